This design comes from an exercise in tuning for small area on the open sky130 flow, not from production work.
At most, simulation tests tie the RTL to the original design; equivalence was not proved.
Runs are listed by start time; runs that overlapped did not see each other's results, and the first one shown may already differ from the original design.
Not every run is shown, and edits may drop behaviour that the tests do not exercise.
The RTL of runs 1 and 2 was laid out without a check of its function.

### flow/run.sh
#!/bin/bash
# synth_recipe.tcl (not shown) runs the flow's synth.tcl, then flattens the netlist and writes it again
# the make line also repeats each setting of config.mk as NAME=value (left out here)
make -C /OpenROAD-flow-scripts/flow DESIGN_CONFIG=/design/flow/config.mk WORK_HOME=/design/flow/orfs CLKGATE_MAP_FILE= SYNTH_SCRIPT=/design/flow/synth_recipe.tcl finish
### flow/config.mk
export PLATFORM = sky130hd
export DESIGN_NAME = Display_Top
export DESIGN_NICKNAME = Display_Top
export VERILOG_FILES = /design/flow/design.v
export SDC_FILE = /design/flow/constraint.sdc
export NUM_CORES = 4
export LEC_CHECK = 0
export CAP_MARGIN = 20
export CORE_MARGIN = 2
export CORE_UTILIZATION = 40
export PLACE_DENSITY = 0.6
export SLEW_MARGIN = 20
### flow/constraint.sdc
create_clock -name core_clock -period 15.0 [get_ports {iClk}]
set_input_delay 3.0000 -clock core_clock [delete_from_list [all_inputs] [get_ports {iClk}]]
set_output_delay 3.0000 -clock core_clock [all_outputs]
set_load 0.01 [all_outputs]
### flow/design.v
`timescale 1ns / 1ps
module Font_Rom (
    input  logic [6:0] char_code,  
    input  logic [3:0] row_addr,   
    output logic [7:0] row_data    
);
    always_comb begin
        case (char_code)
            7'h30: case(row_addr)  
                0: row_data = 8'h3C; 1: row_data = 8'h42; 2: row_data = 8'h42; 3: row_data = 8'h42;
                4: row_data = 8'h42; 5: row_data = 8'h42; 6: row_data = 8'h42; 7: row_data = 8'h3C;
                default: row_data = 0; endcase
            7'h31: case(row_addr)  
                0: row_data = 8'h08; 1: row_data = 8'h18; 2: row_data = 8'h28; 3: row_data = 8'h08;
                4: row_data = 8'h08; 5: row_data = 8'h08; 6: row_data = 8'h08; 7: row_data = 8'h3E;
                default: row_data = 0; endcase
            7'h32: case(row_addr)  
                0: row_data = 8'h3C; 1: row_data = 8'h42; 2: row_data = 8'h02; 3: row_data = 8'h0C;
                4: row_data = 8'h30; 5: row_data = 8'h40; 6: row_data = 8'h42; 7: row_data = 8'h7E;
                default: row_data = 0; endcase
            7'h33: case(row_addr)  
                0: row_data = 8'h3C; 1: row_data = 8'h42; 2: row_data = 8'h02; 3: row_data = 8'h1C;
                4: row_data = 8'h02; 5: row_data = 8'h02; 6: row_data = 8'h42; 7: row_data = 8'h3C;
                default: row_data = 0; endcase
            7'h34: case(row_addr)  
                0: row_data = 8'h04; 1: row_data = 8'h0C; 2: row_data = 8'h14; 3: row_data = 8'h24;
                4: row_data = 8'h44; 5: row_data = 8'h7E; 6: row_data = 8'h04; 7: row_data = 8'h04;
                default: row_data = 0; endcase
            7'h35: case(row_addr)  
                0: row_data = 8'h7E; 1: row_data = 8'h40; 2: row_data = 8'h40; 3: row_data = 8'h7C;
                4: row_data = 8'h02; 5: row_data = 8'h02; 6: row_data = 8'h42; 7: row_data = 8'h3C;
                default: row_data = 0; endcase
            7'h36: case(row_addr)  
                0: row_data = 8'h3C; 1: row_data = 8'h40; 2: row_data = 8'h40; 3: row_data = 8'h7C;
                4: row_data = 8'h42; 5: row_data = 8'h42; 6: row_data = 8'h42; 7: row_data = 8'h3C;
                default: row_data = 0; endcase
            7'h37: case(row_addr)  
                0: row_data = 8'h7E; 1: row_data = 8'h02; 2: row_data = 8'h04; 3: row_data = 8'h08;
                4: row_data = 8'h10; 5: row_data = 8'h10; 6: row_data = 8'h10; 7: row_data = 8'h10;
                default: row_data = 0; endcase
            7'h38: case(row_addr)  
                0: row_data = 8'h3C; 1: row_data = 8'h42; 2: row_data = 8'h42; 3: row_data = 8'h3C;
                4: row_data = 8'h42; 5: row_data = 8'h42; 6: row_data = 8'h42; 7: row_data = 8'h3C;
                default: row_data = 0; endcase
            7'h39: case(row_addr)  
                0: row_data = 8'h3C; 1: row_data = 8'h42; 2: row_data = 8'h42; 3: row_data = 8'h3E;
                4: row_data = 8'h02; 5: row_data = 8'h02; 6: row_data = 8'h42; 7: row_data = 8'h3C;
                default: row_data = 0; endcase
            7'h41: case(row_addr)  
                0: row_data = 8'h18; 1: row_data = 8'h24; 2: row_data = 8'h42; 3: row_data = 8'h42;
                4: row_data = 8'h7E; 5: row_data = 8'h42; 6: row_data = 8'h42; 7: row_data = 8'h42;
                default: row_data = 0; endcase
            7'h42: case(row_addr)  
                0: row_data = 8'h7C; 1: row_data = 8'h42; 2: row_data = 8'h42; 3: row_data = 8'h7C; 
                4: row_data = 8'h42; 5: row_data = 8'h42; 6: row_data = 8'h42; 7: row_data = 8'h7C; 
                default: row_data = 0; endcase
            7'h43: case(row_addr)  
                0: row_data = 8'h3C; 1: row_data = 8'h42; 2: row_data = 8'h40; 3: row_data = 8'h40;
                4: row_data = 8'h40; 5: row_data = 8'h40; 6: row_data = 8'h42; 7: row_data = 8'h3C;
                default: row_data = 0; endcase
            7'h44: case(row_addr)  
                0: row_data = 8'h78; 1: row_data = 8'h44; 2: row_data = 8'h42; 3: row_data = 8'h42;
                4: row_data = 8'h42; 5: row_data = 8'h42; 6: row_data = 8'h44; 7: row_data = 8'h78;
                default: row_data = 0; endcase
            7'h45: case(row_addr)  
                0: row_data = 8'h7E; 1: row_data = 8'h40; 2: row_data = 8'h40; 3: row_data = 8'h7C;
                4: row_data = 8'h40; 5: row_data = 8'h40; 6: row_data = 8'h40; 7: row_data = 8'h7E;
                default: row_data = 0; endcase
            7'h46: case(row_addr)  
                0: row_data = 8'h7E; 1: row_data = 8'h40; 2: row_data = 8'h40; 3: row_data = 8'h7C;
                4: row_data = 8'h40; 5: row_data = 8'h40; 6: row_data = 8'h40; 7: row_data = 8'h40;
                default: row_data = 0; endcase
            7'h47: case(row_addr)  
                0: row_data = 8'h3C; 1: row_data = 8'h42; 2: row_data = 8'h40; 3: row_data = 8'h40;
                4: row_data = 8'h4E; 5: row_data = 8'h42; 6: row_data = 8'h42; 7: row_data = 8'h3C;
                default: row_data = 0; endcase
            7'h48: case(row_addr)  
                0: row_data = 8'h42; 1: row_data = 8'h42; 2: row_data = 8'h42; 3: row_data = 8'h7E;
                4: row_data = 8'h42; 5: row_data = 8'h42; 6: row_data = 8'h42; 7: row_data = 8'h42;
                default: row_data = 0; endcase
            7'h49: case(row_addr)  
                0: row_data = 8'h3C; 1: row_data = 8'h18; 2: row_data = 8'h18; 3: row_data = 8'h18;
                4: row_data = 8'h18; 5: row_data = 8'h18; 6: row_data = 8'h18; 7: row_data = 8'h3C;
                default: row_data = 0; endcase
            7'h4C: case(row_addr)  
                0: row_data = 8'h40; 1: row_data = 8'h40; 2: row_data = 8'h40; 3: row_data = 8'h40;
                4: row_data = 8'h40; 5: row_data = 8'h40; 6: row_data = 8'h40; 7: row_data = 8'h7E;
                default: row_data = 0; endcase
            7'h4D: case(row_addr)  
                0: row_data = 8'h42; 1: row_data = 8'h66; 2: row_data = 8'h5A; 3: row_data = 8'h42;
                4: row_data = 8'h42; 5: row_data = 8'h42; 6: row_data = 8'h42; 7: row_data = 8'h42;
                default: row_data = 0; endcase
            7'h4E: case(row_addr)  
                0: row_data = 8'h42; 1: row_data = 8'h62; 2: row_data = 8'h52; 3: row_data = 8'h4A;
                4: row_data = 8'h46; 5: row_data = 8'h42; 6: row_data = 8'h42; 7: row_data = 8'h42;
                default: row_data = 0; endcase
            7'h4F: case(row_addr)  
                0: row_data = 8'h3C; 1: row_data = 8'h42; 2: row_data = 8'h42; 3: row_data = 8'h42;
                4: row_data = 8'h42; 5: row_data = 8'h42; 6: row_data = 8'h42; 7: row_data = 8'h3C;
                default: row_data = 0; endcase
            7'h50: case(row_addr)  
                0: row_data = 8'h7C; 1: row_data = 8'h42; 2: row_data = 8'h42; 3: row_data = 8'h7C;
                4: row_data = 8'h40; 5: row_data = 8'h40; 6: row_data = 8'h40; 7: row_data = 8'h40;
                default: row_data = 0; endcase
            7'h52: case(row_addr)  
                0: row_data = 8'h7C; 1: row_data = 8'h42; 2: row_data = 8'h42; 3: row_data = 8'h7C;
                4: row_data = 8'h44; 5: row_data = 8'h42; 6: row_data = 8'h42; 7: row_data = 8'h42;
                default: row_data = 0; endcase
            7'h53: case(row_addr)  
                0: row_data = 8'h3C; 1: row_data = 8'h42; 2: row_data = 8'h40; 3: row_data = 8'h3C;
                4: row_data = 8'h02; 5: row_data = 8'h42; 6: row_data = 8'h42; 7: row_data = 8'h3C;
                default: row_data = 0; endcase
            7'h54: case(row_addr)  
                0: row_data = 8'h7E; 1: row_data = 8'h18; 2: row_data = 8'h18; 3: row_data = 8'h18;
                4: row_data = 8'h18; 5: row_data = 8'h18; 6: row_data = 8'h18; 7: row_data = 8'h18;
                default: row_data = 0; endcase
            7'h55: case(row_addr)  
                0: row_data = 8'h42; 1: row_data = 8'h42; 2: row_data = 8'h42; 3: row_data = 8'h42;
                4: row_data = 8'h42; 5: row_data = 8'h42; 6: row_data = 8'h42; 7: row_data = 8'h3C;
                default: row_data = 0; endcase
            7'h56: case(row_addr)  
                0: row_data = 8'h42; 1: row_data = 8'h42; 2: row_data = 8'h42; 3: row_data = 8'h42;
                4: row_data = 8'h42; 5: row_data = 8'h24; 6: row_data = 8'h24; 7: row_data = 8'h18;
                default: row_data = 0; endcase
            7'h57: case(row_addr)  
                0: row_data = 8'h42; 1: row_data = 8'h42; 2: row_data = 8'h42; 3: row_data = 8'h42;
                4: row_data = 8'h5A; 5: row_data = 8'h5A; 6: row_data = 8'h66; 7: row_data = 8'h42;
                default: row_data = 0; endcase
            7'h59: case(row_addr)  
                0: row_data = 8'h82; 1: row_data = 8'h44; 2: row_data = 8'h28; 3: row_data = 8'h10;
                4: row_data = 8'h10; 5: row_data = 8'h10; 6: row_data = 8'h10; 7: row_data = 8'h10;
                default: row_data = 0; endcase
            7'h3A: case(row_addr)  
                2: row_data = 8'h18; 3: row_data = 8'h18; 
                5: row_data = 8'h18; 6: row_data = 8'h18; default: row_data = 0; endcase
            7'h3F: case(row_addr)  
                0: row_data = 8'h3C; 1: row_data = 8'h42; 2: row_data = 8'h02; 3: row_data = 8'h04;
                4: row_data = 8'h08; 5: row_data = 8'h00; 6: row_data = 8'h00; 7: row_data = 8'h08;
                default: row_data = 0; endcase
            default: row_data = 8'h00; 
        endcase
    end
endmodule
`timescale 1ns / 1ps
module Text_Display (
    input logic       clk,
    input logic [9:0] x,
    input logic [9:0] y,         
    input logic [3:0] min10, min1,   
    input logic [3:0] sec10, sec1,   
    input logic [2:0] state,     
    input logic       wait_p1,   
    input logic       wait_p2,   
    input logic [1:0] score_p1,   
    input logic [1:0] score_p2,   
    output logic        is_text,   
    output logic [11:0] txt_rgb    
);
    localparam int CELL_W = 16;
    localparam int CELL_H = 32;
    localparam int SCORE_X = 200;
    localparam int SCORE_Y = 32; 
    localparam int SCORE_CHARS = 5;
    localparam int TIMER_X = 320;
    localparam int TIMER_Y = 32;
    localparam int TIMER_CHARS = 5;
    localparam int TIMER_W = CELL_W * TIMER_CHARS;
    localparam int GAP = CELL_W;
    localparam int PLAYER_X = TIMER_X + TIMER_W + GAP;
    localparam int PLAYER_Y = 32;
    localparam int STATE_X = 320;
    localparam int STATE_Y = 64;
    localparam int STATE_MAX_CHARS = 11;
    wire in_score  = (y >= SCORE_Y && y < SCORE_Y + CELL_H) && (x >= SCORE_X && x < SCORE_X + (CELL_W * SCORE_CHARS));
    wire in_timer  = (y >= TIMER_Y && y < TIMER_Y + CELL_H) && (x >= TIMER_X && x < TIMER_X + (CELL_W * TIMER_CHARS));
    wire in_player = (y >= PLAYER_Y && y < PLAYER_Y + CELL_H) && (x >= PLAYER_X && x < PLAYER_X + (CELL_W * 13));
    wire in_state  = (y >= STATE_Y && y < STATE_Y + CELL_H) && (x >= STATE_X && x < STATE_X + (CELL_W * STATE_MAX_CHARS));
    wire is_box = (in_score || in_timer || in_player || in_state);
    wire [9:0] x_rel = in_score  ? (x - SCORE_X)  :
                       in_timer  ? (x - TIMER_X)  :
                       in_player ? (x - PLAYER_X) :
                       in_state  ? (x - STATE_X)  : 10'd0;
    wire [9:0] y_rel = in_score  ? (y - SCORE_Y)  :
                       in_timer  ? (y - TIMER_Y)  :
                       in_player ? (y - PLAYER_Y) :
                       in_state  ? (y - STATE_Y)  : 10'd0;
    wire [3:0] font_row = y_rel[4:1] - 4'd4; 
    wire [2:0] font_col = 3'd7 - x_rel[3:1];
    logic [6:0] char_code;
    always_comb begin
        char_code = 7'h20;  
        if (in_score) begin
            case ((x - SCORE_X) / CELL_W)
                0: char_code = {3'b011, 2'b00, score_p1};  
                1: char_code = 7'h20;
                2: char_code = 7'h3A;  
                3: char_code = 7'h20;
                4: char_code = {3'b011, 2'b00, score_p2};  
                default: char_code = 7'h20;
            endcase
        end else if (in_timer) begin
            case ((x - TIMER_X) / CELL_W)
                0: char_code = {3'b011, min10};
                1: char_code = {3'b011, min1};
                2: char_code = 7'h3A;
                3: char_code = {3'b011, sec10};
                4: char_code = {3'b011, sec1};
                default: char_code = 7'h20;
            endcase
        end else if (in_player) begin
            case ((x - PLAYER_X) / CELL_W)
                0: char_code = 7'h50; 1: char_code = 7'h4C; 2: char_code = 7'h41;
                3: char_code = 7'h59; 4: char_code = 7'h45; 5: char_code = 7'h52;
                6: char_code = 7'h20;
                7: begin
                    if (wait_p1) char_code = 7'h31;
                    else if (wait_p2) char_code = 7'h32;
                    else char_code = 7'h2D;
                end
                8: char_code = 7'h20; 9: char_code = 7'h54; 10: char_code = 7'h55;
                11: char_code = 7'h52; 12: char_code = 7'h4E;
                default: char_code = 7'h20;
            endcase
        end else if (in_state) begin
            case (state)
                0: begin  
                    case ((x - STATE_X) / CELL_W)
                        0: char_code = 7'h53; 1: char_code = 7'h54; 2: char_code = 7'h41;
                        3: char_code = 7'h52; 4: char_code = 7'h54; 5: char_code = 7'h20;
                        6: char_code = 7'h47; 7: char_code = 7'h41; 8: char_code = 7'h4D;
                        9: char_code = 7'h45; 10: char_code = 7'h3F;
                        default: char_code = 7'h20;
                    endcase
                end
                1: begin
                    case ((x - STATE_X) / CELL_W)
                        0: char_code = 7'h52; 1: char_code = 7'h45; 2: char_code = 7'h41;
                        3: char_code = 7'h44; 4: char_code = 7'h59; 5: char_code = 7'h3F;
                        default: char_code = 7'h20;
                    endcase
                end
                2: begin  
                    case ((x - STATE_X) / CELL_W)
                        0: char_code = 7'h52; 1: char_code = 7'h55; 2: char_code = 7'h4E;
                        3: char_code = 7'h4E; 4: char_code = 7'h49; 5: char_code = 7'h4E; 6: char_code = 7'h47;
                        default: char_code = 7'h20;
                    endcase
                end
                3: begin  
                    case ((x - STATE_X) / CELL_W)
                        0: char_code = 7'h50; 1: char_code = 7'h41; 2: char_code = 7'h55;
                        3: char_code = 7'h53; 4: char_code = 7'h45;
                        default: char_code = 7'h20;
                    endcase
                end
                4: begin  
                    case ((x - STATE_X) / CELL_W)
                        0: char_code = 7'h54; 1: char_code = 7'h49; 2: char_code = 7'h4D; 3: char_code = 7'h45;
                        4: char_code = 7'h20; 5: char_code = 7'h4F; 6: char_code = 7'h56; 7: char_code = 7'h45; 8: char_code = 7'h52;
                        default: char_code = 7'h20;
                    endcase
                end
                5: begin  
                    case ((x - STATE_X) / CELL_W)
                        0: char_code = 7'h47; 1: char_code = 7'h41; 2: char_code = 7'h4D; 3: char_code = 7'h45;
                        4: char_code = 7'h20; 5: char_code = 7'h45; 6: char_code = 7'h4E; 7: char_code = 7'h44;
                        default: char_code = 7'h20;
                    endcase
                end
                6: begin  
                    case ((x - STATE_X) / CELL_W)
                        0: char_code = 7'h52; 1: char_code = 7'h45; 2: char_code = 7'h53; 3: char_code = 7'h54;
                        4: char_code = 7'h41; 5: char_code = 7'h52; 6: char_code = 7'h54;
                        default: char_code = 7'h20;
                    endcase
                end
                default: char_code = 7'h20;
            endcase
        end
    end
    wire [3:0] row_up   = font_row - 4'd1; 
    wire [3:0] row_down = font_row + 4'd1;
    logic [7:0] data_c;  
    logic [7:0] data_u;  
    logic [7:0] data_d;  
    Font_Rom U_Font_C ( .char_code(char_code), .row_addr(font_row), .row_data(data_c) );
    Font_Rom U_Font_U ( .char_code(char_code), .row_addr(row_up),   .row_data(data_u) );
    Font_Rom U_Font_D ( .char_code(char_code), .row_addr(row_down), .row_data(data_d) );
    wire px_c = data_c[font_col];        
    wire px_u = data_u[font_col];        
    wire px_d = data_d[font_col];        
    wire px_l = (font_col < 3'd7) ? data_c[font_col + 1] : 1'b0;  
    wire px_r = (font_col > 3'd0) ? data_c[font_col - 1] : 1'b0;  
    wire is_main   = px_c;
    wire is_border = (!px_c) && (px_u || px_d || px_l || px_r);
    assign is_text = is_box && (is_main || is_border);
    assign txt_rgb = is_main ? 12'hFFF : 12'h000;  
endmodule
`timescale 1ns / 1ps
`timescale 1ns / 1ps
module Game_Piece_Display (
    input  logic       iClk,
    input  logic       iRst,
    input  logic [9:0] iX,
    input  logic [9:0] iY,
    input  logic [5:0] iP1_Pos,
    input  logic [5:0] iP2_Pos,
    output logic       oIs_P1,
    output logic       oIs_P2
);
    logic [9:0] p1_draw_x, p1_draw_y;
    logic [9:0] p2_draw_x, p2_draw_y;
    logic [5:0] p1_anim_pos, p2_anim_pos;
    Piece_Motion_Ctrl U_P1_MOTION (
        .iClk        (iClk),
        .iRst        (iRst),
        .iTarget_Pos (iP1_Pos),
        .oDraw_X     (p1_draw_x),
        .oDraw_Y     (p1_draw_y),
        .oCurrent_Pos(p1_anim_pos)
    );
    Piece_Motion_Ctrl U_P2_MOTION (
        .iClk        (iClk),
        .iRst        (iRst),
        .iTarget_Pos (iP2_Pos),
        .oDraw_X     (p2_draw_x),
        .oDraw_Y     (p2_draw_y),
        .oCurrent_Pos(p2_anim_pos)
    );
    logic [9:0] cX1, cY1;
    logic [9:0] cX2, cY2;
    localparam OFFSET = 8;
    localparam SIZE = 10;
    always_comb begin
        int diff_x, diff_y;
        diff_x = (p1_draw_x > p2_draw_x) ? (p1_draw_x - p2_draw_x) : (p2_draw_x - p1_draw_x);
        diff_y = (p1_draw_y > p2_draw_y) ? (p1_draw_y - p2_draw_y) : (p2_draw_y - p1_draw_y);
        if (diff_x < 5 && diff_y < 5) begin
            cX1 = p1_draw_x - OFFSET;
            cY1 = p1_draw_y - OFFSET;
            cX2 = p2_draw_x + OFFSET;
            cY2 = p2_draw_y + OFFSET;
        end else begin
            cX1 = p1_draw_x;
            cY1 = p1_draw_y;
            cX2 = p2_draw_x;
            cY2 = p2_draw_y;
        end
    end
    always_comb begin
        if (iX >= cX1 - SIZE && iX <= cX1 + SIZE &&
            iY >= cY1 - SIZE && iY <= cY1 + SIZE)
            oIs_P1 = 1;
        else oIs_P1 = 0;
        if (iX >= cX2 - SIZE && iX <= cX2 + SIZE &&
            iY >= cY2 - SIZE && iY <= cY2 + SIZE)
            oIs_P2 = 1;
        else oIs_P2 = 0;
    end
endmodule
module Piece_Motion_Ctrl (
    input logic iClk,
    input logic iRst,
    input logic [5:0] iTarget_Pos,
    output logic [9:0] oDraw_X,
    output logic [9:0] oDraw_Y,
    output logic [5:0] oCurrent_Pos
);
    function automatic logic [19:0] get_coord(input logic [5:0] pos);
        logic [9:0] x, y;
        case (pos)
            6'd0:    {x, y} = {10'd88, 10'd220};
            6'd1:    {x, y} = {10'd88, 10'd264};
            6'd2:    {x, y} = {10'd88, 10'd308};
            6'd3:    {x, y} = {10'd88, 10'd352};
            6'd4:    {x, y} = {10'd88, 10'd396};
            6'd5:    {x, y} = {10'd88, 10'd440};
            6'd6:    {x, y} = {10'd132, 10'd440};
            6'd7:    {x, y} = {10'd177, 10'd440};
            6'd8:    {x, y} = {10'd177, 10'd396};
            6'd9:    {x, y} = {10'd177, 10'd352};
            6'd10:   {x, y} = {10'd177, 10'd308};
            6'd11:   {x, y} = {10'd177, 10'd264};
            6'd12:   {x, y} = {10'd177, 10'd220};
            6'd13:   {x, y} = {10'd222, 10'd220};
            6'd14:   {x, y} = {10'd267, 10'd220};
            6'd15:   {x, y} = {10'd267, 10'd264};
            6'd16:   {x, y} = {10'd267, 10'd308};
            6'd17:   {x, y} = {10'd267, 10'd352};
            6'd18:   {x, y} = {10'd267, 10'd396};
            6'd19:   {x, y} = {10'd267, 10'd440};
            6'd20:   {x, y} = {10'd312, 10'd440};
            6'd21:   {x, y} = {10'd358, 10'd440};
            6'd22:   {x, y} = {10'd358, 10'd396};
            6'd23:   {x, y} = {10'd358, 10'd352};
            6'd24:   {x, y} = {10'd358, 10'd308};
            6'd25:   {x, y} = {10'd358, 10'd264};
            6'd26:   {x, y} = {10'd358, 10'd220};
            6'd27:   {x, y} = {10'd403, 10'd220};
            6'd28:   {x, y} = {10'd449, 10'd220};
            6'd29:   {x, y} = {10'd449, 10'd264};
            6'd30:   {x, y} = {10'd449, 10'd308};
            6'd31:   {x, y} = {10'd449, 10'd352};
            6'd32:   {x, y} = {10'd449, 10'd396};
            6'd33:   {x, y} = {10'd449, 10'd440};
            6'd34:   {x, y} = {10'd493, 10'd440};
            6'd35:   {x, y} = {10'd539, 10'd440};
            6'd36:   {x, y} = {10'd539, 10'd396};
            6'd37:   {x, y} = {10'd539, 10'd352};
            6'd38:   {x, y} = {10'd539, 10'd308};
            6'd39:   {x, y} = {10'd539, 10'd264};
            6'd40:   {x, y} = {10'd539, 10'd220};
            default: {x, y} = {10'd0, 10'd0};
        endcase
        get_coord = {x, y};
    endfunction
    logic [5:0] curr_pos_reg;
    logic [9:0] curr_x_reg, curr_y_reg;
    logic [9:0] dest_x_reg, dest_y_reg;
    logic [5:0] curr_pos_next;
    logic [9:0] curr_x_next, curr_y_next;
    logic [9:0] dest_x_next, dest_y_next;
    assign oCurrent_Pos = curr_pos_reg;
    assign oDraw_X      = curr_x_reg;
    assign oDraw_Y      = curr_y_reg;
    logic [17:0] speed_cnt;
    logic        move_tick;
    localparam SPEED_VAL = 18'd50;   
    always_ff @(posedge iClk) begin
        if (iRst) begin
            speed_cnt <= 0;
            move_tick <= 0;
        end else begin
            if (speed_cnt >= SPEED_VAL) begin
                speed_cnt <= 0;
                move_tick <= 1;
            end else begin
                speed_cnt <= speed_cnt + 1;
                move_tick <= 0;
            end
        end
    end
    typedef enum logic [1:0] {
        IDLE,
        CALC_NEXT,
        SLIDING
    } anim_state_t;
    anim_state_t state, state_next;
    function automatic logic is_special_move(input logic [5:0] from,
                                             input logic [5:0] to);
        is_special_move = (from == 3 && to == 10) || (from == 8 && to == 17) ||
                          (from == 23 && to == 30) ||   
                          (from == 11 && to == 0) || (from == 35 && to == 32) ||
                          (from == 26 && to == 14);     
    endfunction
    always_ff @(posedge iClk) begin
        if (iRst) begin
            state                    <= IDLE;
            curr_pos_reg             <= 0;
            {curr_x_reg, curr_y_reg} <= {10'd88, 10'd220};   
            {dest_x_reg, dest_y_reg} <= {10'd88, 10'd220};
        end else begin
            state                    <= state_next;
            curr_pos_reg             <= curr_pos_next;
            {curr_x_reg, curr_y_reg} <= {curr_x_next, curr_y_next};
            {dest_x_reg, dest_y_reg} <= {dest_x_next, dest_y_next};
        end
    end
    always_comb begin
        state_next                 = state;
        curr_pos_next              = curr_pos_reg;
        {curr_x_next, curr_y_next} = {curr_x_reg, curr_y_reg};
        {dest_x_next, dest_y_next} = {dest_x_reg, dest_y_reg};
        case (state)
            IDLE: begin
                if (curr_pos_reg != iTarget_Pos) begin
                    state_next = CALC_NEXT;
                end
            end
            CALC_NEXT: begin
                if (is_special_move(curr_pos_reg, iTarget_Pos)) begin
                    curr_pos_next = iTarget_Pos;
                    {dest_x_next, dest_y_next} = get_coord(iTarget_Pos);
                end   
                else if (curr_pos_reg < iTarget_Pos) begin
                    curr_pos_next = curr_pos_reg + 1;
                    {dest_x_next, dest_y_next} = get_coord(curr_pos_reg + 1);
                end else if (curr_pos_reg > iTarget_Pos) begin
                    curr_pos_next = curr_pos_reg - 1;
                    {dest_x_next, dest_y_next} = get_coord(curr_pos_reg - 1);
                end
                state_next = SLIDING;
            end
            SLIDING: begin
                if (move_tick) begin
                    if (curr_x_reg < dest_x_reg) begin
                        curr_x_next = curr_x_reg + 1;
                    end else if (curr_x_reg > dest_x_reg) begin
                        curr_x_next = curr_x_reg - 1;
                    end
                    if (curr_y_reg < dest_y_reg) begin
                        curr_y_next = curr_y_reg + 1;
                    end else if (curr_y_reg > dest_y_reg) begin
                        curr_y_next = curr_y_reg - 1;
                    end
                    if ((curr_x_reg == dest_x_reg || (curr_x_reg > dest_x_reg ? curr_x_reg - dest_x_reg < 2 : dest_x_reg - curr_x_reg < 2)) && 
                            (curr_y_reg == dest_y_reg || (curr_y_reg > dest_y_reg ? curr_y_reg - dest_y_reg < 2 : dest_y_reg - curr_y_reg < 2))) begin
                        curr_x_next = dest_x_reg;
                        curr_y_next = dest_y_reg;
                        if (curr_pos_reg == iTarget_Pos)
                            state_next = IDLE;   
                        else state_next = CALC_NEXT;   
                    end
                end
            end
        endcase
    end
endmodule
`timescale 1ns / 1ps
module Display_Top (
    input  logic       iClk,
    input  logic       iRst,
    input  logic [9:0] iX_Pixel,
    input  logic [9:0] iY_Pixel,
    input  logic       iDE,
    input  logic [3:0] iCam_R,
    input  logic [3:0] iCam_G,
    input  logic [3:0] iCam_B,
    input  logic       iIs_Cam_Region,
    input  logic [11:0] iBg_RGB,
    input  logic [5:0] iP1_Pos,
    input  logic [5:0] iP2_Pos,
    input  logic [3:0] iMin10,
    input  logic [3:0] iMin1,
    input  logic [3:0] iSec10,
    input  logic [3:0] iSec1,
    input  logic [2:0] iGame_State,
    input  logic       iWait_P1,
    input  logic       iWait_P2,
    input  logic [1:0] score_p1,         
    input  logic [1:0] score_p2,         
    output logic [3:0] oFinal_R,
    output logic [3:0] oFinal_G,
    output logic [3:0] oFinal_B
);
    logic [11:0] bg_rgb;
    assign bg_rgb = iBg_RGB;
    logic        is_text;
    logic [11:0] txt_rgb;
    Text_Display U_TEXT (
        .clk     (iClk),
        .x       (iX_Pixel),
        .y       (iY_Pixel),
        .min10   (iMin10),
        .min1    (iMin1),
        .sec10   (iSec10),
        .sec1    (iSec1),
        .state   (iGame_State),
        .wait_p1 (iWait_P1),
        .wait_p2 (iWait_P2),
        .score_p1(score_p1),
        .score_p2(score_p2),
        .is_text (is_text),
        .txt_rgb (txt_rgb)
    );
    logic is_p1, is_p2;
    Game_Piece_Display U_PIECE (
        .iClk   (iClk),
        .iRst   (iRst),
        .iX     (iX_Pixel),
        .iY     (iY_Pixel),
        .iP1_Pos(iP1_Pos),
        .iP2_Pos(iP2_Pos),
        .oIs_P1 (is_p1),
        .oIs_P2 (is_p2)
    );
    always_comb begin
        if (!iDE) begin
            {oFinal_R, oFinal_G, oFinal_B} = 12'h000;
        end else if (is_text) begin
            {oFinal_R, oFinal_G, oFinal_B} = txt_rgb;
        end else if (is_p1) begin
            {oFinal_R, oFinal_G, oFinal_B} = 12'hf00;   
        end else if (is_p2) begin
            {oFinal_R, oFinal_G, oFinal_B} = 12'h00f;   
        end else if (iIs_Cam_Region) begin
            {oFinal_R, oFinal_G, oFinal_B} = {
                iCam_R, iCam_G, iCam_B
            };   
        end else begin
            {oFinal_R, oFinal_G, oFinal_B} = bg_rgb;
        end
    end
endmodule
==> results of run 1 <==
## layout by cell type, fill, tap and decap left out, drive strengths merged, types with 20 or more instances in the layout
cell type,Yosys,routed
a311oi,20,20
nor3,147,147
ha,336,336
xnor2,144,144
nand3,126,126
o21ai,328,328
o21bai,26,26
xor2,55,55
dfxtp,128,128
a22oi,20,20
a211oi,119,119
nor4,61,61
inv,201,202
o31ai,28,28
a21oi,399,399
mux2i,48,48
conb,1,24
o32ai,26,26
o211ai,71,71
o22ai,69,69
buf,70,111
a21boi,23,23
nand4,68,68
a31oi,60,60
or4,21,21
a21o,79,79
clkinv,12,20
clkdlybuf4s50,0,95
o2111ai,21,21
nand2,379,379
a211o,46,46
o21a,31,31
o221ai,20,20
a2111oi,30,30
and3,29,29
nor2,426,426
nor2b,53,53
a221oi,25,25
nand2b,58,58
## critical path: cells and delay by family
| family | cells | cell delay (ns) |
|---|---|---|
| buf+inv | 8 | 2.60 |
| compound gates | 10 | 2.45 |
| simple gates | 7 | 2.29 |
| fa+ha+maj | 3 | 1.00 |
| mux | 1 | 0.07 |
## metrics by stage
step	area [sq um]	utilization [%]	hold slack [ns]
finish	31800	43.7	0.461
global route	31800	43.7	0.477
CTS	31800	43.7	0.459
detailed placement	31100	42.8	0.445
global placement	31100	42.8	0.442
floorplan	29300	-	0.426
## cells by family after synthesis
| group | synth area share, % |
|---|---|
| and+or+nand+nor | 24.2 |
| buffers and inverters | 7.06 |
| other | 0.0128 |
| AOI/OAI and AO/OA | 35.9 |
| adders and majority gates | 15.4 |
| xor gates and xnor gates | 6.07 |
| DFF | 8.76 |
| muxes | 2.53 |
## final timing paths
kind,end,slack (ns),startpoint
max,oFinal_R[3],0.56,iX_Pixel[6]
min,U_PIECE.U_P2_MOTION.speed_cnt[0],0.46,U_PIECE.U_P2_MOTION.speed_cnt[0]
max reg2reg,U_PIECE.U_P1_MOTION.curr_x_reg[9],8.87,U_PIECE.U_P1_MOTION.curr_x_reg[1]
min reg2reg,U_PIECE.U_P2_MOTION.speed_cnt[0],0.46,U_PIECE.U_P2_MOTION.speed_cnt[0]
## layout make-up
type / instances / area, sq um
Clock inverter: 13 / 188
Inverter: 213 / 800
Timing Repair Buffer: 206 / 1780
Multi-Input combinational cell: 3688 / 24800
Sequential cell: 128 / 2560
Tap cell: 959 / 1200
Antenna cell: 1 / 2.50
Clock buffer: 18 / 429
Fill cell: 7646 / 40900
## per-layer routing
layer / share of wire (%) / up-vias / wire length, um / track usage, %
met1: 41 / 15900 / 51100 / 41.0
met4: 5.0 / 4 / 6120 / 13.4
met5: 0.019 / - / 23 / 0
li1: - / 16000 / - / -
met3: 8.1 / 413 / 9970 / 4.65
met2: 45 / 1816 / 56000 / 51.8
==> out/metrics.yaml, run 1 <==
seq_area_frac_synth_pct: 8.76
syn_area_sq_um: 29300
clk_pin_slew_ns: 0.06
synth_flop_cell: "dfxtp_1"
antenna_found_initial: 2
instances_no_fill: 5226
coreArea_sq_um: 72700
crit_slowest_cell: "clkdlybuf4s50_1"
syn_to_final_growth_pct: 8.57
ys_top_cells_by_count: "425 x nor2_1, 395 x a21oi_1, 377 x nand2_1, 336 x ha_1, 318 x o21ai_0"
largestRegisters: "U_PIECE.U_P1_MOTION.speed_cnt (18), U_PIECE.U_P2_MOTION.speed_cnt (18)"
cap_violations: 0
critical-path-max-stage-delay_ns: 0.66
wirelength_um: 123000
setup_slack_ns: 0.558
synth_area_leader_cell: "ha_1"
htree_num_levels: 4
track_usage_pct: 31.6
critPathRequiredTime_ns: 12.00
vias: 34100
ios: 97
start_kind: "input port"
placementRows: 99
nets: 4689
fin_crit_sh_pct: 96.3
first_iter_violations: 4591
synth.area.top_cells: "ha_1 14%, dfxtp_1 8.8%, a21oi_1 6.8%, nor2_1 5.5%, o21ai_0 5.4%"
ant_nets: 0
drive_above_1_share_pct: 5.88
final_hold_viol_count: 0
insertion_delay_ns: 0.43
skew_ns: 0.0111
worst_ep_arrival_time_ns: 11.44
outcome: "finished clean"
finalSetupViolCount: 0
grt_overflow: 0
crit_top_cell: "inv_1"
dp_cells: 5194
grt_max_degree: 92
cts_hold_buf: 0
hpwl_um: 92000
post_cts_resized: 0
clock_sinks: 128
die_area_sq_um: 75300
drtPass1Iterations: 7
netlist_instances: 4317
cts_tree: "done"
min_path_type: "reg -> reg"
dp_worst_setup_slack_ns: 0.798
grt_pass1_wl_um: 189000
ys_seq_elements: 128
portBuffers: 96
cts_setup_buffers: 0
place.gp.congestion: 1.04
die_y_um: 274
die_width_um: 274
rsz0062_at_grt: "no"
numCtsBuffers: 17
drc: 0
maxSlewHeadroom_pct: 24.2
ys_async_sr_fraction_pct: 0
syn_avg_cell_area_sq_um: 6.78
via_per_inst: 6.52
start_util_pct: 40.2
worst_r2r_path_depth: 27
grt_pass1_vias: 31100
synth_edf_count: 0
path_class: "in -> out"
cp_max_fo: 12
worst_pin_slew_ns: 1.13
yosysUniqueCellTypes: 118
wl_per_cell_um: 23.6
fin_crit_ns: 14.44
clockRootBuffer: "clkbuf_16"
report.final.slew_viol_count: 0
hold_depth: 1
setup_tns_ns: 0
end_kind: "output pin"
yosysTopAreaCellShare_pct: 14.4
ctsLongestPathBuffers: 2
synth_most_common_cell: "nor2_1"
max_freq_ghz: 0.0692
synth_warnings: 5
Power of run 1 is not shown: the default activity estimate is doubtful for this run.
==> run 2: changes to the inputs <==
==> flow/design.v (replaced) <==
module Font_Rom (
    input  logic [4:0] g,
    input  logic [3:0] r,
    output logic [7:0] main_row,
    output logic [7:0] text_row
);
    always_comb begin
        case ({g, r})
            9'd3: {text_row, main_row} = 16'h3C00;
            9'd4: {text_row, main_row} = 16'h7E3C;
            9'd5: {text_row, main_row} = 16'hFF42;
            9'd6: {text_row, main_row} = 16'hE742;
            9'd7: {text_row, main_row} = 16'hE742;
            9'd8: {text_row, main_row} = 16'hE742;
            9'd9: {text_row, main_row} = 16'hE742;
            9'd10: {text_row, main_row} = 16'hFF42;
            9'd11: {text_row, main_row} = 16'h7E3C;
            9'd12: {text_row, main_row} = 16'h3C00;
            9'd19: {text_row, main_row} = 16'h0800;
            9'd20: {text_row, main_row} = 16'h1C08;
            9'd21: {text_row, main_row} = 16'h3C18;
            9'd22: {text_row, main_row} = 16'h7C28;
            9'd23: {text_row, main_row} = 16'h3C08;
            9'd24: {text_row, main_row} = 16'h1C08;
            9'd25: {text_row, main_row} = 16'h1C08;
            9'd26: {text_row, main_row} = 16'h3E08;
            9'd27: {text_row, main_row} = 16'h7F3E;
            9'd28: {text_row, main_row} = 16'h3E00;
            9'd35: {text_row, main_row} = 16'h3C00;
            9'd36: {text_row, main_row} = 16'h7E3C;
            9'd37: {text_row, main_row} = 16'hFF42;
            9'd38: {text_row, main_row} = 16'h4F02;
            9'd39: {text_row, main_row} = 16'h3E0C;
            9'd40: {text_row, main_row} = 16'h7C30;
            9'd41: {text_row, main_row} = 16'hF240;
            9'd42: {text_row, main_row} = 16'hFF42;
            9'd43: {text_row, main_row} = 16'hFF7E;
            9'd44: {text_row, main_row} = 16'h7E00;
            9'd51: {text_row, main_row} = 16'h3C00;
            9'd52: {text_row, main_row} = 16'h7E3C;
            9'd53: {text_row, main_row} = 16'hFF42;
            9'd54: {text_row, main_row} = 16'h5F02;
            9'd55: {text_row, main_row} = 16'h3E1C;
            9'd56: {text_row, main_row} = 16'h1F02;
            9'd57: {text_row, main_row} = 16'h4702;
            9'd58: {text_row, main_row} = 16'hFF42;
            9'd59: {text_row, main_row} = 16'h7E3C;
            9'd60: {text_row, main_row} = 16'h3C00;
            9'd67: {text_row, main_row} = 16'h0400;
            9'd68: {text_row, main_row} = 16'h0E04;
            9'd69: {text_row, main_row} = 16'h1E0C;
            9'd70: {text_row, main_row} = 16'h3E14;
            9'd71: {text_row, main_row} = 16'h7E24;
            9'd72: {text_row, main_row} = 16'hFE44;
            9'd73: {text_row, main_row} = 16'hFF7E;
            9'd74: {text_row, main_row} = 16'h7E04;
            9'd75: {text_row, main_row} = 16'h0E04;
            9'd76: {text_row, main_row} = 16'h0400;
            9'd83: {text_row, main_row} = 16'h7E00;
            9'd84: {text_row, main_row} = 16'hFF7E;
            9'd85: {text_row, main_row} = 16'hFE40;
            9'd86: {text_row, main_row} = 16'hFC40;
            9'd87: {text_row, main_row} = 16'hFE7C;
            9'd88: {text_row, main_row} = 16'h7F02;
            9'd89: {text_row, main_row} = 16'h4702;
            9'd90: {text_row, main_row} = 16'hFF42;
            9'd91: {text_row, main_row} = 16'h7E3C;
            9'd92: {text_row, main_row} = 16'h3C00;
            9'd99: {text_row, main_row} = 16'h3C00;
            9'd100: {text_row, main_row} = 16'h7E3C;
            9'd101: {text_row, main_row} = 16'hFC40;
            9'd102: {text_row, main_row} = 16'hFC40;
            9'd103: {text_row, main_row} = 16'hFE7C;
            9'd104: {text_row, main_row} = 16'hFF42;
            9'd105: {text_row, main_row} = 16'hE742;
            9'd106: {text_row, main_row} = 16'hFF42;
            9'd107: {text_row, main_row} = 16'h7E3C;
            9'd108: {text_row, main_row} = 16'h3C00;
            9'd115: {text_row, main_row} = 16'h7E00;
            9'd116: {text_row, main_row} = 16'hFF7E;
            9'd117: {text_row, main_row} = 16'h7F02;
            9'd118: {text_row, main_row} = 16'h0E04;
            9'd119: {text_row, main_row} = 16'h1C08;
            9'd120: {text_row, main_row} = 16'h3810;
            9'd121: {text_row, main_row} = 16'h3810;
            9'd122: {text_row, main_row} = 16'h3810;
            9'd123: {text_row, main_row} = 16'h3810;
            9'd124: {text_row, main_row} = 16'h1000;
            9'd131: {text_row, main_row} = 16'h3C00;
            9'd132: {text_row, main_row} = 16'h7E3C;
            9'd133: {text_row, main_row} = 16'hFF42;
            9'd134: {text_row, main_row} = 16'hFF42;
            9'd135: {text_row, main_row} = 16'h7E3C;
            9'd136: {text_row, main_row} = 16'hFF42;
            9'd137: {text_row, main_row} = 16'hE742;
            9'd138: {text_row, main_row} = 16'hFF42;
            9'd139: {text_row, main_row} = 16'h7E3C;
            9'd140: {text_row, main_row} = 16'h3C00;
            9'd147: {text_row, main_row} = 16'h3C00;
            9'd148: {text_row, main_row} = 16'h7E3C;
            9'd149: {text_row, main_row} = 16'hFF42;
            9'd150: {text_row, main_row} = 16'hFF42;
            9'd151: {text_row, main_row} = 16'h7F3E;
            9'd152: {text_row, main_row} = 16'h3F02;
            9'd153: {text_row, main_row} = 16'h4702;
            9'd154: {text_row, main_row} = 16'hFF42;
            9'd155: {text_row, main_row} = 16'h7E3C;
            9'd156: {text_row, main_row} = 16'h3C00;
            9'd165: {text_row, main_row} = 16'h1800;
            9'd166: {text_row, main_row} = 16'h3C18;
            9'd167: {text_row, main_row} = 16'h3C18;
            9'd168: {text_row, main_row} = 16'h1800;
            9'd169: {text_row, main_row} = 16'h3C18;
            9'd170: {text_row, main_row} = 16'h3C18;
            9'd171: {text_row, main_row} = 16'h1800;
            9'd243: {text_row, main_row} = 16'h3C00;
            9'd244: {text_row, main_row} = 16'h7E3C;
            9'd245: {text_row, main_row} = 16'hFF42;
            9'd246: {text_row, main_row} = 16'h4702;
            9'd247: {text_row, main_row} = 16'h0E04;
            9'd248: {text_row, main_row} = 16'h1C08;
            9'd249: {text_row, main_row} = 16'h0800;
            9'd250: {text_row, main_row} = 16'h0800;
            9'd251: {text_row, main_row} = 16'h1C08;
            9'd252: {text_row, main_row} = 16'h0800;
            9'd259: {text_row, main_row} = 16'h7C00;
            9'd260: {text_row, main_row} = 16'hFE7C;
            9'd261: {text_row, main_row} = 16'hFF42;
            9'd262: {text_row, main_row} = 16'hFF42;
            9'd263: {text_row, main_row} = 16'hFE7C;
            9'd264: {text_row, main_row} = 16'hFC40;
            9'd265: {text_row, main_row} = 16'hE040;
            9'd266: {text_row, main_row} = 16'hE040;
            9'd267: {text_row, main_row} = 16'hE040;
            9'd268: {text_row, main_row} = 16'h4000;
            9'd275: {text_row, main_row} = 16'h4000;
            9'd276: {text_row, main_row} = 16'hE040;
            9'd277: {text_row, main_row} = 16'hE040;
            9'd278: {text_row, main_row} = 16'hE040;
            9'd279: {text_row, main_row} = 16'hE040;
            9'd280: {text_row, main_row} = 16'hE040;
            9'd281: {text_row, main_row} = 16'hE040;
            9'd282: {text_row, main_row} = 16'hFE40;
            9'd283: {text_row, main_row} = 16'hFF7E;
            9'd284: {text_row, main_row} = 16'h7E00;
            9'd291: {text_row, main_row} = 16'h1800;
            9'd292: {text_row, main_row} = 16'h3C18;
            9'd293: {text_row, main_row} = 16'h7E24;
            9'd294: {text_row, main_row} = 16'hE742;
            9'd295: {text_row, main_row} = 16'hFF42;
            9'd296: {text_row, main_row} = 16'hFF7E;
            9'd297: {text_row, main_row} = 16'hFF42;
            9'd298: {text_row, main_row} = 16'hE742;
            9'd299: {text_row, main_row} = 16'hE742;
            9'd300: {text_row, main_row} = 16'h4200;
            9'd307: {text_row, main_row} = 16'h8200;
            9'd308: {text_row, main_row} = 16'hC782;
            9'd309: {text_row, main_row} = 16'hEE44;
            9'd310: {text_row, main_row} = 16'h7C28;
            9'd311: {text_row, main_row} = 16'h3810;
            9'd312: {text_row, main_row} = 16'h3810;
            9'd313: {text_row, main_row} = 16'h3810;
            9'd314: {text_row, main_row} = 16'h3810;
            9'd315: {text_row, main_row} = 16'h3810;
            9'd316: {text_row, main_row} = 16'h1000;
            9'd323: {text_row, main_row} = 16'h7E00;
            9'd324: {text_row, main_row} = 16'hFF7E;
            9'd325: {text_row, main_row} = 16'hFE40;
            9'd326: {text_row, main_row} = 16'hFC40;
            9'd327: {text_row, main_row} = 16'hFE7C;
            9'd328: {text_row, main_row} = 16'hFC40;
            9'd329: {text_row, main_row} = 16'hE040;
            9'd330: {text_row, main_row} = 16'hFE40;
            9'd331: {text_row, main_row} = 16'hFF7E;
            9'd332: {text_row, main_row} = 16'h7E00;
            9'd339: {text_row, main_row} = 16'h7C00;
            9'd340: {text_row, main_row} = 16'hFE7C;
            9'd341: {text_row, main_row} = 16'hFF42;
            9'd342: {text_row, main_row} = 16'hFF42;
            9'd343: {text_row, main_row} = 16'hFE7C;
            9'd344: {text_row, main_row} = 16'hFE44;
            9'd345: {text_row, main_row} = 16'hE742;
            9'd346: {text_row, main_row} = 16'hE742;
            9'd347: {text_row, main_row} = 16'hE742;
            9'd348: {text_row, main_row} = 16'h4200;
            9'd355: {text_row, main_row} = 16'h7E00;
            9'd356: {text_row, main_row} = 16'hFF7E;
            9'd357: {text_row, main_row} = 16'h7E18;
            9'd358: {text_row, main_row} = 16'h3C18;
            9'd359: {text_row, main_row} = 16'h3C18;
            9'd360: {text_row, main_row} = 16'h3C18;
            9'd361: {text_row, main_row} = 16'h3C18;
            9'd362: {text_row, main_row} = 16'h3C18;
            9'd363: {text_row, main_row} = 16'h3C18;
            9'd364: {text_row, main_row} = 16'h1800;
            9'd371: {text_row, main_row} = 16'h4200;
            9'd372: {text_row, main_row} = 16'hE742;
            9'd373: {text_row, main_row} = 16'hE742;
            9'd374: {text_row, main_row} = 16'hE742;
            9'd375: {text_row, main_row} = 16'hE742;
            9'd376: {text_row, main_row} = 16'hE742;
            9'd377: {text_row, main_row} = 16'hE742;
            9'd378: {text_row, main_row} = 16'hFF42;
            9'd379: {text_row, main_row} = 16'h7E3C;
            9'd380: {text_row, main_row} = 16'h3C00;
            9'd387: {text_row, main_row} = 16'h4200;
            9'd388: {text_row, main_row} = 16'hE742;
            9'd389: {text_row, main_row} = 16'hF762;
            9'd390: {text_row, main_row} = 16'hFF52;
            9'd391: {text_row, main_row} = 16'hFF4A;
            9'd392: {text_row, main_row} = 16'hEF46;
            9'd393: {text_row, main_row} = 16'hE742;
            9'd394: {text_row, main_row} = 16'hE742;
            9'd395: {text_row, main_row} = 16'hE742;
            9'd396: {text_row, main_row} = 16'h4200;
            9'd403: {text_row, main_row} = 16'h3C00;
            9'd404: {text_row, main_row} = 16'h7E3C;
            9'd405: {text_row, main_row} = 16'hFF42;
            9'd406: {text_row, main_row} = 16'hFE40;
            9'd407: {text_row, main_row} = 16'h7E3C;
            9'd408: {text_row, main_row} = 16'h7F02;
            9'd409: {text_row, main_row} = 16'hE742;
            9'd410: {text_row, main_row} = 16'hFF42;
            9'd411: {text_row, main_row} = 16'h7E3C;
            9'd412: {text_row, main_row} = 16'h3C00;
            9'd419: {text_row, main_row} = 16'h3C00;
            9'd420: {text_row, main_row} = 16'h7E3C;
            9'd421: {text_row, main_row} = 16'hFF42;
            9'd422: {text_row, main_row} = 16'hE240;
            9'd423: {text_row, main_row} = 16'hEE40;
            9'd424: {text_row, main_row} = 16'hFF4E;
            9'd425: {text_row, main_row} = 16'hEF42;
            9'd426: {text_row, main_row} = 16'hFF42;
            9'd427: {text_row, main_row} = 16'h7E3C;
            9'd428: {text_row, main_row} = 16'h3C00;
            9'd435: {text_row, main_row} = 16'h4200;
            9'd436: {text_row, main_row} = 16'hE742;
            9'd437: {text_row, main_row} = 16'hFF66;
            9'd438: {text_row, main_row} = 16'hFF5A;
            9'd439: {text_row, main_row} = 16'hFF42;
            9'd440: {text_row, main_row} = 16'hE742;
            9'd441: {text_row, main_row} = 16'hE742;
            9'd442: {text_row, main_row} = 16'hE742;
            9'd443: {text_row, main_row} = 16'hE742;
            9'd444: {text_row, main_row} = 16'h4200;
            9'd451: {text_row, main_row} = 16'h7800;
            9'd452: {text_row, main_row} = 16'hFC78;
            9'd453: {text_row, main_row} = 16'hFE44;
            9'd454: {text_row, main_row} = 16'hE742;
            9'd455: {text_row, main_row} = 16'hE742;
            9'd456: {text_row, main_row} = 16'hE742;
            9'd457: {text_row, main_row} = 16'hE742;
            9'd458: {text_row, main_row} = 16'hFE44;
            9'd459: {text_row, main_row} = 16'hFC78;
            9'd460: {text_row, main_row} = 16'h7800;
            9'd467: {text_row, main_row} = 16'h3C00;
            9'd468: {text_row, main_row} = 16'h7E3C;
            9'd469: {text_row, main_row} = 16'h3C18;
            9'd470: {text_row, main_row} = 16'h3C18;
            9'd471: {text_row, main_row} = 16'h3C18;
            9'd472: {text_row, main_row} = 16'h3C18;
            9'd473: {text_row, main_row} = 16'h3C18;
            9'd474: {text_row, main_row} = 16'h3C18;
            9'd475: {text_row, main_row} = 16'h7E3C;
            9'd476: {text_row, main_row} = 16'h3C00;
            9'd483: {text_row, main_row} = 16'h3C00;
            9'd484: {text_row, main_row} = 16'h7E3C;
            9'd485: {text_row, main_row} = 16'hFF42;
            9'd486: {text_row, main_row} = 16'hE742;
            9'd487: {text_row, main_row} = 16'hE742;
            9'd488: {text_row, main_row} = 16'hE742;
            9'd489: {text_row, main_row} = 16'hE742;
            9'd490: {text_row, main_row} = 16'hFF42;
            9'd491: {text_row, main_row} = 16'h7E3C;
            9'd492: {text_row, main_row} = 16'h3C00;
            9'd499: {text_row, main_row} = 16'h4200;
            9'd500: {text_row, main_row} = 16'hE742;
            9'd501: {text_row, main_row} = 16'hE742;
            9'd502: {text_row, main_row} = 16'hE742;
            9'd503: {text_row, main_row} = 16'hE742;
            9'd504: {text_row, main_row} = 16'hE742;
            9'd505: {text_row, main_row} = 16'h7E24;
            9'd506: {text_row, main_row} = 16'h7E24;
            9'd507: {text_row, main_row} = 16'h3C18;
            9'd508: {text_row, main_row} = 16'h1800;
            default: {text_row, main_row} = 16'h0000;
        endcase
    end
endmodule
`timescale 1ns / 1ps
module Text_Display (
    input  logic [9:0] x,
    input  logic [9:0] y,
    input  logic [3:0] min10, min1,
    input  logic [3:0] sec10, sec1,
    input  logic [2:0] state,
    input  logic       wait_p1,
    input  logic       wait_p2,
    input  logic [1:0] score_p1,
    input  logic [1:0] score_p2,
    output logic       is_text,    
    output logic       is_main     
);
    localparam logic [4:0] G_COL = 5'd10, G_SP = 5'd11, G_Q = 5'd15;
    localparam logic [4:0] G_P = 5'd16, G_L = 5'd17, G_A = 5'd18, G_Y = 5'd19,
                           G_E = 5'd20, G_R = 5'd21, G_T = 5'd22, G_U = 5'd23,
                           G_N = 5'd24, G_S = 5'd25, G_G = 5'd26, G_M = 5'd27,
                           G_D = 5'd28, G_I = 5'd29, G_O = 5'd30, G_V = 5'd31;
    wire row1 = (y[9:5] == 5'd1);
    wire row2 = (y[9:5] == 5'd2);
    wire [6:0] xs = x[9:3];   
    wire in_score  = row1 && (x >= 10'd200) && (x < 10'd280);
    wire in_timer  = row1 && (x[9:4] >= 6'd20) && (x[9:4] < 6'd25);
    wire in_player = row1 && (x[9:4] >= 6'd26) && (x[9:4] < 6'd39);
    wire in_state  = row2 && (x[9:4] >= 6'd20) && (x[9:4] < 6'd31);
    wire [6:0] sx = x[9:3] - 7'd25;           
    wire [2:0] score_cell = sx[3:1];
    wire [3:0] ccell = x[7:4] - 4'd4;          
    wire [3:0] pcell = x[7:4] - 4'd10;        
    logic [4:0] g;
    always_comb begin
        g = G_SP;
        if (in_score) begin
            case (score_cell)
                3'd0: g = {3'b000, score_p1};
                3'd2: g = G_COL;
                3'd4: g = {3'b000, score_p2};
                default: g = G_SP;
            endcase
        end else if (in_timer) begin
            case (ccell[2:0])
                3'd0: g = {1'b0, min10};
                3'd1: g = {1'b0, min1};
                3'd2: g = G_COL;
                3'd3: g = {1'b0, sec10};
                default: g = {1'b0, sec1};
            endcase
        end else if (in_player) begin
            case (pcell)
                4'd0: g = G_P;  4'd1: g = G_L;  4'd2: g = G_A;  4'd3: g = G_Y;
                4'd4: g = G_E;  4'd5: g = G_R;
                4'd7: g = wait_p1 ? 5'd1 : wait_p2 ? 5'd2 : G_SP;
                4'd9: g = G_T;  4'd10: g = G_U; 4'd11: g = G_R; 4'd12: g = G_N;
                default: g = G_SP;
            endcase
        end else if (in_state) begin
            case (state)
                3'd0: case (ccell)   
                    4'd0: g = G_S; 4'd1: g = G_T; 4'd2: g = G_A; 4'd3: g = G_R; 4'd4: g = G_T;
                    4'd6: g = G_G; 4'd7: g = G_A; 4'd8: g = G_M; 4'd9: g = G_E; 4'd10: g = G_Q;
                    default: g = G_SP;
                endcase
                3'd1: case (ccell)   
                    4'd0: g = G_R; 4'd1: g = G_E; 4'd2: g = G_A; 4'd3: g = G_D; 4'd4: g = G_Y;
                    4'd5: g = G_Q;
                    default: g = G_SP;
                endcase
                3'd2: case (ccell)   
                    4'd0: g = G_R; 4'd1: g = G_U; 4'd2: g = G_N; 4'd3: g = G_N; 4'd4: g = G_I;
                    4'd5: g = G_N; 4'd6: g = G_G;
                    default: g = G_SP;
                endcase
                3'd3: case (ccell)   
                    4'd0: g = G_P; 4'd1: g = G_A; 4'd2: g = G_U; 4'd3: g = G_S; 4'd4: g = G_E;
                    default: g = G_SP;
                endcase
                3'd4: case (ccell)   
                    4'd0: g = G_T; 4'd1: g = G_I; 4'd2: g = G_M; 4'd3: g = G_E;
                    4'd5: g = G_O; 4'd6: g = G_V; 4'd7: g = G_E; 4'd8: g = G_R;
                    default: g = G_SP;
                endcase
                3'd5: case (ccell)   
                    4'd0: g = G_G; 4'd1: g = G_A; 4'd2: g = G_M; 4'd3: g = G_E;
                    4'd5: g = G_E; 4'd6: g = G_N; 4'd7: g = G_D;
                    default: g = G_SP;
                endcase
                3'd6: case (ccell)   
                    4'd0: g = G_R; 4'd1: g = G_E; 4'd2: g = G_S; 4'd3: g = G_T;
                    4'd4: g = G_A; 4'd5: g = G_R; 4'd6: g = G_T;
                    default: g = G_SP;
                endcase
                default: g = G_SP;
            endcase
        end
    end
    wire [2:0] col = x[3:1] ^ {in_score, 2'b00};
    logic [7:0] main_row, text_row;
    Font_Rom U_FONT (.g(g), .r(y[4:1]), .main_row(main_row), .text_row(text_row));
    assign is_main = main_row[3'd7 - col];
    assign is_text = text_row[3'd7 - col];
endmodule
`timescale 1ns / 1ps
module Game_Piece_Display (
    input  logic       iClk,
    input  logic       iRst,
    input  logic [9:0] iX,
    input  logic [9:0] iY,
    input  logic [5:0] iP1_Pos,
    input  logic [5:0] iP2_Pos,
    output logic       oIs_P1,
    output logic       oIs_P2
);
    logic [5:0] speed_cnt;
    wire move_tick = (speed_cnt == 6'd51);
    always_ff @(posedge iClk) begin
        if (iRst) speed_cnt <= 6'd0;
        else      speed_cnt <= move_tick ? 6'd1 : speed_cnt + 6'd1;
    end
    logic [9:0] p1_x, p1_y, p2_x, p2_y;
    Piece_Motion_Ctrl U_P1_MOTION (
        .iClk(iClk), .iRst(iRst), .iTick(move_tick), .iTarget_Pos(iP1_Pos),
        .oDraw_X(p1_x), .oDraw_Y(p1_y)
    );
    Piece_Motion_Ctrl U_P2_MOTION (
        .iClk(iClk), .iRst(iRst), .iTick(move_tick), .iTarget_Pos(iP2_Pos),
        .oDraw_X(p2_x), .oDraw_Y(p2_y)
    );
    wire [10:0] dx = {1'b0, p1_x} - {1'b0, p2_x};
    wire [10:0] dy = {1'b0, p1_y} - {1'b0, p2_y};
    wire near_x = ($signed(dx) < 11'sd5) && ($signed(dx) > -11'sd5);
    wire near_y = ($signed(dy) < 11'sd5) && ($signed(dy) > -11'sd5);
    wire close = near_x && near_y;
    wire [9:0] cX1 = close ? p1_x - 10'd8 : p1_x;
    wire [9:0] cY1 = close ? p1_y - 10'd8 : p1_y;
    wire [9:0] cX2 = close ? p2_x + 10'd8 : p2_x;
    wire [9:0] cY2 = close ? p2_y + 10'd8 : p2_y;
    function automatic logic hit(input logic [9:0] v, input logic [9:0] c);
        logic [10:0] d;
        d = {1'b0, v} - {1'b0, c} + 11'd10;
        hit = (c >= 10'd10) && (d <= 11'd20);
    endfunction
    assign oIs_P1 = hit(iX, cX1) && hit(iY, cY1);
    assign oIs_P2 = hit(iX, cX2) && hit(iY, cY2);
endmodule
module Piece_Motion_Ctrl (
    input  logic       iClk,
    input  logic       iRst,
    input  logic       iTick,
    input  logic [5:0] iTarget_Pos,
    output logic [9:0] oDraw_X,
    output logic [9:0] oDraw_Y
);
    function automatic logic [19:0] get_coord(input logic [5:0] pos);
        logic [9:0] x, y;
        case (pos)
            6'd0:    {x, y} = {10'd88, 10'd220};
            6'd1:    {x, y} = {10'd88, 10'd264};
            6'd2:    {x, y} = {10'd88, 10'd308};
            6'd3:    {x, y} = {10'd88, 10'd352};
            6'd4:    {x, y} = {10'd88, 10'd396};
            6'd5:    {x, y} = {10'd88, 10'd440};
            6'd6:    {x, y} = {10'd132, 10'd440};
            6'd7:    {x, y} = {10'd177, 10'd440};
            6'd8:    {x, y} = {10'd177, 10'd396};
            6'd9:    {x, y} = {10'd177, 10'd352};
            6'd10:   {x, y} = {10'd177, 10'd308};
            6'd11:   {x, y} = {10'd177, 10'd264};
            6'd12:   {x, y} = {10'd177, 10'd220};
            6'd13:   {x, y} = {10'd222, 10'd220};
            6'd14:   {x, y} = {10'd267, 10'd220};
            6'd15:   {x, y} = {10'd267, 10'd264};
            6'd16:   {x, y} = {10'd267, 10'd308};
            6'd17:   {x, y} = {10'd267, 10'd352};
            6'd18:   {x, y} = {10'd267, 10'd396};
            6'd19:   {x, y} = {10'd267, 10'd440};
            6'd20:   {x, y} = {10'd312, 10'd440};
            6'd21:   {x, y} = {10'd358, 10'd440};
            6'd22:   {x, y} = {10'd358, 10'd396};
            6'd23:   {x, y} = {10'd358, 10'd352};
            6'd24:   {x, y} = {10'd358, 10'd308};
            6'd25:   {x, y} = {10'd358, 10'd264};
            6'd26:   {x, y} = {10'd358, 10'd220};
            6'd27:   {x, y} = {10'd403, 10'd220};
            6'd28:   {x, y} = {10'd449, 10'd220};
            6'd29:   {x, y} = {10'd449, 10'd264};
            6'd30:   {x, y} = {10'd449, 10'd308};
            6'd31:   {x, y} = {10'd449, 10'd352};
            6'd32:   {x, y} = {10'd449, 10'd396};
            6'd33:   {x, y} = {10'd449, 10'd440};
            6'd34:   {x, y} = {10'd493, 10'd440};
            6'd35:   {x, y} = {10'd539, 10'd440};
            6'd36:   {x, y} = {10'd539, 10'd396};
            6'd37:   {x, y} = {10'd539, 10'd352};
            6'd38:   {x, y} = {10'd539, 10'd308};
            6'd39:   {x, y} = {10'd539, 10'd264};
            6'd40:   {x, y} = {10'd539, 10'd220};
            default: {x, y} = {10'd0, 10'd0};
        endcase
        get_coord = {x, y};
    endfunction
    function automatic logic is_special_move(input logic [5:0] from, input logic [5:0] to);
        is_special_move = (from == 6'd3 && to == 6'd10) || (from == 6'd8 && to == 6'd17) ||
                          (from == 6'd23 && to == 6'd30) || (from == 6'd11 && to == 6'd0) ||
                          (from == 6'd35 && to == 6'd32) || (from == 6'd26 && to == 6'd14);
    endfunction
    localparam logic [1:0] IDLE = 2'd0, CALC_NEXT = 2'd1, SLIDING = 2'd2;
    logic [1:0] state;
    logic [5:0] curr_pos;
    logic [9:0] curr_x, curr_y;
    assign oDraw_X = curr_x;
    assign oDraw_Y = curr_y;
    logic [9:0] dest_x, dest_y;
    assign {dest_x, dest_y} = get_coord(curr_pos);
    wire [10:0] ddx = {1'b0, curr_x} - {1'b0, dest_x};
    wire [10:0] ddy = {1'b0, curr_y} - {1'b0, dest_y};
    wire x_lt = ddx[10];
    wire x_gt = !ddx[10] && (ddx != 11'd0);
    wire y_lt = ddy[10];
    wire y_gt = !ddy[10] && (ddy != 11'd0);
    wire x_near = (ddx == 11'd0) || (ddx == 11'd1) || (ddx == 11'h7FF);
    wire y_near = (ddy == 11'd0) || (ddy == 11'd1) || (ddy == 11'h7FF);
    wire at_target = (curr_pos == iTarget_Pos);
    always_ff @(posedge iClk) begin
        if (iRst) begin
            state    <= IDLE;
            curr_pos <= 6'd0;
            curr_x   <= 10'd88;
            curr_y   <= 10'd220;
        end else begin
            case (state)
                IDLE: if (!at_target) state <= CALC_NEXT;
                CALC_NEXT: begin
                    if (is_special_move(curr_pos, iTarget_Pos)) curr_pos <= iTarget_Pos;
                    else if (curr_pos < iTarget_Pos)             curr_pos <= curr_pos + 6'd1;
                    else if (curr_pos > iTarget_Pos)             curr_pos <= curr_pos - 6'd1;
                    state <= SLIDING;
                end
                SLIDING: if (iTick) begin
                    if (x_near && y_near) begin
                        curr_x <= dest_x;
                        curr_y <= dest_y;
                        state  <= at_target ? IDLE : CALC_NEXT;
                    end else begin
                        if (x_lt) curr_x <= curr_x + 10'd1;
                        else if (x_gt) curr_x <= curr_x - 10'd1;
                        if (y_lt) curr_y <= curr_y + 10'd1;
                        else if (y_gt) curr_y <= curr_y - 10'd1;
                    end
                end
                default: ;
            endcase
        end
    end
endmodule
`timescale 1ns / 1ps
module Display_Top (
    input  logic       iClk,
    input  logic       iRst,
    input  logic [9:0] iX_Pixel,
    input  logic [9:0] iY_Pixel,
    input  logic       iDE,
    input  logic [3:0] iCam_R,
    input  logic [3:0] iCam_G,
    input  logic [3:0] iCam_B,
    input  logic       iIs_Cam_Region,
    input  logic [11:0] iBg_RGB,
    input  logic [5:0] iP1_Pos,
    input  logic [5:0] iP2_Pos,
    input  logic [3:0] iMin10,
    input  logic [3:0] iMin1,
    input  logic [3:0] iSec10,
    input  logic [3:0] iSec1,
    input  logic [2:0] iGame_State,
    input  logic       iWait_P1,
    input  logic       iWait_P2,
    input  logic [1:0] score_p1,
    input  logic [1:0] score_p2,
    output logic [3:0] oFinal_R,
    output logic [3:0] oFinal_G,
    output logic [3:0] oFinal_B
);
    logic is_text, is_main;
    Text_Display U_TEXT (
        .x       (iX_Pixel),
        .y       (iY_Pixel),
        .min10   (iMin10),
        .min1    (iMin1),
        .sec10   (iSec10),
        .sec1    (iSec1),
        .state   (iGame_State),
        .wait_p1 (iWait_P1),
        .wait_p2 (iWait_P2),
        .score_p1(score_p1),
        .score_p2(score_p2),
        .is_text (is_text),
        .is_main (is_main)
    );
    logic is_p1, is_p2;
    Game_Piece_Display U_PIECE (
        .iClk   (iClk),
        .iRst   (iRst),
        .iX     (iX_Pixel),
        .iY     (iY_Pixel),
        .iP1_Pos(iP1_Pos),
        .iP2_Pos(iP2_Pos),
        .oIs_P1 (is_p1),
        .oIs_P2 (is_p2)
    );
    always_comb begin
        if (!iDE)                 {oFinal_R, oFinal_G, oFinal_B} = 12'h000;
        else if (is_text)         {oFinal_R, oFinal_G, oFinal_B} = is_main ? 12'hfff : 12'h000;
        else if (is_p1)           {oFinal_R, oFinal_G, oFinal_B} = 12'hf00;
        else if (is_p2)           {oFinal_R, oFinal_G, oFinal_B} = 12'h00f;
        else if (iIs_Cam_Region)  {oFinal_R, oFinal_G, oFinal_B} = {iCam_R, iCam_G, iCam_B};
        else                      {oFinal_R, oFinal_G, oFinal_B} = iBg_RGB;
    end
endmodule
--- a/flow/config.mk
+++ b/flow/config.mk
@@ -12 +12,2 @@
 export SLEW_MARGIN = 20
+export SYNTH_MEMORY_MAX_BITS = 16384
==> out/metrics.yaml, run 2 <==
outcome: "finished clean"
grt_pass1_vias: 18800
worst_pin_slew_ns: 1.08
num_antenna_cells: 0
final_cell_mix: "243 x a21oi_1, 231 x inv_1, 231 x ha_1"
post_cts_resized: 0
ys_async_sr_fraction_pct: 0
netlist_instances: 2597
synth_fa_ha_area_share_pct: 17.6
syn_to_final_growth_pct: 8.63
cp_max_fo: 32
nets: 2923
seq_area_frac_synth_pct: 10.5
synthSimpleGateAreaFrac_pct: 21.9
syn_avg_cell_area_sq_um: 7.06
numCtsBuffers: 9
wl_per_cell_um: 19.1
die_width_um: 218
drive_above_1_share_pct: 4.01
yosys.area_share.xor_xnor_pct: 6.01
portBuffers: 96
first_iter_violations: 2026
synth_top_family_by_area: "compound AO/OA/AOI/OAI gates"
die_area_sq_um: 47600
fin_crit_ns: 12.99
vias: 19800
coreArea_sq_um: 45300
insertion_delay_ns: 0.37
path_class: "in -> out"
final_hold_viol_count: 0
synth_most_common_cell: "a21oi_1"
synth_mux_area_share_pct: 4.63
rrSetupSlack_ns: 9.74
start_util_pct: 40.5
wirelength_um: 61000
ios: 97
maxSlewHeadroom_pct: 27.8
ys_top_cells_by_count: "243 x a21oi_1, 232 x ha_1, 231 x inv_1, 219 x nor2_1, 210 x nand2_1"
skew_ns: 0.00970
clk_pin_slew_ns: 0.06
rsz0062_at_grt: "no"
cp_cell_sequence: "clkdlybuf4s50_1 > inv_1 > ha_1 > nand2_1 > a311o_1 > o211ai_1 > mux2i_1 > a21o_1 > buf_4 > nand2_1 > o221ai_1 > o21ai_0 > or4_1 > a32oi_1 > o22a_1 > o21a_2 > a21boi_0 > clkdlybuf4s50_1"
place.gp.congestion: 0.976
via_per_inst: 6.20
start_kind: "input port"
worst_ep_arrival_time_ns: 9.99
max_freq_ghz: 0.0770
synth_compound_area_share_pct: 30.9
syn_area_sq_um: 18300
cts_tree: "done"
end_kind: "output pin"
setup_tns_ns: 0
grt_max_degree: 50
ctsLongestPathBuffers: 2
min_path_type: "reg -> reg"
hpwl_um: 46500
drc: 0
synth_area_leader_cell: "ha_1"
ant_nets: 0
fin_crit_sh_pct: 86.6
cts_hold_buf: 0
cts_setup_buffers: 0
critPathRequiredTime_ns: 12.00
die_y_um: 218
synth.area.top_cells: "ha_1 16%, dfxtp_1 10%, a21oi_1 6.6%, inv_1 4.7%, nor2_1 4.5%"
layout_commonest_cell: "a21oi_1"
yosysTopAreaCellShare_pct: 15.8
antenna_found_initial: 0
synth_edf_count: 0
crit_slowest_cell: "ha_1"
clock_sinks: 96
critical-path-max-stage-delay_ns: 0.92
ys_seq_elements: 96
grt_overflow: 0
cp_num_buf_inv: 4
placementRows: 78
htree_num_levels: 3
synth_flop_cell: "dfxtp_1"
yosysUniqueCellTypes: 104
track_usage_pct: 25.1
grt_pass1_wl_um: 98700
finalSetupViolCount: 0
synth_warnings: 5
clockRootBuffer: "clkbuf_16"
drtPass1Iterations: 8
report.final.slew_viol_count: 0
cap_violations: 0
crit_family: "compound AO/OA/AOI/OAI gates"
[run 2: final timing paths]
check                               to                             from  cells after the start
hold / removal    U_PIECE.speed_cnt[0]             U_PIECE.speed_cnt[0]                      1
hold reg to reg   U_PIECE.speed_cnt[0]             U_PIECE.speed_cnt[0]                      1
setup reg to reg              register  U_PIECE.U_P2_MOTION.curr_pos[1]                     19
setup / recovery           oFinal_B[3]                      iX_Pixel[5]                     18
[run 2: layout make-up]
cell class | instances | area [sq um]
Fill cell | 4690 | 25400
Multi-Input combinational cell | 2125 | 14900
Sequential cell | 96 | 1920
Timing Repair Buffer | 122 | 1150
Inverter | 236 | 886
Tap cell | 600 | 751
Clock buffer | 10 | 229
Clock inverter | 4 | 95.1
[run 2: metrics by stage]
step,worst slack (ns),util [%],cell area [sq um],hold slack [ns],std cells
floorplan,5.30,-,18300,0.437,2597
global placement,2.28,43.3,19600,0.451,3179
detailed placement,1.94,43.3,19600,0.475,3179
CTS,1.94,44.0,19900,0.484,3193
global route,1.56,44.0,19900,0.507,3193
finish,2.01,44.0,19900,0.473,3193
[run 2: kinds of logic (layout without fill, tap and decap cells)]
kind of cell | Yosys count | in the layout
AO/OA/AOI/OAI | 852 | 852
AND/OR/NAND/NOR | 820 | 820
buffers and inverters | 376 | 372
adder cells (fa/ha/maj) | 248 | 248
XOR/XNOR | 125 | 125
flip-flops | 96 | 96
multiplexers | 80 | 80
[run 2: layer usage]
layer | part of all wire, % | GRT usage, % | vias to the layer above
met3 | 7.2 | 2.87 | 173
li1 | - | - | 9477
met1 | 43 | 32.8 | 9217
met5 | 0 | 0 | -
met4 | 3.7 | 9.14 | 0
met2 | 46 | 42.5 | 936
Power of run 2 is not shown: the default activity estimate is doubtful for this run.
==> run 3: changes to the inputs <==
--- a/flow/design.v
+++ b/flow/design.v
@@ -402,2 +402,24 @@
 );
+    function automatic logic [10:0] sub10(input logic [9:0] a, input logic [9:0] b);
+        logic c;
+        c = 1'b1;
+        for (int i = 0; i < 10; i++) begin
+            sub10[i] = a[i] ^ ~b[i] ^ c;
+            c = (a[i] & ~b[i]) | (c & (a[i] | ~b[i]));
+        end
+        sub10[10] = ~c;
+    endfunction
+    function automatic logic in_win(input logic [10:0] d, input logic [10:0] lo,
+                                    input logic [10:0] hi);
+        in_win = ((d ^ 11'h400) >= (lo ^ 11'h400)) && ((d ^ 11'h400) <= (hi ^ 11'h400));
+    endfunction
+    function automatic logic hit1(input logic [10:0] d, input logic [9:0] p, input logic close);
+        if (!close)          hit1 = (p >= 10'd10) && in_win(d, 11'h7F6, 11'd10);
+        else if (p >= 10'd8) hit1 = (p >= 10'd18) && in_win(d, 11'h7EE, 11'd2);
+        else                 hit1 = in_win(d, 11'd1006, 11'd1023);
+    endfunction
+    function automatic logic hit2(input logic [10:0] d, input logic [9:0] p, input logic close);
+        if (!close) hit2 = (p >= 10'd10) && in_win(d, 11'h7F6, 11'd10);
+        else        hit2 = (p >= 10'd2) && in_win(d, -11'd2, 11'd18);
+    endfunction
     logic [5:0] speed_cnt;
@@ -417,18 +439,7 @@
     );
-    wire [10:0] dx = {1'b0, p1_x} - {1'b0, p2_x};
-    wire [10:0] dy = {1'b0, p1_y} - {1'b0, p2_y};
-    wire near_x = ($signed(dx) < 11'sd5) && ($signed(dx) > -11'sd5);
-    wire near_y = ($signed(dy) < 11'sd5) && ($signed(dy) > -11'sd5);
-    wire close = near_x && near_y;
-    wire [9:0] cX1 = close ? p1_x - 10'd8 : p1_x;
-    wire [9:0] cY1 = close ? p1_y - 10'd8 : p1_y;
-    wire [9:0] cX2 = close ? p2_x + 10'd8 : p2_x;
-    wire [9:0] cY2 = close ? p2_y + 10'd8 : p2_y;
-    function automatic logic hit(input logic [9:0] v, input logic [9:0] c);
-        logic [10:0] d;
-        d = {1'b0, v} - {1'b0, c} + 11'd10;
-        hit = (c >= 10'd10) && (d <= 11'd20);
-    endfunction
-    assign oIs_P1 = hit(iX, cX1) && hit(iY, cY1);
-    assign oIs_P2 = hit(iX, cX2) && hit(iY, cY2);
+    wire [10:0] dx = sub10(p1_x, p2_x);
+    wire [10:0] dy = sub10(p1_y, p2_y);
+    wire close = in_win(dx, 11'h7FC, 11'd4) && in_win(dy, 11'h7FC, 11'd4);
+    assign oIs_P1 = hit1(sub10(iX, p1_x), p1_x, close) && hit1(sub10(iY, p1_y), p1_y, close);
+    assign oIs_P2 = hit2(sub10(iX, p2_x), p2_x, close) && hit2(sub10(iY, p2_y), p2_y, close);
 endmodule
@@ -442,48 +453,49 @@
 );
+    function automatic logic [10:0] sub10(input logic [9:0] a, input logic [9:0] b);
+        logic c;
+        c = 1'b1;
+        for (int i = 0; i < 10; i++) begin
+            sub10[i] = a[i] ^ ~b[i] ^ c;
+            c = (a[i] & ~b[i]) | (c & (a[i] | ~b[i]));
+        end
+        sub10[10] = ~c;
+    endfunction
+    function automatic logic [9:0] step10(input logic [9:0] a, input logic up);
+        logic t;
+        t = 1'b1;
+        for (int i = 0; i < 10; i++) begin
+            step10[i] = a[i] ^ t;
+            t = t & (a[i] ~^ up);
+        end
+    endfunction
+    function automatic logic [5:0] step6(input logic [5:0] a, input logic up);
+        logic t;
+        t = 1'b1;
+        for (int i = 0; i < 6; i++) begin
+            step6[i] = a[i] ^ t;
+            t = t & (a[i] ~^ up);
+        end
+    endfunction
     function automatic logic [19:0] get_coord(input logic [5:0] pos);
         logic [9:0] x, y;
-        case (pos)
-            6'd0:    {x, y} = {10'd88, 10'd220};
-            6'd1:    {x, y} = {10'd88, 10'd264};
-            6'd2:    {x, y} = {10'd88, 10'd308};
-            6'd3:    {x, y} = {10'd88, 10'd352};
-            6'd4:    {x, y} = {10'd88, 10'd396};
-            6'd5:    {x, y} = {10'd88, 10'd440};
-            6'd6:    {x, y} = {10'd132, 10'd440};
-            6'd7:    {x, y} = {10'd177, 10'd440};
-            6'd8:    {x, y} = {10'd177, 10'd396};
-            6'd9:    {x, y} = {10'd177, 10'd352};
-            6'd10:   {x, y} = {10'd177, 10'd308};
-            6'd11:   {x, y} = {10'd177, 10'd264};
-            6'd12:   {x, y} = {10'd177, 10'd220};
-            6'd13:   {x, y} = {10'd222, 10'd220};
-            6'd14:   {x, y} = {10'd267, 10'd220};
-            6'd15:   {x, y} = {10'd267, 10'd264};
-            6'd16:   {x, y} = {10'd267, 10'd308};
-            6'd17:   {x, y} = {10'd267, 10'd352};
-            6'd18:   {x, y} = {10'd267, 10'd396};
-            6'd19:   {x, y} = {10'd267, 10'd440};
-            6'd20:   {x, y} = {10'd312, 10'd440};
-            6'd21:   {x, y} = {10'd358, 10'd440};
-            6'd22:   {x, y} = {10'd358, 10'd396};
-            6'd23:   {x, y} = {10'd358, 10'd352};
-            6'd24:   {x, y} = {10'd358, 10'd308};
-            6'd25:   {x, y} = {10'd358, 10'd264};
-            6'd26:   {x, y} = {10'd358, 10'd220};
-            6'd27:   {x, y} = {10'd403, 10'd220};
-            6'd28:   {x, y} = {10'd449, 10'd220};
-            6'd29:   {x, y} = {10'd449, 10'd264};
-            6'd30:   {x, y} = {10'd449, 10'd308};
-            6'd31:   {x, y} = {10'd449, 10'd352};
-            6'd32:   {x, y} = {10'd449, 10'd396};
-            6'd33:   {x, y} = {10'd449, 10'd440};
-            6'd34:   {x, y} = {10'd493, 10'd440};
-            6'd35:   {x, y} = {10'd539, 10'd440};
-            6'd36:   {x, y} = {10'd539, 10'd396};
-            6'd37:   {x, y} = {10'd539, 10'd352};
-            6'd38:   {x, y} = {10'd539, 10'd308};
-            6'd39:   {x, y} = {10'd539, 10'd264};
-            6'd40:   {x, y} = {10'd539, 10'd220};
-            default: {x, y} = {10'd0, 10'd0};
-        endcase
+        x[0] = (pos[5] & ~pos[4] & ~pos[3]) | (~pos[5] & ~pos[4] & pos[3] & pos[1]) | (~pos[5] & pos[4] & ~pos[3] & ~pos[2]) | (~pos[5] & pos[4] & pos[3] & pos[2]) | (~pos[5] & ~pos[4] & pos[3] & ~pos[2]) | (~pos[5] & pos[3] & pos[1] & pos[0]) | (~pos[5] & ~pos[4] & pos[3] & ~pos[0]) | (pos[5] & ~pos[4] & ~pos[2] & ~pos[1] & ~pos[0]) | (~pos[4] & ~pos[3] & pos[2] & pos[1] & pos[0]);
+        x[1] = (~pos[5] & pos[4] & ~pos[2]) | (pos[5] & ~pos[4] & ~pos[3] & pos[2]) | (~pos[5] & pos[4] & ~pos[3] & pos[0]) | (~pos[5] & ~pos[4] & pos[3] & pos[2] & pos[0]) | (~pos[5] & pos[4] & ~pos[3] & pos[1]) | (pos[5] & ~pos[4] & ~pos[3] & pos[1] & pos[0]) | (~pos[5] & ~pos[4] & pos[3] & pos[2] & pos[1]) | (pos[5] & ~pos[4] & pos[3] & ~pos[2] & ~pos[1] & ~pos[0]);
+        x[2] = (~pos[5] & pos[4] & ~pos[3] & pos[2] & pos[0]) | (~pos[5] & pos[4] & pos[3] & ~pos[2] & ~pos[1]) | (~pos[5] & ~pos[3] & pos[2] & pos[1] & ~pos[0]) | (~pos[5] & pos[4] & pos[3] & ~pos[2] & ~pos[0]) | (pos[5] & ~pos[4] & ~pos[3] & ~pos[2] & pos[1] & ~pos[0]) | (~pos[5] & ~pos[4] & pos[3] & pos[2] & ~pos[1] & pos[0]);
+        x[3] = (~pos[5] & ~pos[3] & ~pos[2]) | (pos[5] & ~pos[4] & ~pos[3] & pos[2]) | (~pos[5] & ~pos[3] & ~pos[1] & ~pos[0]) | (~pos[4] & ~pos[3] & ~pos[2] & pos[1]) | (~pos[5] & ~pos[4] & pos[2] & ~pos[1] & pos[0]) | (~pos[5] & ~pos[4] & pos[3] & pos[2] & pos[1]) | (pos[5] & ~pos[4] & pos[3] & ~pos[2] & ~pos[1] & ~pos[0]);
+        x[4] = (~pos[5] & ~pos[4] & ~pos[1]) | (~pos[5] & ~pos[4] & ~pos[2]) | (pos[5] & ~pos[4] & ~pos[3] & pos[2]) | (~pos[4] & ~pos[3] & pos[1] & pos[0]) | (~pos[5] & ~pos[3] & pos[2] & ~pos[1] & ~pos[0]) | (~pos[5] & pos[3] & ~pos[2] & pos[1] & pos[0]) | (~pos[4] & pos[3] & ~pos[2] & ~pos[1] & ~pos[0]);
+        x[5] = (~pos[5] & ~pos[4] & pos[3] & ~pos[2]) | (~pos[5] & pos[4] & ~pos[3] & pos[2]) | (~pos[5] & pos[3] & ~pos[2] & ~pos[1]) | (~pos[5] & pos[3] & ~pos[2] & ~pos[0]) | (~pos[5] & ~pos[4] & pos[3] & ~pos[1] & ~pos[0]) | (~pos[5] & ~pos[3] & pos[2] & pos[1] & pos[0]) | (pos[5] & ~pos[4] & ~pos[3] & ~pos[2] & pos[1] & ~pos[0]);
+        x[6] = (~pos[5] & pos[4] & pos[2] & pos[0]) | (~pos[5] & ~pos[4] & ~pos[3] & ~pos[2]) | (~pos[5] & pos[4] & pos[3] & ~pos[0]) | (~pos[5] & pos[2] & ~pos[1] & pos[0]) | (~pos[4] & ~pos[3] & ~pos[2] & ~pos[0]) | (~pos[5] & ~pos[4] & ~pos[3] & ~pos[1]) | (~pos[5] & pos[4] & pos[2] & pos[1]) | (~pos[5] & pos[4] & pos[3] & ~pos[1]) | (~pos[4] & ~pos[3] & ~pos[2] & ~pos[1]);
+        x[7] = (~pos[5] & pos[3] & pos[2] & ~pos[1]) | (~pos[5] & ~pos[4] & pos[3] & ~pos[2]) | (~pos[5] & pos[4] & pos[3] & pos[2]) | (pos[5] & ~pos[4] & ~pos[3] & ~pos[2] & ~pos[1]) | (~pos[5] & ~pos[4] & ~pos[3] & pos[2] & pos[1]) | (~pos[5] & pos[3] & ~pos[2] & pos[1] & pos[0]) | (pos[5] & ~pos[4] & ~pos[3] & ~pos[2] & ~pos[0]);
+        x[8] = (~pos[5] & pos[4]) | (~pos[5] & pos[3] & pos[2] & pos[1]) | (pos[5] & ~pos[4] & ~pos[3] & ~pos[2] & ~pos[1]) | (pos[5] & ~pos[4] & ~pos[3] & ~pos[2] & ~pos[0]);
+        x[9] = (pos[5] & ~pos[4] & ~pos[3] & pos[2]) | (pos[5] & ~pos[4] & ~pos[3] & pos[1] & pos[0]) | (pos[5] & ~pos[4] & pos[3] & ~pos[2] & ~pos[1] & ~pos[0]);
+        y[0] = 1'b0;
+        y[1] = 1'b0;
+        y[2] = (~pos[5] & ~pos[2] & ~pos[0]) | (~pos[5] & pos[3] & ~pos[0]) | (~pos[4] & ~pos[3] & ~pos[1] & ~pos[0]) | (~pos[5] & pos[4] & pos[1] & ~pos[0]) | (~pos[4] & ~pos[2] & ~pos[1] & ~pos[0]) | (~pos[5] & ~pos[4] & pos[3] & pos[2] & ~pos[1]) | (~pos[5] & pos[4] & pos[3] & ~pos[2] & pos[1]) | (pos[5] & ~pos[4] & ~pos[3] & pos[2] & ~pos[0]);
+        y[3] = (~pos[5] & pos[2] & ~pos[1]) | (~pos[5] & ~pos[4] & pos[2]) | (pos[5] & ~pos[4] & ~pos[3] & ~pos[2]) | (~pos[5] & pos[4] & ~pos[2] & pos[1]) | (~pos[4] & ~pos[2] & ~pos[1] & ~pos[0]) | (~pos[4] & ~pos[3] & ~pos[1] & ~pos[0]) | (~pos[4] & ~pos[3] & ~pos[2] & ~pos[1]) | (~pos[5] & ~pos[3] & pos[2] & ~pos[0]) | (pos[5] & ~pos[4] & ~pos[3] & pos[1] & pos[0]) | (~pos[5] & pos[3] & ~pos[2] & pos[1] & pos[0]) | (~pos[5] & pos[4] & pos[3] & ~pos[2] & pos[0]);
+        y[4] = (~pos[4] & ~pos[3] & pos[1] & ~pos[0]) | (~pos[5] & pos[4] & ~pos[1] & ~pos[0]) | (~pos[5] & pos[3] & pos[1] & ~pos[0]) | (~pos[5] & pos[4] & ~pos[2] & pos[1] & pos[0]) | (~pos[5] & ~pos[4] & pos[3] & pos[2] & ~pos[1]) | (pos[5] & ~pos[4] & ~pos[3] & ~pos[2] & pos[0]) | (~pos[5] & ~pos[3] & pos[2] & ~pos[1] & pos[0]) | (~pos[5] & ~pos[3] & ~pos[2] & ~pos[1] & ~pos[0]) | (~pos[5] & ~pos[4] & ~pos[3] & pos[2] & pos[1]) | (pos[5] & ~pos[4] & pos[3] & ~pos[2] & ~pos[1] & ~pos[0]);
+        y[5] = (~pos[4] & ~pos[3] & ~pos[2] & pos[1]) | (~pos[5] & ~pos[3] & pos[2] & pos[0]) | (~pos[5] & pos[4] & ~pos[3] & ~pos[1]) | (~pos[4] & ~pos[3] & pos[1] & ~pos[0]) | (~pos[5] & pos[4] & pos[3] & pos[2] & pos[1]) | (pos[5] & ~pos[4] & ~pos[3] & ~pos[1] & pos[0]) | (~pos[5] & ~pos[3] & pos[1] & pos[0]) | (~pos[5] & pos[4] & ~pos[2] & ~pos[1] & ~pos[0]) | (~pos[5] & ~pos[4] & ~pos[2] & pos[1] & ~pos[0]) | (~pos[5] & ~pos[4] & pos[3] & ~pos[2] & ~pos[1] & pos[0]);
+        y[6] = (~pos[5] & ~pos[4] & pos[3] & pos[2] & ~pos[1]) | (~pos[5] & pos[4] & pos[3] & ~pos[2] & pos[1]) | (~pos[5] & pos[4] & pos[2] & pos[1] & pos[0]) | (~pos[5] & pos[3] & pos[2] & ~pos[1] & ~pos[0]) | (~pos[5] & ~pos[4] & pos[3] & pos[2] & ~pos[0]) | (~pos[5] & ~pos[4] & pos[3] & ~pos[1] & pos[0]) | (pos[5] & ~pos[4] & ~pos[3] & pos[2] & ~pos[1] & pos[0]) | (~pos[5] & ~pos[4] & ~pos[3] & ~pos[2] & ~pos[1] & ~pos[0]) | (~pos[5] & pos[4] & ~pos[3] & ~pos[2] & ~pos[1] & pos[0]) | (pos[5] & ~pos[4] & pos[3] & ~pos[2] & ~pos[1] & ~pos[0]) | (~pos[5] & ~pos[4] & ~pos[3] & ~pos[2] & pos[1] & pos[0]);
+        y[7] = (~pos[5] & ~pos[4] & pos[2] & ~pos[0]) | (~pos[5] & pos[4] & ~pos[2] & pos[1]) | (~pos[4] & ~pos[2] & ~pos[1] & ~pos[0]) | (pos[5] & ~pos[4] & ~pos[3] & ~pos[2]) | (~pos[5] & ~pos[3] & pos[2] & ~pos[1]) | (~pos[4] & ~pos[3] & ~pos[1] & ~pos[0]) | (~pos[5] & ~pos[4] & ~pos[3] & pos[2]) | (~pos[5] & ~pos[4] & pos[2] & ~pos[1]) | (~pos[5] & ~pos[3] & pos[2] & ~pos[0]) | (~pos[5] & pos[2] & ~pos[1] & ~pos[0]);
+        y[8] = (~pos[4] & ~pos[3] & pos[2]) | (~pos[5] & pos[4] & ~pos[3]) | (~pos[4] & ~pos[3] & pos[1]) | (~pos[5] & pos[3] & ~pos[2] & ~pos[1]) | (~pos[4] & ~pos[3] & pos[0]) | (~pos[5] & pos[4] & pos[2] & pos[0]) | (~pos[5] & ~pos[4] & pos[3] & ~pos[2]) | (pos[5] & ~pos[4] & ~pos[3]) | (~pos[5] & pos[4] & pos[2] & pos[1]) | (~pos[5] & pos[2] & pos[1] & pos[0]);
+        y[9] = 1'b0;
         get_coord = {x, y};
@@ -503,10 +515,16 @@
     assign {dest_x, dest_y} = get_coord(curr_pos);
-    wire [10:0] ddx = {1'b0, curr_x} - {1'b0, dest_x};
-    wire [10:0] ddy = {1'b0, curr_y} - {1'b0, dest_y};
+    wire [10:0] ddx = sub10(curr_x, dest_x);
+    wire [10:0] ddy = sub10(curr_y, dest_y);
     wire x_lt = ddx[10];
-    wire x_gt = !ddx[10] && (ddx != 11'd0);
     wire y_lt = ddy[10];
-    wire y_gt = !ddy[10] && (ddy != 11'd0);
-    wire x_near = (ddx == 11'd0) || (ddx == 11'd1) || (ddx == 11'h7FF);
-    wire y_near = (ddy == 11'd0) || (ddy == 11'd1) || (ddy == 11'h7FF);
+    wire x_eq = (ddx == 11'd0);
+    wire y_eq = (ddy == 11'd0);
+    wire x_near = (ddx[10:1] == 10'd0) || (ddx == 11'h7FF);
+    wire y_near = (ddy[10:1] == 10'd0) || (ddy == 11'h7FF);
+    logic pos_lt;
+    always_comb begin
+        pos_lt = 1'b0;
+        for (int i = 0; i < 6; i++)
+            pos_lt = (~curr_pos[i] & iTarget_Pos[i]) | (pos_lt & ~(curr_pos[i] ^ iTarget_Pos[i]));
+    end
     wire at_target = (curr_pos == iTarget_Pos);
@@ -523,4 +541,3 @@
                     if (is_special_move(curr_pos, iTarget_Pos)) curr_pos <= iTarget_Pos;
-                    else if (curr_pos < iTarget_Pos)             curr_pos <= curr_pos + 6'd1;
-                    else if (curr_pos > iTarget_Pos)             curr_pos <= curr_pos - 6'd1;
+                    else if (!at_target)                        curr_pos <= step6(curr_pos, pos_lt);
                     state <= SLIDING;
@@ -533,6 +550,4 @@
                     end else begin
-                        if (x_lt) curr_x <= curr_x + 10'd1;
-                        else if (x_gt) curr_x <= curr_x - 10'd1;
-                        if (y_lt) curr_y <= curr_y + 10'd1;
-                        else if (y_gt) curr_y <= curr_y - 10'd1;
+                        if (!x_eq) curr_x <= step10(curr_x, x_lt);
+                        if (!y_eq) curr_y <= step10(curr_y, y_lt);
                     end
==> out/metrics.yaml, run 3 <==
ios: 97
num_antenna_cells: 0
syn_to_final_growth_pct: 9.57
rsz0062_at_grt: "no"
vias: 16600
crit_slowest_cell: "o41ai_1"
reg2reg_to: "U_PIECE.U_P2_MOTION.curr_x[8]"
critPathRequiredTime_ns: 12.00
yosysUniqueCellTypes: 108
final_hold_viol_count: 0
hpwl_um: 39900
cp_max_fo: 7
wl_per_cell_um: 21.4
start_kind: "input port"
die_y_um: 193
maxSlewHeadroom_pct: 26.5
yosysTopAreaCellShare_pct: 11.7
track_usage_pct: 27.4
place.gp.congestion: 1.04
synth_edf_count: 0
critPathLaunch: "iY_Pixel[1]"
n_fill_cell: 3692
cts_hold_buf: 0
crit_top_cell: "fa_1"
cp_cell_sequence: "clkdlybuf4s50_1 > fa_1 > fa_1 > fa_1 > fa_1 > fa_1 > fa_1 > fa_1 > fa_1 > fa_1 > nor4_1 > nand3b_1 > nor2b_1 > nor2_1 > o41ai_1 > a211oi_1 > o21ai_1 > clkdlybuf4s50_1"
insertion_delay_ns: 0.34
ctsLongestPathBuffers: 2
instances_no_fill: 2521
nets: 2281
synth_warnings: 5
cp_num_buf_inv: 2
setup_tns_ns: 0
htree_num_levels: 3
crit_family: "adder cells"
fin_crit_sh_pct: 86.3
outcome: "finished clean"
seq_area_frac_synth_pct: 8.67
drc: 0
ys_top_cells_by_count: "220 x nor2_1, 205 x a21oi_1, 170 x nand2_1, 164 x o21ai_0, 110 x inv_1"
wirelength_um: 53900
synth.area.top_cells: "fa_1 12%, dfxtp_1 8.7%, a21oi_1 7.2%, nor2_1 5.8%, o21ai_0 5.7%"
clockRootBuffer: "clkbuf_16"
synth_most_common_cell: "nor2_1"
numCtsBuffers: 9
cts_setup_buffers: 0
worst_ep_arrival_time_ns: 9.95
whs_ns: 0.470
grt_pass1_wl_um: 85000
die_width_um: 193
coreArea_sq_um: 35400
finalSetupViolCount: 0
portBuffers: 96
setup.worst_path.end: "oFinal_B[2]"
report.final.slew_viol_count: 0
drive_above_1_share_pct: 5.58
via_per_inst: 6.60
r2r-start: "U_PIECE.U_P2_MOTION.curr_pos[5]"
first_iter_violations: 2194
post_cts_resized: 0
placementRows: 69
cts_tree: "done"
cap_violations: 0
netlist_instances: 2077
start_util_pct: 40.5
critical-path-max-stage-delay_ns: 0.96
worst_r2r_path_depth: 23
cp.depth: 18
antenna_found_initial: 0
ys_seq_elements: 62
die_area_sq_um: 37300
clk_pin_slew_ns: 0.05
min_path_type: "reg -> reg"
syn_avg_cell_area_sq_um: 6.90
syn_area_sq_um: 14300
end_kind: "output pin"
rrSetupSlack_ns: 6.91
path_class: "in -> out"
synth_flop_cell: "dfxtp_1"
final_cell_mix: "219 x nor2_1, 205 x a21oi_1, 170 x nand2_1"
dp_cells: 2506
worst_pin_slew_ns: 1.09
max_freq_ghz: 0.0772
layout_commonest_cell: "nor2_1"
grt_max_degree: 50
clock_sinks: 62
ys_async_sr_fraction_pct: 0
drtPass1Iterations: 8
ant_nets: 0
grt_overflow: 0
skew_ns: 0.00750
fin_crit_ns: 12.95
final_util_pct: 44.3
synth_area_leader_cell: "fa_1"
grt_pass1_vias: 15200
==> run 3: cell type report <==
type / count / area, sq um / area share (%)
Sequential cell: 62 / 1240 / 7.91
Multi-Input combinational cell: 1748 / 12000 / 76.6
Clock buffer: 14 / 264 / 1.68
Inverter: 112 / 420 / 2.68
Timing Repair Buffer: 123 / 1160 / 7.38
Tap cell: 461 / 577 / 3.68
Clock inverter: 1 / 5.00 / 0.0319
==> run 3: layer usage <==
metal	track usage [%]	wire (um)
met1	37.9	22900
met2	43.3	24200
met3	4.60	4920
met4	9.30	1880
met5	0	0
==> run 3: how the worst min path moves through the flow <==
stage	from	to	depth (start not counted)
after global placement	U_PIECE.speed_cnt[0]	U_PIECE.speed_cnt[0]	1
after floorplan	U_PIECE.speed_cnt[0]	U_PIECE.speed_cnt[0]	1
after global routing	U_PIECE.speed_cnt[0]	U_PIECE.speed_cnt[0]	1
after detailed placement	U_PIECE.speed_cnt[0]	U_PIECE.speed_cnt[0]	1
final	U_PIECE.speed_cnt[0]	U_PIECE.speed_cnt[0]	1
after CTS	U_PIECE.speed_cnt[0]	U_PIECE.speed_cnt[0]	1
==> run 3: kinds of logic after synthesis <==
kind of cell	share of synthesized area [%]
AND/OR/NAND/NOR	27.0
flip-flops	8.67
adder cells (fa/ha/maj)	16.7
XOR/XNOR	2.45
AO/OA/AOI/OAI	35.5
buffers and inverters	7.52
multiplexers	2.24
==> run 3: metrics by stage <==
| step | setup slack (ns) | instance area (sq um) |
|---|---|---|
| CTS | 2.12 | 15700 |
| floorplan | 3.69 | 14300 |
| global route | 1.72 | 15700 |
| global placement | 2.27 | 15400 |
| finish | 2.05 | 15700 |
| detailed placement | 2.08 | 15400 |
Power of run 3 is not shown: the default activity estimate is doubtful for this run.
==> run 4: changes to the inputs <==
--- a/flow/design.v
+++ b/flow/design.v
@@ -545,10 +545,5 @@
                 SLIDING: if (iTick) begin
-                    if (x_near && y_near) begin
-                        curr_x <= dest_x;
-                        curr_y <= dest_y;
-                        state  <= at_target ? IDLE : CALC_NEXT;
-                    end else begin
-                        if (!x_eq) curr_x <= step10(curr_x, x_lt);
-                        if (!y_eq) curr_y <= step10(curr_y, y_lt);
-                    end
+                    if (!x_eq) curr_x <= step10(curr_x, x_lt);
+                    if (!y_eq) curr_y <= step10(curr_y, y_lt);
+                    if (x_near && y_near) state <= at_target ? IDLE : CALC_NEXT;
                 end
--- a/flow/config.mk
+++ b/flow/config.mk
@@ -9,4 +9,4 @@
 export CORE_MARGIN = 2
-export CORE_UTILIZATION = 40
-export PLACE_DENSITY = 0.6
+export CORE_UTILIZATION = 60
+export PLACE_DENSITY = 0.75
 export SLEW_MARGIN = 20
==> out/metrics.yaml, run 4 <==
outcome: "finished clean"
htree_num_levels: 3
nets: 2138
drive_above_1_share_pct: 5.99
reg2reg_to: "U_PIECE.U_P1_MOTION.state[0]"
n_fill_cell: 1970
cts_setup_buffers: 0
drtPass1Iterations: 9
crit_slowest_cell: "o41ai_2"
place.gp.congestion: 1.08
yosysTopAreaCellShare_pct: 12.4
final_area_sq_um: 14900
synth_area_leader_cell: "fa_1"
ys_seq_elements: 62
multi_input_area_sq_um: 11400
hold_end: "U_PIECE.speed_cnt[0]"
cp_max_fo: 9
placementRows: 55
numCtsBuffers: 9
worst_pin_slew_ns: 1.14
finalSetupViolCount: 0
maxSlewHeadroom_pct: 23.8
vias: 15600
seq_area_frac_synth_pct: 9.13
crit_family: "adder cells"
fin_crit_sh_pct: 87.9
antenna_found_initial: 1
cp_cell_sequence: "clkdlybuf4s50_1 > fa_1 > fa_1 > fa_1 > fa_1 > fa_1 > fa_1 > fa_1 > fa_1 > fa_1 > and3_1 > nand3_1 > nor4_1 > a21oi_1 > o41ai_2 > a21oi_1 > a211oi_2 > clkdlybuf4s50_1"
end_kind: "output pin"
start_util_pct: 60.6
wl_per_cell_um: 21.8
grt_pass1_wl_um: 76100
ys_top_cells_by_count: "210 x nor2_1, 172 x nand2_1, 152 x a21oi_1, 141 x o21ai_0, 107 x inv_1"
post_cts_resized: 0
grt_overflow: 0
syn_area_sq_um: 13600
rsz0062_at_grt: "no"
hold_depth: 1
r2r-start: "U_PIECE.U_P1_MOTION.curr_pos[5]"
final_hold_viol_count: 0
grt_pass1_vias: 14400
synth_warnings: 5
dpl_cell_area_sq_um: 14500
layout_commonest_cell: "nor2_1"
synth_flop_cell: "dfxtp_1"
synth_most_common_cell: "nor2_1"
cap_violations: 0
worst_r2r_path_depth: 23
drc: 0
cts_tree: "done"
regArea_sq_um: 1240
skew_ns: 0.0115
min_path_type: "reg -> reg"
ys_async_sr_fraction_pct: 0
first_iter_violations: 2110
portBuffers: 96
wirelength_um: 48000
syn_to_final_growth_pct: 9.27
start_kind: "input port"
via_per_inst: 7.07
worstHoldStart: "U_PIECE.speed_cnt[0]"
clk_pin_slew_ns: 0.05
cts_hold_buf: 0
grt_max_degree: 59
die_width_um: 155
synth_edf_count: 0
rrSetupSlack_ns: 7.53
max_freq_ghz: 0.0758
synth.area.top_cells: "fa_1 12%, dfxtp_1 9.1%, nor2_1 5.8%, a21oi_1 5.6%, o21ai_0 5.2%"
coreArea_sq_um: 22400
clockRootBuffer: "clkbuf_16"
worst_ep_arrival_time_ns: 10.19
cp_num_buf_inv: 2
syn_avg_cell_area_sq_um: 7.10
path_class: "in -> out"
critical-path-max-stage-delay_ns: 0.93
ios: 97
critPathRequiredTime_ns: 12.00
fin_crit_ns: 13.19
netlist_instances: 1914
clock_sinks: 62
die_area_sq_um: 23900
hpwl_um: 35800
setup_tns_ns: 0
ant_nets: 0
ctsLongestPathBuffers: 2
track_usage_pct: 38.9
yosysUniqueCellTypes: 106
die_y_um: 155
final_cell_mix: "210 x nor2_1, 172 x nand2_1, 152 x a21oi_1"
crit_top_cell: "fa_1"
report.final.slew_viol_count: 0
insertion_delay_ns: 0.35
## run 4: cell types whose count changed after synthesis, sizes merged, moves of 18 or more
cell	previous run	this run
a21oi	205	154
and2	21	3
clkbuf	102	75
nor3	90	61
o21ai	177	149
o22ai	35	15
xnor2	25	44
## run 4: how the worst max path moves through the flow
stage | endpoint | cells past startpoint | slack, ns | from
floorplan | oFinal_R[3] | 19 | 3.23 | iY_Pixel[0]
global placement | oFinal_R[0] | 18 | 2.16 | iX_Pixel[1]
detailed placement | oFinal_R[1] | 18 | 1.82 | iX_Pixel[1]
CTS | oFinal_R[1] | 18 | 1.86 | iX_Pixel[1]
global route | oFinal_G[1] | 22 | 1.49 | iY_Pixel[0]
finish | oFinal_R[1] | 18 | 1.81 | iX_Pixel[1]
## run 4: kinds of logic after synthesis
family,count (synthesis),synth area share [%]
DFF,62,9.13
and+or+nand+nor,729,26.6
AOI/OAI and AO/OA,645,32.5
buffers and inverters,242,7.58
muxes,39,3.04
adders and majority gates,140,17.5
xor gates and xnor gates,57,3.67
## run 4: area by class of cell
cell class	instances	area share, %
clock inverters	7	0.657
flip-flops and latches	62	8.36
repair buffers	122	7.75
multi-input cells	1610	76.5
inverters	109	2.75
clock buffers	9	1.52
diodes	1	0.0168
well taps	285	2.40
## run 4: through the flow
step	std cells	hold WS, ns	worst slack, ns	utilization (%)
after floorplan	1914	0.431	3.23	-
after global placement	2188	0.446	2.16	64.7
after detailed placement	2188	0.466	1.82	64.7
after CTS	2204	0.474	1.86	66.1
after global routing	2204	0.482	1.49	66.2
final	2205	0.463	1.81	66.2
## run 4: worst register-to-register path: stages, from the launching register on
cell	delay, ns
dfxtp_1	0.80
clkinv_1	0.66
nor2_1	0.77
o31ai_1	0.18
o21ai_0	0.14
ha_1	0.21
fa_1	0.20
fa_1	0.20
fa_1	0.22
fa_1	0.22
fa_1	0.17
inv_1	0.05
fa_1	0.41
fa_1	0.42
fa_1	0.42
fa_1	0.65
or4_1	0.58
nor3_1	0.26
o21ai_0	0.19
nor2_1	0.21
nor2_1	0.06
nor2_1	0.09
nor2_1	0.05
nor3_1	0.19
## run 4: per-layer routing
metal  GRT usage, %  vias to the layer above  wire length, um  share of wire [%]
met5              0                        -               16              0.033
met4           18.4                        2             2320                4.8
met3           6.19                      232             4830                 10
met2           62.6                     1026            21700                 45
met1           51.3                     7234            19100                 40
li1               -                     7091                -                  -
Power of run 4 is not shown: the default activity estimate is doubtful for this run.
==> run 5: changes to the inputs <==
==> flow/flow/run.sh (new file) <==
#!/bin/bash
# Own layout flow: the standard layout (standard.sh) with an area-oriented ABC script
# in synthesis. Each step's full output goes to a log file in this folder.
set -euo pipefail
W=$(pwd)
sed "s#@ABC_SCRIPT@#$W/flow/abc_area.script#" flow/abc_proc.tcl > own_synth.tcl
cat synth_recipe.tcl >> own_synth.tcl
bash standard.sh SYNTH_SCRIPT="$W/own_synth.tcl" finish > layout.log 2>&1
==> flow/flow/abc_area.script (new file) <==
strash
&get -n
&deepsyn -J 20
&put
dch -f
map -a
topo
==> flow/flow/abc_proc.tcl (new file) <==
# Own flow: the standard synthesis (synth_recipe.tcl, appended below) with ORFS's
# delay-oriented ABC mapping replaced by an area-oriented one. Only the combinational
# logic between the registers is re-mapped; the registers are those of the standard synthesis.
proc abc {args} {
  set kept {}
  set skip 0
  foreach a $args {
    if {$skip} { set skip 0; continue }
    if {$a in {-script -constr -D}} { set skip 1; continue }
    lappend kept $a
  }
  yosys abc -script @ABC_SCRIPT@ {*}$kept
}
==> flow/standard.sh (new file) <==
#!/bin/bash
# synth_recipe.tcl (not shown) runs the flow's synth.tcl, then flattens the netlist and writes it again
# the make line also repeats each setting of config.mk as NAME=value (left out here)
make -C /OpenROAD-flow-scripts/flow DESIGN_CONFIG=/design/flow/config.mk WORK_HOME=/design/flow/orfs CLKGATE_MAP_FILE= SYNTH_SCRIPT=/design/flow/synth_recipe.tcl "${@:-finish}"
removed: flow/run.sh
==> out/metrics.yaml, run 5 <==
hold_end: "U_PIECE.U_P1_MOTION.state[1]"
synth.area.top_cells: "fa_1 15%, nor2_1 11%, dfxtp_1 11%, clkinv_1 10%, nand2_1 7.6%"
critical-path-max-stage-delay_ns: 0.62
cts_hold_buf: 0
path_class: "in -> out"
crit_top_cell: "clkinv_1"
rsz0062_at_grt: "no"
hpwl_um: 34200
drive_above_1_share_pct: 2.86
rrSetupSlack_ns: 6.84
ys_async_sr_fraction_pct: 0
first_iter_violations: 2151
syn_area_sq_um: 11400
nets: 2177
synth_warnings: 5
netlist_instances: 1829
crit_family: "buffers and inverters"
ant_nets: 0
report.final.slew_viol_count: 0
grt_overflow: 0
start_util_pct: 61.1
num_antenna_cells: 0
skew_ns: 0.00665
final_hold_viol_count: 0
htree_num_levels: 3
synth_most_common_cell: "nor2_1"
end_kind: "output pin"
cts_setup_buffers: 0
wl_per_cell_um: 19.8
ios: 97
grt_pass1_vias: 13900
outcome: "finished clean"
fin_crit_ns: 13.72
post_cts_resized: 0
clockRootBuffer: "clkbuf_16"
hold_depth: 2
maxSlewHeadroom_pct: 33.6
synth_area_leader_cell: "fa_1"
placementRows: 50
via_per_inst: 6.68
worst_pin_slew_ns: 0.971
fin_crit_sh_pct: 91.5
cp_num_buf_inv: 10
min_path_type: "reg -> reg"
grt_max_degree: 34
cts_tree: "done"
grt_pass1_wl_um: 69800
gr-usage-met2_pct: 69.4
reg2reg_to: "U_PIECE.U_P2_MOTION.curr_x[9]"
critPathRequiredTime_ns: 12.00
grt_use_met3_pct: 9.69
finalSetupViolCount: 0
die_area_sq_um: 20200
syn_to_final_growth_pct: 15.0
max_freq_ghz: 0.0729
syn_avg_cell_area_sq_um: 6.25
synth_flop_cell: "dfxtp_1"
drtPass1Iterations: 7
clock_sinks: 62
place.gp.congestion: 1.12
portBuffers: 96
start_kind: "input port"
drc: 0
seq_area_frac_synth_pct: 10.9
synth_edf_count: 0
ys_top_cells_by_count: "338 x nor2_1, 317 x clkinv_1, 230 x nand2_1, 154 x o21ai_0, 143 x a21oi_1"
vias: 14600
setup_tns_ns: 0
layout_commonest_cell: "nor2_1"
use_met1_pct: 54.7
clk_pin_slew_ns: 0.06
worst_ep_arrival_time_ns: 10.72
dp_worst_setup_slack_ns: 1.60
cp_max_fo: 24
coreArea_sq_um: 18700
insertion_delay_ns: 0.34
yosysUniqueCellTypes: 52
crit_slowest_cell: "clkdlybuf4s50_1"
antenna_found_initial: 0
r2r-start: "U_PIECE.U_P2_MOTION.curr_pos[1]"
whs_ns: 0.479
ys_seq_elements: 62
worst_r2r_path_depth: 31
numCtsBuffers: 9
cap_violations: 0
worstHoldStart: "U_PIECE.U_P1_MOTION.state[0]"
yosysTopAreaCellShare_pct: 14.7
setup_slack_ns: 1.28
die_width_um: 142
top_usage_layer: "met2"
track_usage_pct: 43.0
ctsLongestPathBuffers: 2
die_y_um: 142
final_cell_mix: "337 x nor2_1, 317 x clkinv_1, 230 x nand2_1"
wirelength_um: 43500
[run 5: cell count changes after synthesis, moves of 18 or more]
| cell | previous run | this run |
|---|---|---|
| a211oi_1 | 39 | 13 |
| nand2_1 | 172 | 230 |
| xnor2_1 | 44 | 2 |
| inv_1 | 107 | 0 |
| clkinv_1 | 1 | 317 |
| nand2b_1 | 34 | 0 |
| buf_2 | 22 | 0 |
| a21o_1 | 18 | 0 |
| clkbuf_1 | 75 | 0 |
| and3_1 | 19 | 0 |
| nor2_1 | 210 | 338 |
| mux2i_1 | 27 | 2 |
[run 5: layout make-up]
class | count | area [sq um]
clock buffer | 11 | 253
clock inverter | 5 | 81.3
fill | 1562 | 5560
inverter | 317 | 1190
multi-input combinational | 1450 | 9000
sequential | 62 | 1240
tap | 234 | 293
timing repair buffer | 113 | 1090
[run 5: logic make-up after synthesis]
| family | Yosys count | share of synthesized area (%) |
|---|---|---|
| buf+inv | 317 | 10.4 |
| mux | 3 | 0.274 |
| xor+xnor | 10 | 0.767 |
| compound gates | 508 | 27.6 |
| fa+ha+maj | 139 | 20.7 |
| simple gates | 790 | 29.4 |
| flops | 62 | 10.9 |
[run 5: worst max path at each step]
stage / start / endpoint / slack, ns / depth (start not counted)
5_1_grt: iX_Pixel[5] / oFinal_R[1] / 0.68 / 34
3_3_place_gp: iX_Pixel[4] / oFinal_R[1] / 1.73 / 35
6_report: iX_Pixel[5] / oFinal_R[0] / 1.28 / 36
2_1_floorplan: iX_Pixel[4] / oFinal_G[0] / 3.77 / 24
4_1_cts: iX_Pixel[5] / oFinal_R[0] / 1.60 / 34
3_5_place_dp: iX_Pixel[5] / oFinal_R[0] / 1.60 / 34
[run 5: metrics by stage]
step           instances  instance area, sq um  util, %
2_1_floorplan       1829                 11400        -
3_3_place_gp        2176                 12800     68.5
3_5_place_dp        2176                 12800     68.5
4_1_cts             2192                 13100     70.3
5_1_grt             2192                 13100     70.3
6_report            2192                 13100     70.3
[run 5: routing by layer]
metal	vias up	share of wire, %
li1	6657	-
met4	0	5.8
met1	6552	37
met5	-	0
met3	285	12
met2	1155	45
[run 5: worst min-delay path: cells and delay by family, from the launching register on]
family | cells | cell delay, ns
DFF | 1 | 0.32
buffers and inverters | 1 | 0.06
AOI/OAI and AO/OA | 1 | 0.05
Power of run 5 is not shown: the default activity estimate is doubtful for this run.
==> run 6: changes to the inputs <==
--- a/flow/design.v
+++ b/flow/design.v
@@ -1,289 +1,294 @@
 module Font_Rom (
-    input  logic [4:0] g,
-    input  logic [3:0] r,
-    output logic [7:0] main_row,
-    output logic [7:0] text_row
+    input  logic [4:0] g,         
+    input  logic [3:0] r,         
+    input  logic [2:0] col,       
+    output logic       is_main,   
+    output logic       is_text    
 );
+    logic [7:0] m, v;   
     always_comb begin
         case ({g, r})
-            9'd3: {text_row, main_row} = 16'h3C00;
-            9'd4: {text_row, main_row} = 16'h7E3C;
-            9'd5: {text_row, main_row} = 16'hFF42;
-            9'd6: {text_row, main_row} = 16'hE742;
-            9'd7: {text_row, main_row} = 16'hE742;
-            9'd8: {text_row, main_row} = 16'hE742;
-            9'd9: {text_row, main_row} = 16'hE742;
-            9'd10: {text_row, main_row} = 16'hFF42;
-            9'd11: {text_row, main_row} = 16'h7E3C;
-            9'd12: {text_row, main_row} = 16'h3C00;
-            9'd19: {text_row, main_row} = 16'h0800;
-            9'd20: {text_row, main_row} = 16'h1C08;
-            9'd21: {text_row, main_row} = 16'h3C18;
-            9'd22: {text_row, main_row} = 16'h7C28;
-            9'd23: {text_row, main_row} = 16'h3C08;
-            9'd24: {text_row, main_row} = 16'h1C08;
-            9'd25: {text_row, main_row} = 16'h1C08;
-            9'd26: {text_row, main_row} = 16'h3E08;
-            9'd27: {text_row, main_row} = 16'h7F3E;
-            9'd28: {text_row, main_row} = 16'h3E00;
-            9'd35: {text_row, main_row} = 16'h3C00;
-            9'd36: {text_row, main_row} = 16'h7E3C;
-            9'd37: {text_row, main_row} = 16'hFF42;
-            9'd38: {text_row, main_row} = 16'h4F02;
-            9'd39: {text_row, main_row} = 16'h3E0C;
-            9'd40: {text_row, main_row} = 16'h7C30;
-            9'd41: {text_row, main_row} = 16'hF240;
-            9'd42: {text_row, main_row} = 16'hFF42;
-            9'd43: {text_row, main_row} = 16'hFF7E;
-            9'd44: {text_row, main_row} = 16'h7E00;
-            9'd51: {text_row, main_row} = 16'h3C00;
-            9'd52: {text_row, main_row} = 16'h7E3C;
-            9'd53: {text_row, main_row} = 16'hFF42;
-            9'd54: {text_row, main_row} = 16'h5F02;
-            9'd55: {text_row, main_row} = 16'h3E1C;
-            9'd56: {text_row, main_row} = 16'h1F02;
-            9'd57: {text_row, main_row} = 16'h4702;
-            9'd58: {text_row, main_row} = 16'hFF42;
-            9'd59: {text_row, main_row} = 16'h7E3C;
-            9'd60: {text_row, main_row} = 16'h3C00;
-            9'd67: {text_row, main_row} = 16'h0400;
-            9'd68: {text_row, main_row} = 16'h0E04;
-            9'd69: {text_row, main_row} = 16'h1E0C;
-            9'd70: {text_row, main_row} = 16'h3E14;
-            9'd71: {text_row, main_row} = 16'h7E24;
-            9'd72: {text_row, main_row} = 16'hFE44;
-            9'd73: {text_row, main_row} = 16'hFF7E;
-            9'd74: {text_row, main_row} = 16'h7E04;
-            9'd75: {text_row, main_row} = 16'h0E04;
-            9'd76: {text_row, main_row} = 16'h0400;
-            9'd83: {text_row, main_row} = 16'h7E00;
-            9'd84: {text_row, main_row} = 16'hFF7E;
-            9'd85: {text_row, main_row} = 16'hFE40;
-            9'd86: {text_row, main_row} = 16'hFC40;
-            9'd87: {text_row, main_row} = 16'hFE7C;
-            9'd88: {text_row, main_row} = 16'h7F02;
-            9'd89: {text_row, main_row} = 16'h4702;
-            9'd90: {text_row, main_row} = 16'hFF42;
-            9'd91: {text_row, main_row} = 16'h7E3C;
-            9'd92: {text_row, main_row} = 16'h3C00;
-            9'd99: {text_row, main_row} = 16'h3C00;
-            9'd100: {text_row, main_row} = 16'h7E3C;
-            9'd101: {text_row, main_row} = 16'hFC40;
-            9'd102: {text_row, main_row} = 16'hFC40;
-            9'd103: {text_row, main_row} = 16'hFE7C;
-            9'd104: {text_row, main_row} = 16'hFF42;
-            9'd105: {text_row, main_row} = 16'hE742;
-            9'd106: {text_row, main_row} = 16'hFF42;
-            9'd107: {text_row, main_row} = 16'h7E3C;
-            9'd108: {text_row, main_row} = 16'h3C00;
-            9'd115: {text_row, main_row} = 16'h7E00;
-            9'd116: {text_row, main_row} = 16'hFF7E;
-            9'd117: {text_row, main_row} = 16'h7F02;
-            9'd118: {text_row, main_row} = 16'h0E04;
-            9'd119: {text_row, main_row} = 16'h1C08;
-            9'd120: {text_row, main_row} = 16'h3810;
-            9'd121: {text_row, main_row} = 16'h3810;
-            9'd122: {text_row, main_row} = 16'h3810;
-            9'd123: {text_row, main_row} = 16'h3810;
-            9'd124: {text_row, main_row} = 16'h1000;
-            9'd131: {text_row, main_row} = 16'h3C00;
-            9'd132: {text_row, main_row} = 16'h7E3C;
-            9'd133: {text_row, main_row} = 16'hFF42;
-            9'd134: {text_row, main_row} = 16'hFF42;
-            9'd135: {text_row, main_row} = 16'h7E3C;
-            9'd136: {text_row, main_row} = 16'hFF42;
-            9'd137: {text_row, main_row} = 16'hE742;
-            9'd138: {text_row, main_row} = 16'hFF42;
-            9'd139: {text_row, main_row} = 16'h7E3C;
-            9'd140: {text_row, main_row} = 16'h3C00;
-            9'd147: {text_row, main_row} = 16'h3C00;
-            9'd148: {text_row, main_row} = 16'h7E3C;
-            9'd149: {text_row, main_row} = 16'hFF42;
-            9'd150: {text_row, main_row} = 16'hFF42;
-            9'd151: {text_row, main_row} = 16'h7F3E;
-            9'd152: {text_row, main_row} = 16'h3F02;
-            9'd153: {text_row, main_row} = 16'h4702;
-            9'd154: {text_row, main_row} = 16'hFF42;
-            9'd155: {text_row, main_row} = 16'h7E3C;
-            9'd156: {text_row, main_row} = 16'h3C00;
-            9'd165: {text_row, main_row} = 16'h1800;
-            9'd166: {text_row, main_row} = 16'h3C18;
-            9'd167: {text_row, main_row} = 16'h3C18;
-            9'd168: {text_row, main_row} = 16'h1800;
-            9'd169: {text_row, main_row} = 16'h3C18;
-            9'd170: {text_row, main_row} = 16'h3C18;
-            9'd171: {text_row, main_row} = 16'h1800;
-            9'd243: {text_row, main_row} = 16'h3C00;
-            9'd244: {text_row, main_row} = 16'h7E3C;
-            9'd245: {text_row, main_row} = 16'hFF42;
-            9'd246: {text_row, main_row} = 16'h4702;
-            9'd247: {text_row, main_row} = 16'h0E04;
-            9'd248: {text_row, main_row} = 16'h1C08;
-            9'd249: {text_row, main_row} = 16'h0800;
-            9'd250: {text_row, main_row} = 16'h0800;
-            9'd251: {text_row, main_row} = 16'h1C08;
-            9'd252: {text_row, main_row} = 16'h0800;
-            9'd259: {text_row, main_row} = 16'h7C00;
-            9'd260: {text_row, main_row} = 16'hFE7C;
-            9'd261: {text_row, main_row} = 16'hFF42;
-            9'd262: {text_row, main_row} = 16'hFF42;
-            9'd263: {text_row, main_row} = 16'hFE7C;
-            9'd264: {text_row, main_row} = 16'hFC40;
-            9'd265: {text_row, main_row} = 16'hE040;
-            9'd266: {text_row, main_row} = 16'hE040;
-            9'd267: {text_row, main_row} = 16'hE040;
-            9'd268: {text_row, main_row} = 16'h4000;
-            9'd275: {text_row, main_row} = 16'h4000;
-            9'd276: {text_row, main_row} = 16'hE040;
-            9'd277: {text_row, main_row} = 16'hE040;
-            9'd278: {text_row, main_row} = 16'hE040;
-            9'd279: {text_row, main_row} = 16'hE040;
-            9'd280: {text_row, main_row} = 16'hE040;
-            9'd281: {text_row, main_row} = 16'hE040;
-            9'd282: {text_row, main_row} = 16'hFE40;
-            9'd283: {text_row, main_row} = 16'hFF7E;
-            9'd284: {text_row, main_row} = 16'h7E00;
-            9'd291: {text_row, main_row} = 16'h1800;
-            9'd292: {text_row, main_row} = 16'h3C18;
-            9'd293: {text_row, main_row} = 16'h7E24;
-            9'd294: {text_row, main_row} = 16'hE742;
-            9'd295: {text_row, main_row} = 16'hFF42;
-            9'd296: {text_row, main_row} = 16'hFF7E;
-            9'd297: {text_row, main_row} = 16'hFF42;
-            9'd298: {text_row, main_row} = 16'hE742;
-            9'd299: {text_row, main_row} = 16'hE742;
-            9'd300: {text_row, main_row} = 16'h4200;
-            9'd307: {text_row, main_row} = 16'h8200;
-            9'd308: {text_row, main_row} = 16'hC782;
-            9'd309: {text_row, main_row} = 16'hEE44;
-            9'd310: {text_row, main_row} = 16'h7C28;
-            9'd311: {text_row, main_row} = 16'h3810;
-            9'd312: {text_row, main_row} = 16'h3810;
-            9'd313: {text_row, main_row} = 16'h3810;
-            9'd314: {text_row, main_row} = 16'h3810;
-            9'd315: {text_row, main_row} = 16'h3810;
-            9'd316: {text_row, main_row} = 16'h1000;
-            9'd323: {text_row, main_row} = 16'h7E00;
-            9'd324: {text_row, main_row} = 16'hFF7E;
-            9'd325: {text_row, main_row} = 16'hFE40;
-            9'd326: {text_row, main_row} = 16'hFC40;
-            9'd327: {text_row, main_row} = 16'hFE7C;
-            9'd328: {text_row, main_row} = 16'hFC40;
-            9'd329: {text_row, main_row} = 16'hE040;
-            9'd330: {text_row, main_row} = 16'hFE40;
-            9'd331: {text_row, main_row} = 16'hFF7E;
-            9'd332: {text_row, main_row} = 16'h7E00;
-            9'd339: {text_row, main_row} = 16'h7C00;
-            9'd340: {text_row, main_row} = 16'hFE7C;
-            9'd341: {text_row, main_row} = 16'hFF42;
-            9'd342: {text_row, main_row} = 16'hFF42;
-            9'd343: {text_row, main_row} = 16'hFE7C;
-            9'd344: {text_row, main_row} = 16'hFE44;
-            9'd345: {text_row, main_row} = 16'hE742;
-            9'd346: {text_row, main_row} = 16'hE742;
-            9'd347: {text_row, main_row} = 16'hE742;
-            9'd348: {text_row, main_row} = 16'h4200;
-            9'd355: {text_row, main_row} = 16'h7E00;
-            9'd356: {text_row, main_row} = 16'hFF7E;
-            9'd357: {text_row, main_row} = 16'h7E18;
-            9'd358: {text_row, main_row} = 16'h3C18;
-            9'd359: {text_row, main_row} = 16'h3C18;
-            9'd360: {text_row, main_row} = 16'h3C18;
-            9'd361: {text_row, main_row} = 16'h3C18;
-            9'd362: {text_row, main_row} = 16'h3C18;
-            9'd363: {text_row, main_row} = 16'h3C18;
-            9'd364: {text_row, main_row} = 16'h1800;
-            9'd371: {text_row, main_row} = 16'h4200;
-            9'd372: {text_row, main_row} = 16'hE742;
-            9'd373: {text_row, main_row} = 16'hE742;
-            9'd374: {text_row, main_row} = 16'hE742;
-            9'd375: {text_row, main_row} = 16'hE742;
-            9'd376: {text_row, main_row} = 16'hE742;
-            9'd377: {text_row, main_row} = 16'hE742;
-            9'd378: {text_row, main_row} = 16'hFF42;
-            9'd379: {text_row, main_row} = 16'h7E3C;
-            9'd380: {text_row, main_row} = 16'h3C00;
-            9'd387: {text_row, main_row} = 16'h4200;
-            9'd388: {text_row, main_row} = 16'hE742;
-            9'd389: {text_row, main_row} = 16'hF762;
-            9'd390: {text_row, main_row} = 16'hFF52;
-            9'd391: {text_row, main_row} = 16'hFF4A;
-            9'd392: {text_row, main_row} = 16'hEF46;
-            9'd393: {text_row, main_row} = 16'hE742;
-            9'd394: {text_row, main_row} = 16'hE742;
-            9'd395: {text_row, main_row} = 16'hE742;
-            9'd396: {text_row, main_row} = 16'h4200;
-            9'd403: {text_row, main_row} = 16'h3C00;
-            9'd404: {text_row, main_row} = 16'h7E3C;
-            9'd405: {text_row, main_row} = 16'hFF42;
-            9'd406: {text_row, main_row} = 16'hFE40;
-            9'd407: {text_row, main_row} = 16'h7E3C;
-            9'd408: {text_row, main_row} = 16'h7F02;
-            9'd409: {text_row, main_row} = 16'hE742;
-            9'd410: {text_row, main_row} = 16'hFF42;
-            9'd411: {text_row, main_row} = 16'h7E3C;
-            9'd412: {text_row, main_row} = 16'h3C00;
-            9'd419: {text_row, main_row} = 16'h3C00;
-            9'd420: {text_row, main_row} = 16'h7E3C;
-            9'd421: {text_row, main_row} = 16'hFF42;
-            9'd422: {text_row, main_row} = 16'hE240;
-            9'd423: {text_row, main_row} = 16'hEE40;
-            9'd424: {text_row, main_row} = 16'hFF4E;
-            9'd425: {text_row, main_row} = 16'hEF42;
-            9'd426: {text_row, main_row} = 16'hFF42;
-            9'd427: {text_row, main_row} = 16'h7E3C;
-            9'd428: {text_row, main_row} = 16'h3C00;
-            9'd435: {text_row, main_row} = 16'h4200;
-            9'd436: {text_row, main_row} = 16'hE742;
-            9'd437: {text_row, main_row} = 16'hFF66;
-            9'd438: {text_row, main_row} = 16'hFF5A;
-            9'd439: {text_row, main_row} = 16'hFF42;
-            9'd440: {text_row, main_row} = 16'hE742;
-            9'd441: {text_row, main_row} = 16'hE742;
-            9'd442: {text_row, main_row} = 16'hE742;
-            9'd443: {text_row, main_row} = 16'hE742;
-            9'd444: {text_row, main_row} = 16'h4200;
-            9'd451: {text_row, main_row} = 16'h7800;
-            9'd452: {text_row, main_row} = 16'hFC78;
-            9'd453: {text_row, main_row} = 16'hFE44;
-            9'd454: {text_row, main_row} = 16'hE742;
-            9'd455: {text_row, main_row} = 16'hE742;
-            9'd456: {text_row, main_row} = 16'hE742;
-            9'd457: {text_row, main_row} = 16'hE742;
-            9'd458: {text_row, main_row} = 16'hFE44;
-            9'd459: {text_row, main_row} = 16'hFC78;
-            9'd460: {text_row, main_row} = 16'h7800;
-            9'd467: {text_row, main_row} = 16'h3C00;
-            9'd468: {text_row, main_row} = 16'h7E3C;
-            9'd469: {text_row, main_row} = 16'h3C18;
-            9'd470: {text_row, main_row} = 16'h3C18;
-            9'd471: {text_row, main_row} = 16'h3C18;
-            9'd472: {text_row, main_row} = 16'h3C18;
-            9'd473: {text_row, main_row} = 16'h3C18;
-            9'd474: {text_row, main_row} = 16'h3C18;
-            9'd475: {text_row, main_row} = 16'h7E3C;
-            9'd476: {text_row, main_row} = 16'h3C00;
-            9'd483: {text_row, main_row} = 16'h3C00;
-            9'd484: {text_row, main_row} = 16'h7E3C;
-            9'd485: {text_row, main_row} = 16'hFF42;
-            9'd486: {text_row, main_row} = 16'hE742;
-            9'd487: {text_row, main_row} = 16'hE742;
-            9'd488: {text_row, main_row} = 16'hE742;
-            9'd489: {text_row, main_row} = 16'hE742;
-            9'd490: {text_row, main_row} = 16'hFF42;
-            9'd491: {text_row, main_row} = 16'h7E3C;
-            9'd492: {text_row, main_row} = 16'h3C00;
-            9'd499: {text_row, main_row} = 16'h4200;
-            9'd500: {text_row, main_row} = 16'hE742;
-            9'd501: {text_row, main_row} = 16'hE742;
-            9'd502: {text_row, main_row} = 16'hE742;
-            9'd503: {text_row, main_row} = 16'hE742;
-            9'd504: {text_row, main_row} = 16'hE742;
-            9'd505: {text_row, main_row} = 16'h7E24;
-            9'd506: {text_row, main_row} = 16'h7E24;
-            9'd507: {text_row, main_row} = 16'h3C18;
-            9'd508: {text_row, main_row} = 16'h1800;
-            default: {text_row, main_row} = 16'h0000;
+            9'd3: {v, m} = 16'h3C00;
+            9'd4: {v, m} = 16'h7E3C;
+            9'd5: {v, m} = 16'h7E42;
+            9'd6: {v, m} = 16'h4242;
+            9'd7: {v, m} = 16'h4242;
+            9'd8: {v, m} = 16'h4242;
+            9'd9: {v, m} = 16'h4242;
+            9'd10: {v, m} = 16'h7E42;
+            9'd11: {v, m} = 16'h7E3C;
+            9'd12: {v, m} = 16'h3C00;
+            9'd19: {v, m} = 16'h0800;
+            9'd20: {v, m} = 16'h1808;
+            9'd21: {v, m} = 16'h3818;
+            9'd22: {v, m} = 16'h3828;
+            9'd23: {v, m} = 16'h2808;
+            9'd24: {v, m} = 16'h0808;
+            9'd25: {v, m} = 16'h0808;
+            9'd26: {v, m} = 16'h3E08;
+            9'd27: {v, m} = 16'h3E3E;
+            9'd28: {v, m} = 16'h3E00;
+            9'd35: {v, m} = 16'h3C00;
+            9'd36: {v, m} = 16'h7E3C;
+            9'd37: {v, m} = 16'h7E42;
+            9'd38: {v, m} = 16'h4E02;
+            9'd39: {v, m} = 16'h3E0C;
+            9'd40: {v, m} = 16'h7C30;
+            9'd41: {v, m} = 16'h7240;
+            9'd42: {v, m} = 16'h7E42;
+            9'd43: {v, m} = 16'h7E7E;
+            9'd44: {v, m} = 16'h7E00;
+            9'd51: {v, m} = 16'h3C00;
+            9'd52: {v, m} = 16'h7E3C;
+            9'd53: {v, m} = 16'h7E42;
+            9'd54: {v, m} = 16'h5E02;
+            9'd55: {v, m} = 16'h1E1C;
+            9'd56: {v, m} = 16'h1E02;
+            9'd57: {v, m} = 16'h4202;
+            9'd58: {v, m} = 16'h7E42;
+            9'd59: {v, m} = 16'h7E3C;
+            9'd60: {v, m} = 16'h3C00;
+            9'd67: {v, m} = 16'h0400;
+            9'd68: {v, m} = 16'h0C04;
+            9'd69: {v, m} = 16'h1C0C;
+            9'd70: {v, m} = 16'h3C14;
+            9'd71: {v, m} = 16'h7424;
+            9'd72: {v, m} = 16'h7E44;
+            9'd73: {v, m} = 16'h7E7E;
+            9'd74: {v, m} = 16'h7E04;
+            9'd75: {v, m} = 16'h0404;
+            9'd76: {v, m} = 16'h0400;
+            9'd83: {v, m} = 16'h7E00;
+            9'd84: {v, m} = 16'h7E7E;
+            9'd85: {v, m} = 16'h7E40;
+            9'd86: {v, m} = 16'h7C40;
+            9'd87: {v, m} = 16'h7E7C;
+            9'd88: {v, m} = 16'h7E02;
+            9'd89: {v, m} = 16'h4202;
+            9'd90: {v, m} = 16'h7E42;
+            9'd91: {v, m} = 16'h7E3C;
+            9'd92: {v, m} = 16'h3C00;
+            9'd99: {v, m} = 16'h3C00;
+            9'd100: {v, m} = 16'h7C3C;
+            9'd101: {v, m} = 16'h7C40;
+            9'd102: {v, m} = 16'h7C40;
+            9'd103: {v, m} = 16'h7E7C;
+            9'd104: {v, m} = 16'h7E42;
+            9'd105: {v, m} = 16'h4242;
+            9'd106: {v, m} = 16'h7E42;
+            9'd107: {v, m} = 16'h7E3C;
+            9'd108: {v, m} = 16'h3C00;
+            9'd115: {v, m} = 16'h7E00;
+            9'd116: {v, m} = 16'h7E7E;
+            9'd117: {v, m} = 16'h7E02;
+            9'd118: {v, m} = 16'h0E04;
+            9'd119: {v, m} = 16'h1C08;
+            9'd120: {v, m} = 16'h1810;
+            9'd121: {v, m} = 16'h1010;
+            9'd122: {v, m} = 16'h1010;
+            9'd123: {v, m} = 16'h1010;
+            9'd124: {v, m} = 16'h1000;
+            9'd131: {v, m} = 16'h3C00;
+            9'd132: {v, m} = 16'h7E3C;
+            9'd133: {v, m} = 16'h7E42;
+            9'd134: {v, m} = 16'h7E42;
+            9'd135: {v, m} = 16'h7E3C;
+            9'd136: {v, m} = 16'h7E42;
+            9'd137: {v, m} = 16'h4242;
+            9'd138: {v, m} = 16'h7E42;
+            9'd139: {v, m} = 16'h7E3C;
+            9'd140: {v, m} = 16'h3C00;
+            9'd147: {v, m} = 16'h3C00;
+            9'd148: {v, m} = 16'h7E3C;
+            9'd149: {v, m} = 16'h7E42;
+            9'd150: {v, m} = 16'h7E42;
+            9'd151: {v, m} = 16'h7E3E;
+            9'd152: {v, m} = 16'h3E02;
+            9'd153: {v, m} = 16'h4202;
+            9'd154: {v, m} = 16'h7E42;
+            9'd155: {v, m} = 16'h7E3C;
+            9'd156: {v, m} = 16'h3C00;
+            9'd165: {v, m} = 16'h1800;
+            9'd166: {v, m} = 16'h1818;
+            9'd167: {v, m} = 16'h1818;
+            9'd168: {v, m} = 16'h1800;
+            9'd169: {v, m} = 16'h1818;
+            9'd170: {v, m} = 16'h1818;
+            9'd171: {v, m} = 16'h1800;
+            9'd243: {v, m} = 16'h3C00;
+            9'd244: {v, m} = 16'h7E3C;
+            9'd245: {v, m} = 16'h7E42;
+            9'd246: {v, m} = 16'h4602;
+            9'd247: {v, m} = 16'h0E04;
+            9'd248: {v, m} = 16'h0C08;
+            9'd249: {v, m} = 16'h0800;
+            9'd250: {v, m} = 16'h0800;
+            9'd251: {v, m} = 16'h0808;
+            9'd252: {v, m} = 16'h0800;
+            9'd259: {v, m} = 16'h7C00;
+            9'd260: {v, m} = 16'h7E7C;
+            9'd261: {v, m} = 16'h7E42;
+            9'd262: {v, m} = 16'h7E42;
+            9'd263: {v, m} = 16'h7E7C;
+            9'd264: {v, m} = 16'h7C40;
+            9'd265: {v, m} = 16'h4040;
+            9'd266: {v, m} = 16'h4040;
+            9'd267: {v, m} = 16'h4040;
+            9'd268: {v, m} = 16'h4000;
+            9'd275: {v, m} = 16'h4000;
+            9'd276: {v, m} = 16'h4040;
+            9'd277: {v, m} = 16'h4040;
+            9'd278: {v, m} = 16'h4040;
+            9'd279: {v, m} = 16'h4040;
+            9'd280: {v, m} = 16'h4040;
+            9'd281: {v, m} = 16'h4040;
+            9'd282: {v, m} = 16'h7E40;
+            9'd283: {v, m} = 16'h7E7E;
+            9'd284: {v, m} = 16'h7E00;
+            9'd291: {v, m} = 16'h1800;
+            9'd292: {v, m} = 16'h3C18;
+            9'd293: {v, m} = 16'h7E24;
+            9'd294: {v, m} = 16'h6642;
+            9'd295: {v, m} = 16'h7E42;
+            9'd296: {v, m} = 16'h7E7E;
+            9'd297: {v, m} = 16'h7E42;
+            9'd298: {v, m} = 16'h4242;
+            9'd299: {v, m} = 16'h4242;
+            9'd300: {v, m} = 16'h4200;
+            9'd307: {v, m} = 16'h8200;
+            9'd308: {v, m} = 16'hC682;
+            9'd309: {v, m} = 16'hEE44;
+            9'd310: {v, m} = 16'h7C28;
+            9'd311: {v, m} = 16'h3810;
+            9'd312: {v, m} = 16'h1010;
+            9'd313: {v, m} = 16'h1010;
+            9'd314: {v, m} = 16'h1010;
+            9'd315: {v, m} = 16'h1010;
+            9'd316: {v, m} = 16'h1000;
+            9'd323: {v, m} = 16'h7E00;
+            9'd324: {v, m} = 16'h7E7E;
+            9'd325: {v, m} = 16'h7E40;
+            9'd326: {v, m} = 16'h7C40;
+            9'd327: {v, m} = 16'h7C7C;
+            9'd328: {v, m} = 16'h7C40;
+            9'd329: {v, m} = 16'h4040;
+            9'd330: {v, m} = 16'h7E40;
+            9'd331: {v, m} = 16'h7E7E;
+            9'd332: {v, m} = 16'h7E00;
+            9'd339: {v, m} = 16'h7C00;
+            9'd340: {v, m} = 16'h7E7C;
+            9'd341: {v, m} = 16'h7E42;
+            9'd342: {v, m} = 16'h7E42;
+            9'd343: {v, m} = 16'h7E7C;
+            9'd344: {v, m} = 16'h7E44;
+            9'd345: {v, m} = 16'h4642;
+            9'd346: {v, m} = 16'h4242;
+            9'd347: {v, m} = 16'h4242;
+            9'd348: {v, m} = 16'h4200;
+            9'd355: {v, m} = 16'h7E00;
+            9'd356: {v, m} = 16'h7E7E;
+            9'd357: {v, m} = 16'h7E18;
+            9'd358: {v, m} = 16'h1818;
+            9'd359: {v, m} = 16'h1818;
+            9'd360: {v, m} = 16'h1818;
+            9'd361: {v, m} = 16'h1818;
+            9'd362: {v, m} = 16'h1818;
+            9'd363: {v, m} = 16'h1818;
+            9'd364: {v, m} = 16'h1800;
+            9'd371: {v, m} = 16'h4200;
+            9'd372: {v, m} = 16'h4242;
+            9'd373: {v, m} = 16'h4242;
+            9'd374: {v, m} = 16'h4242;
+            9'd375: {v, m} = 16'h4242;
+            9'd376: {v, m} = 16'h4242;
+            9'd377: {v, m} = 16'h4242;
+            9'd378: {v, m} = 16'h7E42;
+            9'd379: {v, m} = 16'h7E3C;
+            9'd380: {v, m} = 16'h3C00;
+            9'd387: {v, m} = 16'h4200;
+            9'd388: {v, m} = 16'h6242;
+            9'd389: {v, m} = 16'h7262;
+            9'd390: {v, m} = 16'h7A52;
+            9'd391: {v, m} = 16'h5E4A;
+            9'd392: {v, m} = 16'h4E46;
+            9'd393: {v, m} = 16'h4642;
+            9'd394: {v, m} = 16'h4242;
+            9'd395: {v, m} = 16'h4242;
+            9'd396: {v, m} = 16'h4200;
+            9'd403: {v, m} = 16'h3C00;
+            9'd404: {v, m} = 16'h7E3C;
+            9'd405: {v, m} = 16'h7E42;
+            9'd406: {v, m} = 16'h7E40;
+            9'd407: {v, m} = 16'h7E3C;
+            9'd408: {v, m} = 16'h7E02;
+            9'd409: {v, m} = 16'h4242;
+            9'd410: {v, m} = 16'h7E42;
+            9'd411: {v, m} = 16'h7E3C;
+            9'd412: {v, m} = 16'h3C00;
+            9'd419: {v, m} = 16'h3C00;
+            9'd420: {v, m} = 16'h7E3C;
+            9'd421: {v, m} = 16'h7E42;
+            9'd422: {v, m} = 16'h4240;
+            9'd423: {v, m} = 16'h4E40;
+            9'd424: {v, m} = 16'h4E4E;
+            9'd425: {v, m} = 16'h4E42;
+            9'd426: {v, m} = 16'h7E42;
+            9'd427: {v, m} = 16'h7E3C;
+            9'd428: {v, m} = 16'h3C00;
+            9'd435: {v, m} = 16'h4200;
+            9'd436: {v, m} = 16'h6642;
+            9'd437: {v, m} = 16'h7E66;
+            9'd438: {v, m} = 16'h7E5A;
+            9'd439: {v, m} = 16'h5A42;
+            9'd440: {v, m} = 16'h4242;
+            9'd441: {v, m} = 16'h4242;
+            9'd442: {v, m} = 16'h4242;
+            9'd443: {v, m} = 16'h4242;
+            9'd444: {v, m} = 16'h4200;
+            9'd451: {v, m} = 16'h7800;
+            9'd452: {v, m} = 16'h7C78;
+            9'd453: {v, m} = 16'h7E44;
+            9'd454: {v, m} = 16'h4642;
+            9'd455: {v, m} = 16'h4242;
+            9'd456: {v, m} = 16'h4242;
+            9'd457: {v, m} = 16'h4642;
+            9'd458: {v, m} = 16'h7E44;
+            9'd459: {v, m} = 16'h7C78;
+            9'd460: {v, m} = 16'h7800;
+            9'd467: {v, m} = 16'h3C00;
+            9'd468: {v, m} = 16'h3C3C;
+            9'd469: {v, m} = 16'h3C18;
+            9'd470: {v, m} = 16'h1818;
+            9'd471: {v, m} = 16'h1818;
+            9'd472: {v, m} = 16'h1818;
+            9'd473: {v, m} = 16'h1818;
+            9'd474: {v, m} = 16'h3C18;
+            9'd475: {v, m} = 16'h3C3C;
+            9'd476: {v, m} = 16'h3C00;
+            9'd483: {v, m} = 16'h3C00;
+            9'd484: {v, m} = 16'h7E3C;
+            9'd485: {v, m} = 16'h7E42;
+            9'd486: {v, m} = 16'h4242;
+            9'd487: {v, m} = 16'h4242;
+            9'd488: {v, m} = 16'h4242;
+            9'd489: {v, m} = 16'h4242;
+            9'd490: {v, m} = 16'h7E42;
+            9'd491: {v, m} = 16'h7E3C;
+            9'd492: {v, m} = 16'h3C00;
+            9'd499: {v, m} = 16'h4200;
+            9'd500: {v, m} = 16'h4242;
+            9'd501: {v, m} = 16'h4242;
+            9'd502: {v, m} = 16'h4242;
+            9'd503: {v, m} = 16'h4242;
+            9'd504: {v, m} = 16'h6642;
+            9'd505: {v, m} = 16'h6624;
+            9'd506: {v, m} = 16'h3C24;
+            9'd507: {v, m} = 16'h3C18;
+            9'd508: {v, m} = 16'h1800;
+            default: {v, m} = 16'h0000;
         endcase
     end
+    wire [9:0] me = {1'b0, m, 1'b0};
+    assign is_main = m[3'd7 - col];
+    assign is_text = v[3'd7 - col] | me[4'd9 - col] | me[4'd7 - col];
 endmodule
@@ -386,6 +391,3 @@
     wire [2:0] col = x[3:1] ^ {in_score, 2'b00};
-    logic [7:0] main_row, text_row;
-    Font_Rom U_FONT (.g(g), .r(y[4:1]), .main_row(main_row), .text_row(text_row));
-    assign is_main = main_row[3'd7 - col];
-    assign is_text = text_row[3'd7 - col];
+    Font_Rom U_FONT (.g(g), .r(y[4:1]), .col(col), .is_main(is_main), .is_text(is_text));
 endmodule
@@ -510,5 +512,6 @@
     logic [5:0] curr_pos;
-    logic [9:0] curr_x, curr_y;
+    logic [9:0] curr_x;
+    logic [8:0] curr_y;   
     assign oDraw_X = curr_x;
-    assign oDraw_Y = curr_y;
+    assign oDraw_Y = {1'b0, curr_y};
     logic [9:0] dest_x, dest_y;
@@ -516,3 +519,3 @@
     wire [10:0] ddx = sub10(curr_x, dest_x);
-    wire [10:0] ddy = sub10(curr_y, dest_y);
+    wire [10:0] ddy = sub10({1'b0, curr_y}, dest_y);
     wire x_lt = ddx[10];
@@ -530,2 +533,3 @@
     wire at_target = (curr_pos == iTarget_Pos);
+    wire [9:0] y_step = step10({1'b0, curr_y}, y_lt);
     always_ff @(posedge iClk) begin
@@ -535,3 +539,3 @@
             curr_x   <= 10'd88;
-            curr_y   <= 10'd220;
+            curr_y   <= 9'd220;
         end else begin
@@ -546,3 +550,3 @@
                     if (!x_eq) curr_x <= step10(curr_x, x_lt);
-                    if (!y_eq) curr_y <= step10(curr_y, y_lt);
+                    if (!y_eq) curr_y <= y_step[8:0];
                     if (x_near && y_near) state <= at_target ? IDLE : CALC_NEXT;
==> flow/flow/run.sh (replaced) <==
#!/bin/bash
# Own layout flow: the standard layout (standard.sh) with
#  - an area-oriented ABC script in synthesis, and no full/half-adder cell extraction
#    (ADDER_MAP_FILE empty) so that ABC maps all the logic;
#  - the smallest buffer (buf_1) on each port.
# Each step's full output goes to a log file in this folder.
set -euo pipefail
W=$(pwd)
sed "s#@ABC_SCRIPT@#$W/flow/abc_area.script#" flow/abc_proc.tcl > own_synth.tcl
cat synth_recipe.tcl >> own_synth.tcl
bash standard.sh SYNTH_SCRIPT="$W/own_synth.tcl" ADDER_MAP_FILE= \
  "BUFFER_PORTS_ARGS=-buffer_cell sky130_fd_sc_hd__buf_1" finish > layout.log 2>&1
--- a/flow/config.mk
+++ b/flow/config.mk
@@ -10,2 +10,3 @@
 export CORE_UTILIZATION = 60
+export CTS_BUF_LIST = sky130_fd_sc_hd__clkbuf_8
 export PLACE_DENSITY = 0.75
==> out/metrics.yaml, run 6 <==
cp_max_fo: 20
wl_per_cell_um: 18.5
r2r-start: "U_PIECE.U_P1_MOTION.curr_pos[2]"
ctsLongestPathBuffers: 2
synth_mux_area_share_pct: 0
htree_num_levels: 3
drc: 0
largestRegisters: "U_PIECE.U_P1_MOTION.curr_x (10), U_PIECE.U_P2_MOTION.curr_x (10)"
seq_area_frac_synth_pct: 12.6
cts_setup_buffers: 0
vias: 14300
drive_above_1_share_pct: 1.87
critical-path-max-stage-delay_ns: 0.67
yosysUniqueCellTypes: 43
wirelength_um: 39700
min_path_type: "reg -> reg"
max_freq_ghz: 0.0773
yosys.area_share.xor_xnor_pct: 3.49
crit_slowest_cell: "clkinv_1"
start_util_pct: 60.8
via_per_inst: 6.65
fin_crit_ns: 12.94
first_iter_violations: 2271
synth_most_common_cell: "nor2_1"
synthSimpleGateAreaFrac_pct: 35.5
cts_tree: "done"
clockRootBuffer: "clkbuf_8"
ys_seq_elements: 60
path_class: "in -> out"
yosysTopAreaCellShare_pct: 15.9
fin_crit_sh_pct: 86.3
synth_warnings: 5
rrSetupSlack_ns: 7.63
final_hold_viol_count: 0
insertion_delay_ns: 0.36
synth_area_leader_cell: "nor2_1"
post_cts_resized: 0
rsz0062_at_grt: "no"
syn_avg_cell_area_sq_um: 5.28
portBuffers: 96
worst_pin_slew_ns: 0.822
coreArea_sq_um: 15700
hpwl_um: 29900
syn_to_final_growth_pct: 9.12
placementRows: 46
synth_compound_area_share_pct: 36.6
maxSlewHeadroom_pct: 44.8
final_cell_mix: "404 x nor2_1, 300 x clkinv_1, 245 x nand2_1"
synth_fa_ha_area_share_pct: 0
die_y_um: 130
drtPass1Iterations: 19
synth.area.top_cells: "nor2_1 16%, dfxtp_1 13%, clkinv_1 12%, o21ai_0 10%, nand2_1 9.6%"
clk_pin_slew_ns: 0.06
critPathLaunch: "iX_Pixel[5]"
place.gp.congestion: 1.07
report.final.slew_viol_count: 0
netlist_instances: 1810
nets: 2009
die_area_sq_um: 16900
ys_top_cells_by_count: "404 x nor2_1, 300 x clkinv_1, 245 x nand2_1, 198 x o21ai_0, 174 x a21oi_1"
grt_overflow: 0
start_kind: "input port"
synth_top_family_by_area: "compound AO/OA/AOI/OAI gates"
cts_hold_buf: 0
worst_ep_arrival_time_ns: 9.94
crit_top_cell: "nand2_1"
antenna_found_initial: 1
track_usage_pct: 46.6
ant_nets: 0
ios: 97
ys_async_sr_fraction_pct: 0
synth_flop_cell: "dfxtp_1"
die_width_um: 130
setup_tns_ns: 0
grt_pass1_wl_um: 63500
outcome: "finished clean"
skew_ns: 0.0190
synth_edf_count: 0
regArea_sq_um: 1200
syn_area_sq_um: 9550
worstHoldStart: "U_PIECE.speed_cnt[0]"
finalSetupViolCount: 0
end_kind: "output pin"
critPathRequiredTime_ns: 12.00
cap_violations: 0
clock_sinks: 60
numCtsBuffers: 9
layout_commonest_cell: "nor2_1"
n_fill_cell: 1500
grt_pass1_vias: 12800
multi_input_area_sq_um: 7220
grt_max_degree: 39
## run 6: kinds of logic after synthesis
logic type,Yosys count
compound gates,583
xor+xnor,38
simple gates,829
flops,60
buf+inv,300
## run 6: through the flow
step	cells	utilization, %	hold WS (ns)	setup slack [ns]	instance area (sq um)
finish	2146	66.3	0.455	2.06	10400
global route	2145	66.3	0.463	1.32	10400
CTS	2145	66.3	0.453	2.38	10400
detailed placement	2129	65.1	0.444	2.41	10200
global placement	2129	65.1	0.440	2.65	10200
floorplan	1810	-	0.422	4.40	9550
## run 6: path summary, 6_finish.rpt
check                                  endpoint  cells past startpoint
hold / removal             U_PIECE.speed_cnt[0]                      1
hold reg to reg            U_PIECE.speed_cnt[0]                      1
setup reg to reg  U_PIECE.U_P1_MOTION.curr_x[9]                     38
setup / recovery                    oFinal_G[1]                     35
## run 6: layout make-up
type                    count  share of cell area (%)
multi-input cells        1450                    69.3
flip-flops and latches     60                    11.5
inverters                 300                    10.8
repair buffers            103                    3.97
well taps                 216                    2.59
clock buffers               9                    1.19
clock inverters             7                   0.576
diodes                      1                  0.0240
## run 6: layer usage
metal	share of wire (%)	wire [um]	vias to the layer above	GRT usage (%)
met3	14	5370	362	15.0
met1	36	14300	6113	55.4
met4	8.7	3450	0	33.2
met2	42	16600	1230	71.1
met5	0	0	-	0
li1	-	-	6560	-
## run 6: critical path: cells and delay by family
family                 cells  cell delay [ns]
AOI/OAI and AO/OA         10             1.89
buffers and inverters      9             2.69
and+or+nand+nor           16             2.37
Power of run 6 is not shown: the default activity estimate is doubtful for this run.
==> run 7: changes to the inputs <==
==> flow/flow/abc_area.script (replaced) <==
strash
&get -n
&deepsyn -J 20
&put
dch
amap
topo
--- a/flow/flow/abc_proc.tcl
+++ b/flow/flow/abc_proc.tcl
@@ -1,3 +1,3 @@
 # Own flow: the standard synthesis (synth_recipe.tcl, appended below) with ORFS's
-# delay-oriented ABC mapping replaced by an area-oriented one. Only the combinational
+# delay-oriented ABC mapping replaced by an area-oriented one (deepsyn, then amap). Only the combinational
 # logic between the registers is re-mapped; the registers are those of the standard synthesis.
==> out/metrics.yaml, run 7 <==
clockRootBuffer: "clkbuf_8"
netlist_instances: 1631
synth_warnings: 5
critical-path-max-stage-delay_ns: 0.63
wl_met1_um: 13900
cp.depth: 34
via_per_inst: 7.21
fin_crit_ns: 13.74
setup_tns_ns: 0
die_y_um: 128
cp_num_buf_inv: 8
dpl_cell_area_sq_um: 10000
first_iter_violations: 2119
crit_top_cell: "nor2_1"
rsz0062_at_grt: "no"
syn_area_sq_um: 9270
yosysUniqueCellTypes: 53
highest_layer: "met4"
maxSlewHeadroom_pct: 40.5
placementRows: 45
routed-wl-met2_um: 16600
track_usage_pct: 46.2
ys_top_cells_by_count: "456 x nor2_1, 211 x clkinv_1, 126 x o21ai_0, 112 x nand2_1, 100 x a21oi_1"
end_kind: "output pin"
instances_no_fill: 1947
min_path_type: "reg -> reg"
vias: 14000
grt_overflow: 0
hold_depth: 1
report.final.slew_viol_count: 0
seq_area_frac_synth_pct: 13.0
ant_nets: 0
crit_family: "compound AO/OA/AOI/OAI gates"
drc: 0
insertion_delay_ns: 0.37
fin_crit_sh_pct: 91.6
crit_slowest_cell: "o21ai_0"
grt_pass1_wl_um: 62000
ctsLongestPathBuffers: 2
skew_ns: 0.0134
wl_per_cell_um: 20.0
start_kind: "input port"
antenna_found_initial: 1
clock_sinks: 60
cts_hold_buf: 0
coreArea_sq_um: 15100
max_freq_ghz: 0.0728
finalSetupViolCount: 0
clk_pin_slew_ns: 0.07
final_hold_viol_count: 0
ys_async_sr_fraction_pct: 0
nets: 1839
htree_num_levels: 3
worst_pin_slew_ns: 0.890
grt_pass1_vias: 12500
drtPass1Iterations: 7
place.gp.congestion: 1.14
cap_violations: 0
hpwl_um: 29200
critPathLaunch: "iX_Pixel[4]"
drive_above_1_share_pct: 1.88
final_cell_mix: "456 x nor2_1, 211 x clkinv_1, 126 x o21ai_0"
path_class: "in -> out"
post_cts_resized: 0
ios: 97
r2r-start: "U_PIECE.U_P1_MOTION.curr_pos[3]"
die_width_um: 128
synth_flop_cell: "dfxtp_1"
outcome: "finished clean"
cts_setup_buffers: 0
yosysTopAreaCellShare_pct: 18.5
final_area_sq_um: 10200
cp_max_fo: 17
worst_ep_arrival_time_ns: 10.74
layout_commonest_cell: "nor2_1"
wirelength_um: 39000
numCtsBuffers: 9
synth.area.top_cells: "nor2_1 18%, dfxtp_1 13%, clkinv_1 8.5%, o21ai_0 6.8%, a21oi_1 5.4%"
synth_area_leader_cell: "nor2_1"
synth_most_common_cell: "nor2_1"
grt_max_degree: 36
cts_tree: "done"
ys_seq_elements: 60
syn_to_final_growth_pct: 9.62
largestRegisters: "U_PIECE.U_P1_MOTION.curr_x (10), U_PIECE.U_P2_MOTION.curr_x (10)"
worstHoldStart: "U_PIECE.speed_cnt[0]"
worst_r2r_path_depth: 35
rrSetupSlack_ns: 7.57
n_fill_cell: 1380
syn_avg_cell_area_sq_um: 5.68
wl_met3_um: 5290
critPathRequiredTime_ns: 12.00
start_util_pct: 61.2
synth_edf_count: 0
dp_cells: 1931
portBuffers: 96
die_area_sq_um: 16500
-- run 7: cell types whose count changed in the layout (fill, tap and decap cells not counted), moves of 20 or more --
cell      previous run  this run
nor2_1             404       456
nand3_1             81        16
nor3_1              62        93
xor2_1              27         0
nand2_1            245       112
or3_1                0        20
a21oi_1            174       100
o21ai_0            197       126
clkinv_1           300       211
-- run 7: kinds of logic (layout without fill, tap and decap cells) --
family | after synthesis | count (layout) | share of synthesized area (%)
AO/OA/AOI/OAI | 586 | 586 | 42.9
buffers and inverters | 211 | 338 | 8.54
flip-flops | 60 | 60 | 13.0
other | 0 | 1 | 0
AND/OR/NAND/NOR | 774 | 774 | 35.6
-- run 7: per-layer routing --
layer	GRT usage, %	up-vias
li1	-	6316
met1	56.4	6038
met2	72.8	1323
met3	9.77	352
met4	31.7	0
met5	0	-
-- run 7: final cells by class --
type / instances / area (sq um) / share of cell area (%)
antenna: 1 / 2.50 / 0.0246
clock buffer: 9 / 124 / 1.22
clock inverter: 6 / 33.8 / 0.332
inverter: 211 / 792 / 7.79
multi-input combinational: 1360 / 7290 / 71.8
sequential: 60 / 1200 / 11.8
tap: 188 / 235 / 2.31
timing repair buffer: 112 / 482 / 4.74
-- run 7: through the flow --
| step | setup slack [ns] | hold WS [ns] | util [%] |
|---|---|---|---|
| 6_report | 1.26 | 0.464 | 67.1 |
| 5_1_grt | 0.406 | 0.493 | 67.1 |
| 4_1_cts | 1.54 | 0.465 | 67.1 |
| 3_5_place_dp | 1.58 | 0.460 | 66.0 |
| 3_3_place_gp | 1.83 | 0.439 | 66.0 |
| 2_1_floorplan | 2.59 | 0.418 | - |
-- run 7: path summary, 6_finish.rpt --
| path | endpoint |
|---|---|
| worst max-delay path | oFinal_B[2] |
| worst min-delay path | U_PIECE.speed_cnt[0] |
| worst max register to register | U_PIECE.U_P1_MOTION.curr_x[7] |
| worst min register to register | U_PIECE.speed_cnt[0] |
Power of run 7 is not shown: the default activity estimate is doubtful for this run.
==> run 8: changes to the inputs <==
--- a/flow/design.v
+++ b/flow/design.v
@@ -8,283 +8,20 @@
     logic [7:0] m, v;   
+    wire  [8:0] a = {g, r};
     always_comb begin
-        case ({g, r})
-            9'd3: {v, m} = 16'h3C00;
-            9'd4: {v, m} = 16'h7E3C;
-            9'd5: {v, m} = 16'h7E42;
-            9'd6: {v, m} = 16'h4242;
-            9'd7: {v, m} = 16'h4242;
-            9'd8: {v, m} = 16'h4242;
-            9'd9: {v, m} = 16'h4242;
-            9'd10: {v, m} = 16'h7E42;
-            9'd11: {v, m} = 16'h7E3C;
-            9'd12: {v, m} = 16'h3C00;
-            9'd19: {v, m} = 16'h0800;
-            9'd20: {v, m} = 16'h1808;
-            9'd21: {v, m} = 16'h3818;
-            9'd22: {v, m} = 16'h3828;
-            9'd23: {v, m} = 16'h2808;
-            9'd24: {v, m} = 16'h0808;
-            9'd25: {v, m} = 16'h0808;
-            9'd26: {v, m} = 16'h3E08;
-            9'd27: {v, m} = 16'h3E3E;
-            9'd28: {v, m} = 16'h3E00;
-            9'd35: {v, m} = 16'h3C00;
-            9'd36: {v, m} = 16'h7E3C;
-            9'd37: {v, m} = 16'h7E42;
-            9'd38: {v, m} = 16'h4E02;
-            9'd39: {v, m} = 16'h3E0C;
-            9'd40: {v, m} = 16'h7C30;
-            9'd41: {v, m} = 16'h7240;
-            9'd42: {v, m} = 16'h7E42;
-            9'd43: {v, m} = 16'h7E7E;
-            9'd44: {v, m} = 16'h7E00;
-            9'd51: {v, m} = 16'h3C00;
-            9'd52: {v, m} = 16'h7E3C;
-            9'd53: {v, m} = 16'h7E42;
-            9'd54: {v, m} = 16'h5E02;
-            9'd55: {v, m} = 16'h1E1C;
-            9'd56: {v, m} = 16'h1E02;
-            9'd57: {v, m} = 16'h4202;
-            9'd58: {v, m} = 16'h7E42;
-            9'd59: {v, m} = 16'h7E3C;
-            9'd60: {v, m} = 16'h3C00;
-            9'd67: {v, m} = 16'h0400;
-            9'd68: {v, m} = 16'h0C04;
-            9'd69: {v, m} = 16'h1C0C;
-            9'd70: {v, m} = 16'h3C14;
-            9'd71: {v, m} = 16'h7424;
-            9'd72: {v, m} = 16'h7E44;
-            9'd73: {v, m} = 16'h7E7E;
-            9'd74: {v, m} = 16'h7E04;
-            9'd75: {v, m} = 16'h0404;
-            9'd76: {v, m} = 16'h0400;
-            9'd83: {v, m} = 16'h7E00;
-            9'd84: {v, m} = 16'h7E7E;
-            9'd85: {v, m} = 16'h7E40;
-            9'd86: {v, m} = 16'h7C40;
-            9'd87: {v, m} = 16'h7E7C;
-            9'd88: {v, m} = 16'h7E02;
-            9'd89: {v, m} = 16'h4202;
-            9'd90: {v, m} = 16'h7E42;
-            9'd91: {v, m} = 16'h7E3C;
-            9'd92: {v, m} = 16'h3C00;
-            9'd99: {v, m} = 16'h3C00;
-            9'd100: {v, m} = 16'h7C3C;
-            9'd101: {v, m} = 16'h7C40;
-            9'd102: {v, m} = 16'h7C40;
-            9'd103: {v, m} = 16'h7E7C;
-            9'd104: {v, m} = 16'h7E42;
-            9'd105: {v, m} = 16'h4242;
-            9'd106: {v, m} = 16'h7E42;
-            9'd107: {v, m} = 16'h7E3C;
-            9'd108: {v, m} = 16'h3C00;
-            9'd115: {v, m} = 16'h7E00;
-            9'd116: {v, m} = 16'h7E7E;
-            9'd117: {v, m} = 16'h7E02;
-            9'd118: {v, m} = 16'h0E04;
-            9'd119: {v, m} = 16'h1C08;
-            9'd120: {v, m} = 16'h1810;
-            9'd121: {v, m} = 16'h1010;
-            9'd122: {v, m} = 16'h1010;
-            9'd123: {v, m} = 16'h1010;
-            9'd124: {v, m} = 16'h1000;
-            9'd131: {v, m} = 16'h3C00;
-            9'd132: {v, m} = 16'h7E3C;
-            9'd133: {v, m} = 16'h7E42;
-            9'd134: {v, m} = 16'h7E42;
-            9'd135: {v, m} = 16'h7E3C;
-            9'd136: {v, m} = 16'h7E42;
-            9'd137: {v, m} = 16'h4242;
-            9'd138: {v, m} = 16'h7E42;
-            9'd139: {v, m} = 16'h7E3C;
-            9'd140: {v, m} = 16'h3C00;
-            9'd147: {v, m} = 16'h3C00;
-            9'd148: {v, m} = 16'h7E3C;
-            9'd149: {v, m} = 16'h7E42;
-            9'd150: {v, m} = 16'h7E42;
-            9'd151: {v, m} = 16'h7E3E;
-            9'd152: {v, m} = 16'h3E02;
-            9'd153: {v, m} = 16'h4202;
-            9'd154: {v, m} = 16'h7E42;
-            9'd155: {v, m} = 16'h7E3C;
-            9'd156: {v, m} = 16'h3C00;
-            9'd165: {v, m} = 16'h1800;
-            9'd166: {v, m} = 16'h1818;
-            9'd167: {v, m} = 16'h1818;
-            9'd168: {v, m} = 16'h1800;
-            9'd169: {v, m} = 16'h1818;
-            9'd170: {v, m} = 16'h1818;
-            9'd171: {v, m} = 16'h1800;
-            9'd243: {v, m} = 16'h3C00;
-            9'd244: {v, m} = 16'h7E3C;
-            9'd245: {v, m} = 16'h7E42;
-            9'd246: {v, m} = 16'h4602;
-            9'd247: {v, m} = 16'h0E04;
-            9'd248: {v, m} = 16'h0C08;
-            9'd249: {v, m} = 16'h0800;
-            9'd250: {v, m} = 16'h0800;
-            9'd251: {v, m} = 16'h0808;
-            9'd252: {v, m} = 16'h0800;
-            9'd259: {v, m} = 16'h7C00;
-            9'd260: {v, m} = 16'h7E7C;
-            9'd261: {v, m} = 16'h7E42;
-            9'd262: {v, m} = 16'h7E42;
-            9'd263: {v, m} = 16'h7E7C;
-            9'd264: {v, m} = 16'h7C40;
-            9'd265: {v, m} = 16'h4040;
-            9'd266: {v, m} = 16'h4040;
-            9'd267: {v, m} = 16'h4040;
-            9'd268: {v, m} = 16'h4000;
-            9'd275: {v, m} = 16'h4000;
-            9'd276: {v, m} = 16'h4040;
-            9'd277: {v, m} = 16'h4040;
-            9'd278: {v, m} = 16'h4040;
-            9'd279: {v, m} = 16'h4040;
-            9'd280: {v, m} = 16'h4040;
-            9'd281: {v, m} = 16'h4040;
-            9'd282: {v, m} = 16'h7E40;
-            9'd283: {v, m} = 16'h7E7E;
-            9'd284: {v, m} = 16'h7E00;
-            9'd291: {v, m} = 16'h1800;
-            9'd292: {v, m} = 16'h3C18;
-            9'd293: {v, m} = 16'h7E24;
-            9'd294: {v, m} = 16'h6642;
-            9'd295: {v, m} = 16'h7E42;
-            9'd296: {v, m} = 16'h7E7E;
-            9'd297: {v, m} = 16'h7E42;
-            9'd298: {v, m} = 16'h4242;
-            9'd299: {v, m} = 16'h4242;
-            9'd300: {v, m} = 16'h4200;
-            9'd307: {v, m} = 16'h8200;
-            9'd308: {v, m} = 16'hC682;
-            9'd309: {v, m} = 16'hEE44;
-            9'd310: {v, m} = 16'h7C28;
-            9'd311: {v, m} = 16'h3810;
-            9'd312: {v, m} = 16'h1010;
-            9'd313: {v, m} = 16'h1010;
-            9'd314: {v, m} = 16'h1010;
-            9'd315: {v, m} = 16'h1010;
-            9'd316: {v, m} = 16'h1000;
-            9'd323: {v, m} = 16'h7E00;
-            9'd324: {v, m} = 16'h7E7E;
-            9'd325: {v, m} = 16'h7E40;
-            9'd326: {v, m} = 16'h7C40;
-            9'd327: {v, m} = 16'h7C7C;
-            9'd328: {v, m} = 16'h7C40;
-            9'd329: {v, m} = 16'h4040;
-            9'd330: {v, m} = 16'h7E40;
-            9'd331: {v, m} = 16'h7E7E;
-            9'd332: {v, m} = 16'h7E00;
-            9'd339: {v, m} = 16'h7C00;
-            9'd340: {v, m} = 16'h7E7C;
-            9'd341: {v, m} = 16'h7E42;
-            9'd342: {v, m} = 16'h7E42;
-            9'd343: {v, m} = 16'h7E7C;
-            9'd344: {v, m} = 16'h7E44;
-            9'd345: {v, m} = 16'h4642;
-            9'd346: {v, m} = 16'h4242;
-            9'd347: {v, m} = 16'h4242;
-            9'd348: {v, m} = 16'h4200;
-            9'd355: {v, m} = 16'h7E00;
-            9'd356: {v, m} = 16'h7E7E;
-            9'd357: {v, m} = 16'h7E18;
-            9'd358: {v, m} = 16'h1818;
-            9'd359: {v, m} = 16'h1818;
-            9'd360: {v, m} = 16'h1818;
-            9'd361: {v, m} = 16'h1818;
-            9'd362: {v, m} = 16'h1818;
-            9'd363: {v, m} = 16'h1818;
-            9'd364: {v, m} = 16'h1800;
-            9'd371: {v, m} = 16'h4200;
-            9'd372: {v, m} = 16'h4242;
-            9'd373: {v, m} = 16'h4242;
-            9'd374: {v, m} = 16'h4242;
-            9'd375: {v, m} = 16'h4242;
-            9'd376: {v, m} = 16'h4242;
-            9'd377: {v, m} = 16'h4242;
-            9'd378: {v, m} = 16'h7E42;
-            9'd379: {v, m} = 16'h7E3C;
-            9'd380: {v, m} = 16'h3C00;
-            9'd387: {v, m} = 16'h4200;
-            9'd388: {v, m} = 16'h6242;
-            9'd389: {v, m} = 16'h7262;
-            9'd390: {v, m} = 16'h7A52;
-            9'd391: {v, m} = 16'h5E4A;
-            9'd392: {v, m} = 16'h4E46;
-            9'd393: {v, m} = 16'h4642;
-            9'd394: {v, m} = 16'h4242;
-            9'd395: {v, m} = 16'h4242;
-            9'd396: {v, m} = 16'h4200;
-            9'd403: {v, m} = 16'h3C00;
-            9'd404: {v, m} = 16'h7E3C;
-            9'd405: {v, m} = 16'h7E42;
-            9'd406: {v, m} = 16'h7E40;
-            9'd407: {v, m} = 16'h7E3C;
-            9'd408: {v, m} = 16'h7E02;
-            9'd409: {v, m} = 16'h4242;
-            9'd410: {v, m} = 16'h7E42;
-            9'd411: {v, m} = 16'h7E3C;
-            9'd412: {v, m} = 16'h3C00;
-            9'd419: {v, m} = 16'h3C00;
-            9'd420: {v, m} = 16'h7E3C;
-            9'd421: {v, m} = 16'h7E42;
-            9'd422: {v, m} = 16'h4240;
-            9'd423: {v, m} = 16'h4E40;
-            9'd424: {v, m} = 16'h4E4E;
-            9'd425: {v, m} = 16'h4E42;
-            9'd426: {v, m} = 16'h7E42;
-            9'd427: {v, m} = 16'h7E3C;
-            9'd428: {v, m} = 16'h3C00;
-            9'd435: {v, m} = 16'h4200;
-            9'd436: {v, m} = 16'h6642;
-            9'd437: {v, m} = 16'h7E66;
-            9'd438: {v, m} = 16'h7E5A;
-            9'd439: {v, m} = 16'h5A42;
-            9'd440: {v, m} = 16'h4242;
-            9'd441: {v, m} = 16'h4242;
-            9'd442: {v, m} = 16'h4242;
-            9'd443: {v, m} = 16'h4242;
-            9'd444: {v, m} = 16'h4200;
-            9'd451: {v, m} = 16'h7800;
-            9'd452: {v, m} = 16'h7C78;
-            9'd453: {v, m} = 16'h7E44;
-            9'd454: {v, m} = 16'h4642;
-            9'd455: {v, m} = 16'h4242;
-            9'd456: {v, m} = 16'h4242;
-            9'd457: {v, m} = 16'h4642;
-            9'd458: {v, m} = 16'h7E44;
-            9'd459: {v, m} = 16'h7C78;
-            9'd460: {v, m} = 16'h7800;
-            9'd467: {v, m} = 16'h3C00;
-            9'd468: {v, m} = 16'h3C3C;
-            9'd469: {v, m} = 16'h3C18;
-            9'd470: {v, m} = 16'h1818;
-            9'd471: {v, m} = 16'h1818;
-            9'd472: {v, m} = 16'h1818;
-            9'd473: {v, m} = 16'h1818;
-            9'd474: {v, m} = 16'h3C18;
-            9'd475: {v, m} = 16'h3C3C;
-            9'd476: {v, m} = 16'h3C00;
-            9'd483: {v, m} = 16'h3C00;
-            9'd484: {v, m} = 16'h7E3C;
-            9'd485: {v, m} = 16'h7E42;
-            9'd486: {v, m} = 16'h4242;
-            9'd487: {v, m} = 16'h4242;
-            9'd488: {v, m} = 16'h4242;
-            9'd489: {v, m} = 16'h4242;
-            9'd490: {v, m} = 16'h7E42;
-            9'd491: {v, m} = 16'h7E3C;
-            9'd492: {v, m} = 16'h3C00;
-            9'd499: {v, m} = 16'h4200;
-            9'd500: {v, m} = 16'h4242;
-            9'd501: {v, m} = 16'h4242;
-            9'd502: {v, m} = 16'h4242;
-            9'd503: {v, m} = 16'h4242;
-            9'd504: {v, m} = 16'h6642;
-            9'd505: {v, m} = 16'h6624;
-            9'd506: {v, m} = 16'h3C24;
-            9'd507: {v, m} = 16'h3C18;
-            9'd508: {v, m} = 16'h1800;
-            default: {v, m} = 16'h0000;
-        endcase
+        m[0] = 1'b0;
+        m[1] = (a[7] & ~a[6] & ~a[5] & a[3] & ~a[2] & ~a[0]) | (a[8] & a[7] & a[5] & a[4] & ~a[3] & a[2]) | (a[8] & a[7] & ~a[4] & a[3] & ~a[2] & ~a[1]) | (a[8] & a[6] & a[5] & a[4] & ~a[3] & a[2]) | (~a[6] & ~a[5] & ~a[4] & ~a[3] & a[2] & a[1] & ~a[0]) | (a[7] & ~a[6] & ~a[5] & ~a[3] & a[2] & ~a[1] & a[0]) | (a[8] & ~a[7] & ~a[6] & a[5] & ~a[4] & a[3] & ~a[2]) | (a[8] & a[7] & a[6] & ~a[4] & ~a[3] & a[2] & a[1]) | (a[8] & a[7] & ~a[6] & a[5] & a[4] & a[3] & ~a[2]) | (a[7] & ~a[6] & ~a[5] & a[3] & ~a[2] & ~a[1]) | (a[8] & a[7] & a[5] & ~a[3] & a[2] & ~a[1] & a[0]) | (a[8] & a[7] & a[5] & ~a[4] & a[3] & ~a[2] & ~a[0]) | (~a[8] & ~a[6] & ~a[5] & ~a[4] & a[3] & ~a[2] & ~a[0]) | (~a[7] & ~a[6] & ~a[4] & ~a[3] & a[2] & a[1] & ~a[0]) | (~a[6] & ~a[5] & ~a[4] & ~a[3] & a[2] & ~a[1] & a[0]) | (~a[7] & ~a[6] & a[5] & ~a[4] & a[3] & ~a[2] & a[1]) | (a[8] & a[7] & ~a[6] & ~a[5] & ~a[4] & ~a[3] & a[2]) | (a[6] & a[5] & a[4] & ~a[3] & a[2] & ~a[1] & a[0]) | (~a[8] & ~a[7] & ~a[6] & a[5] & a[4] & a[3] & ~a[2] & ~a[1]) | (a[8] & ~a[7] & a[6] & ~a[4] & ~a[3] & a[2] & ~a[1] & ~a[0]) | (a[8] & ~a[7] & a[6] & a[4] & a[3] & ~a[2] & a[1] & ~a[0]) | (a[8] & a[6] & a[5] & a[4] & a[3] & ~a[2] & ~a[1] & ~a[0]) | (~a[8] & ~a[7] & a[6] & ~a[4] & a[3] & ~a[2] & ~a[1] & a[0]) | (a[8] & ~a[7] & a[6] & ~a[5] & a[3] & ~a[2] & a[1] & a[0]) | (~a[8] & ~a[7] & a[6] & a[4] & ~a[3] & a[2] & ~a[1] & ~a[0]) | (~a[8] & ~a[7] & a[6] & ~a[5] & a[4] & a[3] & ~a[2] & ~a[0]) | (~a[8] & a[7] & ~a[6] & ~a[5] & a[4] & ~a[3] & a[2] & a[1]) | (~a[7] & a[6] & ~a[5] & a[4] & a[3] & ~a[2] & ~a[1] & a[0]) | (~a[7] & ~a[6] & ~a[5] & a[4] & a[3] & ~a[2] & a[1] & a[0]) | (~a[8] & ~a[7] & ~a[6] & a[5] & ~a[3] & a[2] & ~a[1] & a[0]) | (~a[8] & ~a[7] & a[6] & a[5] & ~a[4] & a[3] & ~a[2] & ~a[0]) | (a[8] & a[7] & ~a[6] & ~a[5] & ~a[4] & a[3] & ~a[2]) | (~a[8] & ~a[6] & ~a[5] & ~a[4] & a[3] & ~a[2] & ~a[1]) | (a[8] & a[5] & a[4] & ~a[3] & a[2] & ~a[1] & ~a[0]) | (a[7] & a[6] & a[5] & a[4] & ~a[3] & a[2] & a[1] & ~a[0]) | (~a[8] & ~a[7] & ~a[6] & a[5] & ~a[3] & a[2] & a[1] & ~a[0]) | (a[8] & ~a[7] & a[6] & a[4] & ~a[3] & a[2] & ~a[1] & a[0]) | (~a[8] & ~a[7] & ~a[6] & a[5] & a[3] & ~a[2] & a[1] & ~a[0]) | (a[8] & ~a[7] & a[6] & a[4] & a[3] & ~a[2] & ~a[1] & a[0]) | (~a[8] & ~a[7] & ~a[6] & ~a[5] & ~a[4] & ~a[3] & a[2] & a[1]) | (a[8] & ~a[7] & ~a[6] & a[5] & ~a[4] & ~a[3] & a[2] & a[1]) | (a[8] & ~a[7] & a[6] & a[4] & ~a[3] & a[2] & a[1] & ~a[0]);
+        m[2] = (~a[8] & ~a[7] & ~a[6] & a[3] & ~a[2] & a[1] & a[0]) | (~a[8] & ~a[7] & a[6] & ~a[3] & a[2] & ~a[1] & ~a[0]) | (~a[7] & a[6] & ~a[5] & ~a[3] & a[2] & a[1] & a[0]) | (~a[8] & ~a[7] & a[6] & ~a[5] & ~a[4] & a[3] & ~a[2]) | (~a[7] & ~a[5] & ~a[4] & ~a[3] & a[2] & ~a[1] & ~a[0]) | (~a[6] & ~a[5] & a[4] & a[3] & ~a[2] & a[1] & a[0]) | (~a[8] & ~a[7] & a[5] & ~a[3] & a[2] & ~a[1] & ~a[0]) | (~a[8] & ~a[7] & a[6] & ~a[5] & ~a[4] & ~a[3] & a[2]) | (a[8] & a[7] & ~a[6] & ~a[4] & a[3] & ~a[2] & ~a[1] & ~a[0]) | (~a[8] & a[7] & ~a[6] & ~a[5] & ~a[3] & a[2] & a[1] & a[0]) | (a[8] & a[7] & ~a[5] & a[4] & ~a[3] & a[2] & ~a[1] & ~a[0]) | (a[8] & ~a[7] & ~a[6] & a[5] & ~a[3] & a[2] & ~a[1] & a[0]) | (~a[8] & a[7] & ~a[6] & ~a[5] & ~a[3] & a[2] & ~a[1] & ~a[0]) | (a[8] & a[7] & a[5] & ~a[4] & a[3] & ~a[2] & a[1] & a[0]) | (~a[8] & ~a[7] & ~a[6] & a[5] & ~a[3] & a[2] & a[1] & a[0]) | (a[8] & a[7] & a[5] & ~a[4] & ~a[3] & a[2] & ~a[1] & ~a[0]) | (~a[8] & ~a[7] & ~a[4] & a[3] & ~a[2] & a[1] & a[0]) | (~a[7] & a[6] & ~a[4] & ~a[3] & a[2] & ~a[1] & ~a[0]) | (~a[8] & ~a[7] & ~a[5] & a[3] & ~a[2] & a[1] & a[0]) | (~a[8] & ~a[6] & ~a[5] & a[3] & ~a[2] & a[1] & a[0]) | (~a[7] & a[6] & ~a[5] & ~a[3] & a[2] & ~a[1] & ~a[0]) | (~a[8] & ~a[7] & a[6] & ~a[4] & ~a[3] & a[2] & a[1] & a[0]) | (~a[8] & a[6] & a[5] & a[4] & ~a[3] & a[2] & ~a[1] & ~a[0]) | (a[7] & ~a[6] & ~a[5] & a[4] & ~a[3] & a[2] & a[1] & a[0]) | (a[8] & ~a[7] & ~a[5] & ~a[4] & ~a[3] & a[2] & a[1] & a[0]) | (a[8] & ~a[6] & a[5] & ~a[4] & a[3] & ~a[2] & ~a[1] & ~a[0]) | (a[8] & ~a[6] & a[5] & a[4] & ~a[3] & a[2] & ~a[1] & a[0]) | (~a[8] & ~a[7] & a[6] & a[5] & a[4] & ~a[3] & a[2] & ~a[0]) | (~a[7] & a[6] & ~a[5] & ~a[4] & a[3] & ~a[2] & a[1] & a[0]) | (a[8] & a[7] & ~a[5] & a[4] & a[3] & ~a[2] & a[1] & a[0]) | (a[8] & a[7] & a[6] & a[5] & a[4] & a[3] & ~a[2] & ~a[1] & a[0]) | (a[8] & ~a[7] & a[6] & ~a[5] & a[4] & a[3] & ~a[2] & ~a[1] & ~a[0]) | (~a[8] & a[7] & a[6] & a[5] & a[4] & ~a[3] & a[2] & a[1] & a[0]) | (a[8] & ~a[7] & a[6] & a[5] & a[4] & a[3] & ~a[2] & a[1] & a[0]) | (a[8] & a[7] & a[6] & ~a[5] & ~a[4] & a[3] & ~a[2] & a[1] & ~a[0]) | (a[8] & a[7] & a[6] & a[5] & a[4] & a[3] & ~a[2] & a[1] & ~a[0]) | (a[8] & a[7] & a[6] & ~a[5] & ~a[4] & ~a[3] & a[2] & ~a[1] & a[0]);
+        m[3] = (~a[8] & ~a[7] & ~a[6] & a[3] & ~a[2] & a[1] & a[0]) | (a[8] & a[6] & ~a[4] & ~a[3] & a[2] & ~a[1] & ~a[0]) | (a[8] & ~a[7] & a[6] & a[5] & ~a[4] & a[3] & ~a[2]) | (~a[8] & ~a[7] & a[5] & ~a[3] & a[2] & ~a[1] & ~a[0]) | (a[7] & ~a[6] & ~a[5] & ~a[3] & a[2] & a[1] & a[0]) | (a[8] & a[7] & a[6] & ~a[5] & a[4] & ~a[3] & a[2]) | (a[8] & a[7] & a[6] & ~a[5] & a[4] & a[3] & ~a[2]) | (~a[8] & ~a[7] & ~a[6] & ~a[5] & a[4] & ~a[3] & a[2]) | (~a[8] & ~a[7] & a[5] & ~a[3] & a[2] & a[1] & a[0]) | (a[8] & a[7] & a[6] & a[3] & ~a[2] & a[1] & a[0]) | (~a[6] & ~a[5] & a[4] & a[3] & ~a[2] & a[1] & a[0]) | (~a[7] & ~a[6] & ~a[4] & ~a[3] & a[2] & ~a[1] & ~a[0]) | (~a[8] & ~a[7] & ~a[6] & ~a[5] & a[4] & a[3] & ~a[2]) | (a[8] & ~a[7] & a[6] & a[5] & ~a[4] & ~a[3] & a[2]) | (~a[8] & ~a[6] & ~a[5] & ~a[3] & a[2] & ~a[1] & ~a[0]) | (~a[8] & a[7] & ~a[6] & a[5] & ~a[4] & ~a[3] & a[2] & a[1]) | (a[8] & ~a[7] & ~a[5] & ~a[4] & ~a[3] & a[2] & a[1] & a[0]) | (a[8] & ~a[6] & a[5] & ~a[4] & a[3] & ~a[2] & ~a[1] & ~a[0]) | (~a[7] & a[6] & ~a[5] & a[4] & ~a[3] & a[2] & a[1] & a[0]) | (~a[7] & a[6] & ~a[5] & a[4] & ~a[3] & a[2] & ~a[1] & ~a[0]) | (a[8] & ~a[6] & a[5] & a[4] & ~a[3] & a[2] & a[1] & ~a[0]) | (a[8] & a[5] & ~a[4] & ~a[3] & a[2] & ~a[1] & ~a[0]) | (~a[8] & ~a[6] & ~a[5] & a[3] & ~a[2] & a[1] & a[0]) | (a[8] & a[6] & a[5] & a[3] & ~a[2] & a[1] & a[0]) | (a[8] & a[6] & ~a[4] & a[3] & ~a[2] & a[1] & a[0]) | (~a[8] & a[6] & a[5] & a[4] & ~a[3] & a[2] & ~a[1] & ~a[0]) | (~a[8] & ~a[7] & a[5] & ~a[4] & a[3] & ~a[2] & a[1] & a[0]) | (a[8] & a[7] & ~a[5] & a[4] & ~a[3] & a[2] & ~a[1] & ~a[0]) | (~a[8] & ~a[7] & ~a[5] & a[4] & a[3] & ~a[2] & a[1] & a[0]) | (a[8] & a[7] & a[5] & ~a[4] & a[3] & ~a[2] & a[1] & a[0]) | (a[7] & a[6] & a[5] & a[4] & a[3] & ~a[2] & a[1] & a[0]) | (~a[8] & a[7] & a[6] & a[5] & a[4] & a[3] & ~a[2] & ~a[1] & ~a[0]) | (~a[8] & ~a[7] & a[6] & ~a[5] & ~a[4] & ~a[3] & a[2] & ~a[1] & a[0]) | (~a[8] & a[7] & ~a[6] & a[5] & ~a[4] & a[3] & ~a[2] & a[1] & ~a[0]) | (~a[8] & ~a[7] & a[6] & ~a[5] & ~a[4] & a[3] & ~a[2] & ~a[1] & a[0]) | (~a[8] & a[7] & ~a[6] & a[5] & ~a[4] & a[3] & ~a[2] & ~a[1] & a[0]);
+        m[4] = (a[8] & ~a[7] & ~a[6] & a[5] & a[4] & a[3] & ~a[2]) | (~a[8] & ~a[7] & ~a[6] & a[3] & ~a[2] & a[1] & a[0]) | (a[8] & a[6] & ~a[4] & ~a[3] & a[2] & ~a[1] & ~a[0]) | (a[8] & ~a[7] & a[6] & a[5] & ~a[4] & a[3] & ~a[2]) | (~a[8] & ~a[7] & a[5] & ~a[3] & a[2] & ~a[1] & ~a[0]) | (a[8] & a[7] & a[6] & ~a[5] & a[4] & ~a[3] & a[2]) | (a[8] & a[7] & a[6] & ~a[5] & a[4] & a[3] & ~a[2]) | (~a[8] & ~a[7] & a[6] & a[5] & a[4] & a[3] & ~a[2]) | (a[8] & a[7] & a[6] & a[3] & ~a[2] & a[1] & a[0]) | (~a[6] & ~a[5] & a[4] & a[3] & ~a[2] & a[1] & a[0]) | (~a[7] & ~a[6] & ~a[4] & ~a[3] & a[2] & ~a[1] & ~a[0]) | (a[8] & ~a[7] & a[6] & a[5] & ~a[4] & ~a[3] & a[2]) | (~a[7] & a[6] & a[5] & a[3] & ~a[2] & a[1] & a[0]) | (~a[8] & a[7] & ~a[6] & a[5] & ~a[4] & ~a[3] & a[2] & a[1]) | (~a[8] & a[7] & ~a[6] & ~a[5] & ~a[3] & a[2] & a[1] & a[0]) | (a[8] & ~a[7] & ~a[5] & ~a[4] & ~a[3] & a[2] & a[1] & a[0]) | (~a[7] & a[6] & ~a[5] & a[4] & ~a[3] & a[2] & a[1] & a[0]) | (a[7] & ~a[6] & ~a[5] & a[4] & ~a[3] & a[2] & ~a[1] & ~a[0]) | (~a[7] & ~a[6] & a[5] & ~a[4] & a[3] & ~a[2] & ~a[1] & ~a[0]) | (~a[7] & a[6] & ~a[5] & a[4] & ~a[3] & a[2] & ~a[1] & ~a[0]) | (~a[7] & ~a[6] & a[5] & a[4] & ~a[3] & a[2] & a[1] & a[0]) | (a[8] & a[5] & ~a[4] & ~a[3] & a[2] & ~a[1] & ~a[0]) | (~a[8] & ~a[6] & ~a[5] & a[3] & ~a[2] & a[1] & a[0]) | (a[8] & a[6] & ~a[4] & a[3] & ~a[2] & a[1] & a[0]) | (~a[8] & ~a[7] & a[4] & a[3] & ~a[2] & a[1] & a[0]) | (~a[7] & a[6] & a[5] & ~a[4] & ~a[3] & a[2] & a[1] & a[0]) | (~a[8] & ~a[6] & ~a[5] & ~a[4] & ~a[3] & a[2] & ~a[1] & ~a[0]) | (~a[8] & a[6] & a[5] & a[4] & ~a[3] & a[2] & ~a[1] & ~a[0]) | (a[7] & ~a[6] & ~a[5] & a[4] & ~a[3] & a[2] & a[1] & a[0]) | (a[8] & a[7] & a[5] & ~a[4] & a[3] & ~a[2] & a[1] & a[0]) | (~a[8] & ~a[7] & a[6] & ~a[5] & ~a[4] & ~a[3] & a[2] & a[1] & ~a[0]) | (~a[8] & ~a[7] & ~a[6] & ~a[5] & a[4] & ~a[3] & a[2] & ~a[1] & a[0]) | (~a[8] & a[7] & ~a[6] & a[5] & ~a[4] & a[3] & ~a[2] & a[1] & ~a[0]) | (a[8] & a[7] & ~a[6] & ~a[5] & ~a[4] & ~a[3] & a[2] & a[1] & ~a[0]) | (~a[8] & ~a[7] & a[6] & ~a[5] & ~a[4] & a[3] & ~a[2] & ~a[1] & a[0]) | (a[8] & a[7] & ~a[6] & a[5] & a[4] & ~a[3] & a[2] & a[1] & ~a[0]) | (~a[8] & a[7] & ~a[6] & a[5] & ~a[4] & a[3] & ~a[2] & ~a[1] & a[0]);
+        m[5] = (~a[8] & ~a[7] & ~a[6] & a[3] & ~a[2] & a[1] & a[0]) | (a[8] & a[6] & ~a[4] & ~a[3] & a[2] & ~a[1] & ~a[0]) | (~a[8] & ~a[7] & a[5] & ~a[3] & a[2] & ~a[1] & ~a[0]) | (~a[7] & a[6] & ~a[5] & ~a[3] & a[2] & a[1] & a[0]) | (~a[6] & ~a[5] & a[4] & a[3] & ~a[2] & a[1] & a[0]) | (a[8] & a[6] & ~a[5] & ~a[3] & a[2] & ~a[1] & ~a[0]) | (a[8] & a[7] & a[6] & ~a[5] & a[3] & ~a[2] & a[1] & a[0]) | (~a[8] & ~a[6] & ~a[5] & ~a[4] & ~a[3] & a[2] & ~a[1] & ~a[0]) | (~a[8] & a[7] & ~a[6] & ~a[5] & ~a[3] & a[2] & a[1] & a[0]) | (a[7] & ~a[6] & ~a[5] & a[4] & ~a[3] & a[2] & ~a[1] & ~a[0]) | (a[8] & a[7] & a[5] & ~a[4] & a[3] & ~a[2] & a[1] & a[0]) | (~a[7] & ~a[6] & a[5] & ~a[4] & a[3] & ~a[2] & ~a[1] & ~a[0]) | (~a[8] & ~a[6] & ~a[5] & a[3] & ~a[2] & a[1] & a[0]) | (~a[8] & ~a[7] & a[6] & ~a[4] & ~a[3] & a[2] & a[1] & a[0]) | (~a[8] & ~a[7] & a[6] & a[4] & ~a[3] & a[2] & ~a[1] & ~a[0]) | (~a[7] & ~a[6] & ~a[5] & ~a[4] & ~a[3] & a[2] & ~a[1] & ~a[0]) | (~a[8] & a[6] & a[5] & a[4] & ~a[3] & a[2] & ~a[1] & ~a[0]) | (a[7] & ~a[6] & ~a[5] & a[4] & ~a[3] & a[2] & a[1] & a[0]) | (~a[8] & ~a[7] & a[5] & ~a[4] & a[3] & ~a[2] & a[1] & a[0]) | (a[8] & ~a[7] & ~a[5] & ~a[4] & ~a[3] & a[2] & a[1] & a[0]) | (a[8] & a[6] & ~a[5] & ~a[4] & a[3] & ~a[2] & a[1] & a[0]) | (~a[8] & ~a[7] & ~a[5] & a[4] & a[3] & ~a[2] & a[1] & a[0]) | (a[8] & a[7] & a[5] & ~a[4] & ~a[3] & a[2] & ~a[1] & ~a[0]) | (a[8] & a[7] & ~a[6] & ~a[5] & ~a[4] & ~a[3] & a[2] & ~a[1] & a[0]) | (a[8] & a[7] & ~a[6] & a[5] & a[4] & ~a[3] & a[2] & ~a[1] & a[0]) | (a[8] & a[7] & a[6] & a[5] & a[4] & a[3] & ~a[2] & ~a[1] & a[0]) | (a[8] & ~a[7] & a[6] & a[5] & a[4] & a[3] & ~a[2] & a[1] & a[0]) | (a[8] & ~a[7] & ~a[6] & a[5] & ~a[4] & ~a[3] & a[2] & ~a[1] & a[0]) | (~a[8] & ~a[7] & a[6] & ~a[5] & ~a[4] & a[3] & ~a[2] & ~a[1] & a[0]) | (~a[8] & ~a[7] & ~a[6] & ~a[5] & a[4] & ~a[3] & a[2] & a[1] & ~a[0]) | (a[8] & a[7] & a[6] & a[5] & a[4] & a[3] & ~a[2] & a[1] & ~a[0]) | (a[8] & ~a[7] & ~a[6] & a[5] & a[4] & ~a[3] & a[2] & a[1] & ~a[0]);
+        m[6] = (a[8] & ~a[7] & ~a[5] & ~a[3] & a[2]) | (a[8] & ~a[7] & ~a[5] & a[3] & ~a[2]) | (a[8] & ~a[5] & ~a[4] & ~a[3] & a[2]) | (a[8] & ~a[5] & ~a[4] & a[3] & ~a[2]) | (a[8] & a[7] & a[5] & ~a[3] & a[2] & a[1]) | (a[8] & a[6] & a[5] & a[4] & ~a[3] & a[2]) | (a[8] & ~a[7] & ~a[6] & ~a[4] & a[3] & ~a[2]) | (a[8] & a[7] & ~a[4] & a[3] & ~a[2] & ~a[0]) | (~a[6] & ~a[5] & ~a[4] & a[3] & ~a[2] & ~a[0]) | (~a[7] & a[6] & ~a[5] & a[4] & ~a[3] & a[2]) | (~a[8] & ~a[7] & a[6] & ~a[4] & a[3] & ~a[2] & ~a[1]) | (a[8] & a[7] & ~a[6] & a[5] & a[4] & a[3] & ~a[2]) | (a[8] & a[7] & a[5] & ~a[3] & a[2] & a[0]) | (a[7] & ~a[6] & ~a[5] & ~a[3] & a[2] & ~a[1] & a[0]) | (a[7] & ~a[6] & ~a[5] & ~a[3] & a[2] & a[1] & ~a[0]) | (a[8] & ~a[6] & ~a[4] & ~a[3] & a[2] & a[1]) | (a[8] & a[7] & ~a[4] & a[3] & ~a[2] & ~a[1]) | (~a[6] & ~a[5] & ~a[4] & a[3] & ~a[2] & ~a[1]) | (a[8] & ~a[7] & a[6] & a[4] & a[3] & ~a[2] & ~a[0]) | (~a[7] & ~a[6] & a[5] & ~a[4] & a[3] & ~a[2] & a[0]) | (~a[7] & ~a[6] & ~a[5] & ~a[4] & ~a[3] & a[2] & a[1]) | (a[7] & ~a[6] & ~a[5] & a[3] & ~a[2] & a[1] & ~a[0]) | (~a[8] & ~a[7] & a[6] & a[5] & ~a[4] & ~a[3] & a[2] & a[1]) | (~a[8] & ~a[7] & a[5] & ~a[4] & ~a[3] & a[2] & ~a[1] & a[0]) | (~a[8] & ~a[7] & ~a[6] & a[5] & a[3] & ~a[2] & a[1] & ~a[0]) | (~a[7] & ~a[6] & a[5] & a[4] & ~a[3] & a[2] & ~a[1] & a[0]) | (a[8] & a[7] & a[5] & a[4] & ~a[3] & a[2]) | (a[8] & ~a[6] & ~a[5] & a[3] & ~a[2] & ~a[1] & a[0]) | (~a[7] & a[6] & a[4] & ~a[3] & a[2] & ~a[1] & ~a[0]) | (~a[6] & ~a[5] & ~a[4] & ~a[3] & a[2] & ~a[1] & a[0]) | (a[8] & ~a[7] & a[6] & a[4] & a[3] & ~a[2] & ~a[1]) | (a[8] & ~a[7] & a[6] & ~a[3] & a[2] & ~a[1] & ~a[0]) | (a[8] & a[7] & a[5] & a[3] & ~a[2] & ~a[1] & ~a[0]) | (a[7] & a[6] & a[5] & a[4] & ~a[3] & a[2] & ~a[1] & a[0]) | (~a[8] & ~a[7] & a[5] & ~a[4] & a[3] & ~a[2] & a[1] & ~a[0]) | (~a[7] & a[6] & ~a[5] & a[4] & a[3] & ~a[2] & a[1] & ~a[0]);
+        m[7] = (a[8] & ~a[7] & ~a[6] & a[5] & a[4] & ~a[3] & a[2] & ~a[1] & ~a[0]);
+        v[0] = 1'b0;
+        v[1] = (a[8] & a[7] & a[5] & ~a[3] & a[2]) | (a[7] & ~a[6] & ~a[5] & a[3] & ~a[2]) | (~a[6] & ~a[5] & ~a[4] & ~a[3] & a[2]) | (a[8] & a[7] & ~a[6] & a[3] & ~a[2]) | (a[7] & ~a[6] & ~a[5] & ~a[3] & a[2]) | (~a[7] & ~a[5] & a[4] & a[3] & ~a[2] & a[1]) | (~a[8] & ~a[7] & ~a[6] & a[5] & ~a[3] & a[2]) | (a[8] & ~a[7] & a[6] & ~a[3] & a[2] & ~a[1]) | (~a[8] & ~a[7] & ~a[6] & a[3] & ~a[2] & a[1]) | (a[8] & ~a[7] & a[6] & a[4] & a[3] & ~a[2]) | (a[6] & a[5] & a[4] & ~a[3] & a[2] & ~a[0]) | (a[8] & a[7] & a[5] & ~a[4] & a[3] & ~a[2]) | (a[8] & ~a[6] & a[5] & ~a[4] & a[3] & ~a[2]) | (~a[8] & ~a[7] & a[6] & ~a[4] & a[3] & ~a[2] & ~a[1]) | (a[8] & a[5] & a[4] & ~a[3] & ~a[2] & a[1] & a[0]) | (a[8] & ~a[7] & a[6] & a[4] & ~a[3] & a[2]) | (~a[7] & a[5] & a[4] & ~a[3] & a[2] & ~a[1]) | (a[8] & ~a[6] & ~a[4] & ~a[3] & a[2] & a[0]) | (a[8] & a[7] & ~a[4] & a[3] & ~a[2] & ~a[0]) | (a[7] & a[6] & a[5] & a[4] & ~a[3] & a[2]) | (a[8] & a[7] & ~a[4] & ~a[3] & a[2] & a[0]) | (~a[8] & ~a[6] & ~a[5] & ~a[4] & a[3] & ~a[2]) | (a[8] & a[7] & a[5] & a[3] & ~a[2] & ~a[1]) | (~a[7] & a[6] & a[4] & ~a[3] & a[2] & ~a[1]) | (~a[7] & a[6] & ~a[5] & a[4] & a[3] & ~a[2]) | (~a[8] & ~a[7] & ~a[6] & a[5] & a[3] & ~a[2] & a[0]) | (a[8] & ~a[7] & a[6] & ~a[5] & a[3] & ~a[2] & a[1]) | (~a[8] & ~a[7] & a[5] & ~a[4] & a[3] & ~a[2] & a[1]) | (a[8] & ~a[7] & a[6] & ~a[5] & a[2] & ~a[1] & ~a[0]) | (~a[8] & ~a[7] & a[6] & a[4] & ~a[3] & ~a[2] & a[1] & a[0]) | (~a[7] & ~a[6] & a[5] & ~a[4] & a[3] & a[2] & ~a[1] & ~a[0]) | (~a[7] & ~a[6] & ~a[5] & a[4] & a[3] & a[2] & ~a[1] & ~a[0]) | (a[8] & ~a[7] & a[6] & ~a[4] & ~a[3] & ~a[2] & a[1] & a[0]) | (~a[7] & ~a[6] & ~a[4] & ~a[3] & a[2] & a[1]) | (a[8] & a[7] & ~a[4] & a[3] & ~a[2] & ~a[1]) | (a[8] & a[7] & ~a[4] & ~a[3] & a[2] & a[1]) | (~a[8] & ~a[7] & a[6] & ~a[5] & a[3] & ~a[2] & ~a[0]) | (~a[8] & ~a[7] & ~a[6] & a[5] & a[4] & a[3] & ~a[2]) | (~a[7] & a[6] & ~a[5] & a[4] & ~a[3] & a[2] & a[0]) | (a[8] & a[7] & ~a[6] & ~a[5] & ~a[4] & ~a[2] & a[1] & a[0]) | (a[8] & a[7] & ~a[6] & a[5] & a[4] & a[3] & ~a[1] & ~a[0]) | (~a[8] & ~a[7] & a[5] & ~a[4] & ~a[3] & a[2] & a[1] & a[0]) | (a[8] & a[7] & ~a[6] & ~a[5] & ~a[4] & a[3] & ~a[1] & ~a[0]);
+        v[2] = (~a[8] & ~a[7] & a[6] & ~a[3] & a[2]) | (~a[7] & ~a[4] & ~a[3] & a[2] & ~a[1]) | (~a[8] & ~a[7] & ~a[4] & ~a[2] & a[1] & a[0]) | (a[8] & a[7] & a[6] & a[3] & ~a[2] & a[1]) | (~a[6] & ~a[5] & a[4] & a[3] & ~a[2] & a[1]) | (a[7] & ~a[6] & ~a[5] & a[4] & ~a[3] & a[2]) | (~a[7] & a[6] & ~a[5] & ~a[3] & a[2]) | (~a[8] & ~a[7] & a[5] & ~a[3] & a[2]) | (a[8] & ~a[6] & a[5] & ~a[3] & a[2] & ~a[1]) | (a[8] & a[6] & ~a[5] & ~a[3] & a[2] & ~a[1]) | (~a[8] & ~a[7] & ~a[6] & a[3] & ~a[2] & a[1]) | (a[8] & ~a[7] & ~a[6] & ~a[4] & ~a[3] & a[2]) | (~a[8] & a[6] & a[5] & a[4] & ~a[3] & a[2]) | (~a[8] & a[7] & ~a[6] & ~a[5] & ~a[3] & a[2]) | (~a[8] & ~a[7] & ~a[4] & a[2] & ~a[1] & ~a[0]) | (~a[8] & ~a[7] & a[6] & ~a[5] & a[3] & ~a[2] & ~a[0]) | (a[8] & ~a[6] & a[5] & ~a[4] & a[3] & ~a[2] & ~a[1]) | (a[7] & ~a[6] & ~a[5] & a[3] & ~a[2] & ~a[1] & ~a[0]) | (~a[6] & ~a[5] & a[4] & a[3] & a[2] & ~a[1] & ~a[0]) | (~a[7] & a[6] & ~a[5] & ~a[3] & a[1] & a[0]) | (~a[8] & a[7] & ~a[6] & ~a[5] & ~a[2] & a[1] & a[0]) | (a[8] & a[7] & a[5] & ~a[4] & a[2] & ~a[1] & ~a[0]) | (~a[8] & ~a[7] & ~a[6] & a[5] & a[3] & ~a[1] & ~a[0]) | (a[8] & a[7] & a[5] & ~a[4] & ~a[2] & a[1] & a[0]) | (~a[8] & ~a[7] & a[5] & ~a[3] & a[1] & a[0]) | (a[8] & a[7] & ~a[5] & a[4] & ~a[2] & a[1] & a[0]) | (a[8] & ~a[6] & a[5] & a[4] & ~a[3] & a[2] & ~a[0]) | (~a[7] & a[6] & ~a[5] & ~a[4] & a[3] & ~a[2] & ~a[0]) | (a[8] & a[6] & a[5] & a[4] & a[3] & ~a[2] & a[1]) | (a[8] & a[7] & a[6] & a[5] & a[4] & a[3] & ~a[2]) | (~a[8] & ~a[7] & a[6] & ~a[4] & a[3] & ~a[2] & ~a[0]) | (a[8] & ~a[6] & ~a[4] & ~a[3] & a[2] & a[1] & a[0]) | (a[8] & a[7] & ~a[5] & ~a[4] & a[3] & ~a[2] & ~a[1] & a[0]) | (a[8] & ~a[7] & a[6] & ~a[5] & a[4] & a[3] & ~a[2] & ~a[1]) | (a[8] & a[5] & ~a[4] & ~a[3] & a[2] & ~a[1]) | (~a[8] & ~a[7] & ~a[5] & a[3] & ~a[2] & a[1]) | (~a[8] & ~a[6] & ~a[5] & a[3] & ~a[2] & a[1]) | (~a[8] & ~a[7] & a[6] & ~a[5] & a[2] & ~a[1] & ~a[0]) | (a[8] & a[7] & ~a[6] & a[5] & ~a[4] & a[3] & ~a[2]) | (a[8] & ~a[6] & ~a[4] & a[3] & ~a[2] & ~a[1] & ~a[0]) | (~a[8] & ~a[6] & ~a[5] & ~a[4] & a[2] & ~a[1] & ~a[0]) | (~a[7] & ~a[5] & ~a[4] & ~a[3] & ~a[2] & a[1] & a[0]) | (a[8] & a[6] & ~a[5] & ~a[4] & a[3] & ~a[2] & a[1]) | (~a[7] & a[6] & ~a[5] & ~a[4] & a[3] & ~a[1] & ~a[0]) | (~a[7] & a[6] & ~a[4] & ~a[3] & ~a[2] & a[1] & a[0]) | (a[8] & a[6] & ~a[5] & ~a[4] & ~a[3] & a[2] & ~a[0]) | (~a[8] & a[6] & a[5] & a[4] & ~a[3] & a[1] & a[0]) | (a[8] & a[7] & ~a[5] & a[4] & a[2] & ~a[1] & ~a[0]) | (~a[8] & ~a[7] & a[6] & ~a[5] & ~a[4] & a[3] & ~a[2]) | (a[7] & a[6] & a[5] & a[4] & a[3] & ~a[2] & ~a[1] & ~a[0]) | (a[8] & ~a[7] & a[6] & a[5] & a[4] & a[3] & a[2] & ~a[1] & ~a[0]);
+        v[3] = (~a[7] & ~a[4] & ~a[3] & a[2] & ~a[1]) | (~a[8] & ~a[7] & a[4] & ~a[3] & a[2]) | (a[8] & a[6] & ~a[4] & a[3] & ~a[2] & a[1]) | (a[8] & a[6] & ~a[5] & a[4] & ~a[3] & a[2]) | (a[7] & ~a[6] & a[5] & ~a[4] & a[3] & ~a[2]) | (~a[8] & ~a[6] & ~a[5] & ~a[2] & a[1] & a[0]) | (~a[7] & a[5] & ~a[4] & ~a[3] & a[1] & a[0]) | (a[7] & ~a[6] & ~a[5] & a[4] & ~a[3] & a[2]) | (~a[6] & ~a[5] & a[4] & a[3] & ~a[2] & a[1]) | (a[8] & ~a[6] & a[5] & ~a[3] & a[2] & a[0]) | (a[8] & a[6] & ~a[4] & a[2] & ~a[1] & ~a[0]) | (~a[7] & a[6] & ~a[4] & a[3] & ~a[2] & ~a[0]) | (~a[8] & ~a[6] & ~a[5] & a[2] & ~a[1] & ~a[0]) | (~a[8] & ~a[7] & ~a[6] & a[3] & ~a[2] & a[1]) | (a[8] & a[7] & a[6] & a[3] & ~a[2] & a[1]) | (a[8] & ~a[7] & ~a[4] & ~a[3] & a[1] & a[0]) | (a[7] & ~a[6] & ~a[5] & ~a[3] & a[2] & a[1]) | (~a[7] & a[6] & ~a[4] & ~a[3] & a[2] & ~a[0]) | (a[7] & ~a[6] & ~a[5] & a[3] & ~a[2] & ~a[1] & ~a[0]) | (~a[8] & ~a[7] & ~a[6] & a[5] & a[3] & ~a[1] & ~a[0]) | (~a[8] & a[7] & a[6] & a[5] & a[4] & a[3] & ~a[2]) | (~a[8] & ~a[7] & a[4] & ~a[3] & a[1] & a[0]) | (a[8] & ~a[7] & a[5] & ~a[4] & a[3] & ~a[2] & ~a[1]) | (~a[8] & ~a[7] & ~a[5] & a[4] & a[3] & ~a[2] & ~a[0]) | (a[8] & a[7] & ~a[5] & a[4] & a[3] & ~a[1] & ~a[0]) | (~a[8] & a[7] & ~a[6] & ~a[4] & ~a[3] & a[2] & a[0]) | (a[8] & a[6] & ~a[5] & ~a[3] & ~a[2] & a[1] & a[0]) | (a[8] & a[5] & ~a[4] & ~a[3] & a[2] & ~a[1]) | (a[8] & a[6] & a[5] & a[3] & ~a[2] & a[1]) | (~a[8] & a[6] & a[5] & a[4] & ~a[3] & a[2] & a[0]) | (a[8] & a[6] & a[5] & a[3] & a[2] & ~a[1] & ~a[0]) | (a[8] & ~a[6] & a[5] & a[4] & ~a[3] & a[2] & a[1]) | (~a[8] & ~a[6] & a[5] & ~a[4] & ~a[3] & a[2] & a[1]) | (a[8] & a[5] & ~a[4] & ~a[3] & ~a[2] & a[1] & a[0]) | (~a[8] & a[7] & a[6] & a[5] & a[4] & a[2] & ~a[1] & ~a[0]) | (a[8] & a[6] & ~a[5] & ~a[3] & a[2] & ~a[1]) | (~a[8] & ~a[6] & ~a[4] & a[3] & ~a[2] & a[1]) | (a[8] & ~a[7] & ~a[5] & ~a[4] & ~a[3] & a[2]) | (a[8] & a[7] & ~a[5] & a[4] & ~a[2] & a[1] & a[0]) | (a[8] & ~a[7] & ~a[4] & a[3] & ~a[2] & ~a[1] & ~a[0]) | (~a[7] & a[6] & a[5] & ~a[4] & ~a[2] & a[1] & a[0]) | (~a[8] & ~a[7] & a[5] & ~a[4] & a[3] & ~a[1] & ~a[0]) | (a[8] & a[7] & a[5] & ~a[4] & a[2] & ~a[1] & ~a[0]) | (~a[8] & ~a[7] & ~a[5] & a[4] & ~a[2] & a[1] & a[0]) | (~a[8] & ~a[7] & ~a[5] & a[4] & a[3] & ~a[1] & ~a[0]) | (~a[8] & ~a[7] & ~a[6] & ~a[5] & a[4] & a[3] & ~a[2]) | (~a[8] & ~a[7] & a[6] & a[3] & ~a[2] & ~a[1] & ~a[0]) | (~a[6] & ~a[5] & a[4] & a[3] & a[2] & ~a[1] & ~a[0]) | (~a[8] & a[6] & a[5] & a[4] & ~a[3] & a[1] & a[0]) | (a[8] & a[7] & a[6] & ~a[5] & a[4] & a[3] & ~a[2]) | (~a[7] & a[6] & ~a[5] & a[3] & ~a[2] & ~a[1] & ~a[0]) | (~a[8] & ~a[7] & a[6] & ~a[5] & ~a[4] & a[3] & ~a[2] & ~a[1]);
+        v[4] = (~a[8] & ~a[7] & a[5] & ~a[2] & a[1] & a[0]) | (a[8] & ~a[7] & ~a[4] & ~a[3] & a[2] & a[0]) | (a[8] & a[6] & ~a[4] & a[3] & ~a[2] & a[1]) | (~a[8] & ~a[6] & ~a[5] & a[2] & ~a[1] & ~a[0]) | (a[8] & a[6] & ~a[5] & a[4] & ~a[3] & a[2]) | (~a[8] & ~a[7] & a[5] & a[2] & ~a[1] & ~a[0]) | (~a[8] & ~a[7] & a[6] & a[3] & ~a[2] & ~a[0]) | (~a[6] & ~a[5] & a[4] & a[3] & ~a[2] & a[1]) | (~a[8] & ~a[7] & a[6] & ~a[3] & a[2] & a[0]) | (a[8] & a[6] & ~a[4] & a[2] & ~a[1] & ~a[0]) | (a[7] & ~a[6] & ~a[5] & ~a[3] & a[2] & a[0]) | (~a[8] & ~a[6] & a[5] & ~a[4] & a[3] & ~a[2]) | (~a[7] & a[5] & a[4] & a[3] & ~a[2] & a[1]) | (~a[7] & ~a[6] & ~a[4] & ~a[3] & a[2] & ~a[1]) | (~a[7] & a[6] & ~a[4] & ~a[3] & a[2] & a[1]) | (a[8] & a[7] & a[6] & a[3] & ~a[2] & a[1]) | (a[8] & ~a[7] & ~a[4] & ~a[3] & a[1] & a[0]) | (~a[8] & ~a[6] & ~a[4] & a[3] & ~a[2] & a[1]) | (a[7] & ~a[6] & ~a[5] & ~a[3] & a[2] & a[1]) | (a[8] & ~a[7] & a[5] & ~a[4] & a[3] & ~a[2] & ~a[1]) | (a[8] & ~a[6] & a[5] & a[4] & ~a[3] & a[2] & a[1]) | (a[8] & a[7] & ~a[5] & a[4] & a[3] & ~a[1] & ~a[0]) | (~a[8] & ~a[7] & a[4] & ~a[3] & a[2] & ~a[1]) | (a[8] & a[5] & ~a[4] & ~a[3] & a[2] & ~a[1]) | (~a[7] & ~a[6] & a[5] & a[4] & a[3] & ~a[1] & ~a[0]) | (~a[8] & ~a[6] & a[5] & ~a[4] & ~a[3] & a[2] & a[0]) | (a[8] & a[6] & ~a[5] & ~a[3] & ~a[2] & a[1] & a[0]) | (a[8] & a[7] & a[5] & ~a[4] & ~a[2] & a[1] & a[0]) | (a[8] & a[6] & a[5] & a[3] & a[2] & ~a[1] & ~a[0]) | (a[8] & ~a[7] & ~a[4] & a[3] & ~a[2] & ~a[1] & ~a[0]) | (~a[8] & a[7] & ~a[6] & ~a[5] & ~a[2] & a[1] & a[0]) | (~a[8] & a[6] & a[5] & a[4] & ~a[3] & a[2] & ~a[1]) | (~a[8] & ~a[7] & a[6] & a[4] & ~a[2] & a[1] & a[0]) | (~a[8] & ~a[7] & ~a[5] & a[4] & ~a[3] & a[2] & ~a[0]) | (~a[8] & a[7] & ~a[6] & ~a[5] & a[3] & ~a[2] & ~a[0]) | (~a[7] & ~a[6] & a[5] & a[4] & ~a[3] & a[2] & a[1]) | (a[8] & a[6] & ~a[5] & ~a[3] & a[2] & ~a[1]) | (~a[8] & ~a[7] & a[4] & a[2] & ~a[1] & ~a[0]) | (a[8] & a[7] & ~a[5] & a[4] & ~a[3] & a[2]) | (a[8] & ~a[7] & ~a[5] & ~a[4] & ~a[3] & a[2]) | (a[8] & a[7] & ~a[5] & a[4] & ~a[2] & a[1] & a[0]) | (a[8] & ~a[7] & ~a[6] & a[5] & a[4] & a[3] & ~a[2]) | (~a[8] & ~a[7] & ~a[6] & ~a[4] & ~a[2] & a[1] & a[0]) | (a[8] & a[7] & a[5] & ~a[4] & a[2] & ~a[1] & ~a[0]) | (a[7] & ~a[6] & a[5] & ~a[4] & a[3] & ~a[2] & a[1]) | (a[8] & a[7] & ~a[6] & a[4] & ~a[3] & a[2] & a[0]) | (~a[7] & ~a[6] & a[4] & a[3] & a[2] & ~a[1] & ~a[0]) | (~a[8] & a[7] & ~a[6] & ~a[4] & ~a[3] & a[2] & a[1]) | (a[8] & a[7] & a[6] & ~a[5] & a[4] & a[3] & ~a[2]) | (~a[8] & ~a[7] & a[6] & a[5] & a[4] & a[3] & ~a[2]) | (~a[7] & a[6] & ~a[5] & a[3] & ~a[2] & ~a[1] & ~a[0]) | (~a[8] & a[6] & a[5] & a[4] & ~a[3] & ~a[2] & a[1] & a[0]) | (~a[8] & ~a[7] & a[6] & ~a[5] & ~a[4] & a[3] & ~a[2] & ~a[1]);
+        v[5] = (a[8] & ~a[4] & ~a[3] & a[2] & ~a[1]) | (a[8] & a[7] & a[6] & a[3] & ~a[2] & a[1]) | (~a[7] & a[6] & ~a[5] & ~a[3] & a[2] & a[1]) | (~a[6] & ~a[5] & a[4] & a[3] & ~a[2] & a[1]) | (~a[8] & ~a[7] & a[5] & ~a[3] & a[2] & ~a[1]) | (a[7] & ~a[6] & ~a[5] & a[4] & ~a[3] & a[2]) | (~a[8] & ~a[7] & ~a[6] & a[3] & ~a[2] & a[1]) | (a[8] & a[6] & ~a[5] & ~a[3] & a[2] & ~a[1]) | (~a[6] & ~a[5] & ~a[4] & ~a[3] & a[2] & ~a[1]) | (a[8] & ~a[7] & ~a[6] & ~a[4] & ~a[3] & a[2]) | (~a[8] & ~a[7] & a[6] & ~a[5] & a[3] & ~a[2] & ~a[0]) | (~a[8] & ~a[7] & a[5] & ~a[4] & a[3] & ~a[1] & ~a[0]) | (~a[8] & ~a[7] & a[5] & ~a[4] & ~a[3] & a[1] & a[0]) | (~a[8] & ~a[6] & ~a[5] & a[3] & a[2] & ~a[1] & ~a[0]) | (a[8] & a[6] & ~a[4] & ~a[3] & ~a[2] & a[1] & a[0]) | (~a[8] & a[7] & ~a[6] & ~a[5] & ~a[2] & a[1] & a[0]) | (~a[8] & ~a[7] & ~a[5] & a[4] & ~a[3] & a[2] & a[0]) | (~a[8] & a[7] & ~a[6] & ~a[5] & a[3] & ~a[2] & ~a[0]) | (~a[7] & ~a[6] & a[5] & ~a[4] & a[3] & ~a[2] & ~a[1]) | (a[8] & a[7] & ~a[6] & ~a[3] & a[2] & ~a[1]) | (a[7] & ~a[6] & ~a[5] & ~a[3] & a[2] & ~a[0]) | (a[8] & a[7] & ~a[5] & a[4] & ~a[2] & a[1] & a[0]) | (a[8] & a[6] & ~a[5] & ~a[4] & a[2] & ~a[1] & ~a[0]) | (a[8] & a[7] & a[5] & ~a[4] & a[2] & ~a[1] & ~a[0]) | (~a[7] & a[6] & ~a[5] & ~a[4] & a[3] & ~a[2] & ~a[0]) | (~a[8] & ~a[7] & a[5] & ~a[4] & a[3] & ~a[2] & a[1]) | (a[8] & ~a[7] & ~a[6] & a[5] & ~a[3] & a[2] & a[0]) | (a[8] & a[6] & a[5] & a[4] & a[3] & ~a[2] & a[1]) | (~a[8] & a[6] & a[5] & a[4] & ~a[3] & a[2] & ~a[1]) | (a[8] & a[7] & a[6] & a[5] & a[4] & a[3] & ~a[2]) | (~a[6] & ~a[5] & a[4] & a[3] & a[2] & ~a[1] & ~a[0]) | (~a[8] & ~a[7] & a[5] & ~a[3] & ~a[2] & a[1] & a[0]) | (a[8] & a[7] & a[5] & ~a[4] & ~a[2] & a[1] & a[0]) | (~a[7] & a[6] & ~a[5] & a[4] & ~a[3] & a[1] & a[0]) | (~a[7] & ~a[6] & ~a[5] & ~a[4] & ~a[3] & ~a[2] & a[1] & a[0]) | (a[8] & ~a[6] & a[5] & a[4] & ~a[3] & a[2] & a[1] & ~a[0]) | (~a[8] & ~a[7] & a[6] & ~a[5] & a[4] & a[2] & ~a[1] & ~a[0]) | (~a[8] & a[7] & ~a[6] & ~a[5] & ~a[3] & a[2]) | (~a[8] & ~a[7] & a[6] & ~a[4] & ~a[3] & a[2] & a[1]) | (~a[8] & ~a[7] & ~a[6] & a[5] & a[2] & ~a[1] & ~a[0]) | (~a[8] & ~a[7] & ~a[5] & a[4] & a[3] & ~a[2] & a[1]) | (a[8] & a[6] & ~a[5] & ~a[4] & a[3] & ~a[2] & a[1]) | (a[7] & ~a[6] & ~a[5] & a[4] & a[3] & ~a[2] & ~a[0]) | (~a[8] & ~a[7] & ~a[5] & a[4] & ~a[3] & a[2] & a[1]) | (a[8] & a[7] & a[6] & ~a[5] & a[2] & ~a[1] & ~a[0]) | (~a[7] & a[6] & ~a[5] & a[3] & ~a[2] & ~a[1] & ~a[0]) | (a[8] & a[7] & a[5] & ~a[4] & a[3] & ~a[2] & a[1]) | (a[8] & ~a[7] & ~a[6] & ~a[4] & a[3] & ~a[2] & ~a[1] & ~a[0]) | (~a[8] & a[6] & a[5] & a[4] & ~a[3] & ~a[2] & a[1] & a[0]) | (~a[8] & ~a[7] & a[6] & ~a[5] & ~a[4] & a[3] & ~a[2] & ~a[1]) | (a[8] & ~a[7] & a[6] & a[5] & a[4] & a[3] & a[2] & ~a[1] & ~a[0]);
+        v[6] = (a[8] & a[7] & a[5] & ~a[3] & a[2]) | (~a[7] & ~a[6] & ~a[4] & a[3] & ~a[2]) | (a[8] & a[7] & ~a[6] & a[3] & ~a[2]) | (~a[6] & ~a[5] & ~a[4] & ~a[3] & a[2]) | (a[8] & ~a[7] & ~a[5] & ~a[3] & a[2]) | (a[8] & ~a[7] & ~a[5] & a[3] & ~a[2]) | (a[8] & a[7] & ~a[4] & a[3] & ~a[2]) | (a[7] & ~a[6] & ~a[5] & ~a[3] & a[2]) | (~a[8] & ~a[7] & a[5] & ~a[3] & a[2] & ~a[1]) | (a[8] & ~a[5] & ~a[4] & ~a[3] & a[1] & a[0]) | (a[8] & ~a[5] & ~a[4] & a[2] & ~a[1] & ~a[0]) | (~a[6] & ~a[5] & ~a[4] & a[3] & ~a[2]) | (~a[7] & a[6] & ~a[5] & a[3] & ~a[2] & ~a[0]) | (a[8] & a[5] & a[4] & ~a[3] & a[2] & ~a[0]) | (a[8] & a[5] & ~a[3] & a[2] & ~a[1] & a[0]) | (~a[8] & ~a[7] & a[5] & ~a[4] & a[3] & ~a[2]) | (~a[7] & a[6] & ~a[5] & a[4] & ~a[3] & a[2]) | (a[8] & ~a[7] & a[6] & a[4] & a[3] & ~a[2]) | (~a[7] & a[6] & a[4] & ~a[3] & ~a[2] & a[1] & a[0]) | (~a[7] & ~a[6] & a[5] & ~a[3] & a[2] & a[1] & ~a[0]) | (a[8] & a[7] & ~a[4] & ~a[3] & a[2]) | (a[8] & ~a[7] & ~a[5] & a[3] & ~a[1] & ~a[0]) | (a[7] & ~a[6] & ~a[5] & a[3] & ~a[2] & a[1]) | (a[6] & a[5] & a[4] & ~a[3] & a[2] & ~a[1]) | (~a[7] & a[6] & ~a[5] & a[3] & ~a[2] & ~a[1]) | (a[8] & a[7] & a[5] & a[3] & ~a[2] & ~a[1]) | (~a[8] & ~a[7] & ~a[6] & a[5] & a[3] & ~a[2] & a[0]) | (~a[7] & ~a[6] & a[5] & ~a[4] & a[3] & ~a[1] & ~a[0]) | (~a[8] & ~a[7] & a[6] & a[5] & ~a[4] & ~a[3] & a[2]) | (a[8] & a[7] & a[5] & a[4] & ~a[3] & a[1] & a[0]) | (a[8] & ~a[6] & ~a[4] & ~a[3] & a[2] & a[0]) | (a[8] & ~a[7] & ~a[5] & ~a[2] & a[1] & a[0]) | (a[7] & ~a[6] & ~a[5] & a[3] & ~a[2] & a[0]) | (a[8] & a[6] & a[5] & ~a[3] & a[2] & ~a[1]) | (a[8] & ~a[7] & a[6] & a[4] & ~a[3] & a[2]) | (~a[7] & a[6] & ~a[5] & a[4] & a[3] & ~a[2]) | (a[8] & ~a[7] & a[6] & ~a[3] & ~a[2] & a[1] & a[0]) | (~a[8] & ~a[7] & ~a[6] & a[5] & a[3] & ~a[2] & a[1]) | (~a[7] & a[6] & ~a[5] & ~a[3] & a[2] & a[1] & a[0]) | (a[7] & a[6] & a[5] & a[4] & ~a[3] & a[2] & ~a[0]) | (a[8] & a[7] & ~a[6] & a[5] & a[4] & a[3] & ~a[1] & ~a[0]);
+        v[7] = (a[8] & ~a[7] & ~a[6] & a[5] & a[4] & ~a[3] & a[2] & ~a[1]) | (a[8] & ~a[7] & ~a[6] & a[5] & a[4] & ~a[3] & ~a[2] & a[1] & a[0]);
     end
==> flow/flow/abc_area.script (replaced) <==
strash
&get -n
&deepsyn -J 40
&put
dch
amap
topo
--- a/flow/config.mk
+++ b/flow/config.mk
@@ -9,6 +9,5 @@
 export CORE_MARGIN = 2
-export CORE_UTILIZATION = 60
+export CORE_UTILIZATION = 50
 export CTS_BUF_LIST = sky130_fd_sc_hd__clkbuf_8
-export PLACE_DENSITY = 0.75
+export PLACE_DENSITY = 0.65
 export SLEW_MARGIN = 20
-export SYNTH_MEMORY_MAX_BITS = 16384
==> out/metrics.yaml, run 8 <==
fin_crit_ns: 14.27
largestRegisters: "U_PIECE.U_P1_MOTION.curr_x (10), U_PIECE.U_P2_MOTION.curr_x (10)"
multi_input_area_sq_um: 7310
rsz0062_at_grt: "no"
start_util_pct: 50.5
ys_top_cells_by_count: "424 x nor2_1, 236 x clkinv_1, 140 x o21ai_0, 138 x nand2_1, 97 x a21oi_1"
synth_area_leader_cell: "nor2_1"
min_path_type: "reg -> reg"
syn_area_sq_um: 9390
drive_above_1_share_pct: 2.24
final_hold_viol_count: 0
placementRows: 50
skew_ns: 0.0119
start_kind: "input port"
cp_max_fo: 13
netlist_instances: 1650
ys_seq_elements: 60
portBuffers: 96
n_fill_cell: 1911
place.gp.congestion: 1.09
via_per_inst: 7.01
hold_end: "U_PIECE.speed_cnt[0]"
worstHoldStart: "U_PIECE.speed_cnt[0]"
fin_crit_sh_pct: 95.1
clock_sinks: 60
report.final.slew_viol_count: 0
worst_ep_arrival_time_ns: 11.27
synth_warnings: 5
htree_num_levels: 3
reg2reg_to: "U_PIECE.U_P2_MOTION.curr_y[8]"
wirelength_um: 43300
coreArea_sq_um: 18600
seq_area_frac_synth_pct: 12.8
syn_to_final_growth_pct: 11.2
die_area_sq_um: 19900
numCtsBuffers: 9
final_cell_mix: "424 x nor2_1, 236 x clkinv_1, 139 x o21ai_0"
insertion_delay_ns: 0.37
grt_pass1_vias: 12700
ctsLongestPathBuffers: 2
wl_per_cell_um: 21.5
nets: 1863
worst_pin_slew_ns: 1.12
critical-path-max-stage-delay_ns: 0.50
critPathRequiredTime_ns: 12.00
setup_tns_ns: 0
ant_nets: 0
ios: 97
drc: 0
yosysUniqueCellTypes: 60
synth_edf_count: 0
antenna_found_initial: 1
grt_max_degree: 44
finalSetupViolCount: 0
synth_most_common_cell: "nor2_1"
post_cts_resized: 0
rrSetupSlack_ns: 8.23
grt_pass1_wl_um: 67200
maxSlewHeadroom_pct: 24.2
clockRootBuffer: "clkbuf_8"
layout_commonest_cell: "nor2_1"
path_class: "in -> out"
track_usage_pct: 41.9
first_iter_violations: 2104
cts_tree: "done"
end_kind: "output pin"
regArea_sq_um: 1200
die_width_um: 141
drtPass1Iterations: 11
ys_async_sr_fraction_pct: 0
synth_flop_cell: "dfxtp_1"
synth.area.top_cells: "nor2_1 17%, dfxtp_1 13%, clkinv_1 9.4%, o21ai_0 7.5%, nand2_1 5.5%"
clk_pin_slew_ns: 0.08
hpwl_um: 33600
r2r-start: "U_PIECE.U_P2_MOTION.curr_pos[2]"
outcome: "finished clean"
hold_depth: 1
grt_overflow: 0
cts_setup_buffers: 0
cap_violations: 0
yosysTopAreaCellShare_pct: 17.0
max_freq_ghz: 0.0701
die_y_um: 141
syn_avg_cell_area_sq_um: 5.69
cts_hold_buf: 0
worst_r2r_path_depth: 22
crit_slowest_cell: "or4_1"
vias: 14100
run 8: changes by cell type in the layout (fill, tap and decap cells not counted), moves of 13 or more:
cell and change:
nand2_1 +26, clkinv_1 +25, o22ai_1 +18, o21ai_0 +13, nor3_1 -17, or3_1 -14
nor2_1 -32
run 8: routing by layer:
metal	routed length, um	global-route usage [%]	up-vias
met5	0	0	-
met4	3200	25.4	0
met3	5060	8.29	296
met2	19200	69.0	1144
met1	15800	50.6	6301
li1	-	-	6400
run 8: final cells by class:
class                   count  area share [%]
flip-flops and latches     60            11.5
well taps                 234            2.80
clock inverters             7           0.947
diodes                      1          0.0240
inverters                 236            8.49
multi-input cells        1354            70.1
repair buffers            117            4.97
clock buffers               9            1.19
run 8: critical path, delay by kind of cell:
family,cells,cell delay (ns)
buffers and inverters,6,1.73
and+or+nand+nor,13,2.81
AOI/OAI and AO/OA,15,3.70
run 8: worst max-delay path by stage:
stage	from	endpoint	slack (ns)	depth (start not counted)
after floorplan	iX_Pixel[6]	oFinal_B[2]	1.66	31
after global placement	iX_Pixel[5]	oFinal_B[2]	1.20	34
after detailed placement	iX_Pixel[5]	oFinal_B[2]	0.97	34
after CTS	iX_Pixel[5]	oFinal_B[2]	0.96	34
after global routing	iX_Pixel[5]	oFinal_B[2]	0.02	34
final	iX_Pixel[5]	oFinal_B[2]	0.73	34
run 8: logic make-up (layout without fill, tap and decap cells):
group | after synthesis | after routing | share of synthesized area [%]
AOI/OAI and AO/OA | 610 | 610 | 44.1
and+or+nand+nor | 744 | 744 | 33.6
other | 0 | 1 | 0
buffers and inverters | 236 | 369 | 9.44
DFF | 60 | 60 | 12.8
run 8: stage by stage:
step           cell area [sq um]  utilization (%)  instances  worst slack (ns)  hold slack, ns
2_1_floorplan               9390                -       1650              1.66           0.417
3_3_place_gp               10200             55.0       2001              1.20           0.440
3_5_place_dp               10200             55.0       2001             0.974           0.446
4_1_cts                    10400             56.2       2017             0.956           0.456
5_1_grt                    10400             56.2       2017            0.0239           0.476
6_report                   10400             56.2       2018             0.732           0.452
Power of run 8 is not shown: the default activity estimate is doubtful for this run.
==> run 9: changes to the inputs <==
--- a/flow/config.mk
+++ b/flow/config.mk
@@ -7,3 +7,3 @@
 export LEC_CHECK = 0
-export CAP_MARGIN = 20
+export CAP_MARGIN = 5
 export CORE_MARGIN = 2
@@ -11,3 +11,4 @@
 export CTS_BUF_LIST = sky130_fd_sc_hd__clkbuf_8
+export CTS_CLUSTER_SIZE = 30
 export PLACE_DENSITY = 0.65
-export SLEW_MARGIN = 20
+export SLEW_MARGIN = 5
==> out/metrics.yaml, run 9 <==
outcome: "finished clean"
layout_commonest_cell: "nor2_1"
portBuffers: 96
first_iter_violations: 2106
max_freq_ghz: 0.0700
path_class: "in -> out"
grt_max_degree: 44
nets: 1863
n_fill_cell: 1912
drtPass1Iterations: 7
via_per_inst: 6.99
hpwl_um: 33600
wl_per_cell_um: 21.4
largestRegisters: "U_PIECE.U_P1_MOTION.curr_x (10), U_PIECE.U_P2_MOTION.curr_x (10)"
antenna_found_initial: 1
final_cell_mix: "424 x nor2_1, 236 x clkinv_1, 139 x o21ai_0"
reg2reg_to: "U_PIECE.U_P2_MOTION.curr_y[8]"
ctsLongestPathBuffers: 2
syn_avg_cell_area_sq_um: 5.69
critPathLaunch: "iX_Pixel[5]"
synth_most_common_cell: "nor2_1"
report.final.slew_viol_count: 0
wirelength_um: 43200
rrSetupSlack_ns: 8.24
end_kind: "output pin"
ios: 97
ys_seq_elements: 60
vias: 14100
ys_top_cells_by_count: "424 x nor2_1, 236 x clkinv_1, 140 x o21ai_0, 138 x nand2_1, 97 x a21oi_1"
skew_ns: 0.0111
dp_cells: 2001
worst_pin_slew_ns: 1.31
drc: 0
maxSlewHeadroom_pct: 10.4
cp_max_fo: 13
die_width_um: 141
ant_nets: 0
place.gp.congestion: 1.09
cap_violations: 0
cp.depth: 34
setup_tns_ns: 0
htree_num_levels: 3
fin_crit_sh_pct: 95.3
grt_pass1_wl_um: 67200
instances_no_fill: 2018
cp_num_buf_inv: 6
min_path_type: "reg -> reg"
fin_crit_ns: 14.29
insertion_delay_ns: 0.36
worst_r2r_path_depth: 22
critPathRequiredTime_ns: 12.00
seq_area_frac_synth_pct: 12.8
synth_area_leader_cell: "nor2_1"
die_area_sq_um: 19900
rsz0062_at_grt: "no"
start_kind: "input port"
clockRootBuffer: "clkbuf_8"
crit_family: "compound AO/OA/AOI/OAI gates"
synth_flop_cell: "dfxtp_1"
critical-path-max-stage-delay_ns: 0.50
r2r-start: "U_PIECE.U_P2_MOTION.curr_pos[2]"
die_y_um: 141
synth_warnings: 5
netlist_instances: 1650
cts_tree: "done"
cts_hold_buf: 0
syn_to_final_growth_pct: 11.2
track_usage_pct: 41.9
grt_overflow: 0
numCtsBuffers: 9
final_hold_viol_count: 0
ys_async_sr_fraction_pct: 0
clock_sinks: 60
worst_ep_arrival_time_ns: 11.29
grt_pass1_vias: 12700
start_util_pct: 50.5
yosysTopAreaCellShare_pct: 17.0
coreArea_sq_um: 18600
setup.worst_path.end: "oFinal_B[2]"
yosysUniqueCellTypes: 60
synth_edf_count: 0
crit_slowest_cell: "or4_1"
clk_pin_slew_ns: 0.08
finalSetupViolCount: 0
drive_above_1_share_pct: 2.24
synth.area.top_cells: "nor2_1 17%, dfxtp_1 13%, clkinv_1 9.4%, o21ai_0 7.5%, nand2_1 5.5%"
cts_setup_buffers: 0
placementRows: 50
post_cts_resized: 0
syn_area_sq_um: 9390
-- run 9: cell counts after synthesis --
No cell type changed its count.
-- run 9: area by class of cell --
class | instances | area (sq um) | share of cell area (%)
multi-input combinational | 1354 | 7310 | 70.1
clock inverter | 7 | 98.8 | 0.947
timing repair buffer | 117 | 519 | 4.97
antenna | 1 | 2.50 | 0.0240
clock buffer | 9 | 124 | 1.19
inverter | 236 | 886 | 8.49
sequential | 60 | 1200 | 11.5
tap | 234 | 293 | 2.81
-- run 9: metal layers --
| metal | GRT usage [%] | wire length (um) | share of wire [%] | vias to the layer above |
|---|---|---|---|---|
| met1 | 50.6 | 16000 | 37 | 6322 |
| met3 | 8.29 | 4730 | 11 | 284 |
| met2 | 69.0 | 19200 | 44 | 1100 |
| met4 | 25.4 | 3340 | 7.7 | 0 |
| met5 | 0 | 0 | 0 | - |
| li1 | - | - | - | 6391 |
-- run 9: through the flow --
stage	hold slack, ns	worst slack [ns]	utilization [%]	cell area, sq um
6_report	0.451	0.709	56.2	10400
5_1_grt	0.476	0.0239	56.2	10400
4_1_cts	0.456	0.956	56.2	10400
3_5_place_dp	0.446	0.974	55.0	10200
3_3_place_gp	0.440	1.20	55.0	10200
2_1_floorplan	0.417	1.66	-	9390
-- run 9: logic make-up (layout without fill, tap and decap cells) --
family	count (synthesis)	after routing	share of synthesized area [%]
other	0	1	0
AND/OR/NAND/NOR	744	744	33.6
AO/OA/AOI/OAI	610	610	44.1
buffers and inverters	236	369	9.44
flip-flops	60	60	12.8
-- run 9: worst min path at each step --
stage | startpoint | end | slack, ns | cells past startpoint
4_1_cts | U_PIECE.speed_cnt[0] | U_PIECE.speed_cnt[0] | 0.46 | 1
3_5_place_dp | U_PIECE.speed_cnt[0] | U_PIECE.speed_cnt[0] | 0.45 | 1
6_report | U_PIECE.speed_cnt[0] | U_PIECE.speed_cnt[0] | 0.45 | 1
5_1_grt | U_PIECE.speed_cnt[0] | U_PIECE.speed_cnt[0] | 0.48 | 1
3_3_place_gp | U_PIECE.speed_cnt[0] | U_PIECE.speed_cnt[0] | 0.44 | 1
2_1_floorplan | U_PIECE.speed_cnt[0] | U_PIECE.speed_cnt[0] | 0.42 | 1
Power of run 9 is not shown: the default activity estimate is doubtful for this run.
==> run 10: changes to the inputs <==
==> flow/design.v: back to that of run 6 <==
==> flow/flow/abc_area.script (replaced) <==
strash
&get -n
&deepsyn -J 20
&put
dch
amap
topo
--- a/flow/config.mk
+++ b/flow/config.mk
@@ -9,6 +9,7 @@
 export CORE_MARGIN = 2
-export CORE_UTILIZATION = 50
+export CORE_UTILIZATION = 60
 export CTS_BUF_LIST = sky130_fd_sc_hd__clkbuf_8
 export CTS_CLUSTER_SIZE = 30
-export PLACE_DENSITY = 0.65
+export PLACE_DENSITY = 0.75
 export SLEW_MARGIN = 5
+export SYNTH_MEMORY_MAX_BITS = 16384
==> out/metrics.yaml, run 10 <==
outcome: "finished clean"
crit_top_cell: "nor2_1"
critPathRequiredTime_ns: 12.00
max_freq_ghz: 0.0728
grt_overflow: 0
antenna_found_initial: 1
first_iter_violations: 2161
start_util_pct: 61.2
synth_most_common_cell: "nor2_1"
seq_area_frac_synth_pct: 13.0
worst_ep_arrival_time_ns: 10.73
skew_ns: 0.0159
synth.area.top_cells: "nor2_1 18%, dfxtp_1 13%, clkinv_1 8.5%, o21ai_0 6.8%, a21oi_1 5.4%"
netlist_instances: 1631
grt_max_degree: 36
ctsLongestPathBuffers: 2
maxSlewHeadroom_pct: 16.2
layout_commonest_cell: "nor2_1"
start_kind: "input port"
use_met1_pct: 56.4
cts_tree: "done"
n_fill_cell: 1380
synth_warnings: 5
worst_pin_slew_ns: 1.23
final_cell_mix: "456 x nor2_1, 211 x clkinv_1, 126 x o21ai_0"
final_util_pct: 67.1
syn_avg_cell_area_sq_um: 5.68
numCtsBuffers: 9
ant_nets: 0
via_per_inst: 7.22
ys_async_sr_fraction_pct: 0
coreArea_sq_um: 15100
yosysTopAreaCellShare_pct: 18.5
clock_sinks: 60
crit_slowest_cell: "o21ai_0"
nets: 1839
ys_seq_elements: 60
grt_pass1_wl_um: 62000
drive_above_1_share_pct: 1.88
post_cts_resized: 0
hpwl_um: 29200
end_kind: "output pin"
setup_tns_ns: 0
min_path_type: "reg -> reg"
synth_edf_count: 0
track_usage_pct: 46.2
portBuffers: 96
die_width_um: 128
die_area_sq_um: 16500
final_hold_viol_count: 0
ios: 97
whs_ns: 0.464
wl_per_cell_um: 20.0
report.final.slew_viol_count: 0
cts_setup_buffers: 0
syn_area_sq_um: 9270
clk_pin_slew_ns: 0.07
drc: 0
clockRootBuffer: "clkbuf_8"
rrSetupSlack_ns: 7.60
setup_slack_ns: 1.27
cp_max_fo: 17
vias: 14100
path_class: "in -> out"
dp_worst_setup_slack_ns: 1.58
htree_num_levels: 3
grt_use_met3_pct: 9.77
place.gp.congestion: 1.14
drtPass1Iterations: 13
fin_crit_sh_pct: 91.5
top_usage_layer: "met2"
die_y_um: 128
cap_violations: 0
fin_crit_ns: 13.73
insertion_delay_ns: 0.37
synth_area_leader_cell: "nor2_1"
ys_top_cells_by_count: "456 x nor2_1, 211 x clkinv_1, 126 x o21ai_0, 112 x nand2_1, 100 x a21oi_1"
synth_flop_cell: "dfxtp_1"
gr-usage-met2_pct: 72.8
yosysUniqueCellTypes: 53
finalSetupViolCount: 0
wirelength_um: 39000
grt_pass1_vias: 12500
syn_to_final_growth_pct: 9.61
largestRegisters: "U_PIECE.U_P1_MOTION.curr_x (10), U_PIECE.U_P2_MOTION.curr_x (10)"
rsz0062_at_grt: "no"
critical-path-max-stage-delay_ns: 0.63
cts_hold_buf: 0
placementRows: 45
## run 10: per-stage QoR
| stage | cell area [sq um] | cells |
|---|---|---|
| floorplan | 9270 | 1631 |
| global route | 10200 | 1946 |
| finish | 10200 | 1947 |
| CTS | 10200 | 1946 |
| detailed placement | 10000 | 1931 |
| global placement | 10000 | 1931 |
## run 10: path summary, 6_finish.rpt
kind | from | endpoint | cells past startpoint
min reg2reg | U_PIECE.speed_cnt[0] | U_PIECE.speed_cnt[0] | 1
max | iX_Pixel[4] | oFinal_B[2] | 34
max reg2reg | U_PIECE.U_P1_MOTION.curr_pos[3] | U_PIECE.U_P1_MOTION.curr_x[7] | 35
min | U_PIECE.speed_cnt[0] | U_PIECE.speed_cnt[0] | 1
## run 10: worst max-delay path, delay by kind of cell
family	cells	cell delay (ns)
AOI/OAI and AO/OA	15	3.43
and+or+nand+nor	11	2.25
buffers and inverters	8	2.02
## run 10: logic make-up after synthesis
| logic type | share of synthesized area [%] |
|---|---|
| simple gates | 35.6 |
| compound gates | 42.9 |
| buf+inv | 8.54 |
| flops | 13.0 |
## run 10: cell type report
cell class | count | area (sq um) | area share [%]
Antenna cell | 1 | 2.50 | 0.0246
Clock buffer | 9 | 124 | 1.22
Clock inverter | 6 | 33.8 | 0.332
Inverter | 211 | 792 | 7.79
Multi-Input combinational cell | 1360 | 7290 | 71.8
Sequential cell | 60 | 1200 | 11.8
Tap cell | 188 | 235 | 2.31
Timing Repair Buffer | 112 | 482 | 4.74
## run 10: layer usage
metal	wire, um	part of all wire (%)
met4	3140	8.0
met3	5390	14
met5	0	0
met2	16700	43
met1	13800	35
Power of run 10 is not shown: the default activity estimate is doubtful for this run.

static timing again, ports no longer ideal:
No port has a modelled driver above. Below, the same layouts with a new extraction and two added sets of constraints.
Step 1 (the two cells are an assumption about what drives the block):
set clk [get_ports {iClk}]
set_driving_cell -lib_cell sky130_fd_sc_hd__clkbuf_16 $clk
set_driving_cell -lib_cell sky130_fd_sc_hd__buf_2 [delete_from_list [all_inputs] $clk]
Step 2, shift: input delay + t, output delay - t, t = (earliest + latest rising clock arrival at the registers) / 2. This alone moves slack from input paths to output paths.
Slacks: no drivers / after step 1 / after step 2; pairs: no drivers / after step 1.
run | t (ns) | setup slack, ns | hold slack, ns | slew at the worst register clock pin (ns)
run 1 | 0.479 | 0.558 / 0.526 / 0.526 | 0.461 / 0.461 / 0.461 | 0.06 / 0.06
run 2 | 0.410 | 2.006 / 1.977 / 1.977 | 0.473 / 0.473 / 0.473 | 0.07 / 0.07
run 3 | 0.376 | 2.054 / 2.030 / 2.030 | 0.470 / 0.470 / 0.470 | 0.05 / 0.05
run 4 | 0.385 | 1.812 / 1.776 / 1.776 | 0.463 / 0.463 / 0.463 | 0.07 / 0.07
run 5 | 0.386 | 1.276 / 1.254 / 1.254 | 0.479 / 0.479 / 0.479 | 0.06 / 0.06
run 6 | 0.389 | 2.061 / 2.034 / 2.034 | 0.455 / 0.455 / 0.455 | 0.09 / 0.09
run 7 | 0.397 | 1.260 / 1.236 / 1.236 | 0.464 / 0.464 / 0.464 | 0.08 / 0.08
run 8 | 0.401 | 0.732 / 0.710 / 0.710 | 0.452 / 0.452 / 0.452 | 0.08 / 0.08
run 9 | 0.397 | 0.709 / 0.687 / 0.687 | 0.451 / 0.451 / 0.451 | 0.08 / 0.08
run 10 | 0.394 | 1.269 / 1.245 / 1.245 | 0.464 / 0.464 / 0.464 | 0.08 / 0.08
After both steps setup and hold are still met in every run listed. For run 4, which loses most, drivers alone change the setup slack by -0.036 ns; drivers and shift together by -0.036 ns.
